This is an optimization exercise on Yosys and OpenROAD, whose aim is small area, not a production implementation. The RTL was checked by simulation tests, not by an equivalence proof against the original design. Runs are listed by start time; runs that overlapped did not see each other's results, and the first one shown may already differ from the original design. Not every run is shown, and edits may drop behaviour that the tests do not exercise. Power is estimated from default activity; no workload was simulated.

File: config.mk
export PLATFORM = sky130hd
export DESIGN_NAME = top
export DESIGN_NICKNAME = top
export VERILOG_FILES = /design/flow/design.v
export SDC_FILE = /design/flow/constraint.sdc
export NUM_CORES = 4
export LEC_CHECK = 0
export CAP_MARGIN = 40
export CORE_MARGIN = 2
export CORE_UTILIZATION = 25
export PLACE_DENSITY = 0.45
export SLEW_MARGIN = 30
export SYNTH_MEMORY_MAX_BITS = 8192
File: constraint.sdc
create_clock -name core_clock -period 20.0 [get_ports {clk}]
set_input_delay 4.0000 -clock core_clock [delete_from_list [all_inputs] [get_ports {clk}]]
set_output_delay 4.0000 -clock core_clock [all_outputs]
set_load 0.01 [all_outputs]
File: design.v
module AND_GATE( input1,
                 input2,
                 result );
   parameter [64:0] BubblesMask = 1;
   input input1;
   input input2;
   output result;
   wire s_realInput1;
   wire s_realInput2;
   assign  s_realInput1 = (BubblesMask[0] == 1'b0) ? input1 : ~input1;
   assign  s_realInput2 = (BubblesMask[1] == 1'b0) ? input2 : ~input2;
   assign result = s_realInput1&
                   s_realInput2;
endmodule
module OR_GATE_4_INPUTS( input1,
                         input2,
                         input3,
                         input4,
                         result );
   parameter [64:0] BubblesMask = 1;
   input input1;
   input input2;
   input input3;
   input input4;
   output result;
   wire s_realInput1;
   wire s_realInput2;
   wire s_realInput3;
   wire s_realInput4;
   assign  s_realInput1 = (BubblesMask[0] == 1'b0) ? input1 : ~input1;
   assign  s_realInput2 = (BubblesMask[1] == 1'b0) ? input2 : ~input2;
   assign  s_realInput3 = (BubblesMask[2] == 1'b0) ? input3 : ~input3;
   assign  s_realInput4 = (BubblesMask[3] == 1'b0) ? input4 : ~input4;
   assign result = s_realInput1|
                   s_realInput2|
                   s_realInput3|
                   s_realInput4;
endmodule
module Mux4to1( D0,
                D1,
                D2,
                D3,
                S,
                Y );
   input       D0;
   input       D1;
   input       D2;
   input       D3;
   input [1:0] S;
   output Y;
   wire [1:0] s_logisimBus17;
   wire       s_logisimNet0;
   wire       s_logisimNet1;
   wire       s_logisimNet10;
   wire       s_logisimNet11;
   wire       s_logisimNet12;
   wire       s_logisimNet13;
   wire       s_logisimNet14;
   wire       s_logisimNet15;
   wire       s_logisimNet16;
   wire       s_logisimNet2;
   wire       s_logisimNet3;
   wire       s_logisimNet4;
   wire       s_logisimNet5;
   wire       s_logisimNet6;
   wire       s_logisimNet7;
   wire       s_logisimNet8;
   wire       s_logisimNet9;
   assign s_logisimBus17[1:0] = S;
   assign s_logisimNet14      = D0;
   assign s_logisimNet4       = D2;
   assign s_logisimNet5       = D3;
   assign s_logisimNet7       = D1;
   assign Y = s_logisimNet16;
   assign s_logisimNet15 = ~s_logisimBus17[1];
   assign s_logisimNet6 = ~s_logisimBus17[0];
   AND_GATE #(.BubblesMask(2'b00))
      GATES_1 (.input1(s_logisimNet6),
               .input2(s_logisimNet15),
               .result(s_logisimNet8));
   AND_GATE #(.BubblesMask(2'b00))
      GATES_2 (.input1(s_logisimBus17[0]),
               .input2(s_logisimNet15),
               .result(s_logisimNet9));
   AND_GATE #(.BubblesMask(2'b00))
      GATES_3 (.input1(s_logisimNet6),
               .input2(s_logisimBus17[1]),
               .result(s_logisimNet10));
   AND_GATE #(.BubblesMask(2'b00))
      GATES_4 (.input1(s_logisimBus17[0]),
               .input2(s_logisimBus17[1]),
               .result(s_logisimNet11));
   AND_GATE #(.BubblesMask(2'b00))
      GATES_5 (.input1(s_logisimNet8),
               .input2(s_logisimNet14),
               .result(s_logisimNet12));
   AND_GATE #(.BubblesMask(2'b00))
      GATES_6 (.input1(s_logisimNet9),
               .input2(s_logisimNet7),
               .result(s_logisimNet0));
   AND_GATE #(.BubblesMask(2'b00))
      GATES_7 (.input1(s_logisimNet10),
               .input2(s_logisimNet4),
               .result(s_logisimNet1));
   AND_GATE #(.BubblesMask(2'b00))
      GATES_8 (.input1(s_logisimNet11),
               .input2(s_logisimNet5),
               .result(s_logisimNet13));
   OR_GATE_4_INPUTS #(.BubblesMask(4'h0))
      GATES_9 (.input1(s_logisimNet12),
               .input2(s_logisimNet0),
               .input3(s_logisimNet1),
               .input4(s_logisimNet13),
               .result(s_logisimNet16));
endmodule
`timescale 1ns / 1ps
module Mux4to1b4(
    input  [1:0] S,
    input  [3:0] D0,
    input  [3:0] D1,
    input  [3:0] D2,
    input  [3:0] D3,
    output [3:0] Y
    );
Mux4to1 m0(
    .S(S),
    .D0(D0[0]),
    .D1(D1[0]),
    .D2(D2[0]),
    .D3(D3[0]),
    .Y(Y[0])
);
Mux4to1 m1(
    .S(S),
    .D0(D0[1]),
    .D1(D1[1]),
    .D2(D2[1]),
    .D3(D3[1]),
    .Y(Y[1])
);
Mux4to1 m2(
    .S(S),
    .D0(D0[2]),
    .D1(D1[2]),
    .D2(D2[2]),
    .D3(D3[2]),
    .Y(Y[2])
);
Mux4to1 m3(
    .S(S),
    .D0(D0[3]),
    .D1(D1[3]),
    .D2(D2[3]),
    .D3(D3[3]),
    .Y(Y[3])
);
endmodule
module MyMC14495(
  input D0, D1, D2, D3,
  input LE,
  input point,
  output reg p,
  output reg a, b, c, d, e, f, g
);
always @(*) begin
    a<=(~D3&~D2&~D1&D0)|(~D3&D2&~D1&~D0)|(D3&~D2&D1&D0)|(D3&D2&~D1&D0)|LE;
    b<=(~D3&D2&~D1&D0)|(D2&D1&~D0)|(D3&D2&~D0)|(D3&D1&D0)|LE;
    c<=(~D3&~D2&D1&~D0)|(D3&D2&~D0)|(D3&D2&D1)|LE;
    d<=(~D3&~D2&~D1&D0)|(~D3&D2&~D1&~D0)|(D2&D1&D0)|(D3&~D2&D1&~D0)|LE;
    e<=(~D3&D0)|(~D3&D2&~D1)|(~D2&~D1&D0)|LE;
    f<=(~D3&~D2&D0)|(~D3&~D2&D1)|(~D3&D1&D0)|(D3&D2&~D1&D0)|LE;
    g<=(~D3&~D2&~D1)|(~D3&D2&D1&D0)|(D3&D2&~D1&~D0)|LE;
    p<=~point|LE;
end
endmodule
module clkdiv(
    input               clk,
    input               rst,  
    output reg [31:0]   div_res
);
    always @(posedge clk) begin      
        if(rst == 1'b1) begin
            div_res <= 32'b0;
        end else begin
            div_res <= div_res + 32'b1;   
        end
    end
endmodule
module DisplaySync(
    input [ 1:0] scan,
    input [15:0] hexs,
    input [ 3:0] points,
    input [ 3:0] LEs,
    output[ 3:0] HEX,
    output[ 3:0] AN,
    output       point,
    output       LE
);
Mux4to1b4 mux_hexs(
    .S(scan),
    .D0(hexs[3:0]),
    .D1(hexs[7:4]),
    .D2(hexs[11:8]),
    .D3(hexs[15:12]),
    .Y(HEX)
);
Mux4to1 mux_points(
    .S(scan),
    .D0(points[0]),
    .D1(points[1]),
    .D2(points[2]),
    .D3(points[3]),
    .Y(point)
);
Mux4to1 mux_LE(
    .S(scan),
    .D0(LEs[0]),
    .D1(LEs[1]),
    .D2(LEs[2]),
    .D3(LEs[3]),
    .Y(LE)
);
Mux4to1b4 mux_AN(
    .S(scan),
    .D0(4'b1110),
    .D1(4'b1101),
    .D2(4'b1011),
    .D3(4'b0111),
    .Y(AN)
);
endmodule
module DisplayNumber(
    input        clk,
    input        rst,
    input [15:0] hexs,
    input [ 3:0] points,
    input [ 3:0] LEs,
    output[ 3:0] AN,
    output[ 7:0] SEGMENT
);
wire [31:0] div_res;
wire [3:0] HEX;
wire point, LE;
clkdiv c(
    .clk(clk),
    .rst(rst),
    .div_res(div_res)
);
DisplaySync d(
    .scan(div_res[4:3]),
    .hexs(hexs),
    .points(points),
    .LEs(LEs),
    .HEX(HEX),
    .point(point),
    .LE(LE),
    .AN(AN)
);
MyMC14495 m(
    .D0(HEX[0]),
    .D1(HEX[1]),
    .D2(HEX[2]),
    .D3(HEX[3]),
    .point(point),
    .LE(LE),
    .a(SEGMENT[0]),
    .b(SEGMENT[1]),
    .c(SEGMENT[2]),
    .d(SEGMENT[3]),
    .e(SEGMENT[4]),
    .f(SEGMENT[5]),
    .g(SEGMENT[6]),
    .p(SEGMENT[7])
);
endmodule
module b_to_d(input [9:0] digit_b, output [15:0] digit_d);
wire [3:0] ones, tens, hundreds, thousands;
assign ones=digit_b%10;
assign tens=(digit_b/10)%10;
assign hundreds=(digit_b/100)%10;
assign thousands=digit_b/1000;
assign digit_d={thousands, hundreds, tens, ones};
endmodule
module JudgeBound(input [199:0] block, output isLeftBound, output isRightBound);
assign isLeftBound=block[0]|block[10]|block[20]|block[30]|block[40]|block[50]|block[60]|block[70]|block[80]|block[90]
      |block[100]|block[110]|block[120]|block[130]|block[140]|block[150]|block[160]|block[170]|block[180]|block[190];
assign isRightBound=block[9]|block[19]|block[29]|block[39]|block[49]|block[59]|block[69]|block[79]|block[89]|block[99]
      |block[109]|block[119]|block[129]|block[139]|block[149]|block[159]|block[169]|block[179]|block[189]|block[199];
endmodule
module create_block (
    input wire [2:0] S,
    input wire EN,
    output wire [199:0] shape_up, shape_down, shape_left, shape_right
);
wire [199:0] p_up1, p_up2, p_up3, p_up4, p_up5, p_up6, p_up7, p_up8;
wire [199:0] p_left1, p_left2, p_left3, p_left4, p_left5, p_left6, p_left7, p_left8;
wire [199:0] p_right1, p_right2, p_right3, p_right4, p_right5, p_right6, p_right7, p_right8;
wire [199:0] p_down1, p_down2, p_down3, p_down4, p_down5, p_down6, p_down7, p_down8;
genvar i;
generate
    for(i=0; i<200; i=i+1) begin
        if(i==4 || i==14 || i==24 || i==34) assign p_up1[i]=1;
        else assign p_up1[i]=0;
        if(i==3 || i==4 || i==5 || i==6) assign p_left1[i]=1;
        else assign p_left1[i]=0;
        if(i==3 || i==4 || i==5 || i==6) assign p_right1[i]=1;
        else assign p_right1[i]=0;
        if(i==4 || i==14 || i==24 || i==34) assign p_down1[i]=1;
        else assign p_down1[i]=0;
        if(i==4 || i==5 || i==14 || i==15) assign p_up2[i]=1;
        else assign p_up2[i]=0;
        if(i==4 || i==5 || i==14 || i==15) assign p_left2[i]=1;
        else assign p_left2[i]=0;
        if(i==4 || i==5 || i==14 || i==15) assign p_right2[i]=1;
        else assign p_right2[i]=0;
        if(i==4 || i==5 || i==14 || i==15) assign p_down2[i]=1;
        else assign p_down2[i]=0;
        if(i==5 || i==14 || i==15 || i==25) assign p_up3[i]=1;
        else assign p_up3[i]=0;
        if(i==5 || i==14 || i==15 || i==16) assign p_right3[i]=1;
        else assign p_right3[i]=0;
        if(i==14 || i==15 || i==16 || i==25) assign p_left3[i]=1;
        else assign p_left3[i]=0;
        if(i==5 || i==16 || i==15 || i==25) assign p_down3[i]=1;
        else assign p_down3[i]=0;
        if(i==4 || i==5 || i==14 || i==24) assign p_up4[i]=1;
        else assign p_up4[i]=0;
        if(i==3 || i==13 || i==14 || i==15) assign p_left4[i]=1;
        else assign p_left4[i]=0;
        if(i==13 || i==14 || i==15 || i==25) assign p_right4[i]=1;
        else assign p_right4[i]=0;
        if(i==4 || i==14 || i==23 || i==24) assign p_down4[i]=1;
        else assign p_down4[i]=0;
        if(i==4 || i==14 || i==15 || i==25) assign p_up5[i]=1;
        else assign p_up5[i]=0;
        if(i==4 || i==5 || i==13 || i==14) assign p_left5[i]=1;
        else assign p_left5[i]=0;
        if(i==4 || i==5 || i==13 || i==14) assign p_right5[i]=1;
        else assign p_right5[i]=0;
        if(i==4 || i==14 || i==15 || i==25) assign p_down5[i]=1;
        else assign p_down5[i]=0;
        if(i==5 || i==14 || i==15 || i==24) assign p_up6[i]=1;
        else assign p_up6[i]=0;
        if(i==3 || i==4 || i==14 || i==15) assign p_left6[i]=1;
        else assign p_left6[i]=0;
        if(i==3 || i==4 || i==14 || i==15) assign p_right6[i]=1;
        else assign p_right6[i]=0;
        if(i==5 || i==14 || i==15 || i==24) assign p_down6[i]=1;
        else assign p_down6[i]=0;
        if(i==4 || i==5 || i==15 || i==25) assign p_up7[i]=1;
        else assign p_up7[i]=0;
        if(i==14 || i==15 || i==16 || i==24) assign p_left7[i]=1;
        else assign p_left7[i]=0;
        if(i==6 || i==14 || i==15 || i==16) assign p_right7[i]=1;
        else assign p_right7[i]=0;
        if(i==5 || i==15 || i==25 || i==26) assign p_down7[i]=1;
        else assign p_down7[i]=0;
        if(i==4 || i==5 || i==15) assign p_up8[i]=1;
        else assign p_up8[i]=0;
        if(i==4 || i==5 || i==14) assign p_left8[i]=1;
        else assign p_left8[i]=0;
        if(i==5 || i==14 || i==15) assign p_right8[i]=1;
        else assign p_right8[i]=0;
        if(i==4 || i==14 || i==15) assign p_down8[i]=1;
        else assign p_down8[i]=0;
    end
endgenerate
wire [7:0] sig;
assign sig[0] = S[0] & S[1] & S[2];
assign sig[1] = ~S[0] & S[1] & S[2];
assign sig[2] = S[0] & ~S[1] & S[2];
assign sig[3] = S[0] & S[1] & ~S[2];
assign sig[4] = ~S[0] & ~S[1] & S[2];
assign sig[5] = S[0] & ~S[1] & ~S[2];
assign sig[6] = ~S[0] & S[1] & ~S[2];
assign sig[7] = ~S[0] & ~S[1] & ~S[2];
assign shape_up = EN?
              (sig[0]? p_up1:
               sig[1]? p_up2:
               sig[2]? p_up3:
               sig[3]? p_up4:
               sig[4]? p_up5:
               sig[5]? p_up6:
               sig[6]? p_up7:
               sig[7]? p_up8:0):
               0;
assign shape_left = EN?
              (sig[0]? p_left1:
               sig[1]? p_left2:
               sig[2]? p_left3:
               sig[3]? p_left4:
               sig[4]? p_left5:
               sig[5]? p_left6:
               sig[6]? p_left7:
               sig[7]? p_left8:0):
               0;
assign shape_right = EN?
              (sig[0]? p_right1:
               sig[1]? p_right2:
               sig[2]? p_right3:
               sig[3]? p_right4:
               sig[4]? p_right5:
               sig[5]? p_right6:
               sig[6]? p_right7:
               sig[7]? p_right8:0):
               0;
assign shape_down = EN?
              (sig[0]? p_down1:
               sig[1]? p_down2:
               sig[2]? p_down3:
               sig[3]? p_down4:
               sig[4]? p_down5:
               sig[5]? p_down6:
               sig[6]? p_down7:
               sig[7]? p_down8:0):
               0;
endmodule
module pbdebounce(
    input wire clk,
    input wire reset,
    input wire button, 
    output reg pbreg
    );
    reg [7:0] pbshift;
    always@(posedge clk) begin
        if (reset) begin
            pbshift <= 8'b0;
            pbreg <= 1'b0;
        end else begin
            pbshift <= pbshift<<1;
            pbshift[0] <= button;
            if (pbshift==8'b0)
                pbreg <= 0;
            if (pbshift==8'hFF)
                pbreg <= 1;
        end
    end
endmodule
module cyan(input [9:0] a, output [11:0] spo);
    reg [11:0] mem [0:575];
    initial $readmemh("tile_cyan.hex", mem);
    assign spo = mem[a];
endmodule
module yellow(input [9:0] a, output [11:0] spo);
    reg [11:0] mem [0:575];
    initial $readmemh("tile_yellow.hex", mem);
    assign spo = mem[a];
endmodule
module purple(input [9:0] a, output [11:0] spo);
    reg [11:0] mem [0:575];
    initial $readmemh("tile_purple.hex", mem);
    assign spo = mem[a];
endmodule
module red(input [9:0] a, output [11:0] spo);
    reg [11:0] mem [0:575];
    initial $readmemh("tile_red.hex", mem);
    assign spo = mem[a];
endmodule
module green(input [9:0] a, output [11:0] spo);
    reg [11:0] mem [0:575];
    initial $readmemh("tile_green.hex", mem);
    assign spo = mem[a];
endmodule
module blue(input [9:0] a, output [11:0] spo);
    reg [11:0] mem [0:575];
    initial $readmemh("tile_blue.hex", mem);
    assign spo = mem[a];
endmodule
module orange(input [9:0] a, output [11:0] spo);
    reg [11:0] mem [0:575];
    initial $readmemh("tile_orange.hex", mem);
    assign spo = mem[a];
endmodule
module gray(input [9:0] a, output [11:0] spo);
    reg [11:0] mem [0:575];
    initial $readmemh("tile_gray.hex", mem);
    assign spo = mem[a];
endmodule
module show(
    input [1:0] state,
    input [2:0] shape,
    input [9:0] x,
    input [8:0] y,
    input is_position,
    input is_occupy,
    output [11:0] color
);
wire [4:0] xr, yr;
assign xr = (x-200)%24;
assign yr = y%24;
wire [9:0] pr;
assign pr = xr+yr*24;
wire in_window;
assign in_window = (x>=170 && x<470 && y>=140 && y<340);
wire is_bound;
assign is_bound = (x>=197 && x<=199) || (x>=440 && x<=442) || y<=2 || y>=477;
wire [11:0] color_position1, color_position2, color_position3, color_position4,
     color_position5, color_position6, color_position7, color_position8, color_occupy;
wire [11:0] color_cover, color_end;
cyan cy(.a(pr), .spo(color_position1));
yellow ye(.a(pr), .spo(color_position2));
purple pu(.a(pr), .spo(color_position3));
red re(.a(pr), .spo(color_position4));
green gr(.a(pr), .spo(color_position5));
blue bl(.a(pr), .spo(color_position6));
orange org(.a(pr), .spo(color_position7));
gray gr1(.a(pr), .spo(color_position8));
gray gr2(.a(pr), .spo(color_occupy));
assign color_cover = in_window ? 12'h222 : 12'h111;
assign color_end = in_window ? 12'hfff : 12'h000;
assign color = state==1?
                   is_position==1?
                       shape==0? color_position1:
                       shape==1? color_position2:
                       shape==2? color_position3:
                       shape==3? color_position4:
                       shape==4? color_position5:
                       shape==5? color_position6:
                       shape==6? color_position7:
                       shape==7? color_position8: 0: 
                   is_occupy==1? color_occupy:
                   is_bound==1? 12'h79b: 0:
               state==0? color_cover:
               state==2? color_end: 0;
endmodule
module vgac (vga_clk,vga_en,clrn,d_in,row_addr,col_addr,rdn,r,g,b,hs,vs);  
   input     [11:0] d_in;      
   input            vga_clk;   
   input            vga_en;    
   input            clrn;
   output reg [8:0] row_addr;  
   output reg [9:0] col_addr;  
   output reg [3:0] r,g,b;  
   output reg       rdn;       
   output reg       hs,vs;     
   reg [9:0] h_count;  
   always @ (posedge vga_clk) begin
       if (!clrn) begin
           h_count <= 10'h0;
       end else if (!vga_en) begin
       end else if (h_count == 10'd799) begin
           h_count <= 10'h0;
       end else begin 
           h_count <= h_count + 10'h1;
       end
   end
   reg [9:0] v_count;  
   always @ (posedge vga_clk) begin
       if (!clrn) begin
           v_count <= 10'h0;
       end else if (vga_en && h_count == 10'd799) begin
           if (v_count == 10'd524) begin
               v_count <= 10'h0;
           end else begin
               v_count <= v_count + 10'h1;
           end
       end
   end
    wire  [9:0] row    =  v_count - 10'd35;      
    wire  [9:0] col    =  h_count - 10'd143;     
    wire        h_sync = (h_count > 10'd95);     
    wire        v_sync = (v_count > 10'd1);      
    wire        read   = (h_count > 10'd142) &&  
                         (h_count < 10'd783) &&  
                         (v_count > 10'd34)  &&  
                         (v_count < 10'd515);    
    always @ (posedge vga_clk) begin
      if (!clrn) begin
        row_addr <=  9'h0;
        col_addr <=  10'h0;
        rdn      <=  1'b1;
        hs       <=  1'b0;
        vs       <=  1'b0;
        r        <=  4'h0;
        g        <=  4'h0;
        b        <=  4'h0;
      end else if (vga_en) begin
        row_addr <=  row[8:0];  
        col_addr <=  col;       
        rdn      <= ~read;      
        hs       <=  h_sync;    
        vs       <=  v_sync;    
        r        <=  rdn ? 4'h0 : d_in[3:0];  
        g        <=  rdn ? 4'h0 : d_in[7:4];  
        b        <=  rdn ? 4'h0 : d_in[11:8];  
      end
    end
endmodule
module buzzer_driver (
    input reset,             
    input clk,               
    input begin_button,      
    input getscore,          
    input lose,              
    output reg note          
);
reg pre_getscore, pre_lose;
reg [31:0] clk_div;
reg [31:0] counter[8:0];
wire [31:0] temp_div_time[8:0];
parameter frequence_do = 523;
parameter frequence_re = 587;
parameter frequence_mi = 659;
parameter frequence_fa = 698;
parameter frequence_sol = 784;
parameter frequence_la = 880;
parameter frequence_si = 988;
parameter frequence_la_low = 440;
parameter frequence_si_low = 494;
parameter clk_fre = 400000;
function [31:0] div_clk_fre(input integer frequence_note);
    div_clk_fre = (clk_fre + frequence_note) / (2 * frequence_note);
endfunction
assign temp_div_time[0] = div_clk_fre(frequence_do);
assign temp_div_time[1] = div_clk_fre(frequence_re);
assign temp_div_time[2] = div_clk_fre(frequence_mi);
assign temp_div_time[3] = div_clk_fre(frequence_fa);
assign temp_div_time[4] = div_clk_fre(frequence_sol);
assign temp_div_time[5] = div_clk_fre(frequence_la);
assign temp_div_time[6] = div_clk_fre(frequence_si);
assign temp_div_time[7] = div_clk_fre(frequence_la_low);
assign temp_div_time[8] = div_clk_fre(frequence_si_low);
always @(posedge clk) begin
    if(reset) clk_div<=0;
    else clk_div<=clk_div+1;
end
reg [3:0] note_ouput[6:0];
localparam [627:0] lyric_init = 628'h5023040320101030504302023040503010105035043020230405030101005023040320202304050301010040607605053050435020203010100500300400200300007005003004002003050070000;
reg [3:0] temp_lyric;
reg [627:0] lyric;
always @(posedge clk) begin
  if(reset) begin
    lyric<=lyric_init;
  end else if(clk_div[9:0]==10'h1ff) begin
    lyric[627:4]<=lyric[623:0];
    lyric[3:0]<=lyric[627:624];
  end
end
reg [127:0] prompt;
always @(posedge clk) begin
    if(reset) begin
        prompt<={{20'h12345},{108{1'b0}}};
        pre_getscore<=0;
        pre_lose<=0;
    end
    else if(getscore & ~pre_getscore) begin
        prompt[127:116]<=12'h135;
        pre_getscore<=1;
    end
    else if(~getscore & pre_getscore) begin
        pre_getscore<=0;
    end
    else if(lose & ~pre_lose) begin
        prompt[127:108]<=20'h54321;
        pre_lose<=1;
    end
    else if(~lose & pre_lose) begin
        pre_lose<=0;
    end
    else if(clk_div[9:0]==1) begin
        prompt<=prompt<<4;
    end
end
always @(posedge clk) begin
  if(reset) begin
    counter[0] <= 0; counter[1] <= 0; counter[2] <= 0;
    counter[3] <= 0; counter[4] <= 0; counter[5] <= 0;
    counter[6] <= 0; counter[7] <= 0; counter[8] <= 0;
  end else begin
    if(counter[0] >= temp_div_time[0]) begin
        counter[0] <= 0;
    end else counter[0] <= counter[0] + 1;
    if(counter[1] >= temp_div_time[1]) begin
        counter[1] <= 0;
    end else counter[1] <= counter[1] + 1;
    if(counter[2] >= temp_div_time[2]) begin
        counter[2] <= 0;
    end else counter[2] <= counter[2] + 1;
    if(counter[3] >= temp_div_time[3]) begin
        counter[3] <= 0;
    end else counter[3] <= counter[3] + 1;
    if(counter[4] >= temp_div_time[4]) begin
        counter[4] <= 0;
    end else counter[4] <= counter[4] + 1;
    if(counter[5] >= temp_div_time[5]) begin
        counter[5] <= 0;
    end else counter[5] <= counter[5] + 1;
    if(counter[6] >= temp_div_time[6]) begin
        counter[6] <= 0;
    end else counter[6] <= counter[6] + 1;
    if(counter[7] >= temp_div_time[7]) begin
        counter[7] <= 0;
    end else counter[7] <= counter[7] + 1;
    if(counter[8] >= temp_div_time[8]) begin
        counter[8] <= 0;
    end else counter[8] <= counter[8] + 1;
  end
end
always @(posedge clk) begin
    if(reset) begin
        note <= 0;
    end
    else if(1 == prompt[127:124] && counter[0]==0) begin
        note <= ~note;
    end
    else if(2 == prompt[127:124] && counter[1]==0) begin
        note <= ~note;
    end
    else if(3 == prompt[127:124] && counter[2]==0) begin
        note <= ~note;
    end
    else if(4 == prompt[127:124] && counter[3]==0) begin
        note <= ~note;
    end
    else if(5 == prompt[127:124] && counter[4]==0) begin
        note <= ~note;
    end
    else if(6 == prompt[127:124] && counter[5]==0) begin
        note <= ~note;
    end
    else if(7 == prompt[127:124] && counter[6]==0) begin
        note <= ~note;
    end
    else if(8 == prompt[127:124] && counter[7]==0) begin
        note <= ~note;
    end
    else if(9 == prompt[127:124] && counter[8]==0) begin
        note <= ~note;
    end
    else if(1 == lyric[627:624] && begin_button == 1 && counter[0]==0) begin
        note <= ~note;
    end
    else if(2 == lyric[627:624] && begin_button == 1 && counter[1]==0) begin
        note <= ~note;
    end
    else if(3 == lyric[627:624] && begin_button == 1 && counter[2]==0) begin
        note <= ~note;
    end
    else if(4 == lyric[627:624] && begin_button == 1 && counter[3]==0) begin
        note <= ~note;
    end
    else if(5 == lyric[627:624] && begin_button == 1 && counter[4]==0) begin
        note <= ~note;
    end
    else if(6 == lyric[627:624] && begin_button == 1 && counter[5]==0) begin
        note <= ~note;
    end
    else if(7 == lyric[627:624] && begin_button == 1 && counter[6]==0) begin
        note <= ~note;
    end
    else if(8 == lyric[627:624] && begin_button == 1 && counter[7]==0) begin
        note <= ~note;
    end
    else if(9 == lyric[627:624] && begin_button == 1 && counter[8]==0) begin
        note <= ~note;
    end
end
endmodule
module top(
    input clk,
    input reset,     
    input [7:0] SW,  
    input [3:0] btn, 
    output btn_x,    
    output vga_hs, vga_vs,   
    output [3:0] vga_red, vga_green, vga_blue,    
    output [3:0] AN,
    output [7:0] SEGMENT,   
    output buzzer      
);
reg [31:0] clk_div;
always @(posedge clk) begin
    if (reset) clk_div <= 0;
    else clk_div <= clk_div + 1'b1;
end
reg [9:0] score;
reg getscore;
reg [199:0] occupy;      
reg [199:0] position;    
wire pause, rst, lose;
assign rst = SW[0];              
assign pause = SW[1];            
assign lose = (position & occupy)!=0;  
reg pre_rst, pre_lose;
reg beginning;
reg [1:0] state;
always @(posedge clk) begin
    if(reset) begin
        pre_rst<=SW[0];
        pre_lose<=1;
        beginning<=0;
        state<=0;
    end else if(lose & ~pre_lose) begin
        pre_lose<=1;
        beginning<=0;
        state<=2; 
    end else if((rst^pre_rst) & pre_lose) begin
        pre_rst<=rst;
        pre_lose<=0;
        beginning<=1;
        state<=1;
    end else if(rst^pre_rst & ~pre_lose) pre_rst<=rst;
end
reg [2:0] shape;
wire [15:0] random_option;
wire [199:0] nextblock, nextblock_tleft, nextblock_tright, nextblock_tover;
create_block create1(.S(clk_div[14:12]), .EN(beginning), .shape_up(nextblock), .shape_left(nextblock_tleft), .shape_right(nextblock_tright), .shape_down(nextblock_tover));
reg [199:0] image, image_tleft, image_tright, image_tover;
wire [199:0] img_all;
wire img_isleft, img_isright;
assign img_all=image | image_tleft | image_tright | image_tover;
JudgeBound JudgeImg(.block(img_all), .isLeftBound(img_isleft), .isRightBound(img_isright));
wire [199:0] position_below, position_left, position_right;
assign position_below = position<<10;
assign position_left=position>>1;
assign position_right=position<<1;
wire left, right, turn_left, turn_right, speed_up;
pbdebounce debounce0(.clk(clk), .reset(reset), .button(btn[0]), .pbreg(turn_right));
pbdebounce debounce1(.clk(clk), .reset(reset), .button(btn[1]), .pbreg(right));
pbdebounce debounce2(.clk(clk), .reset(reset), .button(btn[2]), .pbreg(left));
pbdebounce debounce3(.clk(clk), .reset(reset), .button(btn[3]), .pbreg(turn_left));
assign btn_x=0;
assign speed_up=SW[2];
wire isleftb, isrightb;
JudgeBound JudgeBound1(.block(position), .isLeftBound(isleftb), .isRightBound(isrightb));
always @(posedge clk) begin
    if(reset) begin
        score<=0; getscore<=0;
        position<=0; occupy<=0; shape<=0;
        image<=0; image_tleft<=0; image_tright<=0; image_tover<=0;
    end
    else if((rst^pre_rst) & pre_lose) begin
        score<=0;
    end
    else if(~beginning) begin
        position<=0;
        occupy<=0;
    end else if(clk_div[11:0]==0 & ~pause) begin       
        if(position_below & occupy || position[199:190] || position==0) begin
            occupy<=occupy|position;
            position<=nextblock;
            shape<=clk_div[14:12];
            image<=nextblock; image_tleft<=nextblock_tleft;
            image_tright<=nextblock_tright; image_tover<=nextblock_tover;
        end else begin
            position<=position_below;
            image<=image<<10; image_tleft<=image_tleft<<10;
            image_tright<=image_tright<<10; image_tover<=image_tover<<10;
        end 
    end else if(clk_div[9:0]==1 & ~pause) begin    
        if(occupy[9:0]==10'h3ff) begin
            occupy[9:0]<=0;
            score<=score+1; getscore<=1;             
        end
        else if(occupy[19:10]==10'h3ff) begin
            occupy[19:10]<=occupy[9:0];
            occupy[9:0]<=0;
            score<=score+1; getscore<=1;
        end
        else if(occupy[29:20]==10'h3ff) begin
            occupy[29:10]<=occupy[19:0];
            occupy[9:0]<=0;
            score<=score+1; getscore<=1;
        end
        else if(occupy[39:30]==10'h3ff) begin
            occupy[39:10]<=occupy[29:0];
            occupy[9:0]<=0;
            score<=score+1; getscore<=1;
        end
        else if(occupy[49:40]==10'h3ff) begin
            occupy[49:10]<=occupy[39:0];
            occupy[9:0]<=0;
            score<=score+1; getscore<=1;
        end
        else if(occupy[59:50]==10'h3ff) begin
            occupy[59:10]<=occupy[49:0];
            occupy[9:0]<=0;
            score<=score+1; getscore<=1;
        end
        else if(occupy[69:60]==10'h3ff) begin
            occupy[69:10]<=occupy[59:0];
            occupy[9:0]<=0;
            score<=score+1; getscore<=1;
        end
        else if(occupy[79:70]==10'h3ff) begin
            occupy[79:10]<=occupy[69:0];
            occupy[9:0]<=0;
            score<=score+1; getscore<=1;
        end
        else if(occupy[89:80]==10'h3ff) begin
            occupy[89:10]<=occupy[79:0];
            occupy[9:0]<=0;
            score<=score+1; getscore<=1;
        end
        else if(occupy[99:90]==10'h3ff) begin
            occupy[99:10]<=occupy[89:0];
            occupy[9:0]<=0;
            score<=score+1; getscore<=1;
        end
        else if(occupy[109:100]==10'h3ff) begin
            occupy[109:10]<=occupy[99:0];
            occupy[9:0]<=0;
            score<=score+1; getscore<=1;
        end
        else if(occupy[119:110]==10'h3ff) begin
            occupy[119:10]<=occupy[109:0];
            occupy[9:0]<=0;
            score<=score+1; getscore<=1;
        end
        else if(occupy[129:120]==10'h3ff) begin
            occupy[129:10]<=occupy[119:0];
            occupy[9:0]<=0;
            score<=score+1; getscore<=1;
        end
        else if(occupy[139:130]==10'h3ff) begin
            occupy[139:10]<=occupy[129:0];
            occupy[9:0]<=0;
            score<=score+1; getscore<=1;
        end
        else if(occupy[149:140]==10'h3ff) begin
            occupy[149:10]<=occupy[139:0];
            occupy[9:0]<=0;
            score<=score+1; getscore<=1;
        end
        else if(occupy[159:150]==10'h3ff) begin
            occupy[159:10]<=occupy[149:0];
            occupy[9:0]<=0;
            score<=score+1; getscore<=1;
        end
        else if(occupy[169:160]==10'h3ff) begin
            occupy[169:10]<=occupy[159:0];
            occupy[9:0]<=0;
            score<=score+1; getscore<=1;
        end
        else if(occupy[179:170]==10'h3ff) begin
            occupy[179:10]<=occupy[169:0];
            occupy[9:0]<=0;
            score<=score+1; getscore<=1;
        end
        else if(occupy[189:180]==10'h3ff) begin
            occupy[189:10]<=occupy[179:0];
            occupy[9:0]<=0;
            score<=score+1; getscore<=1;
        end
        else if(occupy[199:190]==10'h3ff) begin
            occupy[199:10]<=occupy[189:0];
            occupy[9:0]<=0;
            score<=score+1; getscore<=1;
        end else getscore<=0;
    end else if(clk_div[9:0]==0 & ~pause) begin     
        if((~turn_left|~turn_right) & ~(img_isleft & img_isright) & !(img_all & occupy)) begin
            if(~turn_left) begin
                position<=image_tleft;
                image<=image_tleft; image_tleft<=image_tover;
                image_tover<=image_tright; image_tright<=image;
            end else if(~turn_right) begin
                position<=image_tright;
                image<=image_tright; image_tright<=image_tover;
                image_tover<=image_tleft; image_tleft<=image;
            end
        end
    end else if(clk_div[8:0]==0 & ~pause) begin    
        if(~left & ~isleftb & !(position_left & occupy)) begin
            position<=position_left;
            image<=image>>1; image_tleft<=image_tleft>>1;
            image_tright<=image_tright>>1; image_tover<=image_tover>>1;
        end
        if(~right & ~isrightb & !(position_right & occupy)) begin
            position<=position_right;
            image<=image<<1; image_tleft<=image_tleft<<1;
            image_tright<=image_tright<<1; image_tover<=image_tover<<1;
        end
        if(speed_up & !(position_below & occupy) & !(position[199:190])) begin
            position<=position_below;
            image<=image<<10; image_tleft<=image_tleft<<10;
            image_tright<=image_tright<<10; image_tover<=image_tover<<10;
        end
    end
end
wire [15:0] score_d;
b_to_d d(.digit_b(score), .digit_d(score_d));
DisplayNumber display(.clk(clk), .rst(reset), .hexs(score_d), .points(4'h0), .LEs(4'h0), .AN(AN), .SEGMENT(SEGMENT));
wire [11:0] color;
wire [9:0] x;    
wire [8:0] y;    
wire [3:0] px;   
wire [4:0] py;   
wire [7:0] p;    
assign px=(x-200)/24;
assign py=y/24;
assign p=py*10+px;
wire is_position, is_occupy;
assign is_position = (x>=200 && x<440 && p<200 && position[p]==1);
assign is_occupy = (x>=200 && x<440 && p<200 && occupy[p]==1);
show show_up(.state(state), .shape(shape), .x(x), .y(y), .is_position(is_position), .is_occupy(is_occupy), .color(color));
vgac v0(
    .vga_clk(clk), .vga_en(clk_div[1:0]==2'b01), .clrn(~reset), .d_in(color), 
    .r(vga_red), .g(vga_green), .b(vga_blue), .hs(vga_hs), .vs(vga_vs), .col_addr(x), .row_addr(y)
);
buzzer_driver buzzing(.clk(clk), .reset(reset), .begin_button(beginning), .getscore(getscore), .lose(lose), .note(buzzer));
endmodule
File: tile_blue.hex
c23
faa
fbb
faa
faa
faa
faa
faa
faa
faa
faa
faa
faa
faa
faa
faa
faa
faa
faa
faa
faa
fba
fbb
c33
c00
d44
fdc
fdd
fcc
fcd
fcc
fcc
fcc
fcc
fcc
fcc
fcc
fcc
fcc
fcc
fcc
fcc
fcc
fcc
fcc
fcc
e66
c00
d11
d00
d54
ea9
e99
e99
e99
e99
e99
e99
e99
e98
e98
e98
e98
e98
e98
e88
e88
e88
e98
d66
c00
c11
d11
d10
d00
d00
d00
d00
d00
d00
d00
d00
e00
e00
e00
d00
d00
d00
d00
e00
e00
d00
d00
d00
d11
c10
d10
d10
e10
e11
e11
f11
f11
f11
f11
f11
f11
f11
f11
f11
f11
f11
f11
f11
f11
e11
e11
e11
d10
c10
d10
e10
e10
e10
e10
f10
f10
f10
f10
f10
f10
f10
f10
f10
f10
f10
f10
f10
f10
e10
e10
e10
d10
c10
e10
e10
e10
e10
f10
f10
f10
f10
f10
f10
f10
f10
f10
f10
f10
f10
f10
f10
f10
f10
e10
e10
d10
c10
e10
e10
e10
e10
f10
f10
f10
f10
f10
f10
f10
f10
f10
f10
f10
f10
f10
f10
f10
f10
e10
e10
d10
c10
e10
e10
e10
f10
f10
f10
f10
f10
f10
f10
f10
f10
f10
f10
f10
f10
f10
f10
f10
f10
e10
e10
d10
c10
e10
e10
e10
f10
f10
f10
f10
f10
f10
f10
f10
f10
f10
f10
f10
f10
f10
f10
f10
f10
e10
e10
d10
c10
e10
e10
e10
f10
f10
f10
f10
f10
f10
f10
f10
f10
f10
f10
f10
f10
f10
f10
f10
f10
e10
e10
d10
c10
d10
e10
e10
f10
f10
f10
f10
f10
f10
f10
f10
f10
f10
f10
f10
f10
f10
f10
f10
f10
e10
e10
d10
c10
d10
e10
e10
f10
f10
f10
f10
f10
f10
f10
f10
f10
f10
f10
f10
f10
f10
f10
f10
f10
e10
e10
d10
c10
d10
e10
e10
f10
f10
f10
f10
f10
f10
f10
f10
f10
f10
f10
f10
f10
f10
f10
f10
f10
e10
e10
d10
c10
d10
e10
e10
f10
f10
f10
f10
f10
f10
f10
f10
f10
f10
f10
f10
f10
f10
f10
f10
f10
e10
e10
d10
c10
d10
e10
e10
f10
f10
f10
f10
f10
f10
f10
f10
f10
f10
f10
f10
f10
f10
f10
f10
f10
e10
e10
d10
c10
d10
e10
e10
f10
f10
f10
f10
f10
f10
f10
f10
f10
f10
f10
f10
f10
f10
f10
f10
f10
e10
e10
d10
c10
d10
e10
e10
e10
f10
f10
f10
f10
f10
f10
f10
f10
f10
f10
f10
f10
f10
f10
f10
f10
e10
d10
d10
b10
d10
d10
e10
e10
e10
f10
f10
f10
f10
f10
f10
f10
f10
f10
f10
f10
f10
f10
f10
e10
e10
d10
d10
b10
d10
d10
e10
e10
e10
e10
e10
e10
e10
e10
e10
f10
f10
e10
e10
e10
e10
e10
e10
e10
e10
d10
d10
b10
d10
d10
d10
e10
e10
e10
e10
e10
e10
e10
e10
e10
e10
e10
e10
e10
e10
e10
e10
e10
d10
d10
c10
b10
c10
c10
c10
b10
b10
b10
b10
b10
b10
b10
b10
b10
b10
b10
b10
b10
b10
b10
b10
b10
b10
b00
b00
a00
b00
900
800
700
700
700
700
600
600
600
600
600
600
600
600
600
600
700
700
700
800
800
900
900
900
800
700
700
600
600
600
600
600
600
600
600
600
600
600
600
600
600
600
600
600
700
800
800
File: tile_cyan.hex
ed3
ff9
ffb
ffa
ffb
ffb
ffb
ffb
ffb
ffb
ffb
ffa
ffa
ffa
ffa
ffa
ffa
ffa
ffa
ffa
ffa
ffa
ff9
dd3
ed1
ee3
ffa
ffb
ffb
ffb
ffb
ffb
ffb
ffb
ffb
ffb
ffb
ffb
ffb
ffb
ffb
ffb
ffb
ffb
ffb
ffa
ee3
dd0
ed1
ed0
ee3
ff7
ff7
ff7
ff7
ff7
ff7
ff7
ff7
ff7
ff7
ff7
ff7
ff7
ff7
ff7
ff7
ff7
ff7
ee4
dd0
dd1
dd1
dd1
ed0
fe0
fe0
fe0
fe0
fe0
fe0
fe0
fe0
fe0
fe0
fe0
fe0
fe0
fe0
ee0
ee0
ee0
ee0
ed0
dd0
dd0
dd0
dd0
ed0
fe0
fe0
fe0
fe0
fe0
fe0
fe0
fe0
fe0
fe0
fe0
fe0
fe0
fe0
fe0
fe0
fe0
fe0
ee0
dd0
dd0
dd0
dd0
ed0
fe0
fe0
fe0
fe0
fe0
fe0
fe0
fe0
fe0
fe0
fe0
fe0
fe0
fe0
fe0
fe0
fe0
fe0
ed0
dd0
dd0
dd0
dd0
ed0
fe0
fe0
fe0
fe0
fe0
fe0
fe0
fe0
fe0
fe0
fe0
fe0
fe0
fe0
fe0
fe0
fe0
fe0
ed0
dd0
dd0
dc0
dd0
ed0
fe0
fe0
fe0
fe0
fe0
fe0
fe0
fe0
fe0
fe0
fe0
fe0
fe0
fe0
fe0
fe0
fe0
fe0
ed0
dd0
dd0
dc0
dc0
ed0
fe0
fe0
fe0
fe0
fe0
fe0
fe0
fe0
fe0
fe0
fe0
fe0
fe0
fe0
fe0
fe0
fe0
fe0
ed0
dd0
dd0
dc0
dc0
ed0
fe0
fe0
fe0
fe0
fe0
fe0
fe0
fe0
fe0
fe0
fe0
fe0
fe0
fe0
fe0
fe0
fe0
fe0
ed0
dd0
dd0
dc0
dc0
ed0
fe0
fe0
fe0
fe0
fe0
fe0
fe0
fe0
fe0
fe0
fe0
fe0
fe0
fe0
fe0
fe0
fe0
fe0
ed0
dd0
dd0
dc0
dc0
dd0
fe0
fe0
fe0
fe0
fe0
fe0
fe0
fe0
fe0
fe0
fe0
fe0
fe0
fe0
fe0
fe0
fe0
fe0
ed0
dd0
dd0
dc0
dc0
dd0
fe0
fe0
fe0
fe0
fe0
fe0
fe0
fe0
fe0
fe0
fe0
fe0
fe0
fe0
fe0
fe0
fe0
fe0
ed0
dd0
dd0
dc0
dc0
dc0
fe0
fe0
fe0
fe0
fe0
fe0
fe0
fe0
fe0
fe0
fe0
fe0
fe0
fe0
fe0
fe0
fe0
fe0
ed0
dd0
dd0
dc0
dc0
dc0
fe0
fe0
fe0
fe0
fe0
fe0
fe0
fe0
fe0
fe0
fe0
fe0
fe0
fe0
fe0
fe0
ee0
ee0
ed0
dd0
dd0
dc0
dc0
dc0
fe0
fe0
fe0
fe0
fe0
fe0
fe0
fe0
fe0
fe0
fe0
fe0
fe0
fe0
ee0
ee0
ee0
ee0
ed0
dd0
dd0
dc0
dc0
dc0
fe0
ee0
ee0
fe0
fe0
fe0
fe0
fe0
fe0
fe0
fe0
ee0
ee0
ee0
ee0
ee0
ee0
ee0
ed0
dd0
dd0
dc0
dc0
dc0
ee0
ee0
ee0
ee0
ee0
ee0
ee0
ee0
ee0
ee0
ee0
ee0
ee0
ee0
ee0
ee0
ee0
ee0
ed0
dc0
dd0
dc0
dc0
dc0
ee0
ee0
ee0
ee0
ee0
ee0
ee0
ee0
ee0
ee0
ee0
ee0
ee0
ee0
ee0
ee0
ee0
ee0
ed0
dc0
dc0
dc0
dc0
dc0
ee0
ee0
ee0
ee0
ee0
ee0
ee0
ee0
ee0
ee0
ee0
ee0
ee0
ee0
ee0
ee0
ee0
ee0
dd0
dc0
dc0
dc0
dc0
dc0
fe0
fe0
fe0
fe0
fe0
fe0
fe0
fe0
fe0
fe0
fe0
ff0
ff0
ee0
ee0
ee0
ee0
ee0
ed0
dc0
dc0
cc0
dc0
cc0
cc0
cc0
cc0
cc0
cc0
cb0
cb0
cb0
cb0
cb0
cb0
cc0
cc0
cc0
cc0
cc0
cc0
cc0
cc0
dc0
dc0
cc0
cc0
880
660
660
660
650
650
650
650
650
650
650
650
650
650
650
650
660
660
650
760
cc0
dc0
cb1
980
660
770
770
770
760
760
760
760
760
760
760
760
760
760
760
760
660
660
660
650
980
dc0
File: tile_gray.hex
fff
fff
fff
fff
fff
fff
fff
eee
fff
fff
eee
fff
fff
fff
eee
fff
fff
fff
fff
fff
fff
fff
fff
eef
fff
fff
fff
fff
fff
fff
fff
eee
eee
eee
fff
fff
fff
fff
fff
fff
fff
fff
fff
fff
fff
fff
fff
eee
fff
fff
fff
fff
fff
fff
fff
eee
eee
eee
eee
eee
eee
eee
eee
eee
eee
eee
eee
eee
eee
fff
bbb
999
fff
fff
eee
eee
eee
eee
eee
eee
eee
eee
eee
eee
eee
eee
eee
eee
eee
eee
eee
eee
eee
eee
999
999
fff
fff
eee
eee
eee
eee
eee
eee
eee
eee
eee
eee
eee
eee
eee
eee
eee
eee
eee
eee
eee
eee
aaa
999
fff
fff
eee
eee
eee
eee
eee
eee
eee
eee
eee
eee
eee
eee
ddd
ddd
ddd
ddd
eee
eee
eee
eee
aaa
999
fff
fff
eee
eee
eee
eee
eee
eee
eee
eee
eee
eee
ddd
ddd
ddd
ddd
ddd
ddd
eee
eee
eee
eee
aaa
999
fff
fff
eee
eee
eee
eee
eee
eee
eee
eee
ddd
ddd
ddd
ddd
ddd
ddd
ddd
ddd
ddd
ddd
ddd
eee
aaa
999
fff
fff
eee
eee
eee
eee
eee
ddd
eee
eee
ddd
ddd
ddd
ddd
ddd
ddd
ddd
ddd
ddd
ddd
eee
eee
aaa
999
fff
eee
eee
eee
eee
eee
eee
ddd
ddd
ddd
ddd
ddd
ddd
ddd
ddd
ddd
ddd
ddd
ddd
ddd
ddd
eee
a9a
999
fff
eee
eee
eee
eee
eee
ddd
ddd
ddd
ddd
ddd
ddd
ddd
ddd
ddd
ddd
ddd
ddd
ddd
ddd
ddd
dee
99a
999
fff
eee
eee
eee
eee
eee
ddd
ddd
ddd
ddd
ddd
ddd
ddd
ddd
ddd
ddd
ddd
ddd
ddd
ddd
ddd
ddd
999
999
fff
eee
eee
eee
eee
eee
ddd
ddd
ddd
ddd
ddd
ddd
ddd
ddd
ddd
ddd
ddd
ddd
ddd
ddd
ddd
ddd
999
999
fff
eee
eee
eee
eee
eee
ddd
ddd
ddd
ddd
ddd
ddd
ddd
ddd
ddd
ddd
ddd
ddd
ddd
ddd
ddd
ddd
999
999
eee
eee
eee
eee
eee
ddd
ddd
ddd
ddd
ddd
ddd
ddd
ddd
ddd
ddd
ddd
ddd
ddd
ddd
ddd
eed
ddd
999
999
eee
eee
eee
eee
ddd
ddd
ddd
ddd
ddd
ddd
ddd
ddd
ddd
ddd
ddd
ddd
ddd
ddd
ddd
ddd
eee
ddd
999
999
eee
eee
eee
eee
ddd
ddd
ddd
ddd
ddd
ddd
ddd
ddd
ddd
ddd
ddd
ddd
ddd
ddd
ddd
ddd
ddd
ddd
999
999
eee
eee
eee
eee
eee
ddd
ddd
ddd
ddd
ddd
ddd
ddd
ddd
ddd
ddd
ddd
ddd
ddd
ddd
ddd
ddd
ddd
999
999
eee
eee
eee
eee
eee
ddd
ddd
ddd
ddd
ddd
ddd
ddd
ddd
ddd
ddd
ddd
ddd
ddd
ddd
ddd
ddd
ddd
999
999
eee
eee
eee
eee
ddd
ddd
ddd
ddd
ddd
ddd
ddd
ddd
ddd
ddd
ddd
ddd
ddd
ddd
ddd
ddd
edd
ddd
999
999
eee
eee
eee
ddd
ddd
ddd
ddd
ddd
ddd
ddd
ddd
ddd
ddd
ddd
ddd
ddd
ddd
ddd
ddd
ddd
eee
ddd
999
999
eee
fef
eef
eee
eee
eee
eee
eee
eee
eee
eee
eee
eee
eee
eee
eee
dee
dee
eee
dee
eee
ddd
899
999
fff
ddd
aaa
aaa
aaa
aaa
aaa
aaa
aaa
aaa
aaa
aaa
aaa
aaa
aaa
aaa
aaa
aaa
aaa
aaa
aaa
aaa
899
9aa
eee
ccc
999
999
999
999
999
999
999
999
999
999
999
999
999
999
999
999
999
999
999
999
999
99a
File: tile_green.hex
5e7
cfc
cfc
cfc
cfc
cfc
cfc
cfc
cfc
cfc
cfc
cfc
cfc
cfc
cfb
cfb
cfb
cfb
cfb
cfb
bfb
bfb
bfb
4d5
0c1
5d6
cfb
cfb
bfb
bfa
bfa
bfa
bfa
bfa
bfa
bfa
bfa
bfa
bfa
bfa
bfa
bfa
bfa
bfa
bfa
bfb
4d6
0b1
0c1
0c0
5d5
9f9
9f9
8f9
8f9
8f9
8f9
8f9
8f9
9f9
9f9
9f9
9f9
9f9
8f9
8f9
8f9
8f9
9f9
6e6
0c1
0b1
0c1
0c1
0c0
0c1
0d2
0d2
0d2
0d2
0d2
0d2
0d2
0d2
0d2
0d2
0d2
0d2
0d2
0d2
0d1
0d1
0c1
0c1
0c1
0b1
0c0
0c0
0d0
0d0
0d0
0d0
0d0
0d0
0d0
0d0
0d0
0d0
0d0
0d0
0d0
0d0
0d0
0d0
0d0
0d0
0d0
0d1
0c0
0b1
0c0
0c0
0d0
0d0
0d0
0d0
0d0
0d1
0d0
0d0
0d0
0d0
0d0
0d0
0d0
0d0
0d0
0d0
0d0
0d0
0d0
0d0
0c0
0b0
0c0
0c0
0d0
0d0
0d0
0d0
0d0
0d0
0d0
0d0
0d0
0d0
0d0
0d0
0d0
0d0
0d0
0d0
0d0
0d0
0d0
0d0
0c0
0b0
0c0
0c0
0d0
0d0
0d0
0d0
0d0
0d0
0d0
0d0
0d0
0d0
0d0
0d0
0d0
0d0
0d0
0d0
0d0
0d0
0d0
0d0
0c0
0b0
0c0
0c0
0c0
0d0
0d0
0d0
0d0
0d0
0d0
0d0
0d0
0d0
0d0
0d0
0d0
0d0
0d0
0d0
0d0
0d0
0d0
0d0
0c0
0b0
0c0
0c0
0c0
0d0
0d0
0d0
0d0
0d0
0d0
0d0
0d0
0d0
0d0
0d0
0d0
0d0
0d0
0d0
0d0
0d0
0d0
0d0
0c0
0b0
0c0
0c0
0c0
0d0
0d0
0d0
0d0
0d0
0d0
0d0
0d0
0d0
0d0
0d0
0d0
0d0
0d0
0d0
0d0
0d0
0d0
0d0
0c0
0b1
0c0
0c0
0c0
0d0
0d0
0d0
0d0
0d0
0d0
0d0
0d0
0d0
0d0
0d0
0d0
0d0
0d0
0d0
0d0
0d0
0d0
0d0
0c0
0b1
0c0
0c0
0c0
0d0
0d0
0d0
0d0
0d0
0d0
0d0
0d0
0d0
0d0
0d0
0d0
0d0
0d0
0d0
0d0
0d0
0d0
0d0
0c0
0b1
0c0
0c0
0c0
0d0
0d0
0d0
0d0
0d0
0d0
0d0
0d0
0d0
0d0
0d0
0d0
0d0
0d0
0d0
0d0
0d0
0d0
0d0
0c0
0b1
0c0
0c0
0c0
0d0
0d0
0d0
0d0
0d0
0d0
0d0
0d0
0d0
0d0
0d0
0d0
0d0
0d0
0d0
0d0
0d0
0d0
0d0
0c0
0b1
0c0
0c0
0c0
0d0
0d0
0d0
0d0
0d0
0d0
0d0
0d0
0d0
0d0
0d0
0d0
0d0
0d0
0d0
0d0
0d0
0d0
0c0
0c0
0b1
0c0
0c0
0c0
0d0
0d0
0d0
0d0
0d0
0d0
0d0
0d0
0d0
0d0
0d0
0d0
0d0
0d0
0d0
0d0
0d0
0d0
0c0
0c0
0b1
0c0
0c0
0c0
0d0
0d0
0d0
0d0
0d0
0d0
0d0
0d0
0d0
0d0
0d0
0d0
0d0
0d0
0d0
0d0
0d0
0d0
0c0
0c0
0b0
0c0
0c0
0c0
0d0
0d0
0d0
0d0
0d0
0d0
0d0
0d0
0d0
0d0
0d0
0d0
0d0
0d0
0d0
0d0
0d0
0d0
0c0
0c0
0b0
0c0
0c0
0c0
0c0
0d0
0d0
0d0
0d0
0d0
0d0
0d0
0d0
0d0
0d0
0d0
0d0
0d0
0d0
0d0
0c0
0c0
0c0
0c0
0b0
0c0
0c0
0c0
0d0
0d0
0d0
0d0
0d0
0d0
0d0
0d0
0d0
0d0
0d0
0d0
0d0
0d0
0d0
0d0
0d0
0d0
0c0
0c0
0b0
0c0
0c0
0b0
0a0
0a0
0a0
090
090
090
090
090
090
090
090
090
090
090
090
090
090
0a0
0a0
0b0
0b0
0b0
0a0
060
050
050
050
050
050
050
050
050
050
050
050
050
050
050
050
050
050
050
060
090
0a1
0a0
070
050
060
060
060
060
060
060
060
060
060
060
060
060
060
060
060
060
060
060
060
070
091
File: tile_orange.hex
19d
8df
bef
adf
aef
adf
adf
adf
adf
adf
adf
adf
adf
adf
adf
adf
adf
adf
adf
adf
adf
aef
aef
3ae
08d
29d
9df
bef
bef
bef
aef
aef
aef
aef
aef
aef
aef
aef
aef
aef
aef
aef
aef
bef
aef
bef
4ae
08d
08d
08d
29e
5cf
5cf
5cf
5cf
5cf
5cf
5cf
5bf
5cf
5cf
5cf
5cf
5cf
5cf
5cf
5cf
5cf
6cf
4be
08d
08d
08d
08d
08e
09f
09f
09f
09f
09f
09f
09f
09f
09f
09f
09f
09f
09f
09f
09f
09f
09f
09f
08e
08d
08d
08d
08d
09e
0af
0af
0af
0af
09f
09f
09f
09f
09f
09f
09f
09f
09f
09f
09f
09f
09f
0af
09e
08d
08d
08d
08d
09e
09f
09f
0af
09f
09f
09f
09f
09f
09f
09f
09f
09f
09f
09f
09f
09f
09f
0af
09e
08d
08d
08d
08d
08e
09f
09f
09f
09f
09f
09f
09f
09f
09f
09f
09f
09f
09f
09f
09f
09f
09f
0af
09e
08d
08d
08d
08d
08e
09f
09f
09f
09f
09f
09f
09f
09f
09f
09f
09f
09f
09f
09f
09f
09f
09f
0af
09e
08d
08d
08d
08d
08e
09f
09f
09f
09f
09f
09f
09f
09f
09f
09f
09f
09f
09f
09f
09f
09f
09f
0af
09e
08d
08d
08d
08d
08e
09f
09f
09f
09f
09f
09f
09f
09f
09f
09f
09f
09f
09f
09f
09f
09f
09f
0af
09e
08d
08d
08d
08d
08e
09f
09f
09f
09f
09f
09f
09f
09f
09f
09f
09f
09f
09f
09f
09f
09f
09f
0af
09e
08d
08d
08d
08d
08d
09f
09f
09f
09f
09f
09f
09f
09f
09f
09f
09f
09f
09f
09f
09f
09f
09f
0af
09e
08d
08d
08d
08d
08d
09f
09f
09f
09f
09f
09f
09f
09f
09f
09f
09f
09f
09f
09f
09f
09f
09f
09f
09e
08d
08d
08d
08d
08d
09f
09f
09f
09f
09f
09f
09f
09f
09f
09f
09f
09f
09f
09f
09f
09f
09f
09f
09e
08d
08d
08d
08d
08d
09f
09f
09f
09f
09f
09f
09f
09f
09f
09f
09f
09f
09f
09f
09f
09f
09e
09f
09e
08d
08d
08d
08d
08d
09f
09f
09f
09f
09f
09f
09f
09f
09f
09f
09f
09f
09f
09f
09e
09f
09e
09f
09e
08d
08d
08d
08d
08d
09f
09f
09f
09f
09f
09f
09f
09f
09f
09f
09f
09f
09f
09e
09e
09e
09e
09f
09e
08d
08d
08d
08d
08e
09f
09f
09f
09f
09f
09f
09f
09f
09f
09e
09e
09e
09e
09e
09e
09e
09e
09e
09e
08d
08d
08d
08d
08d
09e
09e
09e
09e
09e
09e
09e
09e
09e
09e
09e
09e
09e
09e
09e
09e
09e
09e
09e
08d
08d
08d
08d
08d
09e
09e
09e
09e
09e
09e
09e
09e
09e
09e
09e
09e
09e
09e
09e
09e
09e
09e
09d
08d
08d
08d
08d
08e
09f
09f
09f
09f
09f
09f
09f
09f
09f
09e
09f
09f
09f
09f
09f
09f
09e
09e
09e
08d
08d
08d
08d
07a
059
059
058
058
058
058
058
058
058
058
058
058
058
058
058
058
058
059
069
08c
08d
08c
07a
047
046
046
046
046
046
046
046
047
047
047
047
047
047
047
047
047
047
047
047
059
08c
06a
057
057
057
047
047
047
047
047
047
047
047
047
047
047
047
047
047
047
047
047
047
047
06a
File: tile_purple.hex
f9d
fbe
fbe
fbe
fbe
fbe
fbe
fbe
fbe
fbe
fae
fae
fae
fae
fae
fae
fae
fae
fae
fae
fae
fae
fbf
c4a
d2a
f9e
fbf
fbe
fbf
fbf
fbe
fbe
fbe
fbe
fbe
fbe
fbe
fbf
fbf
fbf
fbf
fbf
fbf
fbf
fbf
fbf
e6c
b07
d09
d2a
f9e
fae
fae
fae
f9e
f9e
f9e
fae
fae
fae
fae
fae
f9e
f9e
f9e
f9e
f9e
f9e
fae
e6c
c08
c08
d09
d09
d09
d0a
e0a
e09
e0a
e0a
e19
e1a
e09
d09
e09
e09
e09
e09
e09
d09
d0a
d09
d09
d09
d09
c08
d09
d09
e09
e09
e09
e09
e0a
e0a
f0a
f09
f09
f0a
f09
e09
e0a
e0a
e0a
e0a
e0a
e09
e09
d09
d09
c08
d09
d09
e09
e09
e09
e0a
e0a
e0a
f0a
f09
f09
f0a
e0a
e0a
e0a
e0a
e0a
e0a
e09
e09
e09
d09
d09
c08
d09
d09
e09
e09
e09
e0a
e0a
e0a
f09
f09
f09
f0a
e0a
e0a
e0a
e0a
e0a
e0a
e0a
e09
e09
d09
d09
c08
d09
e09
e09
e09
e09
e09
e0a
f0a
f09
f09
f0a
f0a
f0a
f0a
f0a
f0a
f0a
e0a
e0a
e09
e09
d09
d09
c08
d09
e09
e09
e09
e0a
e0a
e0a
f0a
f09
f09
f0a
f0a
f0a
f0a
f0a
f0a
f0a
e09
e09
e09
e09
d09
d09
c08
d09
e09
e09
e09
e0a
e0a
e0a
f0a
f0a
f09
f0a
f0a
f0a
f0a
f0a
f0a
f0a
e0a
e0a
e09
e09
d09
d08
c08
d09
e09
e09
e09
e0a
e0a
e0a
f0a
f0a
f09
f0a
f0a
f0a
f0a
f0a
f0a
f0a
e0a
e0a
e09
e09
d09
d08
c08
d09
e09
e09
e09
e0a
e0a
f0a
f0a
f0a
f09
f0a
f0a
f0a
f0a
f0a
f0a
f0a
e0a
e0a
e09
e09
d09
d08
c08
d09
e09
e09
e09
e0a
e0a
f0a
f0a
f0a
f09
f0a
f0a
f0a
f0a
f0a
f0a
f0a
e0a
e0a
e09
e09
d09
d08
c08
d09
e09
e09
e09
e0a
e0a
f0a
f0a
f0a
f09
f0a
f0a
f0a
f0a
f0a
f0a
f0a
f0a
e0a
e09
e09
d09
d08
c08
d09
d09
e09
e09
e0a
e0a
e0a
e0a
e0a
e09
f0a
f0a
f0a
f0a
f0a
f0a
f0a
e0a
e09
e09
e09
d09
d08
c08
d09
d09
e09
e0a
e0a
e0a
e0a
e0a
f0a
e09
f0a
f0a
f0a
f0a
f0a
f0a
f0a
e0a
e09
e09
e09
d09
d08
c08
d09
d09
e09
e0a
e0a
e0a
e0a
e0a
e0a
e09
f0a
f0a
f0a
f0a
f0a
f0a
f0a
e0a
e09
e09
e09
d09
d08
c08
d09
d09
e09
e0a
e0a
e0a
e0a
e0a
e0a
e09
f0a
f0a
f0a
f0a
e0a
e0a
e0a
e0a
e09
e09
e09
d09
d08
b08
d09
d09
e09
e09
e0a
e09
e0a
e0a
e0a
e09
e0a
f0a
f0a
e0a
e0a
e0a
e0a
e09
e09
e09
d09
d09
d08
b08
d09
d09
e09
e09
e09
e09
e09
e09
e09
e09
e09
e0a
e09
e09
e09
e09
e09
e09
e09
e09
d09
d09
d08
b08
d09
d09
e09
e09
e09
e09
e0a
e0a
e0a
e09
f0a
f0a
e0a
e0a
e0a
e0a
e0a
e09
e09
e09
e09
d09
c08
b08
c08
c08
c08
b08
b07
b07
b08
b07
b07
b07
b07
b08
b07
b07
b07
b07
b07
b07
b07
b07
b07
b07
b08
a07
b07
806
705
605
604
604
604
604
604
604
604
604
604
604
604
604
604
604
605
605
705
705
907
a07
705
605
605
605
604
604
604
604
605
605
605
604
604
604
604
604
604
604
604
605
605
705
806
806
File: tile_red.hex
11c
99e
baf
a9f
aaf
aaf
aaf
aaf
aaf
aaf
aaf
aaf
aaf
aaf
aaf
aaf
aaf
aaf
aaf
aaf
aaf
aaf
9af
22d
00c
33d
bbf
bbf
bbf
bbf
bbf
bbf
bbf
bbf
bbf
bbf
bbf
bbf
bbf
bbf
bbf
bbf
bbf
bbf
bbf
abf
23d
00d
00d
00d
33d
78e
78f
77e
77e
67e
67e
67e
67e
67e
67e
77e
77e
77e
77e
77e
77e
77e
88e
33d
00d
00e
00d
00d
00e
00e
00e
00e
00e
00e
00e
00e
00e
00e
00e
00e
00e
00e
00e
00e
00e
00e
00e
00e
00e
00e
00c
00d
00e
00f
00f
00f
00f
00f
00f
00f
00f
00f
00f
00f
00f
00f
00f
00f
00f
00f
00f
00e
00e
00e
00d
00d
00e
00f
00f
00f
00f
00f
00f
00f
00f
00f
00f
00f
00f
00f
00f
00f
00f
00f
00f
00e
00e
00e
00d
00d
00e
00f
00f
00f
00f
00f
00f
00f
00f
00f
00f
00f
00f
00f
00f
00f
00f
00f
00f
00e
00e
00e
00d
00d
00e
00f
00f
00f
00f
00f
00f
00f
00f
00f
00f
00f
00f
00f
00f
00f
00f
00f
00f
00e
00e
00e
00d
00d
00e
00f
00f
00f
00f
00f
00f
00f
00f
00f
00f
00f
00f
00f
00f
00f
00f
00f
00f
00e
00e
00e
00d
00d
00e
00f
00f
00f
00f
00f
00f
00f
00f
00f
00f
00f
00f
00f
00f
00f
00f
00f
00f
00e
00e
00e
00d
00d
00e
00f
00f
00f
00f
00f
00f
00f
00f
00f
00f
00f
00f
00f
00f
00f
00f
00f
00f
00e
00e
00e
00d
00d
00e
00f
00f
00f
00f
00f
00f
00f
00f
00f
00f
00f
00f
00f
00f
00f
00f
00f
00f
00e
00e
00e
00d
00d
00e
00f
00f
00f
00f
00f
00f
00f
00f
00f
00f
00f
00f
00f
00f
00f
00f
00f
00f
00e
00e
00e
00d
00d
00e
00f
00f
00f
00f
00f
00f
00f
00f
00f
00f
00f
00f
00f
00f
00f
00f
00f
00f
00e
00e
00e
00d
00d
00e
00f
00f
00f
00f
00f
00f
00f
00f
00f
00f
00f
00f
00f
00f
00f
00f
00f
00f
00e
00e
00e
00d
00d
00e
00f
00f
00f
00f
00f
00f
00f
00f
00f
00f
00f
00f
00f
00f
00f
00f
00f
00f
00e
00e
00e
00d
00d
00e
00f
00f
00f
00f
00f
00f
00f
00f
00f
00f
00f
00f
00f
00f
00f
00f
00f
00f
00e
00e
00e
00d
00d
00e
00f
00f
00f
00f
00f
00f
00f
00f
00f
00f
00f
00f
00f
00f
00f
00f
00f
00f
00e
00e
00e
00c
00d
00e
00f
00f
00f
00f
00f
00f
00f
00f
00f
00f
00f
00f
00f
00f
00f
00f
00f
00f
00e
00e
00e
00c
00d
00e
00f
00f
00f
00f
00f
00f
00f
00f
00f
00f
00f
00f
00f
00f
00f
00f
00f
00f
00e
00e
00e
00c
00d
00e
00f
00f
00f
00f
00f
00f
00f
00f
00f
00f
00f
00f
00f
00f
00f
00f
00f
00f
00e
00d
00d
00c
00d
00c
00a
00a
00a
00a
00a
00a
00a
00a
00a
00a
00a
00a
00a
00a
00a
00a
00a
00a
00b
00d
00d
00b
00c
008
006
006
006
006
006
007
007
007
007
007
007
007
007
007
007
007
007
007
008
00b
00d
009
007
006
006
006
006
006
006
006
006
006
006
006
006
006
006
006
006
006
006
006
006
008
00b
File: tile_yellow.hex
4ee
cff
cff
bff
bff
bff
bff
bff
bff
bff
bff
bff
bff
bff
bff
bff
bff
bff
bff
bff
bff
cff
cff
6ee
0dd
6ee
bff
bff
aff
aff
aff
aff
aff
aff
aff
aff
aff
aff
aff
aff
aff
aff
aff
aff
aff
bff
4ee
0dd
0dd
0dd
6ef
9ff
9ff
aff
aff
9ff
9ff
9ff
9ff
9ff
9ff
9ff
9ff
9ff
9ff
9ff
9ff
9ff
aff
5ee
0dd
0dd
0cd
0dd
0de
1ff
1ef
1ef
1ef
1ef
1ef
1ef
1ef
1ef
1ef
1ef
1ef
1ef
1ef
1ef
1ef
1ef
1ef
0dd
0dd
0dd
0cd
0dd
0de
0ff
0ef
0ef
0ef
0ef
0ef
0ef
0ef
0ef
0ef
0ef
0ef
0ef
0ef
0ef
0ef
0ef
0ef
0dd
0dd
0dd
0dd
0dd
0dd
0ff
0ef
0ef
0ef
0ef
0ef
0ef
0ef
0ef
0ef
0ef
0ef
0ef
0ef
0ef
0ef
0ff
0ff
0dd
0dd
0dd
0cd
0dd
0dd
0ff
0ff
0ff
0ef
0ef
0ef
0ef
0ef
0ef
0ef
0ef
0ef
0ef
0ef
0ef
0ef
0ff
0ff
0dd
0dd
0dd
0cd
0cd
0dd
0ff
0ff
0ff
0ef
0ef
0ef
0ef
0ef
0ef
0ef
0ef
0ef
0ef
0ef
0ef
0ef
0ff
0ff
0dd
0dd
0dd
0cd
0cd
0dd
0ff
0ff
0ef
0ef
0ef
0ef
0ef
0ef
0ef
0ef
0ef
0ef
0ef
0ef
0ef
0ef
0ff
0ff
0dd
0dd
0dd
0cd
0cd
0dd
0ff
0ff
0ef
0ef
0ef
0ef
0ef
0ef
0ef
0ef
0ef
0ef
0ef
0ef
0ef
0ef
0ff
0ff
0dd
0dd
0dd
0cd
0cd
0dd
0ff
0ff
0ef
0ef
0ef
0ef
0ef
0ef
0ef
0ef
0ef
0ef
0ef
0ef
0ef
0ef
0ff
0ff
0dd
0dd
0dd
0cd
0cd
0dd
0ff
0ff
0ef
0ef
0ef
0ef
0ef
0ef
0ef
0ef
0ef
0ef
0ef
0ef
0ef
0ef
0ff
0ff
0dd
0dd
0dd
0cd
0cd
0dd
0ff
0ff
0ef
0ef
0ef
0ef
0ef
0ef
0ef
0ef
0ef
0ef
0ef
0ef
0ef
0ef
0ff
0ff
0dd
0dd
0dd
0cd
0cd
0dd
0ff
0ff
0ef
0ef
0ef
0ef
0ef
0ef
0ef
0ef
0ef
0ef
0ef
0ef
0ef
0ef
0ff
0ff
0dd
0dd
0dd
0cd
0cd
0dd
0ff
0ef
0ef
0ef
0ef
0ef
0ef
0ef
0ef
0ef
0ef
0ef
0ef
0ef
0ef
0ef
0ff
0ff
0dd
0dd
0dd
0cd
0cd
0dd
0ff
0ef
0ef
0ef
0ef
0ef
0ef
0ef
0ef
0ef
0ef
0ef
0ef
0ef
0ef
0ef
0ff
0ff
0dd
0dd
0dd
0dd
0cd
0dd
0ff
0ef
0ef
0ef
0ef
0ef
0ef
0ef
0ef
0ef
0ef
0ef
0ef
0ef
0ef
0ef
0ff
0ff
0dd
0dd
0dd
0cd
0cd
0dd
0ff
0ef
0ef
0ef
0ef
0ef
0ef
0ef
0ef
0ef
0ef
0ef
0ef
0ef
0ef
0ef
0ff
0ff
0dd
0dd
0dd
0cd
0dd
0dd
0ef
0ef
0ef
0ef
0ef
0ef
0ef
0ef
0ef
0ef
0ef
0ef
0ef
0ef
0ef
0ef
0ef
0ef
0dd
0dd
0dd
0cd
0dd
0dd
0ee
0ee
0ee
0ee
0ee
0ee
0ee
0ee
0ee
0ee
0ee
0ee
0ee
0ee
0ee
0ee
0ee
0ef
0dd
0dd
0dd
0cd
0cd
0dd
0ff
0ff
0ff
0ff
0ff
0ff
0ff
0ff
0ff
0ff
0ff
0ff
0ff
0ff
0ff
0ff
0ff
0ff
0dd
0cd
0dd
0cd
0dd
0cd
0cc
0cc
0cc
0cc
0cc
0bc
0bc
0bb
0bb
0bb
0bb
0bb
0bb
0bc
0cc
0cc
0cc
0cc
0cd
0dd
0cc
0cd
0cc
077
055
055
055
055
055
055
055
055
055
055
055
055
055
055
055
055
065
055
088
0cd
0dd
0ab
077
067
077
077
077
077
077
077
077
077
077
077
077
077
077
077
077
077
077
077
066
088
0cd
File: run.sh
#!/bin/bash
# synth_recipe.tcl (not shown) runs the flow's synth.tcl, then flattens the netlist and writes it again
# the make line also repeats each setting of config.mk as NAME=value (left out here)
make -C /OpenROAD-flow-scripts/flow DESIGN_CONFIG=/design/flow/config.mk WORK_HOME=/design/flow/orfs CLKGATE_MAP_FILE= SYNTH_SCRIPT=/design/flow/synth_recipe.tcl finish
==> results of run 1 <==
metal layers:
layer  vias to the layer above  wire length (um)  GRT usage (%)
li1                      67600                 -              -
met1                     78000            373000           39.6
met2                      9485            366000           43.1
met3                      2488            101000           10.5
met4                        60             70600           19.9
met5                         -               599              0
final cells by class:
class | instances | share of cell area (%)
Sequential cell | 2271 | 28.0
Clock inverter | 99 | 0.720
Clock buffer | 414 | 5.17
Timing Repair Buffer | 1007 | 5.52
Inverter | 322 | 0.754
Multi-Input combinational cell | 14200 | 54.0
Tap cell | 7452 | 5.74
Antenna cell | 93 | 0.143
cell usage in the layout (no fill, tap or decap), types with 48 or more instances in the layout:
cell	count
a211oi_1	691
a21oi_1	1665
a221oi_1	307
a22o_1	80
a22oi_1	257
a311oi_1	345
a31oi_1	442
a32oi_1	48
buf_12	49
buf_4	845
clkbuf_1	62
clkbuf_16	296
clkbuf_8	57
conb_1	212
dfxtp_1	2257
diode_2	93
ha_1	99
inv_1	310
mux2_2	203
mux2i_1	1308
mux4_2	50
nand2_1	2847
nand3_1	357
nand4_1	212
nor2_1	1378
nor2b_1	68
nor3_1	156
nor4_1	197
o211ai_1	96
o21ai_0	1353
o221ai_1	65
o22ai_1	615
o41ai_1	86
o41ai_2	60
xnor2_1	73
xor2_1	86
cell families (layout without fill, tap and decap cells):
family                   count (synthesis)  after routing  synth area share [%]
XOR/XNOR                               178            178                  1.19
AND/OR/NAND/NOR                       5546           5546                  16.9
flip-flops                            2271           2271                  32.5
AO/OA/AOI/OAI                         6543           6543                  30.1
adder cells (fa/ha/maj)                112            112                  1.02
buffers and inverters                 2326           1842                  6.42
other                                    2            305               0.00538
multiplexers                          1566           1566                  11.9
path summary, 6_finish.rpt:
check	from	slack, ns	depth (start not counted)	end
max reg2reg	v0.col_addr[2]$_SDFFE_PP0P_	6.43	41	v0.g[0]$_SDFFE_PP0P_
min	buzzing.lyric[78]$_SDFFE_PP0N_	0.39	2	buzzing.lyric[82]$_SDFFE_PP0N_
max	score[7]$_SDFFE_PP0P_	5.33	34	SEGMENT[6]
min reg2reg	buzzing.lyric[78]$_SDFFE_PP0N_	0.39	2	buzzing.lyric[82]$_SDFFE_PP0N_
worst min-delay path, cell delays in order (launching register included):
cell and delay, ns:
dfxtp_1 0.31, nand2_1 0.05, a21oi_1 0.05
power by group through the flow:
stage / registers (mW) / clock network [mW] / logic (mW)
after CTS: 5.17 / 5.53 / 12.3
after detailed placement: 5.27 / 0 / 12.3
after global placement: 5.28 / 0 / 12.3
final: 5.22 / 5.42 / 13.4
after global routing: 5.20 / 5.70 / 13.2
after floorplan: 5.01 / 0 / 6.36
per-stage QoR:
stage	hold WS, ns	utilization (%)	power [mW]	instance area, sq um	setup slack [ns]
final	0.393	29.2	24.0	163000	5.33
after detailed placement	0.438	27.3	17.6	152000	6.34
after global placement	0.433	27.0	17.6	150000	5.46
after global routing	0.451	29.2	24.1	162000	4.36
after CTS	0.405	29.0	23.0	162000	5.30
after floorplan	0.418	-	11.4	141000	8.67
==> metrics.csv, run 1 <==
stage,metric,value,unit
floorplan,die_x,752,um
flow_run,maxCapViolCount,0,
sta,hold_violations,0,
yosys,syn_avg_cell_area,7.53,sq um
setup_path,criticalPathCategory,reg2out,
setup_path,required,16.00,ns
floorplan,io_pins,42,
floorplan,core-area,557000,sq um
placement,dpl.cell_count,25200,
floorplan,die-area,565000,sq um
yosys,ys_seq_area_share,32.5,%
sta,tns,0,ns
routing,via_per_inst,6.11,
yosys,syn_area,140000,sq um
floorplan,row_count,274,
layout,largest-register,buzzing.lyric,
floorplan,fp.dieH,752,um
pwr,swShare,53.6,%
clocking,holdBufCountCts,0,
sta,skew,0.108,ns
layout,final_cells,25800,
grt,grt_overflow,0,
layout,multi_input_area,87700,sq um
sta,period_share,73.4,%
routing,wl_per_cell,35.3,um
yosys,synthTopCellsByCount,"nand2_1 (2853), dfxtp_1 (2270), clkbuf_1 (1809)",
grt,gr-usage-all-layers,30.7,%
pwr,seqPwrFrac,21.7,%
setup_path,crit_path_max_fanout,23,
grt,grt_pass1_wl,1240000,um
yosys,yosysMostFrequentCell,nand2_1,
yosys,synthFlopType,dfxtp_1,
placement,numPortBuffers,34,
clocking,htreeDepth,5,
sta,setup_viol,0,
layout,fillers,60000,
clocking,cts_resized,0,
pwr,p_per_area,148,nW/um^2
pwr,power_leakage,54.7,nW
sta,tightest_slew,1.20,ns
clocking,clockRootBuffer,clkbuf_16,
pwr,power_frac_comb,55.7,%
yosys,synth_top_area_cell,dfxtp_1,
pwr,switchingPower,12.9,mW
layout,largest_register_ffs,628,
sta,grt_setup_unrepaired,false,
yosys,synth_edf_count,1,
clocking,cts.sinks,2271,
yosys,syn-instance-count,18500,
setup_path,critPathMaxStageDelay,0.76,ns
layout,final-seq-area,45500,sq um
clocking,clk_pin_slew,0.06,ns
placement,dpl.hpwl,628000,um
clocking,cts_buffer_depth,4,
sta,finalMaxSlewViolations,0,
setup_path,startpoint_type,flop,
sta,maxSlewHeadroom,20.0,%
setup_path,crit_family,compound AO/OA/AOI/OAI gates,
yosys,ys_async_sr_fraction,0,%
yosys,synthTopCellsByArea,"dfxtp_1 (33%), mux2i_1 (9.4%), nand2_1 (7.7%)",
routing,drt_pass1_iterations,7,
sta,layout_min_cycle_time,14.67,ns
routing,num_vias,158000,
grt,grt_pass1_vias,140000,
clocking,worstSkewPairLatency,1.04,ns
routing,drt_iter0_markers,22800,
grt,antenna_found_initial,162,
placement,gp_congestion,1.14,
routing,drt_wl_total,911000,um
clocking,cts_tree,yes,
setup_path,critPathSlowestCell,dfxtp_1,
setup_path,cp.arrival,10.67,ns
pwr,peakVddDrop,0.263,mV
routing,drtAntennaViolNets,0,
run_status,outcome,"complete, no violations",
layout,area_delta_synth_final,16.3,%
sta,max_freq,68.1,MHz
pwr,p_int,11.1,mW
setup_path,critical_path_buf_inv_count,5,
layout,top_regs,"buzzing.lyric x628, buzzing.counter x288",
worst_hold_path,hold_path.class,reg2reg,
yosys,synth_top_area_share,32.5,%
setup_path,cp-end-kind,output pin,
yosys,synth_seq_cells,2271,
pwr,pwr-share-clk,22.6,%
yosys,synth_warnings,15,
setup_path,cpMostUsedCell,ha_1,
floorplan,start_util,25.1,%
yosys,synth_cell_types,129,
layout,num-nets-final,18200,
layout,drive_gt1_share,10.8,%
grt,grt_max_degree,228,
routing,drc,0,
clocking,cts_buffers,289,
clocking,cts_setup_buffers,0,
==> run 2: too many edits to list; what changed since run 1 <==
design.v: 1001 -> 3188 lines; modules unchanged: 1
  pbdebounce: edited, 21 -> 24 lines
  tile_rom: new, 2624 lines, shown in part
  buzzer_driver: edited, 170 -> 67 lines
  top: edited, 243 -> 455 lines, not shown
  removed: AND_GATE, OR_GATE_4_INPUTS, Mux4to1, Mux4to1b4, clkdiv, DisplaySync, DisplayNumber, b_to_d, JudgeBound, create_block, cyan, yellow, purple, red, green, blue, orange, gray, show, vgac
  code outside the modules changed too, not shown
==> module pbdebounce as of run 2 <==
module pbdebounce(
    input wire clk,
    input wire reset,
    input wire button,
    output reg pbreg
    );
    reg b;
    reg [2:0] run;
    always@(posedge clk) begin
        if (reset) begin
            b <= 1'b0;
            run <= 3'd7;
            pbreg <= 1'b0;
        end else begin
            if (button != b) begin
                b <= button;
                run <= 3'd0;
            end else if (run != 3'd7)
                run <= run + 1'b1;
            if (run == 3'd7)
                pbreg <= b;
        end
    end
endmodule
==> module tile_rom as of run 2, first 116 of 2624 lines <==
module tile_rom(sel, yh, yl, xh, xl, c);
  input [2:0] sel;
  wire [2:0] sel;
  input [1:0] yh;
  wire [1:0] yh;
  input [2:0] yl;
  wire [2:0] yl;
  input [1:0] xh;
  wire [1:0] xh;
  input [2:0] xl;
  wire [2:0] xl;
  output [11:0] c;
  wire [11:0] c;
  wire _0000_;
  wire _0001_;
  wire _0002_;
  wire _0003_;
  wire _0004_;
  wire _0005_;
  wire _0006_;
  wire _0007_;
  wire _0008_;
  wire _0009_;
  wire _0010_;
  wire _0011_;
  wire _0012_;
  wire _0013_;
  wire _0014_;
  wire _0015_;
  wire _0016_;
  wire _0017_;
  wire _0018_;
  wire _0019_;
  wire _0020_;
  wire _0021_;
  wire _0022_;
  wire _0023_;
  wire _0024_;
  wire _0025_;
  wire _0026_;
  wire _0027_;
  wire _0028_;
  wire _0029_;
  wire _0030_;
  wire _0031_;
  wire _0032_;
  wire _0033_;
  wire _0034_;
  wire _0035_;
  wire _0036_;
  wire _0037_;
  wire _0038_;
  wire _0039_;
  wire _0040_;
  wire _0041_;
  wire _0042_;
  wire _0043_;
  wire _0044_;
  wire _0045_;
  wire _0046_;
  wire _0047_;
  wire _0048_;
  wire _0049_;
  wire _0050_;
  wire _0051_;
  wire _0052_;
  wire _0053_;
  wire _0054_;
  wire _0055_;
  wire _0056_;
  wire _0057_;
  wire _0058_;
  wire _0059_;
  wire _0060_;
  wire _0061_;
  wire _0062_;
  wire _0063_;
  wire _0064_;
  wire _0065_;
  wire _0066_;
  wire _0067_;
  wire _0068_;
  wire _0069_;
  wire _0070_;
  wire _0071_;
  wire _0072_;
  wire _0073_;
  wire _0074_;
  wire _0075_;
  wire _0076_;
  wire _0077_;
  wire _0078_;
  wire _0079_;
  wire _0080_;
  wire _0081_;
  wire _0082_;
  wire _0083_;
  wire _0084_;
  wire _0085_;
  wire _0086_;
  wire _0087_;
  wire _0088_;
  wire _0089_;
  wire _0090_;
  wire _0091_;
  wire _0092_;
  wire _0093_;
  wire _0094_;
  wire _0095_;
  wire _0096_;
  wire _0097_;
  wire _0098_;
  wire _0099_;
  wire _0100_;
  wire _0101_;
  wire _0102_;
==> module buzzer_driver as of run 2 <==
module buzzer_driver (
    input reset,
    input clk,
    input [9:0] cd,            
    input begin_button,
    input getscore,
    input lose,
    output reg note
);
reg [3:0] m9;
reg [4:0] m19;
reg [7:0] m203;
reg [8:0] m383;
always @(posedge clk) begin
    if (reset) begin
        m9 <= 0; m19 <= 0; m203 <= 0; m383 <= 0;
    end else begin
        m9 <= (m9 == 8) ? 4'd0 : m9 + 1'b1;
        m19 <= (m19 == 18) ? 5'd0 : m19 + 1'b1;
        m203 <= (m203 == 202) ? 8'd0 : m203 + 1'b1;
        m383 <= (m383 == 382) ? 9'd0 : m383 + 1'b1;
    end
end
wire z9 = (m9 == 0), z19 = (m19 == 0);
wire z3 = (m9 == 0) | (m9 == 3) | (m9 == 6);
wire [6:0] z = {m203 == 0, (cd[1:0] == 0) & z3 & z19, cd[7:0] == 0, (cd[4:0] == 0) & z9,
                (cd[3:0] == 0) & z19, ~cd[0] & z9 & z19, m383 == 0};
reg [7:0] li;
always @(posedge clk) begin
    if (reset) li <= 0;
    else if (cd == 10'h1ff) li <= (li == 156) ? 8'd0 : li + 1'b1;
end
localparam [627:0] lyric_init = 628'h5023040320101030504302023040503010105035043020230405030101005023040320202304050301010040607605053050435020203010100500300400200300007005003004002003050070000;
reg [2:0] lt;
integer i;
always @(*) begin
    lt = 0;
    for (i = 0; i < 157; i = i + 1)
        if (li == i) lt = lyric_init[626 - 4*i -: 3];
end
reg [2:0] p0, p1, p2, p3, p4;
reg pre_getscore, pre_lose;
always @(posedge clk) begin
    if (reset) begin
        p0 <= 1; p1 <= 2; p2 <= 3; p3 <= 4; p4 <= 5;
        pre_getscore <= 0; pre_lose <= 0;
    end else if (getscore & ~pre_getscore) begin
        p0 <= 1; p1 <= 3; p2 <= 5;
        pre_getscore <= 1;
    end else if (~getscore & pre_getscore) begin
        pre_getscore <= 0;
    end else if (lose & ~pre_lose) begin
        p0 <= 5; p1 <= 4; p2 <= 3; p3 <= 2; p4 <= 1;
        pre_lose <= 1;
    end else if (~lose & pre_lose) begin
        pre_lose <= 0;
    end else if (cd == 10'd1) begin
        p0 <= p1; p1 <= p2; p2 <= p3; p3 <= p4; p4 <= 0;
    end
end
wire tp = (p0 != 0) & z[p0 - 1'b1];
wire tl = begin_button & (lt != 0) & z[lt - 1'b1];
always @(posedge clk) begin
    if (reset) note <= 0;
    else if (tp | tl) note <= ~note;
end
endmodule
removed: tile_blue.hex
removed: tile_cyan.hex
removed: tile_gray.hex
removed: tile_green.hex
removed: tile_orange.hex
removed: tile_purple.hex
removed: tile_red.hex
removed: tile_yellow.hex
--- a/config.mk
+++ b/config.mk
@@ -5,9 +5,10 @@
 export SDC_FILE = /design/flow/constraint.sdc
 export NUM_CORES = 4
 export LEC_CHECK = 0
+export ABC_AREA = 1
 export CAP_MARGIN = 40
 export CORE_MARGIN = 2
-export CORE_UTILIZATION = 25
-export PLACE_DENSITY = 0.45
+export CORE_UTILIZATION = 50
+export PLACE_DENSITY = 0.6
 export SLEW_MARGIN = 30
 export SYNTH_MEMORY_MAX_BITS = 8192
==> run 2 against run 1 <==
Still clean on timing, DRC and antenna. Sequential power fell by 82%. Cell count is 71% lower. Via count fell by 68%. Flip-flop and latch count down 1900. Register-to-register slack improved by 1.2 ns. Sequential share of layout area decreased by 10 points. Largest power group unchanged.
==> metrics.csv, run 2 <==
stage,metric,value,unit
clocking,worstSkewPairLatency,0.64,ns
yosys,synthTopCellsByArea,"dfxtp_1 (19%), nand2_1 (12%), inv_1 (9.9%)",
floorplan,die-area,80100,sq um
layout,final_common_cell,nand2_1,
routing,drtAntennaViolNets,0,
layout,fillers,7857,
setup_path,cp-end-kind,flop,
sta,skew,0.0421,ns
routing,drt_pass1_iterations,14,
routing,drt_iter0_markers,8223,
routing,drt_wl_total,201000,um
placement,numPortBuffers,34,
layout,largest_register_ffs,200,
setup_path,criticalPathCategory,reg2reg,
routing,wl_per_cell,26.4,um
clocking,holdBufCountCts,0,
yosys,synth_seq_cells,371,
clocking,htreeDepth,2,
setup_path,cpMostUsedCell,nand2_1,
sta,hold_violations,0,
floorplan,row_count,102,
floorplan,die_x,283,um
run_status,outcome,"complete, no violations",
yosys,syn_avg_cell_area,5.93,sq um
setup_path,startpoint_type,flop,
layout,area_delta_synth_final,8.23,%
grt,antenna_found_initial,8,
yosys,synthTopCellsByCount,"nand2_1 (1217), inv_1 (1030), nor2_1 (762)",
floorplan,io_pins,42,
yosys,ys_seq_area_share,19.3,%
sta,tns,0,ns
clocking,cts_setup_buffers,0,
yosys,synth_top_area_cell,dfxtp_1,
sta,period_share,61.8,%
grt,grt_pass1_vias,45300,
setup_path,cp.arrival,12.90,ns
sta,finalMaxSlewViolations,0,
grt,grt_pass1_wl,290000,um
yosys,yosysMostFrequentCell,nand2_1,
pwr,peakVddDrop,0.0811,mV
grt,gr-usage-all-layers,47.4,%
pwr,p_per_area,72.7,nW/um^2
setup_path,required,20.53,ns
clocking,cts_tree,yes,
yosys,synthFlopType,dfxtp_1,
floorplan,fp.dieH,283,um
floorplan,start_util,50.4,%
layout,largest-register,occupy,
sta,layout_min_cycle_time,12.37,ns
sta,tightest_slew,1.17,ns
yosys,synth_edf_count,7,
sta,max_freq,80.9,MHz
clocking,cts_buffers,45,
sta,grt_setup_unrepaired,false,
layout,final_cells,7608,
setup_path,crit_path_max_fanout,24,
clocking,cts.sinks,371,
layout,num-nets-final,6774,
setup_path,critPathMaxStageDelay,0.64,ns
yosys,synth_cell_types,86,
placement,gp_congestion,1.16,
routing,drc,0,
setup_path,critPathSlowestCell,dfxtp_1,
routing,num_vias,50500,
grt,grt_max_degree,192,
flow_run,maxCapViolCount,0,
layout,top_regs,"occupy x200, cd x15",
yosys,synth_warnings,5,
placement,dpl.cell_count,7508,
worst_hold_path,hold_path.class,reg2reg,
yosys,ys_async_sr_fraction,0,%
pwr,power_leakage,17.4,nW
yosys,synth_top_area_share,18.7,%
yosys,syn_area,38900,sq um
sta,maxSlewHeadroom,21.9,%
floorplan,core-area,77200,sq um
grt,grt_overflow,0,
yosys,syn-instance-count,6564,
layout,drive_gt1_share,4.62,%
layout,mostFrequentLayoutCells,"nand2_1 (1217), inv_1 (1027), nor2_1 (759)",
routing,via_per_inst,6.64,
placement,dpl.hpwl,153000,um
clocking,cts_buffer_depth,3,
clocking,clk_pin_slew,0.06,ns
clocking,clockRootBuffer,clkbuf_16,
sta,setup_viol,0,
clocking,cts_resized,0,
run 2: cell types whose count changed after synthesis, sizes merged, moves of 618 or more:
cell,delta
a21oi,-1201
clkbuf,-1623
dfxtp,-1906
inv,+745
mux2i,-1309
nand2,-1631
nor2,-618
o21ai,-661
run 2: kinds of logic after synthesis:
| logic type | share of synthesized area, % |
|---|---|
| other cells | 0.0193 |
| flops | 19.3 |
| compound gates | 28.4 |
| xor+xnor | 1.98 |
| fa+ha+maj | 7.66 |
| buf+inv | 12.9 |
| simple gates | 29.8 |
run 2: report_power, final:
part / internal [mW] / leakage [nW] / switching [mW]
combinational: 0.328 / 13.7 / 0.944
clock: 0.498 / 0.740 / 0.379
sequential: 0.821 / 3.03 / 0.0944
run 2: critical path, delay by kind of cell, from the launching register on:
family / cells / cell delay [ns]
compound gates: 17 / 3.39
xor+xnor: 1 / 0.15
fa+ha+maj: 5 / 1.78
buf+inv: 9 / 2.48
flops: 1 / 0.64
simple gates: 18 / 3.77
run 2: per-stage QoR:
stage / hold slack (ns) / area, sq um / total power, mW / worst slack (ns) / util [%]
after global placement: 0.433 / 40200 / 2.09 / 8.57 / 52.1
final: 0.448 / 42100 / 3.06 / 7.63 / 54.6
after CTS: 0.456 / 42000 / 2.96 / 8.44 / 54.4
after global routing: 0.469 / 42100 / 3.15 / 7.45 / 54.5
after floorplan: 0.417 / 38900 / 1.65 / 12.16 / -
after detailed placement: 0.445 / 40500 / 2.10 / 8.56 / 52.4
run 2: worst paths after layout:
| kind | end | slack, ns | start | depth (start not counted) |
|---|---|---|---|---|
| min | buzzing.m383[0]$_SDFF_PP0_ | 0.45 | buzzing.m383[0]$_SDFF_PP0_ | 1 |
| max | rr[1]$_SDFFE_PP0P_ | 7.63 | cd[4]$_SDFF_PP0_ | 50 |
| min reg2reg | buzzing.m383[0]$_SDFF_PP0_ | 0.45 | buzzing.m383[0]$_SDFF_PP0_ | 1 |
| max reg2reg | rr[1]$_SDFFE_PP0P_ | 7.63 | cd[4]$_SDFF_PP0_ | 50 |
run 2: area by class of cell:
cell class	count	area (sq um)	share of cell area, %
multi-input cells	4883	26500	62.9
flip-flops and latches	371	7500	17.8
inverters	1089	4100	9.73
well taps	1040	1300	3.09
clock buffers	56	1250	2.96
repair buffers	140	1170	2.79
clock inverters	22	279	0.662
diodes	7	17.5	0.0416
run 2: layer usage:
layer / GRT usage (%) / vias to the layer above / routed length, um
met1: 60.8 / 23300 / 76400
met5: 1.25 / - / 349
li1: - / 22300 / -
met3: 21.4 / 802 / 33400
met2: 66.1 / 4013 / 78300
met4: 24.5 / 18 / 12500
--- run 3: outline of the changes from run 2 ---
design.v: 3188 -> 2878 lines; modules unchanged: 3
  tile_rom: edited, 2624 -> 2368 lines, shown in part
  top: edited, 455 -> 401 lines, not shown
==> module tile_rom as of run 3, first 116 of 2368 lines <==
module tile_rom(sel, yh, yl, xh, xl, c);
  input [2:0] sel;
  wire [2:0] sel;
  input [1:0] yh;
  wire [1:0] yh;
  input [2:0] yl;
  wire [2:0] yl;
  input [1:0] xh;
  wire [1:0] xh;
  input [2:0] xl;
  wire [2:0] xl;
  output [11:0] c;
  wire [11:0] c;
  wire _0000_;
  wire _0001_;
  wire _0002_;
  wire _0003_;
  wire _0004_;
  wire _0005_;
  wire _0006_;
  wire _0007_;
  wire _0008_;
  wire _0009_;
  wire _0010_;
  wire _0011_;
  wire _0012_;
  wire _0013_;
  wire _0014_;
  wire _0015_;
  wire _0016_;
  wire _0017_;
  wire _0018_;
  wire _0019_;
  wire _0020_;
  wire _0021_;
  wire _0022_;
  wire _0023_;
  wire _0024_;
  wire _0025_;
  wire _0026_;
  wire _0027_;
  wire _0028_;
  wire _0029_;
  wire _0030_;
  wire _0031_;
  wire _0032_;
  wire _0033_;
  wire _0034_;
  wire _0035_;
  wire _0036_;
  wire _0037_;
  wire _0038_;
  wire _0039_;
  wire _0040_;
  wire _0041_;
  wire _0042_;
  wire _0043_;
  wire _0044_;
  wire _0045_;
  wire _0046_;
  wire _0047_;
  wire _0048_;
  wire _0049_;
  wire _0050_;
  wire _0051_;
  wire _0052_;
  wire _0053_;
  wire _0054_;
  wire _0055_;
  wire _0056_;
  wire _0057_;
  wire _0058_;
  wire _0059_;
  wire _0060_;
  wire _0061_;
  wire _0062_;
  wire _0063_;
  wire _0064_;
  wire _0065_;
  wire _0066_;
  wire _0067_;
  wire _0068_;
  wire _0069_;
  wire _0070_;
  wire _0071_;
  wire _0072_;
  wire _0073_;
  wire _0074_;
  wire _0075_;
  wire _0076_;
  wire _0077_;
  wire _0078_;
  wire _0079_;
  wire _0080_;
  wire _0081_;
  wire _0082_;
  wire _0083_;
  wire _0084_;
  wire _0085_;
  wire _0086_;
  wire _0087_;
  wire _0088_;
  wire _0089_;
  wire _0090_;
  wire _0091_;
  wire _0092_;
  wire _0093_;
  wire _0094_;
  wire _0095_;
  wire _0096_;
  wire _0097_;
  wire _0098_;
  wire _0099_;
  wire _0100_;
  wire _0101_;
  wire _0102_;
removed: run.sh
==> flow/run.sh (new file) <==
#!/bin/bash
set -euo pipefail
export CTS_ARGS="-sink_clustering_enable -repair_clock_nets -dont_use_dummy_load -sink_clustering_size 20 -sink_clustering_max_diameter 100"
bash standard.sh > standard_flow.log 2>&1
==> standard.sh (new file) <==
#!/bin/bash
# synth_recipe.tcl (not shown) runs the flow's synth.tcl, then flattens the netlist and writes it again
# the make line also repeats each setting of config.mk as NAME=value (left out here)
make -C /OpenROAD-flow-scripts/flow DESIGN_CONFIG=/design/flow/config.mk WORK_HOME=/design/flow/orfs CLKGATE_MAP_FILE= SYNTH_SCRIPT=/design/flow/synth_recipe.tcl "${@:-finish}"
--- a/config.mk
+++ b/config.mk
@@ -8,7 +8,7 @@
 export ABC_AREA = 1
 export CAP_MARGIN = 40
 export CORE_MARGIN = 2
-export CORE_UTILIZATION = 50
-export PLACE_DENSITY = 0.6
+export CORE_UTILIZATION = 40
+export PLACE_DENSITY = 0.55
 export SLEW_MARGIN = 30
 export SYNTH_MEMORY_MAX_BITS = 8192
==> run 3 against run 2 <==
Still clean. Flip-flop and latch count shrank 2. Die area grew 7.1%. Via count shrank 19%. Combinational power shrank 58%. Area after synthesis shrank 14%. Count of clock-buffer cells in the layout shrank 31. Critical endpoint is now buzzing.p1[1]$_SDFFE_PP1P_. Largest cell class unchanged.
==> metrics.csv, run 3 <==
stage,metric,value,unit
worst_hold_path,hold_end,buzzing.m19[0]$_SDFF_PP0_,
pwr,peakVddDrop,0.0751,mV
grt,gr-usage-all-layers,39.8,%
grt,grt_overflow,0,
yosys,ys_async_sr_fraction,0,%
clocking,cts_buffer_depth,3,
yosys,synthTopCellsByArea,"dfxtp_1 (22%), nand2_1 (14%), inv_1 (8.7%)",
setup_path,criticalPathCategory,reg2reg,
routing,drt_wl_total,178000,um
yosys,synthFlopType,dfxtp_1,
setup_path,timing.rr.start,cd[0]$_SDFF_PP0_,
setup_path,cpMostUsedCell,nor2_1,
sta,grt_setup_unrepaired,false,
setup_path,cp.arrival,12.37,ns
setup_path,startpoint_type,flop,
worst_hold_path,hold_start,buzzing.m19[0]$_SDFF_PP0_,
yosys,syn-instance-count,5498,
pwr,power_frac_comb,29.4,%
grt,grt_max_degree,176,
sta,skew,0.125,ns
setup_path,reg2reg_to,buzzing.p1[1]$_SDFFE_PP1P_,
yosys,synthTopCellsByCount,"nand2_1 (1246), inv_1 (772), nor2_1 (681)",
worst_hold_path,hold_path.class,reg2reg,
placement,pre_cts_slack,8.43,ns
setup_path,r2r_slack,8.15,ns
yosys,synth_edf_count,8,
floorplan,core-area,82400,sq um
floorplan,die_x,293,um
yosys,syn_area,33400,sq um
routing,drt_iter0_markers,5417,
floorplan,fp.dieH,293,um
setup_path,required,20.52,ns
yosys,synth_cell_types,88,
clocking,cts_setup_buffers,0,
layout,drive_gt1_share,5.93,%
pwr,p_total,1.80,mW
yosys,synth_top_area_cell,dfxtp_1,
pwr,swShare,38.6,%
sta,period_share,59.3,%
run_status,outcome,"complete, no violations",
sta,setup_ws,8.15,ns
clocking,htreeDepth,1,
placement,dpl.hpwl,139000,um
routing,drc,0,
layout,area_delta_synth_final,8.57,%
setup_path,critPathSlowestCell,nor4_2,
clocking,cts_resized,0,
pwr,pwr-share-clk,27.9,%
pwr,power_leakage,15.2,nW
clocking,cts_tree,yes,
sta,layout_min_cycle_time,11.85,ns
sta,maxSlewHeadroom,31.7,%
layout,largest-register,occupy,
clocking,clk_pin_slew,0.08,ns
routing,drtAntennaViolNets,0,
grt,antenna_found_initial,11,
sta,tightest_slew,1.02,ns
sta,setup_viol,0,
routing,drt_pass1_iterations,7,
yosys,yosysMostFrequentCell,nand2_1,
routing,num_vias,40800,
clocking,cts.sinks,369,
sta,finalMaxSlewViolations,0,
yosys,synth_seq_cells,369,
placement,gp_congestion,1.11,
setup_path,r2r.worst_path.cells,54,
layout,top_regs,"occupy x200, cd x15, buzzing.m383 x9",
setup_path,critPathMaxStageDelay,0.74,ns
pwr,p_per_area,49.7,nW/um^2
clocking,clockRootBuffer,clkbuf_16,
yosys,synth_warnings,5,
pwr,seqPwrFrac,42.7,%
yosys,syn_avg_cell_area,6.08,sq um
yosys,synth_top_area_share,21.6,%
layout,mostFrequentLayoutCells,"nand2_1 (1246), inv_1 (770), nor2_1 (680)",
grt,grt_pass1_vias,37000,
pwr,p_int,1.11,mW
clocking,worstSkewPairLatency,0.64,ns
floorplan,die-area,85800,sq um
layout,largest_register_ffs,200,
layout,num-nets-final,5747,
setup_path,crit_path_max_fanout,9,
placement,numPortBuffers,34,
yosys,ys_seq_area_share,22.4,%
floorplan,row_count,105,
layout,final_common_cell,nand2_1,
sta,tns,0,ns
setup_path,cp-end-kind,flop,
clocking,cts_buffers,25,
routing,via_per_inst,6.16,
grt,grt_pass1_wl,254000,um
floorplan,io_pins,42,
flow_run,maxCapViolCount,0,
clocking,holdBufCountCts,0,
routing,wl_per_cell,26.8,um
worst_hold_path,holdPathStages,1,
floorplan,start_util,40.6,%
sta,max_freq,84.4,MHz
sta,hold_violations,0,
pwr,switchingPower,0.695,mW
[run 3: changes by cell type after synthesis, moves of 48 or more]
cell	change
o21ai_0	-277
inv_1	-258
nand3_1	-106
nor2_1	-81
o22ai_1	-76
clkbuf_1	-68
a211oi_1	-62
a21oi_1	-48
[run 3: worst max-delay path by stage]
stage / to / slack, ns / cells after the start / start
floorplan: buzzing.p1[1]$_SDFFE_PP1P_ / 11.27 / 54 / cd[0]$_SDFF_PP0_
global placement: buzzing.p1[1]$_SDFFE_PP1P_ / 8.55 / 54 / cd[0]$_SDFF_PP0_
detailed placement: buzzing.p1[1]$_SDFFE_PP1P_ / 8.43 / 54 / cd[0]$_SDFF_PP0_
CTS: buzzing.p1[1]$_SDFFE_PP1P_ / 8.45 / 54 / cd[0]$_SDFF_PP0_
global route: buzzing.p1[1]$_SDFFE_PP1P_ / 7.52 / 54 / cd[0]$_SDFF_PP0_
finish: buzzing.p1[1]$_SDFFE_PP1P_ / 8.15 / 54 / cd[0]$_SDFF_PP0_
[run 3: power by group through the flow]
stage          clock network [mW]  registers [mW]  logic [mW]
2_1_floorplan                   0           0.779       0.322
3_3_place_gp                    0           0.785       0.507
3_5_place_dp                    0           0.785       0.505
4_1_cts                     0.512           0.768       0.506
5_1_grt                     0.535           0.771       0.566
6_report                    0.502           0.768       0.530
[run 3: area by class of cell]
class | count | area (sq um)
repair buffers | 159 | 1310
fillers | 9127 | 46100
inverters | 863 | 3240
clock buffers | 25 | 626
flip-flops and latches | 369 | 7470
well taps | 1070 | 1340
multi-input cells | 4128 | 22300
diodes | 6 | 15.0
[run 3: stage by stage]
step                      hold WS [ns]  cell area, sq um  cells  utilization (%)
after CTS                        0.471             36200   6604             43.9
after global routing             0.483             36300   6615             44.0
after detailed placement         0.450             35500   6579             43.1
final                            0.464             36300   6620             44.0
after global placement           0.445             35300   6556             42.9
after floorplan                  0.430             33400   5498                -
[run 3: per-layer routing]
metal | global-route usage [%] | part of all wire (%) | vias up
li1 | - | - | 18600
met1 | 52.8 | 41 | 19000
met2 | 58.4 | 40 | 2565
met3 | 12.2 | 13 | 569
met4 | 19.2 | 5.9 | 8
met5 | 0.0567 | 0.034 | -
[run 3: cells by family (layout without fill, tap and decap cells)]
group                    after synthesis  in the layout  synth area share [%]
AO/OA/AOI/OAI                       1389           1389                  25.5
XOR/XNOR                              70             70                  1.90
adder cells (fa/ha/maj)              187            187                  7.25
buffers and inverters               1001           1047                  11.5
flip-flops                           369            369                  22.4
multiplexers                          14             14                 0.420
other                                  2              8                0.0225
AND/OR/NAND/NOR                     2466           2466                  31.1
[run 3: critical path: cells and delay by family (launching register included)]
| kind | cells | cell delay [ns] |
|---|---|---|
| and+or+nand+nor | 23 | 3.91 |
| adders and majority gates | 8 | 2.73 |
| AOI/OAI and AO/OA | 9 | 2.48 |
| buffers and inverters | 11 | 1.37 |
| xor gates and xnor gates | 3 | 0.73 |
| DFF | 1 | 0.47 |
==> inputs of run 4 (changes only) <==
--- a/design.v
+++ b/design.v
@@ -2421,32 +2421,98 @@
 reg [4:0] m19;
 reg [7:0] m203;
 reg [8:0] m383;
-always @(posedge clk) begin
-    if (reset) begin
-        m9 <= 0; m19 <= 0; m203 <= 0; m383 <= 0;
-    end else begin
-        m9 <= (m9 == 8) ? 4'd0 : m9 + 1'b1;
-        m19 <= (m19 == 18) ? 5'd0 : m19 + 1'b1;
-        m203 <= (m203 == 202) ? 8'd0 : m203 + 1'b1;
-        m383 <= (m383 == 382) ? 9'd0 : m383 + 1'b1;
-    end
-end
-wire z9 = (m9 == 0), z19 = (m19 == 0);
-wire z3 = (m9 == 0) | (m9 == 3) | (m9 == 6);
-wire [6:0] z = {m203 == 0, (cd[1:0] == 0) & z3 & z19, cd[7:0] == 0, (cd[4:0] == 0) & z9,
-                (cd[3:0] == 0) & z19, ~cd[0] & z9 & z19, m383 == 0};
 reg [7:0] li;
 always @(posedge clk) begin
-    if (reset) li <= 0;
-    else if (cd == 10'h1ff) li <= (li == 156) ? 8'd0 : li + 1'b1;
-end
-localparam [627:0] lyric_init = 628'h5023040320101030504302023040503010105035043020230405030101005023040320202304050301010040607605053050435020203010100500300400200300007005003004002003050070000;
+    m9   <= (reset | m9 == 4'd5) ? 4'd1 : {m9[2:0], m9[3] ^ m9[2]};
+    m19  <= (reset | m19 == 5'd3) ? 5'd1 : {m19[3:0], m19[4] ^ m19[2]};
+    m203 <= (reset | m203 == 8'd117) ? 8'd1 : {m203[6:0], m203[7] ^ m203[5] ^ m203[4] ^ m203[3]};
+    m383 <= (reset | m383 == 9'd510) ? 9'd1 : {m383[7:0], m383[8] ^ m383[4]};
+    if (reset) li <= 8'd1;
+    else if (cd == 10'h1ff) li <= (li == 8'd238) ? 8'd1 : {li[6:0], li[7] ^ li[5] ^ li[4] ^ li[3]};
+end
+wire z9 = (m9 == 4'd1), z19 = (m19 == 5'd1);
+wire z3 = (m9 == 4'd1) | (m9 == 4'd9) | (m9 == 4'd13);    
+wire [6:0] z = {m203 == 8'd1, (cd[1:0] == 0) & z3 & z19, cd[7:0] == 0, (cd[4:0] == 0) & z9,
+                (cd[3:0] == 0) & z19, ~cd[0] & z9 & z19, m383 == 9'd1};
 reg [2:0] lt;
-integer i;
 always @(*) begin
-    lt = 0;
-    for (i = 0; i < 157; i = i + 1)
-        if (li == i) lt = lyric_init[626 - 4*i -: 3];
+    lt = 3'd0;
+    if (li == 8'd1) lt = 3'd5;
+    if (li == 8'd4) lt = 3'd2;
+    if (li == 8'd8) lt = 3'd3;
+    if (li == 8'd35) lt = 3'd4;
+    if (li == 8'd142) lt = 3'd3;
+    if (li == 8'd28) lt = 3'd2;
+    if (li == 8'd113) lt = 3'd1;
+    if (li == 8'd196) lt = 3'd1;
+    if (li == 8'd18) lt = 3'd3;
+    if (li == 8'd75) lt = 3'd5;
+    if (li == 8'd46) lt = 3'd4;
+    if (li == 8'd92) lt = 3'd3;
+    if (li == 8'd112) lt = 3'd2;
+    if (li == 8'd192) lt = 3'd2;
+    if (li == 8'd129) lt = 3'd3;
+    if (li == 8'd6) lt = 3'd4;
+    if (li == 8'd25) lt = 3'd5;
+    if (li == 8'd100) lt = 3'd3;
+    if (li == 8'd146) lt = 3'd1;
+    if (li == 8'd73) lt = 3'd1;
+    if (li == 8'd38) lt = 3'd5;
+    if (li == 8'd155) lt = 3'd3;
+    if (li == 8'd55) lt = 3'd5;
+    if (li == 8'd220) lt = 3'd4;
+    if (li == 8'd185) lt = 3'd3;
+    if (li == 8'd228) lt = 3'd2;
+    if (li == 8'd144) lt = 3'd2;
+    if (li == 8'd32) lt = 3'd3;
+    if (li == 8'd130) lt = 3'd4;
+    if (li == 8'd10) lt = 3'd5;
+    if (li == 8'd43) lt = 3'd3;
+    if (li == 8'd173) lt = 3'd1;
+    if (li == 8'd182) lt = 3'd1;
+    if (li == 8'd181) lt = 3'd5;
+    if (li == 8'd214) lt = 3'd2;
+    if (li == 8'd172) lt = 3'd3;
+    if (li == 8'd178) lt = 3'd4;
+    if (li == 8'd203) lt = 3'd3;
+    if (li == 8'd150) lt = 3'd2;
+    if (li == 8'd88) lt = 3'd2;
+    if (li == 8'd97) lt = 3'd2;
+    if (li == 8'd195) lt = 3'd3;
+    if (li == 8'd15) lt = 3'd4;
+    if (li == 8'd62) lt = 3'd5;
+    if (li == 8'd251) lt = 3'd3;
+    if (li == 8'd237) lt = 3'd1;
+    if (li == 8'd183) lt = 3'd1;
+    if (li == 8'd189) lt = 3'd4;
+    if (li == 8'd245) lt = 3'd6;
+    if (li == 8'd215) lt = 3'd7;
+    if (li == 8'd174) lt = 3'd6;
+    if (li == 8'd186) lt = 3'd5;
+    if (li == 8'd232) lt = 3'd5;
+    if (li == 8'd209) lt = 3'd3;
+    if (li == 8'd68) lt = 3'd5;
+    if (li == 8'd16) lt = 3'd4;
+    if (li == 8'd33) lt = 3'd3;
+    if (li == 8'd67) lt = 3'd5;
+    if (li == 8'd13) lt = 3'd2;
+    if (li == 8'd54) lt = 3'd2;
+    if (li == 8'd216) lt = 3'd3;
+    if (li == 8'd99) lt = 3'd1;
+    if (li == 8'd143) lt = 3'd1;
+    if (li == 8'd121) lt = 3'd5;
+    if (li == 8'd206) lt = 3'd3;
+    if (li == 8'd115) lt = 3'd4;
+    if (li == 8'd152) lt = 3'd2;
+    if (li == 8'd197) lt = 3'd3;
+    if (li == 8'd180) lt = 3'd7;
+    if (li == 8'd164) lt = 3'd5;
+    if (li == 8'd34) lt = 3'd3;
+    if (li == 8'd20) lt = 3'd4;
+    if (li == 8'd165) lt = 3'd2;
+    if (li == 8'd42) lt = 3'd3;
+    if (li == 8'd169) lt = 3'd5;
+    if (li == 8'd78) lt = 3'd7;
 end
 reg [2:0] p0, p1, p2, p3, p4;
 reg pre_getscore, pre_lose;
@@ -2544,7 +2610,7 @@
         5'd19: pat = 16'b0100010100010010;
         5'd20: pat = 16'b1010010101100010;
         5'd21: pat = 16'b1010010101100111;
-        5'd22: pat = 16'b1010011001110010;
+        5'd22: pat = 16'b1010011101100010;
         5'd23: pat = 16'b0101011001110010;
         5'd24: pat = 16'b0101011000010010;
         5'd25: pat = 16'b0101011000010010;
@@ -2590,10 +2656,8 @@
                          (d == 2'd3) ? ((c0 == 0) ? 4'd9 : c0 - 4'd1) : c0;
     end
 endfunction
-wire [1:0] ssh = (sstep == 3'd4) ? 2'd3 : (sstep == 3'd5) ? 2'd2 : (sstep == 3'd6) ? 2'd1 : 2'd0;
-wire [9:0] sRC = shift_off(ssh, R, C);
-wire signed [5:0] uR = rp ? sRC[9:4] : R;
-wire [3:0] uC = rp ? sRC[3:0] : C;
+wire signed [5:0] uR = rp ? nR : R;
+wire [3:0] uC = rp ? nC : C;
 wire [15:0] pp = pat(shape, uo);
 wire [9:0] pc0 = pcell(pp[15:12], uR, uC, Lo, Hv);
 wire [9:0] pc1 = pcell(pp[11:8], uR, uC, Lo, Hv);
@@ -2601,12 +2665,10 @@
 wire [9:0] pc3 = pcell(pp[3:0], uR, uC, Lo, Hv);
 wire pv0 = pc0[9] & ~pos_zero, pv1 = pc1[9] & ~pos_zero;
 wire pv2 = pc2[9] & ~pos_zero, pv3 = pc3[9] & ~pos_zero;
-wire pos_empty = ~(pv0 | pv1 | pv2 | pv3);
 wire isl_u = (pc0[9] & pc0[3:0] == 0) | (pc1[9] & pc1[3:0] == 0) | (pc2[9] & pc2[3:0] == 0) | (pc3[9] & pc3[3:0] == 0);
 wire isr_u = (pc0[9] & pc0[3:0] == 9) | (pc1[9] & pc1[3:0] == 9) | (pc2[9] & pc2[3:0] == 9) | (pc3[9] & pc3[3:0] == 9);
-wire isleftb  = isl_u & ~pos_zero;
-wire isrightb = isr_u & ~pos_zero;
-wire bottom   = (pv0 & pc0[8:4] == 19) | (pv1 & pc1[8:4] == 19) | (pv2 & pc2[8:4] == 19) | (pv3 & pc3[8:4] == 19);
+wire bot_u = (pc0[9] & pc0[8:4] == 19) | (pc1[9] & pc1[8:4] == 19) | (pc2[9] & pc2[8:4] == 19) | (pc3[9] & pc3[8:4] == 19);
+wire emp_u = ~(pc0[9] | pc1[9] | pc2[9] | pc3[9]);
 function [2:0] mod5;
     input [4:0] r;
     mod5 = (r >= 15) ? r - 15 : (r >= 10) ? r - 10 : (r >= 5) ? r - 5 : r;
@@ -2670,6 +2732,7 @@
 assign sstep = cd[4:2];
 assign rp = (cd[8:7] == 2'b10) & (cd[6:5] == 2'b00) & (cd[4:2] != 3'd7) & (cd[1:0] == 2'b11);
 reg img_l, img_r, img_ov, ovL, ovR, ovB;
+reg pl_b, pr_b, pbot, pemp;         
 always @(posedge clk) begin
     if (rp) begin
         if (~sstep[2]) begin
@@ -2677,6 +2740,9 @@
             img_r  <= (sstep[1:0] != 0 & img_r)  | isr_u;
             img_ov <= (sstep[1:0] != 0 & img_ov) | lose_live;
         end
+        if (sstep == 3'd0) begin
+            pl_b <= isl_u; pr_b <= isr_u; pbot <= bot_u; pemp <= emp_u;
+        end
         if (sstep == 3'd4) ovL <= lose_live;
         if (sstep == 3'd5) ovR <= lose_live;
         if (sstep == 3'd6) ovB <= lose_live;
@@ -2684,6 +2750,10 @@
 end
 wire ovL_e = ovL & ~pos_zero, ovR_e = ovR & ~pos_zero, ovB_e = ovB & ~pos_zero;
 wire img_ov_e = img_ov & ~pos_zero;
+wire isleftb = pl_b & ~pos_zero;
+wire isrightb = pr_b & ~pos_zero;
+wire bottom = pbot & ~pos_zero;
+wire pos_empty = pemp | pos_zero;
 wire fall_t = (cd[11:0] == 0) & ~pause;
 wire clr_t  = (cd[9:0] == 1) & ~pause;
 wire rot_t  = (cd[9:0] == 0) & ~pause;
@@ -2696,7 +2766,8 @@
 reg [1:0] sh;
 always @(*) begin
     sh = 2'd0;
-    if (fall_t) sh = 2'd1;
+    if (rp) sh = (sstep == 3'd4) ? 2'd3 : (sstep == 3'd5) ? 2'd2 : (sstep == 3'd6) ? 2'd1 : 2'd0;
+    else if (fall_t) sh = 2'd1;
     else if (mov_t) begin
         if (left_ok) sh = 2'd3;
         if (right_ok) sh = 2'd2;
@@ -2756,13 +2827,26 @@
 reg [3:0] d0, d1, d2;
 reg d3;
 reg getscore;
+wire clr_go = go & ~fall_t & clr_t;
+wire s_wrap = d3 & (d2 == 0) & (d1 == 2) & (d0 == 3);
+wire s_c0 = (d0 == 9), s_c1 = s_c0 & (d1 == 9), s_c2 = s_c1 & (d2 == 9);
+always @(posedge clk) begin
+    if (reset | start_ev) begin
+        d0 <= 0; d1 <= 0; d2 <= 0; d3 <= 0;
+    end else if (shift_go) begin
+        d0 <= (s_wrap | s_c0) ? 4'd0 : d0 + 1'b1;
+        d1 <= s_wrap ? 4'd0 : ~s_c0 ? d1 : (d1 == 9) ? 4'd0 : d1 + 1'b1;
+        d2 <= s_wrap ? 4'd0 : ~s_c1 ? d2 : (d2 == 9) ? 4'd0 : d2 + 1'b1;
+        d3 <= ~s_wrap & (d3 | s_c2);
+    end
+    if (reset) getscore <= 1'b0;
+    else if (clr_go) getscore <= |full;
+end
 always @(posedge clk) begin
     if (reset) begin
-        d0 <= 0; d1 <= 0; d2 <= 0; d3 <= 0; getscore <= 0;
         shape <= 0; ko <= 0; R <= 0; C <= 0;
         Lo <= 4'd14; Hv <= 4'd14; pos_zero <= 1'b1;
     end else if (start_ev) begin
-        d0 <= 0; d1 <= 0; d2 <= 0; d3 <= 0;
     end else if (~beginning) begin
         pos_zero <= 1'b1;
     end else if (fall_t) begin
@@ -2776,21 +2860,6 @@
             if (hv_c < Hv) Hv <= hv_c;
         end
     end else if (clr_t) begin
-        if (|full) begin
-            getscore <= 1;
-            if (d3 & d2 == 0 & d1 == 2 & d0 == 3) begin
-                d0 <= 0; d1 <= 0; d2 <= 0; d3 <= 0;
-            end else if (d0 != 9) d0 <= d0 + 1;
-            else begin
-                d0 <= 0;
-                if (d1 != 9) d1 <= d1 + 1;
-                else begin
-                    d1 <= 0;
-                    if (d2 != 9) d2 <= d2 + 1;
-                    else begin d2 <= 0; d3 <= 1; end
-                end
-            end
-        end else getscore <= 0;
     end else if (rot_t) begin
         if (rot_ok) begin
             pos_zero <= 1'b0;
--- a/config.mk
+++ b/config.mk
@@ -8,7 +8,7 @@
 export ABC_AREA = 1
 export CAP_MARGIN = 40
 export CORE_MARGIN = 2
-export CORE_UTILIZATION = 40
-export PLACE_DENSITY = 0.55
+export CORE_UTILIZATION = 30
+export PLACE_DENSITY = 0.45
 export SLEW_MARGIN = 30
 export SYNTH_MEMORY_MAX_BITS = 8192
==> run 4 against run 3 <==
Clock skew increased by 0.042 ns. Worst hold slack got worse by 0.034 ns. Final area increased by 4.9%. Setup slack got worse by 2.1 ns. Cell count increased by 11%. Maximum frequency decreased by 15%. Critical endpoint is now buzzing.p1[2]$_SDFFE_PP0P_.
==> metrics.csv, run 4 <==
stage,metric,value,unit
run_status,outcome,"complete, no violations",
clocking,cts_buffer_depth,3,
setup_path,required,20.51,ns
routing,drt_wl_total,194000,um
grt,gr-usage-all-layers,31.1,%
routing,wl_per_cell,26.2,um
sta,max_freq,71.9,MHz
sta,maxSlewHeadroom,32.9,%
clocking,holdBufCountCts,0,
sta,layout_min_cycle_time,13.91,ns
sta,hold_slack,0.430,ns
setup_path,timing.rr.start,cd[4]$_SDFF_PP0_,
clocking,cts_buffers,30,
floorplan,row_count,125,
layout,drive_gt1_share,5.95,%
yosys,synth_warnings,5,
yosys,synth_top_area_share,20.6,%
floorplan,die_x,346,um
clocking,worstSkewPairLatency,0.70,ns
floorplan,start_util,30.2,%
layout,top_regs,"occupy x200, cd x15, buzzing.m383 x9",
worst_hold_path,hold_path.class,reg2reg,
layout,largest_register_ffs,200,
clocking,cts.sinks,373,
pwr,peakVddDrop,0.0751,mV
yosys,synthFlopType,dfxtp_1,
yosys,yosysMostFrequentCell,nand2_1,
yosys,synthTopCellsByArea,"dfxtp_1 (21%), nand2_1 (16%), inv_1 (7.7%)",
grt,grt_overflow,0,
setup_path,r2r_slack,8.52,ns
layout,final_common_cell,nand2_1,
setup_path,crit_path_max_fanout,34,
yosys,syn-instance-count,5864,
setup_path,cp.arrival,14.42,ns
yosys,ys_async_sr_fraction,0,%
layout,mostFrequentLayoutCells,"nand2_1 (1461), inv_1 (719), nor2_1 (657)",
placement,dpl.cell_count,7339,
clocking,cts_setup_buffers,0,
pwr,p_per_area,48.7,nW/um^2
routing,via_per_inst,5.73,
placement,gp_congestion,1.04,
routing,drtAntennaViolNets,0,
sta,grt_setup_unrepaired,false,
clocking,htreeDepth,1,
setup_path,critPathMaxStageDelay,0.74,ns
setup_path,critPathSlowestCell,fa_1,
layout,fillers,13200,
sta,skew,0.166,ns
pwr,power_leakage,16.4,nW
yosys,synth_cell_types,80,
floorplan,die-area,119000,sq um
sta,tightest_slew,0.997,ns
setup_path,cp-startpoint,SW[1],
sta,period_share,69.6,%
yosys,synth_top_area_cell,dfxtp_1,
routing,drt_pass1_iterations,8,
setup_path,critical_path.endpoint,buzzing.p1[2]$_SDFFE_PP0P_,
routing,drt_iter0_markers,5296,
yosys,synth_seq_cells,373,
clocking,cts_tree,yes,
yosys,syn_avg_cell_area,5.97,sq um
yosys,syn_area,35000,sq um
clocking,clockRootBuffer,clkbuf_16,
placement,numPortBuffers,34,
clocking,clk_pin_slew,0.09,ns
setup_path,cp-end-kind,flop,
floorplan,fp.dieH,346,um
sta,setup_viol,0,
floorplan,io_pins,42,
layout,largest-register,occupy,
setup_path,criticalPathCategory,in2reg,
routing,num_vias,42300,
setup_path,startpoint_type,input pin,
layout,final_cells,7380,
grt,grt_pass1_vias,38800,
routing,drc,0,
setup_path,reg2reg_to,buzzing.p1[2]$_SDFFE_PP0P_,
sta,hold_violations,0,
grt,antenna_found_initial,5,
placement,dpl.hpwl,150000,um
clocking,cts_resized,0,
yosys,synthTopCellsByCount,"nand2_1 (1461), inv_1 (720), nor2_1 (658)",
setup_path,cpMostUsedCell,nand2_1,
layout,area_delta_synth_final,8.63,%
sta,tns,0,ns
sta,finalMaxSlewViolations,0,
layout,num-nets-final,6045,
grt,grt_pass1_wl,278000,um
yosys,ys_seq_area_share,21.7,%
yosys,synth_edf_count,12,
setup_path,r2r.worst_path.cells,53,
grt,grt_max_degree,74,
floorplan,core-area,116000,sq um
flow_run,maxCapViolCount,0,
## run 4: how the worst min path moves through the flow
stage | cells past startpoint | end | slack [ns] | from
global placement | 2 | buzzing.m19[4]$_SDFF_PP0_ | 0.42 | buzzing.m19[3]$_SDFF_PP0_
floorplan | 2 | buzzing.m19[4]$_SDFF_PP0_ | 0.41 | buzzing.m19[3]$_SDFF_PP0_
finish | 2 | buzzing.m19[1]$_SDFF_PP0_ | 0.43 | buzzing.m19[0]$_SDFF_PP1_
CTS | 2 | buzzing.m203[2]$_SDFF_PP0_ | 0.43 | buzzing.m203[1]$_SDFF_PP0_
global route | 2 | buzzing.m19[1]$_SDFF_PP0_ | 0.45 | buzzing.m19[0]$_SDFF_PP1_
detailed placement | 2 | buzzing.m203[2]$_SDFF_PP0_ | 0.42 | buzzing.m203[1]$_SDFF_PP0_
## run 4: cell type report
| cell class | instances | area (sq um) | share of cell area [%] |
|---|---|---|---|
| Multi-Input combinational cell | 4514 | 23700 | 62.2 |
| Sequential cell | 373 | 7590 | 19.9 |
| Inverter | 807 | 3030 | 7.97 |
| Tap cell | 1524 | 1910 | 5.01 |
| Timing Repair Buffer | 129 | 1100 | 2.88 |
| Clock buffer | 30 | 751 | 1.97 |
| Antenna cell | 3 | 7.51 | 0.0197 |
## run 4: metrics by stage
stage	instance area, sq um	worst slack (ns)	utilization (%)	power, mW
floorplan	35000	9.05	-	1.09
global placement	37000	5.42	31.9	1.28
detailed placement	37200	5.63	32.1	1.28
CTS	38000	6.25	32.7	1.85
global route	38000	5.31	32.8	1.93
finish	38000	6.09	32.8	1.85
## run 4: logic make-up (layout without fill, tap and decap cells)
family / count (synthesis) / after routing / share of synthesized area (%)
AOI/OAI and AO/OA: 1101 / 1101 / 18.3
and+or+nand+nor: 3170 / 3170 / 40.8
other: 2 / 5 / 0.0214
DFF: 373 / 373 / 21.7
xor gates and xnor gates: 44 / 44 / 1.10
muxes: 21 / 21 / 0.600
adders and majority gates: 176 / 176 / 6.52
buffers and inverters: 977 / 966 / 11.0
## run 4: critical path: cells and delay by family
kind / cells / cell delay [ns]
adder cells (fa/ha/maj): 6 / 2.07
AO/OA/AOI/OAI: 4 / 0.59
buffers and inverters: 10 / 1.69
AND/OR/NAND/NOR: 36 / 6.04
## run 4: metal layers
layer,share of wire [%],track usage (%)
met1,45,44.1
met2,42,46.8
met3,9.1,5.64
met4,4.5,11.4
met5,0.014,0
## run 4: report_power, final
group	leakage, nW	switching, mW	internal, mW	total (mW)
registers	3.03	0.0133	0.761	0.775
logic	13.0	0.381	0.125	0.506
clock network	0.370	0.309	0.262	0.571
total	16.4	0.703	1.15	1.85
## Run 5: large edit since run 4, in outline
design.v: 2947 -> 12451 lines; modules unchanged: 0
  top: edited, 404 -> 12451 lines, shown in part
  removed: MyMC14495, pbdebounce, tile_rom, buzzer_driver
==> module top as of run 5, first 102 of 12451 lines <==
module top(clk, reset, SW, btn, btn_x, vga_hs, vga_vs, vga_red, vga_green, vga_blue, AN, SEGMENT, buzzer);
  input clk;
  wire clk;
  input reset;
  wire reset;
  input [7:0] SW;
  wire [7:0] SW;
  input [3:0] btn;
  wire [3:0] btn;
  output btn_x;
  wire btn_x;
  output vga_hs;
  wire vga_hs;
  output vga_vs;
  wire vga_vs;
  output [3:0] vga_red;
  wire [3:0] vga_red;
  output [3:0] vga_green;
  wire [3:0] vga_green;
  output [3:0] vga_blue;
  wire [3:0] vga_blue;
  output [3:0] AN;
  wire [3:0] AN;
  output [7:0] SEGMENT;
  wire [7:0] SEGMENT;
  output buzzer;
  wire buzzer;
  wire _00000_;
  wire _00001_;
  wire _00002_;
  wire _00003_;
  wire _00004_;
  wire _00005_;
  wire _00006_;
  wire _00007_;
  wire _00008_;
  wire _00009_;
  wire _00010_;
  wire _00011_;
  wire _00012_;
  wire _00013_;
  wire _00014_;
  wire _00015_;
  wire _00016_;
  wire _00017_;
  wire _00018_;
  wire _00019_;
  wire _00020_;
  wire _00021_;
  wire _00022_;
  wire _00023_;
  wire _00024_;
  wire _00025_;
  wire _00026_;
  wire _00027_;
  wire _00028_;
  wire _00029_;
  wire _00030_;
  wire _00031_;
  wire _00032_;
  wire _00033_;
  wire _00034_;
  wire _00035_;
  wire _00036_;
  wire _00037_;
  wire _00038_;
  wire _00039_;
  wire _00040_;
  wire _00041_;
  wire _00042_;
  wire _00043_;
  wire _00044_;
  wire _00045_;
  wire _00046_;
  wire _00047_;
  wire _00048_;
  wire _00049_;
  wire _00050_;
  wire _00051_;
  wire _00052_;
  wire _00053_;
  wire _00054_;
  wire _00055_;
  wire _00056_;
  wire _00057_;
  wire _00058_;
  wire _00059_;
  wire _00060_;
  wire _00061_;
  wire _00062_;
  wire _00063_;
  wire _00064_;
  wire _00065_;
  wire _00066_;
  wire _00067_;
  wire _00068_;
  wire _00069_;
  wire _00070_;
  wire _00071_;
  wire _00072_;
  wire _00073_;
  wire _00074_;
--- a/config.mk
+++ b/config.mk
@@ -8,7 +8,7 @@
 export ABC_AREA = 1
 export CAP_MARGIN = 40
 export CORE_MARGIN = 2
-export CORE_UTILIZATION = 30
-export PLACE_DENSITY = 0.45
+export CORE_UTILIZATION = 40
+export PLACE_DENSITY = 0.55
 export SLEW_MARGIN = 30
 export SYNTH_MEMORY_MAX_BITS = 8192
==> run 5 against run 4 <==
Setup slack lost 0.0083 ns. Count of clock-buffer cells in the layout decreased by 4. Synthesized cell count down 9.0%. Via count shrank 6.9%. Total power fell by 8.9%. Area after synthesis decreased by 9.7%. Register-to-register slack improved by 0.55 ns. Sequential power fell by 0.8%. Maximum frequency is essentially flat. Clock skew decreased by 0.051 ns. Wire length decreased by 8.8%. Critical path type unchanged. Critical endpoint is now buzzing.p2[2]$_SDFFE_PP0P_.
==> metrics.csv, run 5 <==
stage,metric,value,unit
routing,drt_pass1_iterations,9,
floorplan,die-area,81300,sq um
layout,largest-register,occupy,
sta,setup_viol,0,
setup_path,required,20.51,ns
yosys,synth_seq_cells,373,
layout,mostFrequentLayoutCells,"nand2_1 (1453), inv_1 (695), nor2_1 (520)",
clocking,cts_tree,yes,
layout,num-nets-final,5464,
clocking,holdBufCountCts,0,
yosys,synthFlopType,dfxtp_1,
placement,numPortBuffers,34,
layout,area_delta_synth_final,7.44,%
sta,skew,0.116,ns
grt,gr-usage-all-layers,41.7,%
yosys,synthTopCellsByCount,"nand2_1 (1453), inv_1 (696), nor2_1 (521)",
yosys,yosysMostFrequentCell,nand2_1,
pwr,power_frac_comb,23.5,%
clocking,clk_pin_slew,0.09,ns
grt,grt_pass1_wl,250000,um
sta,layout_min_cycle_time,13.92,ns
yosys,syn_area,31600,sq um
yosys,synth_cell_types,77,
setup_path,criticalPathCategory,in2reg,
clocking,cts_setup_buffers,0,
yosys,syn-instance-count,5339,
grt,antenna_found_initial,10,
floorplan,die_x,285,um
setup_path,critPathMaxStageDelay,0.49,ns
setup_path,cp.arrival,14.43,ns
layout,top_regs,"occupy x200, cd x15, buzzing.m383 x9",
sta,max_freq,71.8,MHz
layout,largest_register_ffs,200,
routing,drtAntennaViolNets,0,
clocking,worstSkewPairLatency,0.66,ns
sta,finalMaxSlewViolations,0,
floorplan,core-area,78600,sq um
placement,dpl.hpwl,139000,um
routing,drt_iter0_markers,5926,
yosys,synth_top_area_cell,dfxtp_1,
yosys,ys_seq_area_share,24.0,%
sta,period_share,69.6,%
run_status,outcome,"complete, no violations",
layout,final_cells,6393,
pwr,switchingPower,0.607,mW
routing,via_per_inst,6.16,
pwr,peakVddDrop,0.0755,mV
sta,tightest_slew,0.978,ns
floorplan,start_util,40.2,%
pwr,pwr-share-clk,30.9,%
sta,hold_violations,0,
setup_path,crit_path_max_fanout,9,
clocking,clockRootBuffer,clkbuf_16,
floorplan,io_pins,42,
yosys,synth_edf_count,12,
grt,grt_max_degree,202,
floorplan,row_count,103,
clocking,cts_resized,0,
pwr,power_leakage,14.7,nW
routing,drt_wl_total,177000,um
sta,grt_setup_unrepaired,false,
setup_path,critPathSlowestCell,clkdlybuf4s50_1,
routing,drc,0,
grt,grt_pass1_vias,35500,
pwr,p_total,1.69,mW
flow_run,maxCapViolCount,0,
placement,dpl.cell_count,6348,
yosys,ys_async_sr_fraction,0,%
setup_path,cp-end-kind,flop,
clocking,cts_buffers,26,
clocking,cts_buffer_depth,3,
placement,gp_congestion,1.14,
worst_hold_path,hold_path.class,reg2reg,
yosys,synth_warnings,1,
yosys,syn_avg_cell_area,5.92,sq um
yosys,synthTopCellsByArea,"dfxtp_1 (23%), nand2_1 (17%), inv_1 (8.3%)",
layout,final_common_cell,nand2_1,
pwr,p_int,1.08,mW
routing,wl_per_cell,27.6,um
pwr,swShare,36.0,%
clocking,cts.sinks,373,
floorplan,fp.dieH,285,um
pwr,p_per_area,49.7,nW/um^2
setup_path,startpoint_type,input pin,
sta,maxSlewHeadroom,34.1,%
layout,drive_gt1_share,6.31,%
clocking,htreeDepth,1,
setup_path,cpMostUsedCell,nand2_1,
yosys,synth_top_area_share,22.8,%
routing,num_vias,39400,
grt,grt_overflow,0,
pwr,seqPwrFrac,45.6,%
sta,tns,0,ns
## run 5: per-stage QoR
step                utilization (%)  instance area, sq um  setup slack (ns)  hold slack, ns
floorplan                         -                 31600              8.44           0.403
global placement               42.1                 33100              5.45           0.408
detailed placement             42.2                 33200              5.38           0.414
CTS                            43.1                 33900              6.04           0.424
global route                   43.2                 34000              5.44           0.435
finish                         43.2                 34000              6.08           0.422
## run 5: cell type report
class / count / area, sq um
inverters: 783 / 2940
well taps: 1050 / 1310
flip-flops and latches: 373 / 7590
fillers: 8790 / 44600
clock buffers: 26 / 651
repair buffers: 122 / 998
multi-input cells: 4033 / 20500
diodes: 6 / 15.0
## run 5: logic make-up (layout without fill, tap and decap cells)
family	count (synthesis)	count (layout)	synth area share [%]
AND/OR/NAND/NOR	2762	2762	38.4
AO/OA/AOI/OAI	1132	1132	20.8
buffers and inverters	933	931	11.4
flip-flops	373	373	24.0
adder cells (fa/ha/maj)	111	111	4.63
XOR/XNOR	25	25	0.692
other	2	8	0.0237
multiplexers	1	1	0.0316
## run 5: path summary, 6_finish.rpt
| kind | from | endpoint | slack [ns] | depth (start not counted) |
|---|---|---|---|---|
| worst min-delay path | buzzing.m9[1]$_SDFF_PP0_ | buzzing.m9[2]$_SDFF_PP0_ | 0.42 | 2 |
| worst max-delay path | SW[1] | buzzing.p2[2]$_SDFFE_PP0P_ | 6.08 | 59 |
| worst min register to register | buzzing.m9[1]$_SDFF_PP0_ | buzzing.m9[2]$_SDFF_PP0_ | 0.42 | 2 |
| worst max register to register | cd[4]$_SDFF_PP0_ | buzzing.p2[2]$_SDFFE_PP0P_ | 9.07 | 59 |
## run 5: critical path, delay by kind of cell
| kind | cells | cell delay [ns] |
|---|---|---|
| and+or+nand+nor | 34 | 5.25 |
| AOI/OAI and AO/OA | 6 | 1.03 |
| adders and majority gates | 10 | 3.13 |
| buffers and inverters | 9 | 1.00 |
## run 5: power by group through the flow
stage / registers [mW] / logic, mW / clock network (mW)
after global routing: 0.771 / 0.418 / 0.546
after CTS: 0.769 / 0.374 / 0.526
after global placement: 0.786 / 0.375 / 0
after floorplan: 0.783 / 0.234 / 0
final: 0.769 / 0.397 / 0.521
after detailed placement: 0.787 / 0.372 / 0
## run 5: routing by layer
| layer | track usage [%] | wire, um |
|---|---|---|
| met4 | 17.8 | 9490 |
| met3 | 15.4 | 25100 |
| met1 | 55.3 | 71300 |
| met5 | 1.45 | 225 |
| met2 | 60.1 | 70400 |
==> run 6: too many edits to list; what changed since run 5 <==
design.v: 12451 -> 12305 lines; modules unchanged: 0
  top: edited, 12451 -> 12305 lines, shown in part
==> module top as of run 6, first 102 of 12305 lines <==
module top(clk, reset, SW, btn, btn_x, vga_hs, vga_vs, vga_red, vga_green, vga_blue, AN, SEGMENT, buzzer);
  input clk;
  wire clk;
  input reset;
  wire reset;
  input [7:0] SW;
  wire [7:0] SW;
  input [3:0] btn;
  wire [3:0] btn;
  output btn_x;
  wire btn_x;
  output vga_hs;
  wire vga_hs;
  output vga_vs;
  wire vga_vs;
  output [3:0] vga_red;
  wire [3:0] vga_red;
  output [3:0] vga_green;
  wire [3:0] vga_green;
  output [3:0] vga_blue;
  wire [3:0] vga_blue;
  output [3:0] AN;
  wire [3:0] AN;
  output [7:0] SEGMENT;
  wire [7:0] SEGMENT;
  output buzzer;
  wire buzzer;
  wire _00000_;
  wire _00001_;
  wire _00002_;
  wire _00003_;
  wire _00004_;
  wire _00005_;
  wire _00006_;
  wire _00007_;
  wire _00008_;
  wire _00009_;
  wire _00010_;
  wire _00011_;
  wire _00012_;
  wire _00013_;
  wire _00014_;
  wire _00015_;
  wire _00016_;
  wire _00017_;
  wire _00018_;
  wire _00019_;
  wire _00020_;
  wire _00021_;
  wire _00022_;
  wire _00023_;
  wire _00024_;
  wire _00025_;
  wire _00026_;
  wire _00027_;
  wire _00028_;
  wire _00029_;
  wire _00030_;
  wire _00031_;
  wire _00032_;
  wire _00033_;
  wire _00034_;
  wire _00035_;
  wire _00036_;
  wire _00037_;
  wire _00038_;
  wire _00039_;
  wire _00040_;
  wire _00041_;
  wire _00042_;
  wire _00043_;
  wire _00044_;
  wire _00045_;
  wire _00046_;
  wire _00047_;
  wire _00048_;
  wire _00049_;
  wire _00050_;
  wire _00051_;
  wire _00052_;
  wire _00053_;
  wire _00054_;
  wire _00055_;
  wire _00056_;
  wire _00057_;
  wire _00058_;
  wire _00059_;
  wire _00060_;
  wire _00061_;
  wire _00062_;
  wire _00063_;
  wire _00064_;
  wire _00065_;
  wire _00066_;
  wire _00067_;
  wire _00068_;
  wire _00069_;
  wire _00070_;
  wire _00071_;
  wire _00072_;
  wire _00073_;
  wire _00074_;
==> run 6 against run 5 <==
Clock power up 2%. Sequential share of layout area up 0.33 points. Cell count down 4.5%. Worst hold slack better by 0.0056 ns. Combinational power down 29%. Count of clock-buffer cells in the layout up 1. Non-clock buffer count down 4. Critical path depth up 9. Sequential power about the same. Largest power group unchanged.
==> metrics.csv, run 6 <==
stage,metric,value,unit
run_status,outcome,"complete, no violations",
setup_path,required,20.51,ns
clocking,holdBufCountCts,0,
setup_path,critPathSlowestCell,a21boi_2,
setup_path,cp.arrival,17.02,ns
routing,wl_per_cell,29.2,um
routing,drt_iter0_markers,6166,
yosys,synth_top_area_share,23.4,%
setup_path,timing.rr.start,cd[0]$_SDFF_PP0_,
clocking,cts.sinks,373,
clocking,cts_setup_buffers,0,
grt,antenna_found_initial,8,
clocking,htreeDepth,1,
yosys,synth_warnings,1,
floorplan,die-area,79500,sq um
sta,tns,0,ns
layout,area_delta_synth_final,8.34,%
layout,final_cells,6106,
sta,layout_min_cycle_time,16.51,ns
clocking,clk_pin_slew,0.08,ns
sta,maxSlewHeadroom,30.2,%
clocking,cts_tree,yes,
sta,period_share,82.6,%
layout,mostFrequentLayoutCells,"nand2_1 (1318), inv_1 (765), nor2_1 (520)",
yosys,synthMuxAreaShare,0,%
yosys,syn-instance-count,5023,
pwr,p_per_area,47.4,nW/um^2
setup_path,cp-startpoint,SW[1],
grt,grt_max_degree,72,
layout,final_common_cell,nand2_1,
yosys,synthFlopType,dfxtp_1,
clocking,cts_buffers,27,
floorplan,core-area,76200,sq um
sta,finalMaxSlewViolations,0,
clocking,cts_resized,0,
yosys,yosysMostFrequentCell,nand2_1,
floorplan,row_count,101,
worst_hold_path,hold_path.class,reg2reg,
sta,tightest_slew,1.04,ns
clocking,clockRootBuffer,clkbuf_16,
yosys,syn_area,30900,sq um
floorplan,die_x,282,um
yosys,synth_edf_count,12,
layout,fillers,8310,
pwr,p_total,1.59,mW
grt,gr-usage-all-layers,43.6,%
setup_path,r2r_slack,6.50,ns
yosys,ys_seq_area_share,24.5,%
routing,drt_wl_total,178000,um
layout,drive_gt1_share,5.72,%
yosys,synth_cell_types,79,
yosys,synth_top_area_cell,dfxtp_1,
routing,num_vias,38700,
floorplan,io_pins,42,
setup_path,cp-end-kind,flop,
setup_path,crit_path_max_fanout,17,
sta,hold_violations,0,
setup_path,startpoint_type,input pin,
clocking,cts_buffer_depth,3,
setup_path,critical_path.endpoint,buzzing.p1[1]$_SDFFE_PP1P_,
sta,hold_slack,0.427,ns
yosys,synth_xor_xnor_area_share,1.13,%
placement,gp_congestion,1.14,
routing,drc,0,
placement,placed_area,32700,sq um
pwr,peakVddDrop,0.0655,mV
yosys,synthTopCellsByCount,"nand2_1 (1318), inv_1 (765), nor2_1 (523)",
sta,max_freq,60.6,MHz
yosys,synth_compound_area_share,23.2,%
yosys,synth_top_family_by_area,simple AND/OR/NAND/NOR gates,
clocking,worstSkewPairLatency,0.63,ns
layout,num-nets-final,5201,
layout,top_regs,"occupy x200, cd x15, buzzing.m383 x9",
worst_hold_path,hold_start,buzzing.m203[1]$_SDFF_PP0_,
setup_path,critPathMaxStageDelay,0.64,ns
placement,dpl.cell_count,6064,
routing,drtAntennaViolNets,0,
grt,grt_overflow,0,
grt,grt_pass1_vias,34600,
sta,setup_viol,0,
sta,grt_setup_unrepaired,false,
layout,largest_register_ffs,200,
placement,dpl.hpwl,142000,um
setup_path,reg2reg_to,buzzing.p1[1]$_SDFFE_PP1P_,
sta,skew,0.0472,ns
layout,stdcell_area,33500,sq um
setup_path,cpMostUsedCell,nand2_1,
grt,grt_pass1_wl,251000,um
yosys,synthTopCellsByArea,"dfxtp_1 (23%), nand2_1 (16%), inv_1 (9.3%)",
layout,largest-register,occupy,
yosys,syn_avg_cell_area,6.15,sq um
setup_path,criticalPathCategory,in2reg,
yosys,synth_seq_cells,373,
yosys,synth_fa_ha_area_share,4.74,%
pwr,power_leakage,13.5,nW
yosys,ys_async_sr_fraction,0,%
routing,via_per_inst,6.34,
yosys,yosys.area_share.simple,35.1,%
flow_run,maxCapViolCount,0,
routing,drt_pass1_iterations,8,
setup_path,r2r.worst_path.cells,69,
floorplan,start_util,40.6,%
placement,numPortBuffers,34,
floorplan,fp.dieH,282,um
==> run 6: cell count changes after synthesis, moves of 48 or more <==
cell      previous run  this run
a21oi_1            401       206
inv_1              696       765
nand2_1           1453      1318
nand3_1            379       246
o211ai_1            31       113
o21ai_0            338       290
o221ai_1            16       116
o22ai_1            135        80
==> run 6: worst min path at each step <==
stage | to | slack (ns) | depth (start not counted)
CTS | buzzing.m203[2]$_SDFF_PP0_ | 0.43 | 2
detailed placement | buzzing.m203[2]$_SDFF_PP0_ | 0.42 | 2
global route | buzzing.m9[2]$_SDFF_PP0_ | 0.46 | 2
global placement | buzzing.m203[2]$_SDFF_PP0_ | 0.41 | 2
floorplan | buzzing.m203[2]$_SDFF_PP0_ | 0.41 | 2
finish | buzzing.m203[2]$_SDFF_PP0_ | 0.43 | 2
==> run 6: cell type report <==
cell class / instances / area, sq um / share of cell area [%]
well taps: 1030 / 1290 / 3.85
inverters: 806 / 3030 / 9.04
diodes: 5 / 12.5 / 0.0374
repair buffers: 118 / 981 / 2.93
clock buffers: 27 / 676 / 2.02
flip-flops and latches: 373 / 7590 / 22.7
multi-input cells: 3747 / 19900 / 59.5
==> run 6: power breakdown <==
group / leakage, nW / switching (mW) / internal, mW
Clock: 0.333 / 0.296 / 0.238
Combinational: 10.1 / 0.215 / 0.0671
Sequential: 3.05 / 0.0108 / 0.759
==> run 6: logic make-up after synthesis <==
family / count (synthesis)
AO/OA/AOI/OAI: 1095
XOR/XNOR: 39
adder cells (fa/ha/maj): 115
buffers and inverters: 903
flip-flops: 373
other: 2
AND/OR/NAND/NOR: 2496
==> run 6: routing by layer <==
layer  vias to the layer above  part of all wire [%]  GRT usage [%]  wire (um)
met5                         -                 0.090          0.794        161
met4                        12                   5.6           20.2      10000
met3                       555                    15           17.4      26700
met2                      2842                    38           59.1      68500
met1                     18300                    41           59.5      73000
li1                      17000                     -              -          -
==> run 6: worst max-delay path, delay by kind of cell <==
family / cells / cell delay (ns)
buffers and inverters: 15 / 2.93
adder cells (fa/ha/maj): 6 / 1.83
AO/OA/AOI/OAI: 8 / 2.11
AND/OR/NAND/NOR: 37 / 5.63
XOR/XNOR: 2 / 0.48
==> run 6: through the flow <==
step	worst slack, ns	utilization (%)
after floorplan	7.61	-
after global placement	3.39	42.7
after detailed placement	3.45	42.9
after CTS	4.05	43.8
after global routing	2.82	43.9
final	3.49	43.9
## Run 7: large edit since run 6, in outline
design.v: 12305 -> 12051 lines; modules unchanged: 0
  top: edited, 12305 -> 12051 lines, shown in part
==> module top as of run 7, first 102 of 12051 lines <==
module top(clk, reset, SW, btn, btn_x, vga_hs, vga_vs, vga_red, vga_green, vga_blue, AN, SEGMENT, buzzer);
  input clk;
  wire clk;
  input reset;
  wire reset;
  input [7:0] SW;
  wire [7:0] SW;
  input [3:0] btn;
  wire [3:0] btn;
  output btn_x;
  wire btn_x;
  output vga_hs;
  wire vga_hs;
  output vga_vs;
  wire vga_vs;
  output [3:0] vga_red;
  wire [3:0] vga_red;
  output [3:0] vga_green;
  wire [3:0] vga_green;
  output [3:0] vga_blue;
  wire [3:0] vga_blue;
  output [3:0] AN;
  wire [3:0] AN;
  output [7:0] SEGMENT;
  wire [7:0] SEGMENT;
  output buzzer;
  wire buzzer;
  wire _00000_;
  wire _00001_;
  wire _00002_;
  wire _00003_;
  wire _00004_;
  wire _00005_;
  wire _00006_;
  wire _00007_;
  wire _00008_;
  wire _00009_;
  wire _00010_;
  wire _00011_;
  wire _00012_;
  wire _00013_;
  wire _00014_;
  wire _00015_;
  wire _00016_;
  wire _00017_;
  wire _00018_;
  wire _00019_;
  wire _00020_;
  wire _00021_;
  wire _00022_;
  wire _00023_;
  wire _00024_;
  wire _00025_;
  wire _00026_;
  wire _00027_;
  wire _00028_;
  wire _00029_;
  wire _00030_;
  wire _00031_;
  wire _00032_;
  wire _00033_;
  wire _00034_;
  wire _00035_;
  wire _00036_;
  wire _00037_;
  wire _00038_;
  wire _00039_;
  wire _00040_;
  wire _00041_;
  wire _00042_;
  wire _00043_;
  wire _00044_;
  wire _00045_;
  wire _00046_;
  wire _00047_;
  wire _00048_;
  wire _00049_;
  wire _00050_;
  wire _00051_;
  wire _00052_;
  wire _00053_;
  wire _00054_;
  wire _00055_;
  wire _00056_;
  wire _00057_;
  wire _00058_;
  wire _00059_;
  wire _00060_;
  wire _00061_;
  wire _00062_;
  wire _00063_;
  wire _00064_;
  wire _00065_;
  wire _00066_;
  wire _00067_;
  wire _00068_;
  wire _00069_;
  wire _00070_;
  wire _00071_;
  wire _00072_;
  wire _00073_;
  wire _00074_;
==> flow/run.sh (replaced) <==
#!/bin/bash
set -euo pipefail
export CTS_ARGS="-sink_clustering_enable -repair_clock_nets -dont_use_dummy_load -sink_clustering_size 20 -sink_clustering_max_diameter 100"
export BUFFER_PORTS_ARGS="-buffer_cell sky130_fd_sc_hd__buf_2"
bash standard.sh > standard_flow.log 2>&1
==> run 7 against run 6 <==
Wire length fell by 4.6%. Cell count fell by 3.8%. Clock power rose by 0.7%. Total power rose by 6.1%. Final area fell by 4.0%. Setup slack improved by 3.6 ns. Flip-flop and latch count did not move. Combinational power rose by 33%.
==> metrics.csv, run 7 <==
stage,metric,value,unit
run_status,outcome,"complete, no violations",
sta,period_share,64.7,%
yosys,synthFlopType,dfxtp_1,
clocking,clk_pin_slew,0.09,ns
worst_hold_path,hold_path.class,reg2reg,
setup_path,timing.rr.start,cd[2]$_SDFF_PP0_,
worst_hold_path,holdPathStages,2,
clocking,cts_buffer_depth,3,
routing,drc,0,
layout,num-nets-final,5013,
placement,gp_congestion,1.16,
yosys,syn_avg_cell_area,6.15,sq um
placement,dpl.hpwl,135000,um
setup_path,reg2reg_to,buzzing.p1[1]$_SDFFE_PP1P_,
pwr,seqPwrFrac,45.9,%
setup_path,critPathSlowestCell,nor2_1,
layout,final_common_cell,nand2_1,
pwr,p_total,1.68,mW
yosys,synth_fa_ha_area_share,4.23,%
sta,max_freq,77.3,MHz
pwr,power_leakage,13.1,nW
clocking,clockRootBuffer,clkbuf_16,
setup_path,cp-end-kind,flop,
routing,wl_per_cell,29.0,um
routing,drtAntennaViolNets,0,
sta,maxSlewHeadroom,28.1,%
layout,area_delta_synth_final,7.33,%
placement,numPortBuffers,34,
setup_path,r2r_slack,9.90,ns
pwr,switchingPower,0.590,mW
floorplan,start_util,40.3,%
yosys,yosys.area_share.simple,34.7,%
grt,grt_pass1_wl,240000,um
setup_path,critical_path_buf_inv_count,13,
pwr,power_frac_comb,22.2,%
setup_path,crit_path_max_fanout,16,
setup_path,required,20.54,ns
sta,grt_setup_unrepaired,false,
grt,grt_pass1_vias,33700,
placement,placed_area,31400,sq um
yosys,syn-instance-count,4869,
floorplan,io_pins,42,
setup_path,r2r.worst_path.cells,56,
pwr,p_per_area,52.3,nW/um^2
routing,drt_pass1_iterations,6,
yosys,syn_area,30000,sq um
floorplan,die-area,77100,sq um
floorplan,die_x,278,um
setup_path,cpMostUsedCell,nand2_1,
grt,grt_overflow,0,
worst_hold_path,hold_start,buzzing.m19[0]$_SDFF_PP1_,
grt,gr-usage-all-layers,42.4,%
sta,layout_min_cycle_time,12.94,ns
yosys,synth_edf_count,12,
floorplan,fp.dieH,278,um
yosys,ys_async_sr_fraction,0,%
grt,grt_max_degree,64,
sta,setup_viol,0,
pwr,pwr-share-clk,31.9,%
routing,drt_iter0_markers,6376,
clocking,cts_tree,yes,
clocking,htreeDepth,1,
clocking,cts_buffers,28,
setup_path,crit_family,simple AND/OR/NAND/NOR gates,
yosys,synth_xor_xnor_area_share,0.906,%
clocking,cts_setup_buffers,0,
yosys,ys_seq_area_share,25.3,%
sta,hold_violations,0,
pwr,swShare,35.1,%
sta,finalMaxSlewViolations,0,
pwr,p_int,1.09,mW
yosys,synthTopCellsByCount,"nand2_1 (1263), inv_1 (726), nor2_1 (540)",
sta,tightest_slew,1.08,ns
yosys,synth_top_area_share,24.1,%
setup_path,cp-startpoint,SW[1],
flow_run,maxCapViolCount,0,
yosys,synth_warnings,1,
clocking,holdBufCountCts,0,
grt,antenna_found_initial,4,
layout,final_core_util,43.3,%
layout,stdcell_area,32200,sq um
clocking,worstSkewPairLatency,0.66,ns
routing,via_per_inst,6.38,
sta,tns,0,ns
yosys,yosysMostFrequentCell,nand2_1,
clocking,cts_resized,0,
floorplan,core-area,74300,sq um
clocking,cts.sinks,373,
setup_path,path_depth,56,
setup_path,critPathMaxStageDelay,0.62,ns
layout,mostFrequentLayoutCells,"nand2_1 (1263), inv_1 (726), nor2_1 (537)",
yosys,synthMuxAreaShare,0.100,%
yosys,synth_compound_area_share,23.3,%
routing,num_vias,37500,
layout,top_regs,"occupy x200, cd x15, buzzing.m383 x9",
layout,drive_gt1_share,6.61,%
setup_path,cp.arrival,13.49,ns
yosys,synthTopCellsByArea,"dfxtp_1 (24%), nand2_1 (16%), inv_1 (9.1%)",
routing,drt_wl_total,170000,um
worst_hold_path,hold_end,buzzing.m19[1]$_SDFF_PP0_,
yosys,synth_top_area_cell,dfxtp_1,
yosys,synth_cell_types,76,
setup_path,criticalPathCategory,in2reg,
pwr,peakVddDrop,0.0737,mV
layout,largest-register,occupy,
sta,hold_slack,0.404,ns
yosys,synth_top_family_by_area,simple AND/OR/NAND/NOR gates,
sta,skew,0.0999,ns
yosys,synth_seq_cells,373,
layout,largest_register_ffs,200,
setup_path,startpoint_type,input pin,
floorplan,row_count,100,
## run 7: cell count changes after synthesis, moves of 24 or more
| cell | delta |
|---|---|
| nor3_1 | -24 |
| o21ai_0 | -43 |
| o211ai_1 | +37 |
| nand3_1 | -26 |
| inv_1 | -39 |
| nand2_1 | -55 |
## run 7: cell type report
type | count | area, sq um
flip-flops and latches | 373 | 7590
inverters | 784 | 2940
repair buffers | 111 | 734
well taps | 969 | 1210
fillers | 8212 | 42200
clock buffers | 28 | 701
diodes | 6 | 15.0
multi-input cells | 3603 | 19000
## run 7: power groups by stage
stage          clock network (mW)  logic [mW]  registers, mW
2_1_floorplan                   0       0.216          0.785
3_3_place_gp                    0       0.356          0.789
3_5_place_dp                    0       0.351          0.789
4_1_cts                     0.542       0.352          0.772
5_1_grt                     0.564       0.391          0.773
6_report                    0.538       0.374          0.772
## run 7: worst min-delay path, stage by stage (launching register included)
cell	delay [ns]
dfxtp_1	0.31
inv_1	0.05
nor2_1	0.03
## run 7: kinds of logic (layout without fill, tap and decap cells)
| kind of cell | after synthesis | in the layout |
|---|---|---|
| AO/OA/AOI/OAI | 1056 | 1056 |
| XOR/XNOR | 31 | 31 |
| adder cells (fa/ha/maj) | 99 | 99 |
| buffers and inverters | 893 | 923 |
| flip-flops | 373 | 373 |
| multiplexers | 3 | 3 |
| other | 2 | 8 |
| AND/OR/NAND/NOR | 2412 | 2412 |
## run 7: layer usage
layer	routed length [um]	GRT usage (%)	part of all wire [%]	vias to the layer above
met5	161	0	0.095	-
li1	-	-	-	16500
met1	68900	56.3	40	17700
met3	26400	19.2	16	497
met4	8460	16.5	5.0	4
met2	66400	59.2	39	2779
## run 7: worst max path at each step
stage	endpoint	slack (ns)
after floorplan	buzzing.p1[1]$_SDFFE_PP1P_	9.48
after global placement	buzzing.p3[2]$_SDFFE_PP1P_	6.75
after detailed placement	buzzing.p3[2]$_SDFFE_PP1P_	6.75
after CTS	buzzing.p3[2]$_SDFFE_PP1P_	7.45
after global routing	buzzing.p3[2]$_SDFFE_PP1P_	6.43
final	buzzing.p1[1]$_SDFFE_PP1P_	7.06
## run 7: per-stage QoR
stage / worst slack, ns / std cells
after floorplan: 9.48 / 4869
after global placement: 6.75 / 5826
after detailed placement: 6.75 / 5834
after CTS: 7.45 / 5862
after global routing: 6.43 / 5869
final: 7.06 / 5874
## Run 8: large edit since run 7, in outline
design.v: 12051 -> 12349 lines; modules unchanged: 0
  top: edited, 12051 -> 12349 lines, shown in part
==> module top, changes in run 8, first 104 of 12099 lines <==
@@ -5303,8 +5303,174 @@
   wire _05275_;
   wire _05276_;
   wire _05277_;
-  wire [14:0] _05278_;
-  wire [14:0] _05279_;
+  wire _05278_;
+  wire _05279_;
+  wire _05280_;
+  wire _05281_;
+  wire _05282_;
+  wire _05283_;
+  wire _05284_;
+  wire _05285_;
+  wire _05286_;
+  wire _05287_;
+  wire _05288_;
+  wire _05289_;
+  wire _05290_;
+  wire _05291_;
+  wire _05292_;
+  wire _05293_;
+  wire _05294_;
+  wire _05295_;
+  wire _05296_;
+  wire _05297_;
+  wire _05298_;
+  wire _05299_;
+  wire _05300_;
+  wire _05301_;
+  wire _05302_;
+  wire _05303_;
+  wire _05304_;
+  wire _05305_;
+  wire _05306_;
+  wire _05307_;
+  wire _05308_;
+  wire _05309_;
+  wire _05310_;
+  wire _05311_;
+  wire _05312_;
+  wire _05313_;
+  wire _05314_;
+  wire _05315_;
+  wire _05316_;
+  wire _05317_;
+  wire _05318_;
+  wire _05319_;
+  wire _05320_;
+  wire _05321_;
+  wire _05322_;
+  wire _05323_;
+  wire _05324_;
+  wire _05325_;
+  wire _05326_;
+  wire _05327_;
+  wire _05328_;
+  wire _05329_;
+  wire _05330_;
+  wire _05331_;
+  wire _05332_;
+  wire _05333_;
+  wire _05334_;
+  wire _05335_;
+  wire _05336_;
+  wire _05337_;
+  wire _05338_;
+  wire _05339_;
+  wire _05340_;
+  wire _05341_;
+  wire _05342_;
+  wire _05343_;
+  wire _05344_;
+  wire _05345_;
+  wire _05346_;
+  wire _05347_;
+  wire _05348_;
+  wire _05349_;
+  wire _05350_;
+  wire _05351_;
+  wire _05352_;
+  wire _05353_;
+  wire _05354_;
+  wire _05355_;
+  wire _05356_;
+  wire _05357_;
+  wire _05358_;
+  wire _05359_;
+  wire _05360_;
+  wire _05361_;
+  wire _05362_;
+  wire _05363_;
+  wire _05364_;
+  wire _05365_;
+  wire _05366_;
+  wire _05367_;
+  wire _05368_;
+  wire _05369_;
+  wire _05370_;
+  wire _05371_;
+  wire _05372_;
+  wire _05373_;
+  wire _05374_;
+  wire _05375_;
==> run 8 against run 7 <==
Highest routed layer unchanged. Cell count up 0.92%. Wire length up 4.2%. Total power down 0.60%. Area after synthesis up 1.9%. Sequential share of layout area down 0.83 points. Clock skew up 0.029 ns. Clock power down 4.1%. Worst hold slack better by 0.0040 ns. Non-clock buffer count down 9. Critical path type unchanged. Combinational power up 7.2%. First-iteration DRC count down 3.3%. Still clean. Final area up 1.2%.
==> metrics.csv, run 8 <==
stage,metric,value,unit
run_status,outcome,"complete, no violations",
clocking,cts.sinks,364,
floorplan,row_count,101,
floorplan,die_x,280,um
grt,gr-usage-all-layers,43.6,%
routing,wl_per_cell,29.9,um
worst_hold_path,hold_end,buzzing.m383[2]$_SDFF_PP0_,
pwr,switchingPower,0.608,mW
yosys,syn-instance-count,4941,
layout,num-nets-final,5083,
worst_hold_path,holdPathStages,2,
flow_run,maxCapViolCount,0,
yosys,synthTopCellsByCount,"nand2_1 (1137), inv_1 (744), nor2_1 (530)",
clocking,cts_buffer_depth,3,
pwr,p_per_area,51.4,nW/um^2
routing,drt_pass1_iterations,6,
layout,stdcell_area,32500,sq um
floorplan,fp.dieH,280,um
layout,multi_input_area,19500,sq um
sta,setup_viol,0,
setup_path,crit_path_max_fanout,16,
sta,layout_min_cycle_time,12.57,ns
pwr,p_total,1.67,mW
grt,grt_max_degree,69,
clocking,cts_buffers,26,
clocking,cts_resized,0,
yosys,ys_seq_area_share,24.3,%
layout,mostFrequentLayoutCells,"nand2_1 (1137), inv_1 (743), nor2_1 (527)",
setup_path,critPathSlowestCell,o21ai_0,
grt,grtUsageMet2,60.9,%
grt,grt_use_met1,60.4,%
worst_hold_path,hold_path.class,reg2reg,
placement,gp_congestion,1.14,
routing,drtAntennaViolNets,0,
yosys,synthTopCellsByArea,"dfxtp_1 (23%), nand2_1 (14%), inv_1 (9.1%)",
clocking,cts_tree,yes,
yosys,synth_top_area_cell,dfxtp_1,
pwr,seqPwrFrac,45.2,%
setup_path,cpMostUsedCell,nand2_1,
clocking,clockRootBuffer,clkbuf_16,
pwr,power_leakage,12.8,nW
setup_path,r2r.worst_path.cells,53,
sta,hold_slack,0.408,ns
pwr,pwr-share-clk,30.8,%
layout,final_core_util,42.9,%
sta,grt_setup_unrepaired,false,
yosys,synth_cell_types,79,
yosys,synth_warnings,1,
sta,skew,0.129,ns
clocking,cts_setup_buffers,0,
layout,largest-register,occupy,
sta,max_freq,79.6,MHz
routing,drt_iter0_markers,6167,
layout,final_common_cell,nand2_1,
pwr,swShare,36.3,%
yosys,synth_edf_count,12,
worst_hold_path,hold_start,buzzing.m383[1]$_SDFF_PP0_,
routing,drt_wl_total,177000,um
sta,tns,0,ns
setup_path,required,20.49,ns
setup_path,startpoint_type,input pin,
setup_path,timing.rr.start,shape[1]$_SDFFE_PP0P_,
grt,grt_pass1_wl,249000,um
setup_path,criticalPathCategory,in2reg,
yosys,synthFlopType,dfxtp_1,
clocking,holdBufCountCts,0,
floorplan,io_pins,42,
grt,grt_overflow,0,
layout,final-seq-area,7410,sq um
yosys,syn_avg_cell_area,6.18,sq um
floorplan,start_util,40.3,%
clocking,htreeDepth,1,
yosys,synth_seq_cells,364,
routing,via_per_inst,6.47,
yosys,ys_async_sr_fraction,0,%
placement,numPortBuffers,34,
layout,top_regs,"occupy x200, cd x15, buzzing.m383 x9",
grt,grt-busiest-layer,met2,
grt,grt_pass1_vias,34200,
layout,area_delta_synth_final,6.56,%
clocking,clk_pin_slew,0.09,ns
placement,placed_area,31800,sq um
sta,maxSlewHeadroom,36.5,%
floorplan,core-area,75800,sq um
pwr,p_int,1.07,mW
setup_path,reg2reg_to,buzzing.pq[0]$_SDFFE_PP0P_,
clocking,worstSkewPairLatency,0.66,ns
pwr,peakVddDrop,0.0748,mV
sta,period_share,62.8,%
sta,finalMaxSlewViolations,0,
setup_path,r2r_slack,9.54,ns
placement,dpl.hpwl,142000,um
setup_path,cp.arrival,13.05,ns
yosys,syn_area,30500,sq um
routing,drc,0,
pwr,power_frac_comb,23.9,%
grt,grt.met3_usage,16.0,%
layout,fillers,8341,
layout,drive_gt1_share,6.63,%
floorplan,die-area,78600,sq um
yosys,synth_top_area_share,23.1,%
layout,largest_register_ffs,200,
sta,tightest_slew,0.942,ns
sta,hold_violations,0,
routing,num_vias,38400,
yosys,yosysMostFrequentCell,nand2_1,
grt,antenna_found_initial,6,
setup_path,cp-end-kind,flop,
setup_path,critPathMaxStageDelay,0.53,ns
run 8: cell types whose count changed after synthesis, sizes merged, moves of 10 or more:
cell     change
o21ai      +158
nand2      -146
a21oi       +55
o211ai      -33
inv         +28
a22oi       +25
ha          +24
nand3       -20
nor4        +14
o221ai      -14
a2111oi     -10
run 8: logic make-up after synthesis:
group	after synthesis	synth area share, %
AND/OR/NAND/NOR	2241	32.0
AO/OA/AOI/OAI	1251	26.3
flip-flops	364	24.3
buffers and inverters	939	11.9
adder cells (fa/ha/maj)	120	4.93
other	2	0.0246
XOR/XNOR	24	0.688
run 8: routing by layer:
layer / share of wire [%] / vias up
met4: 4.7 / 10
li1: - / 16800
met1: 41 / 18100
met3: 15 / 507
met5: 0.094 / -
met2: 39 / 2972
run 8: critical path, delay by kind of cell:
| family | cells | cell delay, ns |
|---|---|---|
| compound gates | 8 | 1.76 |
| fa+ha+maj | 5 | 1.23 |
| buf+inv | 12 | 1.49 |
| simple gates | 33 | 4.55 |
run 8: cell type report:
type                    count  share of cell area [%]
multi-input cells        3638                    60.0
flip-flops and latches    364                    22.8
inverters                 818                    9.44
well taps                 978                    3.76
repair buffers            102                    2.02
clock buffers              26                    2.00
diodes                      2                  0.0154
run 8: how the worst max path moves through the flow:
stage	depth (start not counted)	slack, ns	endpoint	from
floorplan	60	9.62	buzzing.pq[0]$_SDFFE_PP0P_	SW[1]
global placement	58	7.25	buzzing.pq[0]$_SDFFE_PP0P_	SW[1]
detailed placement	58	7.15	buzzing.pq[0]$_SDFFE_PP0P_	SW[1]
CTS	58	7.75	buzzing.pq[0]$_SDFFE_PP0P_	SW[1]
global route	62	6.71	buzzing.pq[0]$_SDFFE_PP0P_	SW[1]
finish	58	7.43	buzzing.pq[0]$_SDFFE_PP0P_	SW[1]
run 8: power groups by stage:
stage	sequential, mW	clock, mW	combinational [mW]
detailed placement	0.774	0	0.377
global route	0.759	0.537	0.423
floorplan	0.766	0	0.239
finish	0.757	0.516	0.401
global placement	0.773	0	0.381
CTS	0.757	0.517	0.378
run 8: per-stage QoR:
stage,instances,worst slack (ns)
floorplan,4941,9.62
global placement,5882,7.25
detailed placement,5894,7.15
CTS,5920,7.75
global route,5926,6.71
finish,5928,7.43
==> inputs of run 9 (changes only) <==
==> design.v: back to that of run 7 <==
==> flow/run.sh (replaced) <==
#!/bin/bash
set -euo pipefail
export CTS_ARGS="-sink_clustering_enable -repair_clock_nets -dont_use_dummy_load -sink_clustering_size 22 -sink_clustering_max_diameter 90"
export BUFFER_PORTS_ARGS="-buffer_cell sky130_fd_sc_hd__buf_2"
bash standard.sh > standard_flow.log 2>&1
--- a/config.mk
+++ b/config.mk
@@ -8,7 +8,7 @@
 export ABC_AREA = 1
 export CAP_MARGIN = 40
 export CORE_MARGIN = 2
-export CORE_UTILIZATION = 40
-export PLACE_DENSITY = 0.55
+export CORE_UTILIZATION = 45
+export PLACE_DENSITY = 0.6
 export SLEW_MARGIN = 30
 export SYNTH_MEMORY_MAX_BITS = 8192
==> run 9 against run 8 <==
Die area down 13%. Count of clock-buffer cells in the layout rose by 2. Flip-flop and latch count increased by 9. Still clean on timing, DRC and antenna. Largest power group unchanged. Cell count fell by 2.7%. Largest cell class unchanged. Sequential share of layout area rose by 0.97 points. Register-to-register slack got worse by 0.24 ns. Clock power increased by 3.9%. Combinational power down 7.2%. Total power grew 0.35%. Wire length is 5.3% lower.
==> metrics.csv, run 9 <==
stage,metric,value,unit
run_status,outcome,"complete, no violations",
yosys,ys_seq_area_share,25.3,%
layout,final_cells,5767,
routing,drc,0,
yosys,ys_async_sr_fraction,0,%
grt,grt_pass1_wl,237000,um
layout,final_common_cell,nand2_1,
pwr,p_per_area,52.5,nW/um^2
yosys,synth_edf_count,12,
layout,stdcell_area,32000,sq um
layout,top_regs,"occupy x200, cd x15, buzzing.m383 x9",
layout,multi_input_area,19000,sq um
sta,skew,0.159,ns
setup_path,critical_path_buf_inv_count,14,
sta,hold_slack,0.439,ns
setup_path,crit_family,simple AND/OR/NAND/NOR gates,
sta,tightest_slew,1.19,ns
sta,hold_violations,0,
layout,largest-register,occupy,
sta,layout_min_cycle_time,12.98,ns
clocking,cts.sinks,373,
layout,final-seq-area,7590,sq um
placement,placed_area,31200,sq um
setup_path,cpMostUsedCell,nand2_1,
sta,grt_setup_unrepaired,false,
layout,largest_register_ffs,200,
floorplan,die_x,262,um
setup_path,required,20.47,ns
layout,drive_gt1_share,6.42,%
clocking,clockRootBuffer,clkbuf_16,
setup_path,critPathMaxStageDelay,0.48,ns
yosys,synthFlopType,dfxtp_1,
sta,maxSlewHeadroom,20.8,%
clocking,cts_setup_buffers,0,
routing,drt_wl_total,168000,um
yosys,syn_avg_cell_area,6.15,sq um
routing,wl_per_cell,29.1,um
sta,setup_ws,7.02,ns
yosys,yosysMostFrequentCell,nand2_1,
grt,gr-usage-all-layers,47.3,%
setup_path,startpoint_type,input pin,
yosys,synth_warnings,1,
setup_path,critPathSlowestCell,nor2_1,
clocking,cts_buffers,28,
layout,final_core_util,48.5,%
floorplan,die-area,68700,sq um
yosys,syn_area,30000,sq um
grt,grt_pass1_vias,34000,
yosys,synth_top_area_cell,dfxtp_1,
placement,numPortBuffers,34,
floorplan,row_count,94,
floorplan,start_util,45.5,%
routing,drt_pass1_iterations,12,
routing,drt_iter0_markers,6093,
clocking,clk_pin_slew,0.09,ns
routing,drtAntennaViolNets,0,
layout,mostFrequentLayoutCells,"nand2_1 (1263), inv_1 (726), nor2_1 (538)",
yosys,synthTopCellsByCount,"nand2_1 (1263), inv_1 (726), nor2_1 (540)",
placement,gp_congestion,1.16,
grt,grt_max_degree,63,
clocking,holdBufCountCts,0,
clocking,cts_buffer_depth,3,
layout,num-nets-final,5006,
pwr,p_total,1.68,mW
clocking,htreeDepth,1,
setup_path,criticalPathCategory,in2reg,
placement,dpl.cell_count,5724,
placement,pre_cts_slack,6.82,ns
placement,dpl.hpwl,132000,um
grt,grt_overflow,0,
clocking,worstSkewPairLatency,0.68,ns
flow_run,maxCapViolCount,0,
pwr,peakVddDrop,0.0582,mV
routing,num_vias,38400,
grt,antenna_found_initial,9,
routing,via_per_inst,6.65,
yosys,synth_seq_cells,373,
pwr,power_leakage,13.0,nW
sta,period_share,64.9,%
clocking,cts_resized,0,
floorplan,core-area,65900,sq um
layout,fillers,7072,
setup_path,crit_path_max_fanout,16,
yosys,synthTopCellsByArea,"dfxtp_1 (24%), nand2_1 (16%), inv_1 (9.1%)",
setup_path,cp.arrival,13.44,ns
yosys,syn-instance-count,4869,
clocking,cts_tree,yes,
sta,tns,0,ns
sta,max_freq,77.1,MHz
yosys,synth_top_area_share,24.1,%
sta,finalMaxSlewViolations,0,
yosys,synth_cell_types,76,
layout,area_delta_synth_final,6.71,%
floorplan,io_pins,42,
sta,setup_viol,0,
floorplan,fp.dieH,262,um
worst_hold_path,hold_path.class,reg2reg,
setup_path,cp-end-kind,flop,
==> run 9: cell families (layout without fill, tap and decap cells) <==
logic type,count (synthesis),in the layout,synth area share (%)
buffers and inverters,893,916,11.4
and+or+nand+nor,2412,2412,34.7
AOI/OAI and AO/OA,1056,1056,23.3
DFF,373,373,25.3
adders and majority gates,99,99,4.23
xor gates and xnor gates,31,31,0.906
other,2,13,0.0251
muxes,3,3,0.100
==> run 9: routing by layer <==
metal | vias to the layer above | global-route usage, % | routed length, um
met2 | 3315 | 64.0 | 63100
met3 | 727 | 23.8 | 29000
met1 | 17800 | 62.0 | 65500
li1 | 16500 | - | -
met5 | - | 1.46 | 460
met4 | 20 | 20.8 | 9960
==> run 9: area by class of cell <==
type / instances / area share, %
flip-flops and latches: 373 / 23.7
well taps: 864 / 3.38
repair buffers: 104 / 2.11
clock buffers: 28 / 2.19
diodes: 11 / 0.0861
multi-input cells: 3603 / 59.3
inverters: 784 / 9.20
==> run 9: final timing paths <==
path / to / from / cells past startpoint / slack (ns)
worst max-delay path: buzzing.p3[2]$_SDFFE_PP1P_ / SW[1] / 58 / 7.02
worst min-delay path: buzzing.m203[2]$_SDFF_PP0_ / buzzing.m203[1]$_SDFF_PP0_ / 2 / 0.44
worst max register to register: occupy[184]$_SDFF_PN1_ / occupy[119]$_SDFF_PN1_ / 37 / 9.30
worst min register to register: buzzing.m203[2]$_SDFF_PP0_ / buzzing.m203[1]$_SDFF_PP0_ / 2 / 0.44
==> run 9: worst register-to-register path: cells and delay by family (launching register included) <==
family / cells / cell delay [ns]
and+or+nand+nor: 25 / 7.57
buffers and inverters: 11 / 2.34
DFF: 1 / 0.52
AOI/OAI and AO/OA: 1 / 0.10
==> run 9: power by group <==
group          switching (mW)  internal (mW)  total (mW)
Combinational           0.283         0.0888       0.372
Clock                   0.291          0.245       0.536
Sequential             0.0118          0.760       0.771
Total                   0.586           1.09        1.68

-- separate check: timing with driven ports --
The results above use ideal ports. As a check the final layouts listed here were re-extracted and re-timed, cells and wires unchanged. Step 1, drivers: a clkbuf_16 drives clk and a buf_2 each remaining input, both assumed. Step 2 also shifts input and output timing later by t, the mid clock arrival at the registers, as if the neighbouring blocks saw the same clock. Slacks: ideal ports / drivers / drivers and shift; pairs: ideal ports / drivers.
run | t, ns | slack for setup (ns) | worst data-port slew with drivers (ns) | cell pins on the clock port's net
run 1 | 1.108 | 5.325 / 5.195 / 6.303 | 0.23 | 1
run 2 | 0.693 | 7.635 / 7.635 / 7.635 | 0.06 | 1
run 3 | 0.650 | 8.149 / 8.149 / 8.149 | 0.14 | 1
run 4 | 0.697 | 6.088 / 6.130 / 5.433 | 0.04 | 1
run 5 | 0.666 | 6.080 / 6.118 / 5.452 | 0.05 | 1
run 6 | 0.673 | 3.488 / 3.533 / 2.860 | 0.04 | 1
run 7 | 0.676 | 7.056 / 7.060 / 6.384 | 0.08 | 1
run 8 | 0.673 | 7.435 / 7.468 / 6.795 | 0.07 | 1
run 9 | 0.674 | 7.024 / 7.068 / 6.393 | 0.05 | 1
After both steps every run listed still meets setup and hold. For run 7, which loses most, drivers alone change the setup slack by +0.004 ns; drivers and shift together by -0.672 ns.
